Source: an optimization exercise on an open RTL-to-GDS flow (aim: small area and a short achievable clock period). Production flows keep margins and buffers that such runs may drop. Where RTL was checked, it was by simulation tests only, not by an equivalence proof against the original. The runs stand in the order in which they began. Some may have run side by side, so a run need not build on the results above it, and the first need not be the original design. Not every run is shown, and edits may drop behaviour that the tests do not exercise. The RTL of runs 2, 9 and 17 to 23 was laid out without a check of its function. The clock port is modelled as an ideal driver; clocking choices that lean on that would not hold on a real chip.

==> design/flow/design.v <==
`timescale 1ns / 1ps
module adatreclock(clk, rst, sdi, sample, sample_valid);
	input wire clk;
	input wire rst;
	input wire sdi;
	output wire sample;
	output wire sample_valid;
	reg d1, d2;
	assign sample = d2;
        reg [2:0] sample_timer;
	wire edge_detected;	
        assign edge_detected = (d1 ^ d2);
	assign sample_valid = (sample_timer == 3'b100);	
        always @ (posedge clk) begin
		if (rst) begin
			d1 <= 1'b0;
			d2 <= 1'b0;
			sample_timer <= 3'b0;
		end
		else begin
                d1 <= sdi;
		d2 <= d1;		
		if (edge_detected) begin
			sample_timer <= 3'b0;			
		end
		else begin
			sample_timer <= sample_timer + 3'd1;
		end				
		end
        end		
endmodule
`timescale 1ns / 1ps
module adatreceive(clk8x, rst, sdi, frame_sync, bit_sync,
	ch1, ch2, ch3, ch4,
	ch5, ch6, ch7, ch8);
	input wire clk8x;
	input wire rst;
	input wire sdi;
	output reg frame_sync;
	output wire bit_sync;
	output reg [23:0] ch1;
	output reg [23:0] ch2;
	output reg [23:0] ch3;
	output reg [23:0] ch4;
	output reg [23:0] ch5;
	output reg [23:0] ch6;
	output reg [23:0] ch7;
	output reg [23:0] ch8;
	reg [7:0] bitpos;
	reg [28:0] shiftreg;
	reg prevbit;
	wire [23:0] sample;
	wire [23:0] rsample;
	wire sdi_reclocked;
	wire found_sync_pattern;
	assign sample[23:20] = shiftreg[28:25];
	assign sample[19:16] = shiftreg[23:20];
	assign sample[15:12] = shiftreg[18:15];
	assign sample[11:8]  = shiftreg[13:10];
	assign sample[7:4]   = shiftreg[8:5];
	assign sample[3:0]   = shiftreg[3:0];
	genvar i;
	generate
		for (i = 0; i < 24; i = i + 1) begin
			assign rsample[i] = sample[23-i];
		end
	endgenerate
	adatreclock reclocker(
		.clk(clk8x),
		.rst(rst),
		.sdi(sdi),
		.sample(sdi_reclocked),
		.sample_valid(bit_sync)
	);
	assign found_sync_pattern =
		(shiftreg[28:19] == 10'b0000000000);
	always @ (posedge clk8x) begin
		if (rst) begin
			frame_sync <= 1'b0;
			bitpos <= 8'd0;
			shiftreg <= 29'h1fffffff;
			prevbit <= 1'b0;
			ch1 <= 24'd0;
			ch2 <= 24'd0;
			ch3 <= 24'd0;
			ch4 <= 24'd0;
			ch5 <= 24'd0;
			ch6 <= 24'd0;
			ch7 <= 24'd0;
			ch8 <= 24'd0;
		end
		else begin
		frame_sync <= 0;
		if (bit_sync) begin
			prevbit <= sdi_reclocked;
			shiftreg[28] <= sdi_reclocked ^ prevbit;
			shiftreg[27:0] <= shiftreg[28:1];
			if (found_sync_pattern) begin
				frame_sync <= 1;
				bitpos <= 0;
			end
			else begin
				bitpos <= bitpos + 1;
			end
		end
		case (bitpos)
			8'd34: ch1 <= rsample;
			8'd64: ch2 <= rsample;
			8'd94: ch3 <= rsample;
			8'd124: ch4 <= rsample;
			8'd154: ch5 <= rsample;
			8'd184: ch6 <= rsample;
			8'd214: ch7 <= rsample;
			8'd244: ch8 <= rsample;
		endcase
		end
	end
endmodule
==> design/flow/run.sh <==
#!/bin/bash
# synth_recipe.tcl (not shown) runs the flow's synth.tcl, then flattens the netlist and writes it again
# the make line also repeats each setting of config.mk as NAME=value (left out here)
make -C /OpenROAD-flow-scripts/flow DESIGN_CONFIG=/design/flow/config.mk WORK_HOME=/design/flow/orfs CLKGATE_MAP_FILE= SYNTH_SCRIPT=/design/flow/synth_recipe.tcl finish
==> design/flow/config.mk <==
export PLATFORM = sky130hd
export DESIGN_NAME = adatreceive
export DESIGN_NICKNAME = adatreceive
export VERILOG_FILES = /design/flow/design.v
export SDC_FILE = /design/flow/constraint.sdc
export NUM_CORES = 4
export LEC_CHECK = 0
export CAP_MARGIN = 20
export CORE_MARGIN = 2
export CORE_UTILIZATION = 40
export SLEW_MARGIN = 20
==> design/flow/constraint.sdc <==
create_clock -name core_clock -period 2.7 [get_ports {clk8x}]
set_input_delay 0.5400 -clock core_clock [delete_from_list [all_inputs] [get_ports {clk8x}]]
set_output_delay 0.5400 -clock core_clock [all_outputs]
set_load 0.01 [all_outputs]
==> results.cfg, run 1 <==
[critical_path]
critical_path_required_ns = 2.16
r2r_start = bitpos[0]
critical_path_class = flip-flop to output pin
cp.arrival_ns = 1.86
cp_max_fo = 6
endpoint_kind = output pin
start_kind = flip-flop
crit_start = reclocker.sample_timer[0]

[route]
post_drt_wl_per_cell_um = 20.5
routed.top_layer = met4
dr.pass1.iters = 6
drt.antenna.violating_nets = 0
dr_wl_met2_mm = 14.5
routed-wl-met3_mm = 1.69
drc_errors = 0
via_per_inst = 5.85
m1WireLength_mm = 13.7
wl_mm = 30.7
drtIter0Drc = 999
vias = 8753

[timing]
fin_skew_ns = 0.00996
period_needed_ns = 2.40
setup_viol = 0
period_share_pct = 89.0
slew_viol_final = 0
rsz0062_at_grt = no
hold_violations = 0
holdWs_ns = 0.449
max_freq_mhz = 416
max_slew_margin_pct = 41.8
fin_setup_tns_ns = 0
worst_pin_slew_ns = 0.872

[cts]
post_cts_resized = 0
clk_path_buf_depth = 3
cts_made_buffers = 25
clock-sinks = 236
post_cts_buffers = 0
clk_pin_slew_ns = 0.05
postCtsHoldBufs = 0
h-tree-depth = 1
cts_tree = built
clk_latency_ns = 0.51
cts-root-buf = clkbuf_16

[global_routing]
grt_pass1_vias = 7831
antenna_found_initial = 0
grt_pass1_wl_mm = 46.8
overflow = 0
grt_start_max_net_pins = 83
gr-usage-all-layers_pct = 24.2

[placed_design]
gp_congestion = 0.801
numPortBuffers = 196
post-dp-hpwl_mm = 17.6

[yosys]
synth_seq_cells = 236
muxShareOfSynthArea_pct = 0
yosysUniqueCellTypes = 35
syn_nets = 1098
synth_fa_ha_area_share_pct = 0.680
synth_edf_count = 0
syn_area_um2 = 9210
synth-xor-area-share_pct = 0.476
yosysWarnings = 2
synthSimpleGateAreaFrac_pct = 15.7
syn_inst = 1090
synthArstFlopShare_pct = 0
postSynthAreaPerCell_um2 = 8.45
synth_top_family_by_area = compound AO/OA/AOI/OAI gates
yosysSeqAreaShare_pct = 51.3
synth_compound_area_share_pct = 24.4
synth-main-ff-cell = dfxtp_1

[cells_and_area]
mostFrequentLayoutCell = dfxtp_1
antennaDiodeCount = 0
final_cell_mix = dfxtp_1 (236), a21oi_1 (199), nand3_1 (195), clkdlybuf4s50_1 (195), o21ai_0 (178)
post-route-util_pct = 52.9
area_growth_pct = 30.1
drive_above_1_share_pct = 6.35
fin_nets = 1203

[min_path]
hold_path_class = flip-flop to flip-flop
hold_start = reclocker.sample_timer[0]

[job]
cap_violations = 0

[floorplanning]
rows = 55
die_area_um2 = 24200
io_pins = 197
core_um2 = 22600
fp.dieH_um = 156
initial_core_util_pct = 40.7
fp.dieW_um = 156

[run_status]
status = no timing/DRC/antenna violations
## kinds of logic after synthesis
kind of cell             after synthesis
adder cells (fa/ha/maj)                5
AO/OA/AOI/OAI                        426
buffers and inverters                151
flip-flops                           236
AND/OR/NAND/NOR                      267
XOR/XNOR                               5
## per-stage QoR
step,area [um^2],std cells,setup slack (ns)
6_report,12000,1497,0.297
5_1_grt,12000,1497,0.181
4_1_cts,12000,1497,0.278
3_5_place_dp,11200,1453,0.757
3_3_place_gp,11200,1453,0.764
2_1_floorplan,9210,1090,1.19
## per-layer routing
layer  track usage [%]  up-vias
li1                  -     4106
met1              34.7     4288
met2              38.8      307
met3              3.06       52
met4              6.07        0
met5                 0        -
## cell type report
type / instances / area [um^2]
fill: 2103 / 10700
sequential: 236 / 4720
multi-input combinational: 703 / 3830
timing repair buffer: 222 / 2230
clock buffer: 39 / 778
tap: 285 / 357
inverter: 7 / 26.3
clock inverter: 5 / 25.0
## synthesized netlist by cell type, drive strengths merged, types with 2 or more instances
cell type    n  area, um^2
a211o       29         254
a21oi      199         996
and3        29         181
and4b        2        20.0
and4bb       2        25.0
buf         48         292
clkbuf      96         364
dfxtp      236        4720
ha           5        62.6
inv          7        26.3
nand2        9        33.8
nand3      196         981
nand4b       2        17.5
nand4bb      3        33.8
nor2         7        26.3
nor2b        2        12.5
nor3         2        15.0
nor4         2        12.5
o21ai      195         976
o31ai        2        15.0
or3          4        30.0
or4          2        15.0
xnor2        5        43.8
## critical path, cell delays in order, from the launching register on
cell	delay [ns]
dfxtp_1	0.32
inv_1	0.06
ha_1	0.15
nand2_1	0.06
inv_1	0.18
clkdlybuf4s50_1	0.58
## registers in the layout, indices dropped and copies added (netlist names)
name / flops
bitpos: 8
ch1: 24
ch2: 24
ch3: 24
ch4: 24
ch5: 24
ch6: 24
ch7: 24
ch8: 24
frame_sync: 1
prevbit: 1
reclocker.d1: 1
reclocker.d2: 1
reclocker.sample_timer: 3
shiftreg: 29
## worst paths after layout
| kind | end | slack [ns] | cells past startpoint |
|---|---|---|---|
| hold reg to reg | reclocker.sample_timer[0] | 0.45 | 1 |
| setup / recovery | bit_sync | 0.30 | 5 |
| setup reg to reg | ch5[11] | 0.72 | 6 |
| hold / removal | reclocker.sample_timer[0] | 0.45 | 1 |
Power of run 1 is not shown: the default activity estimate is doubtful for this run.
==> run 2, diff against run 1 <==
==> design/flow/design.v (replaced) <==
`timescale 1ns / 1ps
module adatreclock(clk, rst, sdi, sample, sample_valid);
	input wire clk;
	input wire rst;
	input wire sdi;
	output wire sample;
	output reg sample_valid;
	reg d1, d2;
	reg [2:0] sample_timer;
	wire edge_detected = d1 ^ d2;
	assign sample = d2;
	always @ (posedge clk) begin
		if (rst) begin
			d1 <= 1'b0;
			d2 <= 1'b0;
			sample_timer <= 3'b0;
			sample_valid <= 1'b0;
		end
		else begin
			d1 <= sdi;
			d2 <= d1;
			if (edge_detected)
				sample_timer <= 3'b0;
			else
				sample_timer <= sample_timer + 3'd1;
			sample_valid <= !edge_detected && (sample_timer == 3'd3);
		end
	end
endmodule
`timescale 1ns / 1ps
module adatreceive(clk8x, rst, sdi, frame_sync, bit_sync,
	ch1, ch2, ch3, ch4,
	ch5, ch6, ch7, ch8);
	input wire clk8x;
	input wire rst;
	input wire sdi;
	output reg frame_sync;
	output wire bit_sync;
	output reg [23:0] ch1;
	output reg [23:0] ch2;
	output reg [23:0] ch3;
	output reg [23:0] ch4;
	output reg [23:0] ch5;
	output reg [23:0] ch6;
	output reg [23:0] ch7;
	output reg [23:0] ch8;
	reg [7:0] bitpos;
	reg [28:0] shiftreg;
	reg prevbit;
	wire [23:0] sample;
	wire [23:0] rsample;
	wire [23:0] ldval;
	wire sdi_reclocked;
	wire found_sync_pattern;
	assign sample[23:20] = shiftreg[28:25];
	assign sample[19:16] = shiftreg[23:20];
	assign sample[15:12] = shiftreg[18:15];
	assign sample[11:8]  = shiftreg[13:10];
	assign sample[7:4]   = shiftreg[8:5];
	assign sample[3:0]   = shiftreg[3:0];
	genvar i;
	generate
		for (i = 0; i < 24; i = i + 1) begin
			assign rsample[i] = sample[23-i];
		end
	endgenerate
	assign ldval = rst ? 24'd0 : rsample;
	adatreclock reclocker(
		.clk(clk8x),
		.rst(rst),
		.sdi(sdi),
		.sample(sdi_reclocked),
		.sample_valid(bit_sync)
	);
	assign found_sync_pattern =
		(shiftreg[28:19] == 10'b0000000000);
	wire ld1 = rst | (bitpos == 8'd34);
	wire ld2 = rst | (bitpos == 8'd64);
	wire ld3 = rst | (bitpos == 8'd94);
	wire ld4 = rst | (bitpos == 8'd124);
	wire ld5 = rst | (bitpos == 8'd154);
	wire ld6 = rst | (bitpos == 8'd184);
	wire ld7 = rst | (bitpos == 8'd214);
	wire ld8 = rst | (bitpos == 8'd244);
	always @ (posedge clk8x) begin
		if (ld1) ch1 <= ldval;
		if (ld2) ch2 <= ldval;
		if (ld3) ch3 <= ldval;
		if (ld4) ch4 <= ldval;
		if (ld5) ch5 <= ldval;
		if (ld6) ch6 <= ldval;
		if (ld7) ch7 <= ldval;
		if (ld8) ch8 <= ldval;
	end
	always @ (posedge clk8x) begin
		if (rst) begin
			frame_sync <= 1'b0;
			bitpos <= 8'd0;
			shiftreg <= 29'h1fffffff;
			prevbit <= 1'b0;
		end
		else begin
			frame_sync <= bit_sync & found_sync_pattern;
			if (bit_sync) begin
				prevbit <= sdi_reclocked;
				shiftreg <= {sdi_reclocked ^ prevbit, shiftreg[28:1]};
				if (found_sync_pattern)
					bitpos <= 8'd0;
				else
					bitpos <= bitpos + 8'd1;
			end
		end
	end
endmodule
--- a/design/flow/config.mk
+++ b/design/flow/config.mk
@@ -8,4 +8,5 @@
 export CAP_MARGIN = 20
 export CORE_MARGIN = 2
 export CORE_UTILIZATION = 40
+export SETUP_SLACK_MARGIN = 1.2
 export SLEW_MARGIN = 20
==> results.cfg, run 2 <==
[cts]
clk_path_buf_depth = 3
h-tree-depth = 1
cts-root-buf = clkbuf_16
cts_made_buffers = 23
clk_latency_ns = 0.50
postCtsHoldBufs = 0
clock-sinks = 237
clk_pin_slew_ns = 0.07
cts_tree = built

[critical_path]
slowest_stage = dfxtp_4
crit_chain = buf_12 > nand4b_1 > buf_4 > o21ai_4 > buf_6 > buf_12
crit_top_cell = buf_12
endpoint_kind = flip-flop
critical_path_class = flip-flop to flip-flop
cp_max_fo = 8
cp_num_buf_inv = 4
cp.arrival_ns = 1.88
cp_top_family = buffers and inverters
start_kind = flip-flop
slowest_delay_ns = 0.38
critical_path_required_ns = 2.90

[floorplanning]
core_um2 = 18800
rows = 50
initial_core_util_pct = 41.1
fp.dieW_um = 143
die_area_um2 = 20500
io_pins = 197
fp.dieH_um = 143

[cells_and_area]
largest_reg_flops = 29
antennaDiodeCount = 0
fin_nets = 692
mostFrequentLayoutCell = edfxtp_1
fin_area_um2 = 11100
area_growth_pct = 43.7
largest_register = shiftreg
final_cell_mix = edfxtp_1 (192), buf_2 (189), dfxtp_1 (35)
drive_above_1_share_pct = 48.0

[global_routing]
use_met2_pct = 32.4
overflow = 0
gr-usage-all-layers_pct = 20.0
grt_start_max_net_pins = 40
grt.met3_usage_pct = 3.55
antenna_found_initial = 0
grt_pass1_wl_mm = 30.1
grt_util_met1_pct = 27.9
grt_pass1_vias = 4672
busiest_layer = met2

[placed_design]
gp_congestion = 0.766
post-dp-hpwl_mm = 11.0
numPortBuffers = 196
placed_area_um2 = 10100

[timing]
max_slew_margin_pct = 55.9
rsz0062_at_grt = yes
slew_viol_final = 0
setup_viol = 0
period_share_pct = 62.3
fin_setup_tns_ns = 0
worst_pin_slew_ns = 0.660
period_needed_ns = 1.68
hold_violations = 0
fin_skew_ns = 0.0221
max_freq_mhz = 595

[yosys]
synth_top_area_cell = edfxtp_1
syn_inst = 403
yosysSeqAreaShare_pct = 86.1
netlist.area_leader.share_pct = 74.4
synth_edf_count = 192
postSynthAreaPerCell_um2 = 19.2
syn_nets = 411
synth_common_cells = edfxtp_1 (192), dfxtp_1 (45), nand2_1 (33)
synth_seq_cells = 237
yosysMostFrequentCell = edfxtp_1
yosysWarnings = 2
synth-main-ff-cell = edfxtp_1
synthArstFlopShare_pct = 0
synth.area.top_cells = edfxtp_1 (74%), dfxtp_1 (12%), mux2i_1 (3.9%)
yosysUniqueCellTypes = 29
syn_area_um2 = 7740

[route]
wl_mm = 21.4
drtIter0Drc = 391
dr.pass1.iters = 5
drc_errors = 0
vias = 4714
drt.antenna.violating_nets = 0
via_per_inst = 4.91
post_drt_wl_per_cell_um = 22.3

[run_status]
status = no timing/DRC/antenna violations

[job]
cap_violations = 0

[min_path]
hold_path_class = flip-flop to flip-flop
==> run 2: cell count changes in the layout (fill, tap and decap cells not counted), sizes merged, moves of 9 or more <==
cell and delta:
buf +228, a21oi -196, clkdlybuf4s50 -194, edfxtp +192, dfxtp -191, nand3 -191, o21ai -186, mux2i +30
a211o -29, and3 -27, nand2 +27, nor2b +24, a41o +9
==> run 2: timing repair <==
| action | CTS | global route |
|---|---|---|
| setup buffers | 35 | 17 |
| setup endpoints to repair | 389 | 393 |
| cloned | 14 | 2 |
| pin swaps | 17 | 14 |
| resized for setup | 828 | 21 |
==> run 2: path summary, 6_finish.rpt <==
path	to	slack, ns	cells past startpoint	from
worst max-delay path	ch7[17]	1.02	6	bitpos[7]
worst min register to register	reclocker.sample_timer[0]	0.43	1	reclocker.sample_timer[0]
worst min-delay path	reclocker.sample_timer[0]	0.43	1	reclocker.sample_timer[0]
worst max register to register	ch7[17]	1.02	6	bitpos[7]
==> run 2: layout make-up <==
type | count | area [um^2]
well taps | 260 | 325
fillers | 1439 | 7700
multi-input cells | 158 | 1430
clock buffers | 30 | 643
repair buffers | 258 | 1870
flip-flops and latches | 237 | 6700
clock inverters | 11 | 125
inverters | 6 | 35.0
==> run 2: logic make-up (layout without fill, tap and decap cells) <==
kind of cell | count (synthesis) | after routing | share of synthesized area (%)
muxes | 30 | 30 | 3.88
AOI/OAI and AO/OA | 15 | 23 | 1.28
and+or+nand+nor | 91 | 94 | 6.06
buffers and inverters | 19 | 305 | 1.23
xor gates and xnor gates | 6 | 6 | 0.679
adders and majority gates | 5 | 5 | 0.808
DFF | 237 | 237 | 86.1
==> run 2: layer usage <==
metal  up-vias  share of wire, %
met5         -                 0
met4         0               2.3
met3        31               6.7
met2       195                48
met1      2388                43
li1       2100                 -
==> run 2: stage by stage <==
stage	setup slack, ns	std cells	utilization, %	hold WS [ns]
finish	1.02	960	59.1	0.428
global route	0.994	960	59.1	0.441
CTS	1.05	941	57.8	0.430
detailed placement	0.548	851	53.8	0.421
global placement	0.635	851	53.8	0.406
floorplan	1.08	403	-	0.398
Power of run 2 is not shown: the default activity estimate is doubtful for this run.
==> run 3, diff against run 2 <==
--- a/design/flow/design.v
+++ b/design/flow/design.v
@@ -74,14 +74,24 @@
 	);
 	assign found_sync_pattern =
 		(shiftreg[28:19] == 10'b0000000000);
-	wire ld1 = rst | (bitpos == 8'd34);
-	wire ld2 = rst | (bitpos == 8'd64);
-	wire ld3 = rst | (bitpos == 8'd94);
-	wire ld4 = rst | (bitpos == 8'd124);
-	wire ld5 = rst | (bitpos == 8'd154);
-	wire ld6 = rst | (bitpos == 8'd184);
-	wire ld7 = rst | (bitpos == 8'd214);
-	wire ld8 = rst | (bitpos == 8'd244);
+	reg [7:0] ld_q;
+	wire [7:0] ld_next;
+	assign ld_next[0] = ~found_sync_pattern & (bitpos == 8'd33);
+	assign ld_next[1] = ~found_sync_pattern & (bitpos == 8'd63);
+	assign ld_next[2] = ~found_sync_pattern & (bitpos == 8'd93);
+	assign ld_next[3] = ~found_sync_pattern & (bitpos == 8'd123);
+	assign ld_next[4] = ~found_sync_pattern & (bitpos == 8'd153);
+	assign ld_next[5] = ~found_sync_pattern & (bitpos == 8'd183);
+	assign ld_next[6] = ~found_sync_pattern & (bitpos == 8'd213);
+	assign ld_next[7] = ~found_sync_pattern & (bitpos == 8'd243);
+	wire ld1 = rst | ld_q[0];
+	wire ld2 = rst | ld_q[1];
+	wire ld3 = rst | ld_q[2];
+	wire ld4 = rst | ld_q[3];
+	wire ld5 = rst | ld_q[4];
+	wire ld6 = rst | ld_q[5];
+	wire ld7 = rst | ld_q[6];
+	wire ld8 = rst | ld_q[7];
 	always @ (posedge clk8x) begin
 		if (ld1) ch1 <= ldval;
 		if (ld2) ch2 <= ldval;
@@ -98,11 +108,13 @@
 			bitpos <= 8'd0;
 			shiftreg <= 29'h1fffffff;
 			prevbit <= 1'b0;
+			ld_q <= 8'd0;
 		end
 		else begin
 			frame_sync <= bit_sync & found_sync_pattern;
 			if (bit_sync) begin
 				prevbit <= sdi_reclocked;
+				ld_q <= ld_next;
 				shiftreg <= {sdi_reclocked ^ prevbit, shiftreg[28:1]};
 				if (found_sync_pattern)
 					bitpos <= 8'd0;
==> results.cfg, run 3 <==
[run_status]
status = no timing/DRC/antenna violations

[yosys]
yosysUniqueCellTypes = 35
yosysSeqAreaShare_pct = 84.7
synthArstFlopShare_pct = 0
synth_seq_cells = 245
synth.area.top_cells = edfxtp_1 (72%), dfxtp_1 (13%), mux2i_1 (3.7%)
synth_edf_count = 192
netlist.area_leader.share_pct = 71.6
syn_nets = 430
syn_area_um2 = 8060
synth_top_area_cell = edfxtp_1
syn_inst = 423
postSynthAreaPerCell_um2 = 19.0
synth-main-ff-cell = edfxtp_1
yosysWarnings = 2
yosysMostFrequentCell = edfxtp_1
synth_common_cells = edfxtp_1 (192), dfxtp_1 (53), nand2_1 (32)

[cts]
clock-sinks = 245
clk_latency_ns = 0.50
cts_made_buffers = 24
h-tree-depth = 1
cts_tree = built
clk_pin_slew_ns = 0.06
clk_path_buf_depth = 3
cts-root-buf = clkbuf_16

[timing]
period_needed_ns = 1.61
fin_skew_ns = 0.0126
hold_violations = 0
max_slew_margin_pct = 56.9
period_share_pct = 59.8
rsz0062_at_grt = yes
fin_setup_tns_ns = 0
worst_pin_slew_ns = 0.646
setup_viol = 0
fin_ws_ns = 1.09
max_freq_mhz = 620
slew_viol_final = 0
holdWs_ns = 0.426

[route]
drt.antenna.violating_nets = 0
post_drt_wl_per_cell_um = 19.4
drtIter0Drc = 271
wl_mm = 17.9
drc_errors = 0
via_per_inst = 4.72
vias = 4340
dr.pass1.iters = 4

[floorplanning]
io_pins = 197
fp.dieH_um = 146
die_area_um2 = 21300
rows = 51
fp.dieW_um = 146
core_um2 = 19600
initial_core_util_pct = 41.1

[cells_and_area]
fin_nets = 644
fin_area_um2 = 10200
area_growth_pct = 26.2
nFillCells = 1655
drive_above_1_share_pct = 39.1
final_cell_mix = edfxtp_1 (192), buf_2 (192), dfxtp_1 (49)
antennaDiodeCount = 0
largest_reg_flops = 29
largest_register = shiftreg

[min_path]
min_to = reclocker.sample_timer[0]
hold_depth = 1
hold_start = reclocker.sample_timer[0]
hold_path_class = flip-flop to flip-flop

[critical_path]
start_kind = flip-flop
crit_chain = buf_2
r2r_start = reclocker.sample_valid
cp.arrival_ns = 1.07
cp_max_fo = 1
endpoint_kind = output pin
critical_path_required_ns = 2.16
r2r_cells = 3
r2r_slack_ns = 1.29
critical_path_class = flip-flop to output pin
cp_top_family = flip-flops
slowest_stage = edfxtp_1
slowest_delay_ns = 0.42
r2r-end = bitpos[1]
cp_num_buf_inv = 1

[global_routing]
gr-usage-all-layers_pct = 16.3
grt_start_max_net_pins = 39
grt_pass1_wl_mm = 27.1
antenna_found_initial = 0
overflow = 0
grt_pass1_vias = 4535

[placed_design]
pre_cts_slack_ns = 0.744
numPortBuffers = 196
post-dp-hpwl_mm = 11.4
placed_area_um2 = 10300
gp_congestion = 0.726

[job]
cap_violations = 0
run 3: cell types whose count changed in the layout (fill, tap and decap cells not counted), moves of 9 or more:
cell | before | now
dfxtp_1 | 35 | 49
a41o_4 | 10 | 0
buf_12 | 19 | 0
buf_6 | 13 | 4
buf_4 | 29 | 4
run 3: cells by family (layout without fill, tap and decap cells):
kind of cell,after synthesis,in the layout,synth area share (%)
flops,245,245,84.7
simple gates,103,103,7.33
mux,30,30,3.73
compound gates,19,19,1.96
buf+inv,17,249,1.10
xor+xnor,5,5,0.544
fa+ha+maj,4,4,0.621
run 3: per-layer routing:
metal	up-vias	global-route usage (%)	wire length [um]
li1	2024	-	-
met3	19	3.73	961
met4	0	3.33	200
met1	2167	21.0	7670
met2	130	28.3	9050
met5	-	0	0
run 3: worst max path at each step:
stage	from	end	slack [ns]	depth (start not counted)
6_report	ch2[0]	ch2[0]	1.09	1
5_1_grt	ch2[0]	ch2[0]	1.05	1
4_1_cts	ch2[0]	ch2[0]	1.07	1
3_5_place_dp	rst	ld_q[4]	0.74	3
3_3_place_gp	rst	ld_q[4]	0.79	3
2_1_floorplan	rst	ch1[0]	1.20	3
run 3: cell type report:
cell class                      count  area [um^2]  area share, %
Sequential cell                   245         6830           67.2
Multi-Input combinational cell    161         1170           11.5
Timing Repair Buffer              201         1050           10.3
Clock buffer                       31          648           6.37
Tap cell                          265          332           3.26
Clock inverter                     13          115           1.13
Inverter                            3         15.0          0.148
Timing Repair inverter              1         5.00         0.0492
run 3: per-stage QoR:
stage	std cells	utilization, %
2_1_floorplan	423	-
4_1_cts	917	51.6
3_3_place_gp	872	52.6
3_5_place_dp	872	52.6
5_1_grt	920	51.9
6_report	920	51.9
run 3: what timing repair did:
| item | 4_1_cts | 5_1_grt |
|---|---|---|
| pin swaps | 0 | 1 |
| cloned | 0 | 1 |
| hold buffers | 0 | 0 |
| endpoints found under the setup margin | 209 | 204 |
| setup buffers | 1 | 2 |
| resized for setup | 778 | 9 |
Power of run 3 is not shown: the default activity estimate is doubtful for this run.
==> run 4, diff against run 3 <==
--- a/design/flow/config.mk
+++ b/design/flow/config.mk
@@ -7,6 +7,8 @@
 export LEC_CHECK = 0
 export CAP_MARGIN = 20
 export CORE_MARGIN = 2
-export CORE_UTILIZATION = 40
+export CORE_UTILIZATION = 60
+export CTS_CLUSTER_DIAMETER = 60
+export CTS_CLUSTER_SIZE = 30
 export SETUP_SLACK_MARGIN = 1.2
 export SLEW_MARGIN = 20
==> results.cfg, run 4 <==
[cells_and_area]
post-route-util_pct = 73.5
mostFrequentLayoutCell = buf_2
antennaDiodeCount = 0
nFillCells = 841
fin_area_um2 = 9700
drive_above_1_share_pct = 38.6
area_growth_pct = 20.3
final_cell_mix = buf_2 (194), edfxtp_1 (192), dfxtp_1 (50)
largest_reg_flops = 29
largest_register = shiftreg
fin_nets = 635

[yosys]
yosysWarnings = 2
synth_top_area_cell = edfxtp_1
netlist.area_leader.share_pct = 71.6
syn_inst = 423
synth_edf_count = 192
syn_area_um2 = 8060
yosysUniqueCellTypes = 35
synth.area.top_cells = edfxtp_1 (72%), dfxtp_1 (13%), mux2i_1 (3.7%)
yosysSeqAreaShare_pct = 84.7
postSynthAreaPerCell_um2 = 19.0
syn_nets = 430
synth_seq_cells = 245
synth-main-ff-cell = edfxtp_1
synthArstFlopShare_pct = 0
yosysMostFrequentCell = edfxtp_1
synth_common_cells = edfxtp_1 (192), dfxtp_1 (53), nand2_1 (32)

[cts]
clock-sinks = 245
cts-root-buf = clkbuf_16
clk_pin_slew_ns = 0.10
cts_made_buffers = 13
h-tree-depth = 1
cts_tree = built
clk_latency_ns = 0.49
clk_path_buf_depth = 3

[floorplanning]
fp.dieH_um = 120
die_area_um2 = 14400
core_um2 = 13200
fp.dieW_um = 120
initial_core_util_pct = 61.1
rows = 42
io_pins = 197

[route]
vias = 4303
post_drt_wl_per_cell_um = 19.8
dr.pass1.iters = 5
drtIter0Drc = 342
drc_errors = 0
via_per_inst = 5.31
drt.antenna.violating_nets = 0
wl_mm = 16.1

[critical_path]
cp_top_family = flip-flops
cp_num_buf_inv = 1
crit_chain = buf_2
slowest_delay_ns = 0.42
endpoint_kind = output pin
critical_path_class = flip-flop to output pin
start_kind = flip-flop
cp.arrival_ns = 1.07
slowest_stage = edfxtp_1
critical_path_required_ns = 2.16
cp_max_fo = 1

[global_routing]
grt_pass1_vias = 4145
gr-usage-all-layers_pct = 22.1
antenna_found_initial = 0
overflow = 0
grt_start_max_net_pins = 35
grt_pass1_wl_mm = 24.2

[min_path]
hold_path_class = flip-flop to flip-flop

[timing]
slew_viol_final = 0
period_share_pct = 59.5
max_slew_margin_pct = 58.9
worst_pin_slew_ns = 0.616
period_needed_ns = 1.61
fin_ws_ns = 1.09
setup_viol = 0
fin_setup_tns_ns = 0
fin_skew_ns = 0.0350
max_freq_mhz = 622
rsz0062_at_grt = yes
hold_violations = 0

[placed_design]
pre_cts_slack_ns = 0.732
post-dp-hpwl_mm = 10.0
numPortBuffers = 196
placed_area_um2 = 10200
gp_congestion = 0.790

[run_status]
status = no timing/DRC/antenna violations

[job]
cap_violations = 0
==> run 4: cell counts after synthesis <==
No cell type changed its count.
==> run 4: final timing paths <==
path	from	end	slack, ns	cells past startpoint
worst max-delay path	ch5[15]	ch5[15]	1.09	1
worst min-delay path	reclocker.sample_timer[0]	reclocker.sample_timer[0]	0.43	1
worst max register to register	reclocker.sample_valid	bitpos[7]	1.26	5
worst min register to register	reclocker.sample_timer[0]	reclocker.sample_timer[0]	0.43	1
==> run 4: area by class of cell <==
| cell class | instances | area (um^2) | share of cell area (%) |
|---|---|---|---|
| multi-input cells | 162 | 1170 | 12.1 |
| repair buffers | 203 | 1050 | 10.8 |
| clock inverters | 7 | 76.3 | 0.787 |
| clock buffers | 15 | 333 | 3.43 |
| inverters | 3 | 15.0 | 0.155 |
| flip-flops and latches | 245 | 6830 | 70.5 |
| well taps | 176 | 220 | 2.27 |
==> run 4: routing by layer <==
| layer | vias to the layer above | wire length [um] | global-route usage [%] |
|---|---|---|---|
| met4 | 0 | 223 | 4.63 |
| met2 | 172 | 7920 | 36.8 |
| met1 | 2123 | 6950 | 32.0 |
| met5 | - | 0 | 0 |
| li1 | 1992 | - | - |
| met3 | 16 | 965 | 3.14 |
==> run 4: cells by family after synthesis <==
group	synth area share, %
XOR/XNOR	0.544
AO/OA/AOI/OAI	1.96
multiplexers	3.73
flip-flops	84.7
adder cells (fa/ha/maj)	0.621
buffers and inverters	1.10
AND/OR/NAND/NOR	7.33
==> run 4: worst reg2reg max path, cell delays in order (launching register included) <==
cell and delay (ns):
dfxtp_4 0.37, buf_4 0.12, buf_6 0.13, nand4_1 0.11, or4_4 0.50, a21oi_2 0.13
==> run 4: timing repair <==
action,CTS,global route
hold buffers,0,0
setup endpoints to repair,209,310
gates resized for setup,778,6
setup buffers,2,2
pin swaps,0,2
gates cloned,0,1
==> run 4: per-stage QoR <==
step,hold WS (ns),cells
after floorplan,0.398,423
after global placement,0.407,784
after detailed placement,0.422,784
after CTS,0.438,808
after global routing,0.443,811
final,0.432,811
Power of run 4 is not shown: the default activity estimate is doubtful for this run.
==> run 5, diff against run 4 <==
--- a/design/flow/config.mk
+++ b/design/flow/config.mk
@@ -7,8 +7,9 @@
 export LEC_CHECK = 0
 export CAP_MARGIN = 20
 export CORE_MARGIN = 2
-export CORE_UTILIZATION = 60
-export CTS_CLUSTER_DIAMETER = 60
-export CTS_CLUSTER_SIZE = 30
-export SETUP_SLACK_MARGIN = 1.2
+export CORE_UTILIZATION = 75
+export CTS_CLUSTER_DIAMETER = 150
+export CTS_CLUSTER_SIZE = 40
+export PLACE_DENSITY = 0.8
+export SETUP_SLACK_MARGIN = 1.4
 export SLEW_MARGIN = 20
==> results.cfg, run 5 <==
[run_status]
status = did not finish
lastStage = detailed placement
error_line = Error: detail_place.tcl, 38 bad optional access

[yosys]
synth_common_cells = edfxtp_1 (192), dfxtp_1 (53), nand2_1 (32)
synthArstFlopShare_pct = 0
synth_top_area_cell = edfxtp_1
synth_seq_cells = 245
yosysWarnings = 2
synth_edf_count = 192
syn_inst = 423
yosysUniqueCellTypes = 35
yosysSeqAreaShare_pct = 84.7
syn_area_um2 = 8060
synth.area.top_cells = edfxtp_1 (72%), dfxtp_1 (13%), mux2i_1 (3.7%)
yosysMostFrequentCell = edfxtp_1
netlist.area_leader.share_pct = 71.6
postSynthAreaPerCell_um2 = 19.0
synth-main-ff-cell = edfxtp_1
syn_nets = 430

[floorplanning]
fp.dieH_um = 108
io_pins = 197
fp.dieW_um = 108
rows = 37
initial_core_util_pct = 77.7

[placed_design]
numPortBuffers = 196
gp_congestion = 0.772
## run 5: cell counts after synthesis
Identical to the previous run, type by type.
## run 5: cell families after synthesis
group                    share of synthesized area, %
buffers and inverters                            1.10
AO/OA/AOI/OAI                                    1.96
multiplexers                                     3.73
XOR/XNOR                                        0.544
flip-flops                                       84.7
adder cells (fa/ha/maj)                         0.621
AND/OR/NAND/NOR                                  7.33
## run 5: worst max path at each step
stage | start | endpoint | cells past startpoint
floorplan | rst | ch1[0] | 3
global placement | rst | ld_q[4] | 3
## run 5: stage by stage
step	instance area (um^2)	setup WS [ns]	cells	hold slack, ns
2_1_floorplan	8110	1.28	423	0.398
3_3_place_gp	10100	0.852	743	0.413
==> run 6, diff against run 5 <==
==> design/flow/config.mk (replaced) <==
export PLATFORM = sky130hd
export DESIGN_NAME = adatreceive
export DESIGN_NICKNAME = adatreceive
export VERILOG_FILES = /design/flow/design.v
export SDC_FILE = /design/flow/constraint.sdc
export NUM_CORES = 4
export LEC_CHECK = 0
export CAP_MARGIN = 20
export CORE_MARGIN = 2
export CORE_UTILIZATION = 60
export CTS_CLUSTER_DIAMETER = 60
export CTS_CLUSTER_SIZE = 30
export SETUP_SLACK_MARGIN = 0.9
export SLEW_MARGIN = 20
==> results.cfg, run 6 <==
[critical_path]
start_kind = flip-flop
cp.arrival_ns = 1.20
crit_chain = dlygate4sd2_1
slowest_delay_ns = 0.43
cp_top_family = flip-flops
r2r_start = reclocker.sample_valid
slowest_stage = edfxtp_1
critical_path_class = flip-flop to output pin
critical_path_required_ns = 2.16
crit_start = ch8[22]
endpoint_kind = output pin
cp_max_fo = 1
cp_num_buf_inv = 1

[route]
dr_wl_met2_mm = 7.82
drc_errors = 0
dr.pass1.iters = 5
drtIter0Drc = 295
wl_mm = 16.4
drt.antenna.violating_nets = 0
vias = 4376
via_per_inst = 5.42
m1WireLength_mm = 7.10
routed.top_layer = met4
routed-wl-met3_mm = 1.19
post_drt_wl_per_cell_um = 20.3

[cts]
clk_latency_ns = 0.47
cts_made_buffers = 13
clk_pin_slew_ns = 0.11
clk_path_buf_depth = 3
clock-sinks = 245
post_cts_buffers = 0
cts-root-buf = clkbuf_16
h-tree-depth = 1
cts_tree = built

[cells_and_area]
area_growth_pct = 28.7
regArea_um2 = 6830
largest_register = shiftreg
drive_above_1_share_pct = 6.80
mostFrequentLayoutCell = dlygate4sd2_1
nFillCells = 833
fin_nets = 633
final_cell_mix = dlygate4sd2_1 (194), edfxtp_1 (192), dfxtp_1 (52)
antennaDiodeCount = 0
multi_input_area_um2 = 1140
largest_reg_flops = 29

[yosys]
yosysWarnings = 2
syn_area_um2 = 8060
synthArstFlopShare_pct = 0
yosysSeqAreaShare_pct = 84.7
synth_edf_count = 192
yosysMostFrequentCell = edfxtp_1
synth_common_cells = edfxtp_1 (192), dfxtp_1 (53), nand2_1 (32)
synth.area.top_cells = edfxtp_1 (72%), dfxtp_1 (13%), mux2i_1 (3.7%)
synth_seq_cells = 245
syn_inst = 423
netlist.area_leader.share_pct = 71.6
synth-main-ff-cell = edfxtp_1
yosysUniqueCellTypes = 35
syn_nets = 430
postSynthAreaPerCell_um2 = 19.0
synth_top_area_cell = edfxtp_1

[timing]
setup_viol = 0
period_needed_ns = 1.74
hold_violations = 0
rsz0062_at_grt = no
period_share_pct = 64.6
fin_skew_ns = 0.0301
max_slew_margin_pct = 48.2
worst_pin_slew_ns = 0.776
slew_viol_final = 0
fin_setup_tns_ns = 0
max_freq_mhz = 574

[placed_design]
numPortBuffers = 196
post-dp-hpwl_mm = 10.6
gp_congestion = 0.812

[floorplanning]
io_pins = 197
fp.dieH_um = 120
core_um2 = 13200
initial_core_util_pct = 61.1
fp.dieW_um = 120
rows = 42
die_area_um2 = 14400

[min_path]
hold_path_class = flip-flop to flip-flop
hold_start = reclocker.sample_timer[0]

[global_routing]
grt_pass1_vias = 4373
gr-usage-all-layers_pct = 22.9
grt_start_max_net_pins = 45
overflow = 0
antenna_found_initial = 0
grt_pass1_wl_mm = 24.9

[job]
cap_violations = 0

[run_status]
status = no timing/DRC/antenna violations
run 6: metal layers:
| layer | vias up | track usage, % |
|---|---|---|
| met2 | 211 | 37.5 |
| met1 | 2167 | 33.5 |
| met3 | 24 | 3.42 |
| met4 | 0 | 5.07 |
| met5 | - | 0 |
| li1 | 1974 | - |
run 6: final cells by class:
type / instances / area share [%]
clock buffers: 17 / 3.32
well taps: 176 / 2.12
clock inverters: 4 / 0.615
repair buffers: 202 / 17.0
multi-input cells: 161 / 11.0
inverters: 3 / 0.109
flip-flops and latches: 245 / 65.8
run 6: final timing paths:
kind                                     to  slack, ns  cells after the start
hold reg to reg   reclocker.sample_timer[0]       0.45                      1
setup / recovery                    ch8[22]       0.96                      1
hold / removal    reclocker.sample_timer[0]       0.45                      1
setup reg to reg                  bitpos[7]       1.10                      4
run 6: per-stage QoR:
stage                     area [um^2]  utilization, %  setup slack, ns  hold WS (ns)  std cells
after floorplan                  8060               -             1.01         0.398        423
final                           10400            78.6            0.956         0.448        808
after global placement          10200            77.4            0.690         0.405        787
after detailed placement        10200            77.4            0.651         0.436        787
after global routing            10400            78.6            0.909         0.464        808
after CTS                       10400            78.6            0.909         0.451        808
run 6: logic make-up after synthesis:
logic type | count (synthesis) | synth area share, %
DFF | 245 | 84.7
and+or+nand+nor | 103 | 7.33
muxes | 30 | 3.73
AOI/OAI and AO/OA | 19 | 1.96
buffers and inverters | 17 | 1.10
xor gates and xnor gates | 5 | 0.544
adders and majority gates | 4 | 0.621
run 6: timing repair:
item,4_1_cts,5_1_grt
setup endpoints to repair,194,5
resized for setup,194,1
hold buffers,0,0
Power of run 6 is not shown: the default activity estimate is doubtful for this run.
==> run 7, diff against run 6 <==
==> design/flow/flow/run.sh (new file) <==
#!/bin/bash
# Own layout flow: the standard ORFS layout, with one change to clock tree
# synthesis (cts_hook.tcl): the intermediate levels of TritonCTS's tree are
# removed, so the leaf buffers hang directly on the root buffer's net. The tree
# stays balanced (every register is two buffers from the clock port).
set -euo pipefail
here=$(pwd)
export PRE_CTS_TCL=$here/flow/cts_hook.tcl
export POST_GLOBAL_PLACE_TCL=$here/flow/place_hook.tcl
bash standard.sh > "$here/standard_flow.log" 2>&1
==> design/flow/flow/cts_hook.tcl (new file) <==
# Wrap clock_tree_synthesis: after TritonCTS builds its tree, remove the
# buffers between the root buffer and the leaf (cluster) buffers, and hang
# the leaf buffers directly on the net their removed driver was driven by.
rename clock_tree_synthesis tritoncts_clock_tree_synthesis
proc clock_tree_synthesis { args } {
  tritoncts_clock_tree_synthesis {*}$args
  set block [ord::get_db_block]
  for { set level 1 } { $level < 10 } { incr level } {
    foreach inst [$block getInsts] {
      set name [$inst getName]
      if { ![string match "clkbuf_${level}_*" $name] } { continue }
      set in [[$inst findITerm A] getNet]
      set out [[$inst findITerm X] getNet]
      foreach it [$out getITerms] {
        if { [$it getInst] ne $inst } {
          $it disconnect
          $it connect $in
        }
      }
      odb::dbInst_destroy $inst
      odb::dbNet_destroy $out
      puts "cts_hook: removed $name"
    }
  }
}
==> design/flow/flow/place_hook.tcl (new file) <==
# After global placement: put each output port buffer on the spot of the cell
# that drives it (detailed placement then legalizes it next to that cell), so
# that the buffer, not the register, drives the wire to the port.
set block [ord::get_db_block]
foreach inst [$block getInsts] {
  if { ![string match "output*" [$inst getName]] } { continue }
  set net [[$inst findITerm A] getNet]
  if { $net eq "NULL" } { continue }
  foreach it [$net getITerms] {
    if { [$it isOutputSignal] } {
      set drv [$it getInst]
      set loc [$drv getLocation]
      $inst setLocation [lindex $loc 0] [lindex $loc 1]
      break
    }
  }
}
puts "place_hook: output buffers moved to their drivers"
==> design/flow/standard.sh (new file) <==
#!/bin/bash
# synth_recipe.tcl (not shown) runs the flow's synth.tcl, then flattens the netlist and writes it again
# the make line also repeats each setting of config.mk as NAME=value (left out here)
make -C /OpenROAD-flow-scripts/flow DESIGN_CONFIG=/design/flow/config.mk WORK_HOME=/design/flow/orfs CLKGATE_MAP_FILE= SYNTH_SCRIPT=/design/flow/synth_recipe.tcl "${@:-finish}"
--- a/design/flow/config.mk
+++ b/design/flow/config.mk
@@ -10,5 +10,5 @@
 export CORE_UTILIZATION = 60
 export CTS_CLUSTER_DIAMETER = 60
 export CTS_CLUSTER_SIZE = 30
-export SETUP_SLACK_MARGIN = 0.9
+export SETUP_SLACK_MARGIN = 1.2
 export SLEW_MARGIN = 20
removed: design/flow/run.sh
==> results.cfg, run 7 <==
[yosys]
muxShareOfSynthArea_pct = 3.73
yosysWarnings = 2
syn_area_um2 = 8060
synthSimpleGateAreaFrac_pct = 7.33
synth_common_cells = edfxtp_1 (192), dfxtp_1 (53), nand2_1 (32)
netlist.area_leader.share_pct = 71.6
yosysMostFrequentCell = edfxtp_1
synth.area.top_cells = edfxtp_1 (72%), dfxtp_1 (13%), mux2i_1 (3.7%)
synth-xor-area-share_pct = 0.543
yosysUniqueCellTypes = 35
syn_nets = 430
yosysSeqAreaShare_pct = 84.7
synth_top_family_by_area = simple AND/OR/NAND/NOR gates
synth_top_area_cell = edfxtp_1
synthArstFlopShare_pct = 0
synth_edf_count = 192
synth-main-ff-cell = edfxtp_1
syn_inst = 423
synth_compound_area_share_pct = 1.96
synth_fa_ha_area_share_pct = 0.621
postSynthAreaPerCell_um2 = 19.0
synth_seq_cells = 245

[timing]
setup_viol = 0
worst_pin_slew_ns = 0.628
fin_skew_ns = 0.0148
rsz0062_at_grt = yes
period_share_pct = 58.0
period_needed_ns = 1.57
max_slew_margin_pct = 58.0
fin_setup_tns_ns = 0
max_freq_mhz = 638
slew_viol_final = 0
hold_violations = 0

[critical_path]
critical_path_required_ns = 2.16
cp_top_family = flip-flops
cp_max_fo = 1
r2r-end = ld_q[4]
critical_path_class = flip-flop to output pin
endpoint_kind = output pin
r2r_cells = 3
cp.arrival_ns = 1.03
cp_num_buf_inv = 1
slowest_delay_ns = 0.45
worstSetupPathDepth = 1
crit_chain = buf_6
start_kind = flip-flop
slowest_stage = edfxtp_1
r2r_slack_ns = 1.29
r2r_start = shiftreg[28]

[cts]
cts_made_buffers = 15
clock-sinks = 245
clk_latency_ns = 0.43
clk_pin_slew_ns = 0.08
cts_tree = built

[min_path]
min_to = reclocker.sample_timer[0]
hold_start = reclocker.sample_timer[0]
hold_depth = 1
hold_path_class = flip-flop to flip-flop

[placed_design]
placed_area_um2 = 10200
post-dp-hpwl_mm = 12.4
numPortBuffers = 196

[cells_and_area]
area_growth_pct = 21.8
largest_reg_flops = 29
largest_register = shiftreg
fin_area_um2 = 9810
final_cell_mix = edfxtp_1 (192), buf_2 (176), dfxtp_1 (50)
mostFrequentLayoutCell = edfxtp_1
antennaDiodeCount = 0
drive_above_1_share_pct = 38.7
fin_nets = 635

[floorplanning]
core_um2 = 13200
io_pins = 197
fp.dieW_um = 120
rows = 42
initial_core_util_pct = 61.1
die_area_um2 = 14400
fp.dieH_um = 120

[route]
drt.antenna.violating_nets = 0
drtIter0Drc = 424
post_drt_wl_per_cell_um = 24.3
wl_mm = 19.7
via_per_inst = 5.65
dr.pass1.iters = 5
drc_errors = 0
vias = 4586

[global_routing]
grt_pass1_vias = 4351
overflow = 0
antenna_found_initial = 0
grt_pass1_wl_mm = 28.3
grt_start_max_net_pins = 38
gr-usage-all-layers_pct = 28.1

[run_status]
status = no timing/DRC/antenna violations

[job]
cap_violations = 0
-- run 7: cell type report --
class                   instances  area [um^2]
clock inverters                 8         80.1
repair buffers                200         1130
flip-flops and latches        245         6830
clock buffers                  15          343
well taps                     176          220
multi-input cells             165         1190
fillers                       835         3380
inverters                       3         11.3
-- run 7: how the worst max path moves through the flow --
| stage | from | to |
|---|---|---|
| global route | ch1[7] | ch1[7] |
| detailed placement | rst | ch4[12] |
| global placement | rst | ch2[10] |
| finish | ch1[7] | ch1[7] |
| floorplan | rst | ch1[0] |
| CTS | reclocker.sample_valid | bit_sync |
-- run 7: layer usage --
layer  global-route usage, %  wire, um  vias to the layer above
met5                       0         0                        -
met4                    9.49       317                        0
met3                    9.93      1960                       21
met2                    42.3      9270                      275
met1                    38.8      8180                     2305
li1                        -         -                     1985
-- run 7: cell families after synthesis --
| logic type | count (synthesis) |
|---|---|
| buffers and inverters | 17 |
| AO/OA/AOI/OAI | 19 |
| adder cells (fa/ha/maj) | 4 |
| XOR/XNOR | 5 |
| flip-flops | 245 |
| multiplexers | 30 |
| AND/OR/NAND/NOR | 103 |
-- run 7: stage by stage --
stage	setup WS, ns	cells	utilization, %	hold WS [ns]
3_5_place_dp	0.726	784	77.3	0.429
2_1_floorplan	1.20	423	-	0.398
6_report	1.13	812	74.4	0.441
3_3_place_gp	0.777	784	77.3	0.407
4_1_cts	1.13	812	73.7	0.442
5_1_grt	1.10	812	74.4	0.464
-- run 7: what timing repair did --
item	4_1_cts	5_1_grt
hold buffers	0	0
pin swaps	4	0
cloned	4	0
endpoints found under the setup margin	254	341
gates resized for setup	783	32
buffers inserted	1	0
Power of run 7 is not shown: the default activity estimate is doubtful for this run.
==> run 8, diff against run 7 <==
--- a/design/flow/flow/run.sh
+++ b/design/flow/flow/run.sh
@@ -6,5 +6,4 @@
 set -euo pipefail
 here=$(pwd)
 export PRE_CTS_TCL=$here/flow/cts_hook.tcl
-export POST_GLOBAL_PLACE_TCL=$here/flow/place_hook.tcl
 bash standard.sh > "$here/standard_flow.log" 2>&1
removed: design/flow/flow/place_hook.tcl
==> results.cfg, run 8 <==
[job]
cap_violations = 0

[cells_and_area]
largest_register = shiftreg
nFillCells = 848
largest_reg_flops = 29
final_cell_mix = buf_2 (194), edfxtp_1 (192), dfxtp_1 (49)
antennaDiodeCount = 0
fin_nets = 630
multi_input_area_um2 = 1170
drive_above_1_share_pct = 38.1
mostFrequentLayoutCell = buf_2
area_growth_pct = 19.4
regArea_um2 = 6830

[yosys]
synthArstFlopShare_pct = 0
synth_top_area_cell = edfxtp_1
yosysMostFrequentCell = edfxtp_1
syn_inst = 423
synth_seq_cells = 245
netlist.area_leader.share_pct = 71.6
yosysWarnings = 2
yosysSeqAreaShare_pct = 84.7
synth_common_cells = edfxtp_1 (192), dfxtp_1 (53), nand2_1 (32)
yosysUniqueCellTypes = 35
synth.area.top_cells = edfxtp_1 (72%), dfxtp_1 (13%), mux2i_1 (3.7%)
postSynthAreaPerCell_um2 = 19.0
synth-main-ff-cell = edfxtp_1
syn_area_um2 = 8060
syn_nets = 430
synth_edf_count = 192

[cts]
cts_tree = built
clock-sinks = 245
cts_made_buffers = 13
clk_latency_ns = 0.42
clk_pin_slew_ns = 0.11

[floorplanning]
rows = 42
die_area_um2 = 14400
io_pins = 197
fp.dieW_um = 120
fp.dieH_um = 120
core_um2 = 13200
initial_core_util_pct = 61.1

[critical_path]
cp.arrival_ns = 1.01
slowest_stage = edfxtp_1
slowest_delay_ns = 0.43
cp_num_buf_inv = 1
critical_path_class = flip-flop to output pin
cp_top_family = flip-flops
critical_path_required_ns = 2.16
endpoint_kind = output pin
crit_chain = buf_2
start_kind = flip-flop
cp_max_fo = 1

[route]
drtIter0Drc = 366
drt.antenna.violating_nets = 0
vias = 4331
post_drt_wl_per_cell_um = 19.9
wl_mm = 16.0
dr.pass1.iters = 5
via_per_inst = 5.37
drc_errors = 0

[placed_design]
numPortBuffers = 196
gp_congestion = 0.790
post-dp-hpwl_mm = 10.0

[global_routing]
grt_start_max_net_pins = 35
antenna_found_initial = 0
grt_pass1_wl_mm = 24.3
overflow = 0
grt_pass1_vias = 4117
gr-usage-all-layers_pct = 23.2

[min_path]
hold_path_class = flip-flop to flip-flop

[timing]
setup_viol = 0
holdWs_ns = 0.434
fin_setup_tns_ns = 0
max_freq_mhz = 647
max_slew_margin_pct = 59.4
period_share_pct = 57.3
fin_skew_ns = 0.0150
worst_pin_slew_ns = 0.608
period_needed_ns = 1.55
hold_violations = 0
rsz0062_at_grt = yes
slew_viol_final = 0

[run_status]
status = no timing/DRC/antenna violations
-- run 8: cell type report --
cell class,instances,share of cell area (%)
Timing Repair Buffer,200,10.6
Clock buffer,13,2.94
Tap cell,176,2.29
Sequential cell,245,71.0
Clock inverter,7,0.793
Multi-Input combinational cell,162,12.2
Inverter,3,0.117
-- run 8: routing by layer --
metal / GRT usage, % / share of wire (%) / vias to the layer above
li1: - / - / 1982
met5: 0 / 0 / -
met2: 37.3 / 50 / 183
met3: 6.37 / 6.3 / 16
met4: 5.66 / 1.5 / 0
met1: 32.1 / 43 / 2150
-- run 8: kinds of logic (layout without fill, tap and decap cells) --
| kind of cell | Yosys count | count (layout) | synth area share [%] |
|---|---|---|---|
| AND/OR/NAND/NOR | 103 | 104 | 7.33 |
| adder cells (fa/ha/maj) | 4 | 4 | 0.621 |
| buffers and inverters | 17 | 223 | 1.10 |
| multiplexers | 30 | 30 | 3.73 |
| XOR/XNOR | 5 | 5 | 0.544 |
| flip-flops | 245 | 245 | 84.7 |
| AO/OA/AOI/OAI | 19 | 19 | 1.96 |
-- run 8: per-stage QoR --
step,cells,utilization (%),instance area (um^2),setup WS (ns)
2_1_floorplan,423,-,8080,1.20
3_3_place_gp,784,77.3,10200,0.777
3_5_place_dp,784,77.3,10200,0.732
4_1_cts,806,72.9,9620,1.12
5_1_grt,806,72.9,9620,1.11
6_report,806,72.9,9620,1.15
-- run 8: worst paths after layout --
check             slack (ns)                   endpoint  cells past startpoint                      start
setup / recovery        1.15                    ch5[15]                      1                    ch5[15]
hold / removal          0.43  reclocker.sample_timer[0]                      1  reclocker.sample_timer[0]
setup reg to reg        1.29                    ld_q[4]                      3               shiftreg[28]
hold reg to reg         0.43  reclocker.sample_timer[0]                      1  reclocker.sample_timer[0]
-- run 8: worst register-to-register path, stage by stage (launching register included) --
cell     delay [ns]
dfxtp_1        0.37
nor4_4         0.41
nand3_1        0.25
a41o_1         0.28
-- run 8: timing repair --
item,in CTS,in global routing
gates cloned,1,0
resized for setup,778,6
setup endpoints to repair,232,393
setup buffers,1,0
hold buffers,0,0
pin swaps,1,0
Power of run 8 is not shown: the default activity estimate is doubtful for this run.
==> run 9, diff against run 8 <==
--- a/design/flow/design.v
+++ b/design/flow/design.v
@@ -75,6 +75,7 @@
 	assign found_sync_pattern =
 		(shiftreg[28:19] == 10'b0000000000);
 	reg [7:0] ld_q;
+	reg [7:0] ldn_q;	 
 	wire [7:0] ld_next;
 	assign ld_next[0] = ~found_sync_pattern & (bitpos == 8'd33);
 	assign ld_next[1] = ~found_sync_pattern & (bitpos == 8'd63);
@@ -93,14 +94,14 @@
 	wire ld7 = rst | ld_q[6];
 	wire ld8 = rst | ld_q[7];
 	always @ (posedge clk8x) begin
-		if (ld1) ch1 <= ldval;
-		if (ld2) ch2 <= ldval;
-		if (ld3) ch3 <= ldval;
-		if (ld4) ch4 <= ldval;
-		if (ld5) ch5 <= ldval;
-		if (ld6) ch6 <= ldval;
-		if (ld7) ch7 <= ldval;
-		if (ld8) ch8 <= ldval;
+		ch1 <= ({24{ld1}} & ldval) | ({24{ldn_q[0] & ~rst}} & ch1);
+		ch2 <= ({24{ld2}} & ldval) | ({24{ldn_q[1] & ~rst}} & ch2);
+		ch3 <= ({24{ld3}} & ldval) | ({24{ldn_q[2] & ~rst}} & ch3);
+		ch4 <= ({24{ld4}} & ldval) | ({24{ldn_q[3] & ~rst}} & ch4);
+		ch5 <= ({24{ld5}} & ldval) | ({24{ldn_q[4] & ~rst}} & ch5);
+		ch6 <= ({24{ld6}} & ldval) | ({24{ldn_q[5] & ~rst}} & ch6);
+		ch7 <= ({24{ld7}} & ldval) | ({24{ldn_q[6] & ~rst}} & ch7);
+		ch8 <= ({24{ld8}} & ldval) | ({24{ldn_q[7] & ~rst}} & ch8);
 	end
 	always @ (posedge clk8x) begin
 		if (rst) begin
@@ -109,12 +110,14 @@
 			shiftreg <= 29'h1fffffff;
 			prevbit <= 1'b0;
 			ld_q <= 8'd0;
+			ldn_q <= 8'hff;
 		end
 		else begin
 			frame_sync <= bit_sync & found_sync_pattern;
 			if (bit_sync) begin
 				prevbit <= sdi_reclocked;
 				ld_q <= ld_next;
+				ldn_q <= ~ld_next;
 				shiftreg <= {sdi_reclocked ^ prevbit, shiftreg[28:1]};
 				if (found_sync_pattern)
 					bitpos <= 8'd0;
--- a/design/flow/config.mk
+++ b/design/flow/config.mk
@@ -5,6 +5,7 @@
 export SDC_FILE = /design/flow/constraint.sdc
 export NUM_CORES = 4
 export LEC_CHECK = 0
+export ABC_AREA = 1
 export CAP_MARGIN = 20
 export CORE_MARGIN = 2
 export CORE_UTILIZATION = 60
==> results.cfg, run 9 <==
[floorplanning]
core_um2 = 13900
rows = 43
initial_core_util_pct = 61.5
io_pins = 197
fp.dieW_um = 124
fp.dieH_um = 124
die_area_um2 = 15300

[placed_design]
pre_cts_slack_ns = 0.546
gp_congestion = 0.887
post-dp-hpwl_mm = 16.8
numPortBuffers = 196
placed_area_um2 = 10600

[route]
via_per_inst = 5.92
drc_errors = 0
vias = 8036
drtIter0Drc = 1023
drt.antenna.violating_nets = 0
post_drt_wl_per_cell_um = 19.8
dr.pass1.iters = 5
wl_mm = 26.9

[critical_path]
slowest_delay_ns = 0.39
critical_path_required_ns = 2.16
slowest_stage = dfxtp_2
cp_max_fo = 2
cp_num_buf_inv = 1
crit_chain = buf_6
start_kind = flip-flop
critical_path_class = flip-flop to output pin
cp.arrival_ns = 0.94
cp_top_family = flip-flops
endpoint_kind = output pin

[run_status]
status = no timing/DRC/antenna violations

[timing]
fin_ws_ns = 1.22
period_share_pct = 54.9
hold_violations = 0
fin_setup_tns_ns = 0
setup_viol = 0
slew_viol_final = 0
period_needed_ns = 1.48
fin_skew_ns = 0.0219
worst_pin_slew_ns = 1.00
holdWs_ns = 0.433
max_freq_mhz = 675
max_slew_margin_pct = 33.2
rsz0062_at_grt = yes

[yosys]
synth_common_cells = dfxtp_1 (253), nand3_1 (228), o21ai_0 (181)
syn_inst = 1001
yosysUniqueCellTypes = 21
yosysMostFrequentCell = dfxtp_1
postSynthAreaPerCell_um2 = 8.56
synthArstFlopShare_pct = 0
synth_edf_count = 0
synth_seq_cells = 253
syn_nets = 1008
synth-main-ff-cell = dfxtp_1
netlist.area_leader.share_pct = 59.1
yosysWarnings = 2
synth_top_area_cell = dfxtp_1
yosysSeqAreaShare_pct = 59.1
synth.area.top_cells = dfxtp_1 (59%), nand3_1 (13%), o21ai_0 (11%)
syn_area_um2 = 8570

[cells_and_area]
regArea_um2 = 5260
largest_register = shiftreg
area_growth_pct = 22.4
antennaDiodeCount = 0
largest_reg_flops = 29
mostFrequentLayoutCell = nand3_1
drive_above_1_share_pct = 36.8
fin_nets = 1178
nFillCells = 1092
fin_area_um2 = 10500
multi_input_area_um2 = 3080
final_cell_mix = nand3_1 (228), buf_2 (182), o21ai_0 (178)

[global_routing]
overflow = 0
grt_start_max_net_pins = 55
grt_pass1_wl_mm = 40.4
antenna_found_initial = 0
gr-usage-all-layers_pct = 35.2
grt_pass1_vias = 7201

[cts]
clk_latency_ns = 0.44
clock-sinks = 253
postCtsHoldBufs = 0
clk_pin_slew_ns = 0.10
cts_tree = built
cts_made_buffers = 14

[job]
cap_violations = 0

[min_path]
hold_path_class = flip-flop to flip-flop
## run 9: changes by cell type after synthesis, moves of 26 or more
| cell | change |
|---|---|
| clkbuf_1 | +33 |
| dfxtp_1 | +200 |
| edfxtp_1 | -192 |
| inv_1 | +33 |
| mux2i_1 | -30 |
| nand2_1 | +90 |
| nand3_1 | +225 |
| nor2_1 | +41 |
| nor2b_1 | -26 |
| o21ai_0 | +178 |
## run 9: per-layer routing
layer	vias to the layer above	GRT usage (%)	part of all wire (%)
met5	-	0	0
met4	0	12.4	2.2
met3	46	4.66	7.5
met2	404	57.9	48
met1	3867	47.7	42
li1	3719	-	-
## run 9: kinds of logic after synthesis
kind of cell | count (synthesis) | share of synthesized area, %
DFF | 253 | 59.1
AOI/OAI and AO/OA | 212 | 12.4
adders and majority gates | 4 | 0.584
buffers and inverters | 116 | 5.81
and+or+nand+nor | 412 | 21.7
xor gates and xnor gates | 4 | 0.409
## run 9: per-stage QoR
| stage | util, % | cells |
|---|---|---|
| after detailed placement | 75.9 | 1315 |
| final | 75.3 | 1358 |
| after floorplan | - | 1001 |
| after global routing | 75.3 | 1358 |
| after CTS | 74.7 | 1357 |
| after global placement | 75.9 | 1315 |
## run 9: repair_timing
| action | in CTS | in global routing |
|---|---|---|
| setup endpoints to repair | 381 | 56 |
| hold endpoints to repair | 0 | 0 |
| setup buffers | 20 | 0 |
| pin swaps | 0 | 1 |
| gates cloned | 1 | 1 |
| resized for setup | 932 | 38 |
## run 9: worst paths after layout
path                        startpoint                         to  slack (ns)  depth (start not counted)
max                            ch1[13]                    ch1[13]        1.22                          1
min          reclocker.sample_timer[0]  reclocker.sample_timer[0]        0.43                          1
max reg2reg                    ld_q[2]                     ch3[1]        1.26                          2
min reg2reg  reclocker.sample_timer[0]  reclocker.sample_timer[0]        0.43                          1
## run 9: final cells by class
type | instances | area share (%)
multi-input cells | 633 | 29.3
repair inverters | 1 | 0.0835
inverters | 38 | 1.61
clock inverters | 6 | 0.525
flip-flops and latches | 253 | 50.2
clock buffers | 15 | 3.17
repair buffers | 232 | 13.0
well taps | 180 | 2.15
Power of run 9 is not shown: the default activity estimate is doubtful for this run.
==> run 10, diff against run 9 <==
--- a/design/flow/design.v
+++ b/design/flow/design.v
@@ -75,7 +75,6 @@
 	assign found_sync_pattern =
 		(shiftreg[28:19] == 10'b0000000000);
 	reg [7:0] ld_q;
-	reg [7:0] ldn_q;	 
 	wire [7:0] ld_next;
 	assign ld_next[0] = ~found_sync_pattern & (bitpos == 8'd33);
 	assign ld_next[1] = ~found_sync_pattern & (bitpos == 8'd63);
@@ -94,14 +93,14 @@
 	wire ld7 = rst | ld_q[6];
 	wire ld8 = rst | ld_q[7];
 	always @ (posedge clk8x) begin
-		ch1 <= ({24{ld1}} & ldval) | ({24{ldn_q[0] & ~rst}} & ch1);
-		ch2 <= ({24{ld2}} & ldval) | ({24{ldn_q[1] & ~rst}} & ch2);
-		ch3 <= ({24{ld3}} & ldval) | ({24{ldn_q[2] & ~rst}} & ch3);
-		ch4 <= ({24{ld4}} & ldval) | ({24{ldn_q[3] & ~rst}} & ch4);
-		ch5 <= ({24{ld5}} & ldval) | ({24{ldn_q[4] & ~rst}} & ch5);
-		ch6 <= ({24{ld6}} & ldval) | ({24{ldn_q[5] & ~rst}} & ch6);
-		ch7 <= ({24{ld7}} & ldval) | ({24{ldn_q[6] & ~rst}} & ch7);
-		ch8 <= ({24{ld8}} & ldval) | ({24{ldn_q[7] & ~rst}} & ch8);
+		if (ld1) ch1 <= ldval;
+		if (ld2) ch2 <= ldval;
+		if (ld3) ch3 <= ldval;
+		if (ld4) ch4 <= ldval;
+		if (ld5) ch5 <= ldval;
+		if (ld6) ch6 <= ldval;
+		if (ld7) ch7 <= ldval;
+		if (ld8) ch8 <= ldval;
 	end
 	always @ (posedge clk8x) begin
 		if (rst) begin
@@ -110,14 +109,12 @@
 			shiftreg <= 29'h1fffffff;
 			prevbit <= 1'b0;
 			ld_q <= 8'd0;
-			ldn_q <= 8'hff;
 		end
 		else begin
 			frame_sync <= bit_sync & found_sync_pattern;
 			if (bit_sync) begin
 				prevbit <= sdi_reclocked;
 				ld_q <= ld_next;
-				ldn_q <= ~ld_next;
 				shiftreg <= {sdi_reclocked ^ prevbit, shiftreg[28:1]};
 				if (found_sync_pattern)
 					bitpos <= 8'd0;
--- a/design/flow/flow/run.sh
+++ b/design/flow/flow/run.sh
@@ -3,7 +3,9 @@
 # synthesis (cts_hook.tcl): the intermediate levels of TritonCTS's tree are
 # removed, so the leaf buffers hang directly on the root buffer's net. The tree
 # stays balanced (every register is two buffers from the clock port).
+# Port buffers start as buf_1 (the smallest buffer) instead of clkdlybuf4s50_1.
 set -euo pipefail
 here=$(pwd)
 export PRE_CTS_TCL=$here/flow/cts_hook.tcl
+export BUFFER_PORTS_ARGS="-buffer_cell sky130_fd_sc_hd__buf_1"
 bash standard.sh > "$here/standard_flow.log" 2>&1
--- a/design/flow/config.mk
+++ b/design/flow/config.mk
@@ -5,7 +5,6 @@
 export SDC_FILE = /design/flow/constraint.sdc
 export NUM_CORES = 4
 export LEC_CHECK = 0
-export ABC_AREA = 1
 export CAP_MARGIN = 20
 export CORE_MARGIN = 2
 export CORE_UTILIZATION = 60
==> results.cfg, run 10 <==
[critical_path]
cp_num_buf_inv = 1
endpoint_kind = output pin
r2r_cells = 3
critical_path_required_ns = 2.16
cp_top_family = flip-flops
r2r_start = shiftreg[28]
r2r-end = ld_q[6]
slowest_stage = edfxtp_1
slowest_delay_ns = 0.43
r2r_slack_ns = 1.29
start_kind = flip-flop
cp.arrival_ns = 1.00
cp_max_fo = 1
crit_chain = clkbuf_2
critical_path_class = flip-flop to output pin

[cts]
clk_latency_ns = 0.42
postCtsHoldBufs = 0
cts_tree = built
cts_made_buffers = 14
clk_pin_slew_ns = 0.10
clock-sinks = 245

[route]
drc_errors = 0
post_drt_wl_per_cell_um = 18.8
vias = 4294
wl_mm = 15.2
dr.pass1.iters = 4
drtIter0Drc = 320
drt.antenna.violating_nets = 0
via_per_inst = 5.31

[cells_and_area]
final_cell_mix = edfxtp_1 (192), clkbuf_2 (153), dfxtp_1 (50)
antennaDiodeCount = 0
multi_input_area_um2 = 1190
mostFrequentLayoutCell = edfxtp_1
nFillCells = 898
largest_reg_flops = 29
drive_above_1_share_pct = 33.6
largest_register = shiftreg
regArea_um2 = 6830
area_growth_pct = 20.0
fin_nets = 633

[timing]
hold_violations = 0
setup_viol = 0
max_freq_mhz = 651
rsz0062_at_grt = yes
fin_setup_tns_ns = 0
period_share_pct = 56.9
slew_viol_final = 0
max_slew_margin_pct = 64.2
fin_skew_ns = 0.0129
worst_pin_slew_ns = 0.535
period_needed_ns = 1.54

[global_routing]
grt_start_max_net_pins = 31
overflow = 0
grt_pass1_wl_mm = 22.3
antenna_found_initial = 0
gr-usage-all-layers_pct = 21.4
grt_pass1_vias = 4023

[floorplanning]
io_pins = 197
initial_core_util_pct = 61.1
die_area_um2 = 14400
core_um2 = 13200
fp.dieW_um = 120
fp.dieH_um = 120
rows = 42

[yosys]
syn_area_um2 = 8060
synth_top_area_cell = edfxtp_1
synthArstFlopShare_pct = 0
netlist.area_leader.share_pct = 71.6
synth_common_cells = edfxtp_1 (192), dfxtp_1 (53), nand2_1 (32)
postSynthAreaPerCell_um2 = 19.0
yosysUniqueCellTypes = 35
synth_seq_cells = 245
syn_inst = 423
yosysWarnings = 2
yosysMostFrequentCell = edfxtp_1
synth-main-ff-cell = edfxtp_1
synth_edf_count = 192
synth.area.top_cells = edfxtp_1 (72%), dfxtp_1 (13%), mux2i_1 (3.7%)
syn_nets = 430
yosysSeqAreaShare_pct = 84.7

[min_path]
hold_path_class = input pin to flip-flop
min_to = reclocker.d1
hold_depth = 2
hold_start = sdi

[placed_design]
post-dp-hpwl_mm = 9.32
numPortBuffers = 196
gp_congestion = 0.764

[run_status]
status = no timing/DRC/antenna violations

[job]
cap_violations = 0
==> run 10: changes by cell type after synthesis, sizes merged, moves of 6 or more <==
cell	previous run	this run
a32o	0	6
o21ai	199	3
nand2	130	33
mux2i	0	30
nor2b	0	26
buf	39	8
inv	38	3
or2	0	8
nor2	53	11
clkbuf	39	6
a21oi	11	4
edfxtp	0	192
nand3	228	3
dfxtp	253	53
==> run 10: timing repair <==
action / CTS / global route
pin swaps: 0 / 0
gates resized for setup: 1 / 170
setup buffers: 2 / 0
endpoints found under the setup margin: 87 / 260
==> run 10: worst max-delay path by stage <==
stage | end | cells past startpoint | start | slack (ns)
detailed placement | ch4[13] | 3 | rst | 0.80
global route | ch8[0] | 1 | ch8[0] | 1.13
floorplan | ch1[0] | 3 | rst | 1.20
finish | ch3[7] | 1 | ch3[7] | 1.16
global placement | ch1[6] | 3 | rst | 0.86
CTS | ch8[0] | 1 | ch8[0] | 1.14
==> run 10: per-stage QoR <==
stage          hold WS, ns  worst slack (ns)  util [%]  std cells  cell area (um^2)
6_report             0.354              1.16      73.3        809              9670
5_1_grt              0.347              1.13      73.3        809              9670
4_1_cts              0.336              1.14      71.5        809              9440
3_5_place_dp         0.425             0.796      68.2        786              9000
3_3_place_gp         0.410             0.857      68.2        786              9000
2_1_floorplan        0.398              1.20         -        423              8080
==> run 10: cell families (layout without fill, tap and decap cells) <==
logic type	count (synthesis)	after routing	synth area share (%)
compound gates	19	19	1.96
xor+xnor	5	5	0.544
fa+ha+maj	4	4	0.621
buf+inv	17	227	1.10
flops	245	245	84.7
mux	30	30	3.73
simple gates	103	103	7.33
==> run 10: metal layers <==
metal,track usage (%),routed length [um]
met5,0,0
met3,5.28,762
met1,29.7,6850
met4,6.40,192
met2,34.1,7400
==> run 10: area by class of cell <==
class	instances	share of cell area (%)
sequential	245	70.7
multi-input combinational	161	12.3
timing repair buffer	203	10.2
clock buffer	14	3.40
tap	176	2.28
clock inverter	7	0.958
inverter	3	0.117
Power of run 10 is not shown: the default activity estimate is doubtful for this run.
==> run 11, diff against run 10 <==
--- a/design/flow/flow/run.sh
+++ b/design/flow/flow/run.sh
@@ -4,8 +4,11 @@
 # removed, so the leaf buffers hang directly on the root buffer's net. The tree
 # stays balanced (every register is two buffers from the clock port).
 # Port buffers start as buf_1 (the smallest buffer) instead of clkdlybuf4s50_1.
+# After global placement each output register is moved next to its port
+# buffer (place_hook.tcl).
 set -euo pipefail
 here=$(pwd)
 export PRE_CTS_TCL=$here/flow/cts_hook.tcl
 export BUFFER_PORTS_ARGS="-buffer_cell sky130_fd_sc_hd__buf_1"
+export POST_GLOBAL_PLACE_TCL=$here/flow/place_hook.tcl
 bash standard.sh > "$here/standard_flow.log" 2>&1
==> design/flow/flow/place_hook.tcl (new file) <==
# After global placement: move each register that drives an output port
# buffer onto that buffer's spot (next to the port); detailed placement then
# legalizes both. This keeps the wire from the register to its port buffer
# short.
set block [ord::get_db_block]
set moved 0
foreach inst [$block getInsts] {
  if { ![string match "output*" [$inst getName]] } { continue }
  set net [[$inst findITerm A] getNet]
  if { $net eq "NULL" } { continue }
  foreach it [$net getITerms] {
    if { [$it isOutputSignal] } {
      set drv [$it getInst]
      if { [[$drv getMaster] isSequential] } {
        set loc [$inst getLocation]
        $drv setLocation [lindex $loc 0] [lindex $loc 1]
        incr moved
      }
      break
    }
  }
}
puts "place_hook: moved $moved registers to their output port buffers"
==> results.cfg, run 11 <==
[timing]
rsz0062_at_grt = yes
slew_viol_final = 0
fin_setup_tns_ns = 0
hold_violations = 0
period_needed_ns = 1.55
setup_viol = 0
period_share_pct = 57.4
max_slew_margin_pct = 61.5
fin_skew_ns = 0.0161
holdWs_ns = 0.383
worst_pin_slew_ns = 0.577
max_freq_mhz = 645

[cts]
postCtsHoldBufs = 0
cts_made_buffers = 14
clock-sinks = 245
cts_tree = built
clk_latency_ns = 0.43
clk_pin_slew_ns = 0.10

[min_path]
hold_depth = 2
min_to = reclocker.d1
hold_start = sdi
hold_path_class = input pin to flip-flop

[critical_path]
crit_chain = buf_1
r2r-end = ld_q[4]
r2r_slack_ns = 1.29
cp.arrival_ns = 1.01
critical_path_class = flip-flop to output pin
cp_num_buf_inv = 1
r2r_cells = 4
cp_top_family = flip-flops
endpoint_kind = output pin
start_kind = flip-flop
critical_path_required_ns = 2.16
cp_max_fo = 1
slowest_delay_ns = 0.44
r2r_start = shiftreg[21]
slowest_stage = edfxtp_1

[job]
cap_violations = 0

[yosys]
yosysMostFrequentCell = edfxtp_1
postSynthAreaPerCell_um2 = 19.0
synth_seq_cells = 245
netlist.area_leader.share_pct = 71.6
syn_inst = 423
synth_edf_count = 192
synthArstFlopShare_pct = 0
synth_top_area_cell = edfxtp_1
syn_nets = 430
yosysUniqueCellTypes = 35
yosysWarnings = 2
synth.area.top_cells = edfxtp_1 (72%), dfxtp_1 (13%), mux2i_1 (3.7%)
synth-main-ff-cell = edfxtp_1
synth_common_cells = edfxtp_1 (192), dfxtp_1 (53), nand2_1 (32)
yosysSeqAreaShare_pct = 84.7
syn_area_um2 = 8060

[route]
vias = 4389
drtIter0Drc = 401
wl_mm = 16.0
via_per_inst = 5.41
dr.pass1.iters = 5
drc_errors = 0
drt.antenna.violating_nets = 0
post_drt_wl_per_cell_um = 19.7

[cells_and_area]
multi_input_area_um2 = 1190
final_cell_mix = edfxtp_1 (192), clkbuf_2 (155), dfxtp_1 (50)
fin_area_um2 = 9690
area_growth_pct = 20.2
fin_nets = 634
antennaDiodeCount = 0
fin_cells = 811
largest_register = shiftreg
drive_above_1_share_pct = 34.5
largest_reg_flops = 29
mostFrequentLayoutCell = edfxtp_1
nFillCells = 828
regArea_um2 = 6830

[floorplanning]
rows = 42
initial_core_util_pct = 61.1
core_um2 = 13200
io_pins = 197
fp.dieW_um = 120
die_area_um2 = 14400
fp.dieH_um = 120

[placed_design]
dp_cells = 786
placed_area_um2 = 9000
post-dp-hpwl_mm = 9.82
numPortBuffers = 196

[global_routing]
grt_pass1_vias = 4141
grt_pass1_wl_mm = 23.7
gr-usage-all-layers_pct = 22.7
antenna_found_initial = 0
grt_start_max_net_pins = 32
overflow = 0

[run_status]
status = no timing/DRC/antenna violations
## run 11: worst max-delay path by stage
| stage | startpoint | to | slack [ns] | cells after the start |
|---|---|---|---|---|
| after global placement | rst | ch1[6] | 0.86 | 3 |
| after floorplan | rst | ch1[0] | 1.20 | 3 |
| final | ch7[11] | ch7[11] | 1.15 | 1 |
| after detailed placement | rst | ch1[0] | 0.75 | 3 |
| after global routing | ch7[11] | ch7[11] | 1.09 | 1 |
| after CTS | ch7[11] | ch7[11] | 1.11 | 1 |
## run 11: stage by stage
step	setup slack, ns	utilization (%)
after floorplan	1.20	-
after global placement	0.857	68.2
after detailed placement	0.748	68.2
after CTS	1.11	71.5
after global routing	1.09	73.4
final	1.15	73.4
## run 11: what timing repair did
action / CTS / global route
pin swaps: 0 / 1
endpoints found under the setup margin: 94 / 270
gates resized for setup: 4 / 171
buffers inserted: 0 / 3
## run 11: logic make-up after synthesis
group	count (synthesis)	synth area share [%]
DFF	245	84.7
adders and majority gates	4	0.621
buffers and inverters	17	1.10
muxes	30	3.73
xor gates and xnor gates	5	0.544
and+or+nand+nor	103	7.33
AOI/OAI and AO/OA	19	1.96
## run 11: per-layer routing
| layer | global-route usage [%] | wire length (um) | part of all wire [%] |
|---|---|---|---|
| met1 | 31.7 | 7030 | 44 |
| met2 | 36.3 | 7840 | 49 |
| met3 | 5.51 | 974 | 6.1 |
| met4 | 6.25 | 127 | 0.80 |
| met5 | 0 | 0 | 0 |
## run 11: cell type report
cell class	count	area share (%)
well taps	176	2.27
flip-flops and latches	245	70.5
multi-input cells	161	12.3
clock inverters	8	1.01
clock buffers	14	3.40
inverters	3	0.116
repair buffers	204	10.3
Power of run 11 is not shown: the default activity estimate is doubtful for this run.
==> run 12, diff against run 11 <==
==> design/flow/flow/run.sh (replaced) <==
#!/bin/bash
# Own layout flow: the standard ORFS layout, with one change to clock tree
# synthesis (cts_hook.tcl): the intermediate levels of TritonCTS's tree are
# removed, so the leaf buffers hang directly on the root buffer's net. The tree
# stays balanced (every register is two buffers from the clock port).
# Port buffers start as buf_1 (the smallest buffer) instead of clkdlybuf4s50_1.
set -euo pipefail
here=$(pwd)
export PRE_CTS_TCL=$here/flow/cts_hook.tcl
export BUFFER_PORTS_ARGS="-buffer_cell sky130_fd_sc_hd__buf_1"
bash standard.sh > "$here/standard_flow.log" 2>&1
--- a/design/flow/config.mk
+++ b/design/flow/config.mk
@@ -10,5 +10,5 @@
 export CORE_UTILIZATION = 60
 export CTS_CLUSTER_DIAMETER = 60
 export CTS_CLUSTER_SIZE = 30
-export SETUP_SLACK_MARGIN = 1.2
+export SETUP_SLACK_MARGIN = 1.1
 export SLEW_MARGIN = 20
removed: design/flow/flow/place_hook.tcl
==> results.cfg, run 12 <==
[yosys]
synth-main-ff-cell = edfxtp_1
synth_edf_count = 192
syn_nets = 430
netlist.area_leader.share_pct = 71.6
yosysMostFrequentCell = edfxtp_1
synth_compound_area_share_pct = 1.96
yosysSeqAreaShare_pct = 84.7
synthSimpleGateAreaFrac_pct = 7.33
synth-xor-area-share_pct = 0.543
synth_seq_cells = 245
syn_inst = 423
synth_common_cells = edfxtp_1 (192), dfxtp_1 (53), nand2_1 (32)
muxShareOfSynthArea_pct = 3.73
syn_area_um2 = 8060
synth_top_area_cell = edfxtp_1
synth_top_family_by_area = simple AND/OR/NAND/NOR gates
synth_fa_ha_area_share_pct = 0.621
yosysWarnings = 2
yosysUniqueCellTypes = 35
synthArstFlopShare_pct = 0
synth.area.top_cells = edfxtp_1 (72%), dfxtp_1 (13%), mux2i_1 (3.7%)
postSynthAreaPerCell_um2 = 19.0

[critical_path]
worstSetupPathDepth = 2
cp.arrival_ns = 1.62
endpoint_kind = flip-flop
critical_path_class = input pin to flip-flop
cp_max_fo = 24
crit_chain = clkbuf_2 > or2_2
r2r_cells = 4
cp_num_buf_inv = 1
r2r_slack_ns = 1.27
critical_path_required_ns = 2.75
cp_top_family = simple AND/OR/NAND/NOR gates
slowest_delay_ns = 0.71
start_kind = input pin
slowest_stage = or2_2

[job]
cap_violations = 0

[cells_and_area]
largest_reg_flops = 29
final_cell_mix = buf_1 (195), edfxtp_1 (192), dfxtp_1 (52)
antennaDiodeCount = 0
fin_nets = 631
nFillCells = 906
post-route-util_pct = 71.4
largest_register = shiftreg
area_growth_pct = 16.9
mostFrequentLayoutCell = buf_1
drive_above_1_share_pct = 7.12

[route]
drc_errors = 0
vias = 4295
wl_mm = 15.1
via_per_inst = 5.32
dr.pass1.iters = 5
post_drt_wl_per_cell_um = 18.6
drt.antenna.violating_nets = 0
drtIter0Drc = 363

[placed_design]
gp_congestion = 0.753
numPortBuffers = 196
pre_cts_slack_ns = 0.692
post-dp-hpwl_mm = 9.46

[cts]
postCtsHoldBufs = 0
clk_pin_slew_ns = 0.09
clock-sinks = 245
cts_tree = built
cts_made_buffers = 14
clk_latency_ns = 0.42

[floorplanning]
die_area_um2 = 14400
initial_core_util_pct = 61.1
fp.dieW_um = 120
rows = 42
io_pins = 197
fp.dieH_um = 120
core_um2 = 13200

[global_routing]
antenna_found_initial = 0
grt_start_max_net_pins = 36
grt_pass1_vias = 4020
overflow = 0
grt_pass1_wl_mm = 22.7
gr-usage-all-layers_pct = 21.9

[min_path]
hold_path_class = input pin to flip-flop
hold_depth = 2

[timing]
holdWs_ns = 0.319
period_needed_ns = 1.57
max_freq_mhz = 637
fin_ws_ns = 1.13
slew_viol_final = 0
hold_violations = 0
period_share_pct = 58.1
worst_pin_slew_ns = 0.782
fin_skew_ns = 0.0124
setup_viol = 0
fin_setup_tns_ns = 0
max_slew_margin_pct = 47.9
rsz0062_at_grt = yes

[run_status]
status = no timing/DRC/antenna violations
[run 12: layout make-up]
| type | count | area [um^2] | area share (%) |
|---|---|---|---|
| clock buffers | 14 | 329 | 3.49 |
| clock inverters | 8 | 97.6 | 1.04 |
| inverters | 3 | 11.3 | 0.120 |
| multi-input cells | 161 | 1150 | 12.2 |
| flip-flops and latches | 245 | 6830 | 72.5 |
| well taps | 176 | 220 | 2.34 |
| repair buffers | 201 | 778 | 8.26 |
[run 12: repair_timing]
item	in CTS	in global routing
setup buffers	0	1
endpoints found under the setup margin	8	64
cloned	0	0
resized for setup	2	3
pin swaps	0	0
[run 12: per-layer routing]
layer	GRT usage [%]	vias up	share of wire (%)
li1	-	1970	-
met1	30.8	2138	44
met2	33.3	173	48
met3	6.18	14	6.7
met4	8.24	0	1.5
met5	0	-	0
[run 12: kinds of logic after synthesis]
group | count (synthesis)
AOI/OAI and AO/OA | 19
DFF | 245
and+or+nand+nor | 103
muxes | 30
adders and majority gates | 4
xor gates and xnor gates | 5
buffers and inverters | 17
[run 12: path summary, 6_finish.rpt]
kind                        startpoint                        end
min                                sdi               reclocker.d1
max reg2reg                  bitpos[0]                    ld_q[3]
max                                rst                    ch8[11]
min reg2reg  reclocker.sample_timer[0]  reclocker.sample_timer[0]
[run 12: stage by stage]
| step | cell area (um^2) | instances |
|---|---|---|
| floorplan | 8060 | 423 |
| global placement | 8970 | 785 |
| detailed placement | 8970 | 785 |
| CTS | 9400 | 807 |
| global route | 9420 | 808 |
| finish | 9420 | 808 |
Power of run 12 is not shown: the default activity estimate is doubtful for this run.
==> run 13, diff against run 12 <==
--- a/design/flow/config.mk
+++ b/design/flow/config.mk
@@ -10,5 +10,5 @@
 export CORE_UTILIZATION = 60
 export CTS_CLUSTER_DIAMETER = 60
 export CTS_CLUSTER_SIZE = 30
-export SETUP_SLACK_MARGIN = 1.1
+export SETUP_SLACK_MARGIN = 1.0
 export SLEW_MARGIN = 20
==> results.cfg, run 13 <==
[cells_and_area]
final_cell_mix = buf_1 (195), edfxtp_1 (192), dfxtp_1 (52)
largest_register = shiftreg
largest_reg_flops = 29
nFillCells = 911
antennaDiodeCount = 0
area_growth_pct = 16.6
drive_above_1_share_pct = 6.97
fin_nets = 630
mostFrequentLayoutCell = buf_1
fin_cells = 807

[timing]
fin_skew_ns = 0.0127
hold_violations = 0
slew_viol_final = 0
setup_viol = 0
period_needed_ns = 1.59
max_freq_mhz = 630
fin_setup_tns_ns = 0
max_slew_margin_pct = 44.9
worst_pin_slew_ns = 0.827
period_share_pct = 58.8
fin_ws_ns = 1.11
rsz0062_at_grt = no

[yosys]
synth-main-ff-cell = edfxtp_1
synth_top_area_cell = edfxtp_1
syn_nets = 430
yosysWarnings = 2
synth_edf_count = 192
yosysMostFrequentCell = edfxtp_1
yosysSeqAreaShare_pct = 84.7
synth_fa_ha_area_share_pct = 0.621
synth-xor-area-share_pct = 0.543
synth_compound_area_share_pct = 1.96
netlist.area_leader.share_pct = 71.6
synth.area.top_cells = edfxtp_1 (72%), dfxtp_1 (13%), mux2i_1 (3.7%)
synth_seq_cells = 245
yosysUniqueCellTypes = 35
syn_area_um2 = 8060
synthSimpleGateAreaFrac_pct = 7.33
synth_common_cells = edfxtp_1 (192), dfxtp_1 (53), nand2_1 (32)
postSynthAreaPerCell_um2 = 19.0
synth_top_family_by_area = simple AND/OR/NAND/NOR gates
syn_inst = 423
synthArstFlopShare_pct = 0
muxShareOfSynthArea_pct = 3.73

[route]
vias = 4268
drc_errors = 0
dr_wl_met2_mm = 7.12
wl_mm = 15.1
routed-wl-met3_mm = 1.00
m1WireLength_mm = 6.76
post_drt_wl_per_cell_um = 18.7
routed.top_layer = met4
drtIter0Drc = 293
drt.antenna.violating_nets = 0
dr.pass1.iters = 5
via_per_inst = 5.29

[global_routing]
overflow = 0
grt_pass1_wl_mm = 22.7
gr-usage-all-layers_pct = 21.9
grt_start_max_net_pins = 36
antenna_found_initial = 0
grt_pass1_vias = 4020

[critical_path]
slowest_delay_ns = 0.46
cp_top_family = flip-flops
cp_max_fo = 11
slowest_stage = dfxtp_2
critical_path_class = flip-flop to output pin
cp.arrival_ns = 1.05
critical_path_required_ns = 2.16
cp_num_buf_inv = 1
start_kind = flip-flop
r2r_start = reclocker.sample_valid
r2r-end = bitpos[1]
endpoint_kind = output pin
crit_chain = buf_1
worstSetupPathDepth = 1
r2r_cells = 3
r2r_slack_ns = 1.23

[cts]
clk_latency_ns = 0.42
clock-sinks = 245
clk_pin_slew_ns = 0.09
cts_made_buffers = 14
cts_tree = built

[min_path]
min_to = reclocker.d1
hold_start = sdi
hold_depth = 2
hold_path_class = input pin to flip-flop

[placed_design]
gp_congestion = 0.753
pre_cts_slack_ns = 0.692
post-dp-hpwl_mm = 9.46
dp_cells = 785
numPortBuffers = 196

[floorplanning]
fp.dieW_um = 120
fp.dieH_um = 120
die_area_um2 = 14400
io_pins = 197
rows = 42
initial_core_util_pct = 61.1
core_um2 = 13200

[run_status]
status = no timing/DRC/antenna violations

[job]
cap_violations = 0
-- run 13: cell counts after synthesis --
No cell type changed its count.
-- run 13: stage by stage --
stage	hold WS (ns)	cell area [um^2]	util [%]
after global placement	0.411	8970	68.0
after CTS	0.306	9400	71.2
after detailed placement	0.416	8970	68.0
final	0.320	9400	71.3
after floorplan	0.398	8060	-
after global routing	0.341	9400	71.3
-- run 13: layer usage --
metal  GRT usage (%)  vias up
met1            30.7     2110
met2            33.3      177
met4            8.24        0
li1                -     1968
met5               0        -
met3            6.18       13
-- run 13: what timing repair did --
item,CTS,global route
hold buffers,0,0
buffers inserted,0,0
endpoints found under the setup margin,0,8
gates resized for setup,0,1
-- run 13: kinds of logic (layout without fill, tap and decap cells) --
kind of cell / count (synthesis) / count (layout)
compound gates: 19 / 19
xor+xnor: 5 / 5
fa+ha+maj: 4 / 4
buf+inv: 17 / 225
flops: 245 / 245
mux: 30 / 30
simple gates: 103 / 103
-- run 13: worst max path at each step --
stage	from	end	slack, ns
final	reclocker.sample_valid	bit_sync	1.11
after global routing	reclocker.sample_valid	bit_sync	1.03
after CTS	reclocker.sample_valid	bitpos[1]	1.06
after detailed placement	rst	ch6[7]	0.69
after global placement	rst	ch6[7]	0.72
after floorplan	rst	ch1[0]	1.01
-- run 13: final cells by class --
| cell class | count | area, um^2 | share of cell area [%] |
|---|---|---|---|
| tap | 176 | 220 | 2.34 |
| sequential | 245 | 6830 | 72.6 |
| clock inverter | 8 | 97.6 | 1.04 |
| clock buffer | 14 | 329 | 3.50 |
| multi-input combinational | 161 | 1140 | 12.2 |
| inverter | 3 | 11.3 | 0.120 |
| timing repair buffer | 200 | 771 | 8.20 |
Power of run 13 is not shown: the default activity estimate is doubtful for this run.
==> run 14, diff against run 13 <==
--- a/design/flow/config.mk
+++ b/design/flow/config.mk
@@ -10,5 +10,5 @@
 export CORE_UTILIZATION = 60
 export CTS_CLUSTER_DIAMETER = 60
 export CTS_CLUSTER_SIZE = 30
-export SETUP_SLACK_MARGIN = 1.0
+export SETUP_SLACK_MARGIN = 1.3
 export SLEW_MARGIN = 20
==> results.cfg, run 14 <==
[yosys]
synth_top_area_cell = edfxtp_1
synth.area.top_cells = edfxtp_1 (72%), dfxtp_1 (13%), mux2i_1 (3.7%)
synth-main-ff-cell = edfxtp_1
synth_common_cells = edfxtp_1 (192), dfxtp_1 (53), nand2_1 (32)
yosysUniqueCellTypes = 35
netlist.area_leader.share_pct = 71.6
syn_nets = 430
syn_inst = 423
postSynthAreaPerCell_um2 = 19.0
syn_area_um2 = 8060
yosysMostFrequentCell = edfxtp_1
synthArstFlopShare_pct = 0
yosysWarnings = 2
synth_edf_count = 192
yosysSeqAreaShare_pct = 84.7
synth_seq_cells = 245

[floorplanning]
die_area_um2 = 14400
fp.dieH_um = 120
initial_core_util_pct = 61.1
core_um2 = 13200
fp.dieW_um = 120
rows = 42
io_pins = 197

[cells_and_area]
mostFrequentLayoutCell = edfxtp_1
fin_nets = 639
drive_above_1_share_pct = 34.3
largest_register = shiftreg
nFillCells = 902
regArea_um2 = 6840
antennaDiodeCount = 0
largest_reg_flops = 29
final_cell_mix = edfxtp_1 (192), clkbuf_2 (151), dfxtp_1 (47)
area_growth_pct = 20.4
multi_input_area_um2 = 1230

[global_routing]
antenna_found_initial = 0
grt_pass1_vias = 4003
overflow = 0
grt_pass1_wl_mm = 22.5
grt_start_max_net_pins = 34
gr-usage-all-layers_pct = 21.6

[critical_path]
r2r_cells = 4
r2r_start = reclocker.sample_valid
cp_num_buf_inv = 1
start_kind = flip-flop
slowest_stage = edfxtp_1
critical_path_required_ns = 2.16
cp.arrival_ns = 1.02
slowest_delay_ns = 0.45
crit_start = ch3[0]
critical_path_class = flip-flop to output pin
cp_top_family = flip-flops
r2r_slack_ns = 1.34
cp_max_fo = 1
worstSetupPathDepth = 1
crit_path_end = ch3[0]
endpoint_kind = output pin
r2r-end = bitpos[7]
crit_chain = buf_1

[placed_design]
post-dp-hpwl_mm = 9.37
numPortBuffers = 196
gp_congestion = 0.764

[cts]
clk_pin_slew_ns = 0.10
postCtsHoldBufs = 0
clock-sinks = 245
clk_latency_ns = 0.41
cts_made_buffers = 13
cts_tree = built

[timing]
fin_skew_ns = 0.0140
rsz0062_at_grt = yes
period_share_pct = 57.7
worst_pin_slew_ns = 0.534
setup_viol = 0
fin_setup_tns_ns = 0
max_freq_mhz = 642
slew_viol_final = 0
max_slew_margin_pct = 64.3
hold_violations = 0
period_needed_ns = 1.56

[route]
via_per_inst = 5.28
dr.pass1.iters = 4
post_drt_wl_per_cell_um = 19.0
drt.antenna.violating_nets = 0
wl_mm = 15.5
drc_errors = 0
vias = 4306
drtIter0Drc = 322

[min_path]
hold_path_class = input pin to flip-flop

[job]
cap_violations = 0

[run_status]
status = no timing/DRC/antenna violations
run 14: changes by cell type in the layout (fill, tap and decap cells not counted), sizes merged:
cell	delta
inv	-5
or2	+3
buf	-143
clkinv	+1
clkbuf	+151
clkinvlp	+1
run 14: kinds of logic (layout without fill, tap and decap cells):
| group | count (synthesis) | after routing | share of synthesized area [%] |
|---|---|---|---|
| xor+xnor | 5 | 5 | 0.544 |
| compound gates | 19 | 19 | 1.96 |
| simple gates | 103 | 106 | 7.33 |
| flops | 245 | 245 | 84.7 |
| mux | 30 | 30 | 3.73 |
| fa+ha+maj | 4 | 4 | 0.621 |
| buf+inv | 17 | 230 | 1.10 |
run 14: layout make-up:
type | instances | area share [%]
flip-flops and latches | 245 | 70.5
well taps | 176 | 2.27
inverters | 3 | 0.155
clock inverters | 5 | 0.761
clock buffers | 15 | 3.00
multi-input cells | 164 | 12.6
repair buffers | 207 | 10.7
run 14: metrics by stage:
step	std cells	setup WS (ns)	area (um^2)	utilization, %	hold slack, ns
finish	815	1.14	9700	73.6	0.352
CTS	807	1.12	9400	71.2	0.330
global placement	784	0.724	8980	68.1	0.410
global route	815	1.12	9700	73.6	0.351
floorplan	423	1.28	8100	-	0.398
detailed placement	784	0.690	8980	68.1	0.428
run 14: worst min-delay path by stage:
stage                               from                        end  cells past startpoint
4_1_cts                              sdi               reclocker.d1                      2
5_1_grt                              sdi               reclocker.d1                      2
2_1_floorplan  reclocker.sample_timer[0]  reclocker.sample_timer[0]                      1
3_5_place_dp   reclocker.sample_timer[0]  reclocker.sample_timer[0]                      1
6_report                             sdi               reclocker.d1                      2
3_3_place_gp   reclocker.sample_timer[0]  reclocker.sample_timer[0]                      1
run 14: layer usage:
metal,GRT usage [%],wire (um)
met1,30.5,6670
met2,33.9,7660
met3,5.23,991
met4,6.84,167
met5,0,0
run 14: repair_timing:
item / 4_1_cts / 5_1_grt
setup buffers: 2 / 6
setup endpoints to repair: 525 / 276
gates resized for setup: 10 / 170
cloned: 1 / 2
pin swaps: 2 / 8
Power of run 14 is not shown: the default activity estimate is doubtful for this run.
==> run 15, diff against run 14 <==
--- a/design/flow/design.v
+++ b/design/flow/design.v
@@ -45,7 +45,9 @@
 	output reg [23:0] ch7;
 	output reg [23:0] ch8;
 	reg [7:0] bitpos;
-	reg [28:0] shiftreg;
+	reg [9:0] hist_hi;
+	reg [18:0] hist_lo;
+	wire [28:0] shiftreg = {hist_hi, hist_lo};
 	reg prevbit;
 	wire [23:0] sample;
 	wire [23:0] rsample;
@@ -93,6 +95,10 @@
 	wire ld7 = rst | ld_q[6];
 	wire ld8 = rst | ld_q[7];
 	always @ (posedge clk8x) begin
+		if (bit_sync)
+			hist_lo <= {hist_hi[0], hist_lo[18:1]};
+	end
+	always @ (posedge clk8x) begin
 		if (ld1) ch1 <= ldval;
 		if (ld2) ch2 <= ldval;
 		if (ld3) ch3 <= ldval;
@@ -106,7 +112,7 @@
 		if (rst) begin
 			frame_sync <= 1'b0;
 			bitpos <= 8'd0;
-			shiftreg <= 29'h1fffffff;
+			hist_hi <= 10'h3ff;
 			prevbit <= 1'b0;
 			ld_q <= 8'd0;
 		end
@@ -115,7 +121,7 @@
 			if (bit_sync) begin
 				prevbit <= sdi_reclocked;
 				ld_q <= ld_next;
-				shiftreg <= {sdi_reclocked ^ prevbit, shiftreg[28:1]};
+				hist_hi <= {sdi_reclocked ^ prevbit, hist_hi[9:1]};
 				if (found_sync_pattern)
 					bitpos <= 8'd0;
 				else
--- a/design/flow/config.mk
+++ b/design/flow/config.mk
@@ -10,5 +10,5 @@
 export CORE_UTILIZATION = 60
 export CTS_CLUSTER_DIAMETER = 60
 export CTS_CLUSTER_SIZE = 30
-export SETUP_SLACK_MARGIN = 1.3
+export SETUP_SLACK_MARGIN = 1.2
 export SLEW_MARGIN = 20
==> results.cfg, run 15 <==
[route]
vias = 4078
dr_wl_met2_mm = 8.29
dr.pass1.iters = 4
routed.top_layer = met4
routed-wl-met3_mm = 1.02
drc_errors = 0
drtIter0Drc = 383
m1WireLength_mm = 6.43
via_per_inst = 5.29
post_drt_wl_per_cell_um = 20.7
drt.antenna.violating_nets = 0
wl_mm = 16.0

[floorplanning]
io_pins = 197
rows = 42
initial_core_util_pct = 60.7
die_area_um2 = 14200
fp.dieW_um = 119
fp.dieH_um = 119
core_um2 = 13100

[yosys]
yosysSeqAreaShare_pct = 88.0
synth.area.top_cells = edfxtp_1 (79%), dfxtp_1 (8.5%), nor2b_1 (1.4%)
syn_nets = 391
synth_top_area_cell = edfxtp_1
netlist.area_leader.share_pct = 79.4
synth_seq_cells = 245
syn_area_um2 = 7980
yosysWarnings = 2
yosysUniqueCellTypes = 39
syn_inst = 384
postSynthAreaPerCell_um2 = 20.8
yosysMostFrequentCell = edfxtp_1
synth_common_cells = edfxtp_1 (211), dfxtp_1 (34), nor2b_1 (18)
synth_edf_count = 211
synth-main-ff-cell = edfxtp_1
synthArstFlopShare_pct = 0

[run_status]
status = no timing/DRC/antenna violations

[timing]
period_needed_ns = 1.55
fin_setup_tns_ns = 0
worst_pin_slew_ns = 0.557
max_slew_margin_pct = 62.8
rsz0062_at_grt = yes
slew_viol_final = 0
fin_skew_ns = 0.0139
max_freq_mhz = 647
setup_viol = 0
period_share_pct = 57.2
hold_violations = 0

[cells_and_area]
area_growth_pct = 18.2
final_cell_mix = edfxtp_1 (211), clkbuf_2 (97), buf_1 (94)
fin_nets = 597
nFillCells = 888
drive_above_1_share_pct = 25.4
antennaDiodeCount = 0
mostFrequentLayoutCell = edfxtp_1

[cts]
cts_made_buffers = 13
clk_pin_slew_ns = 0.10
clock-sinks = 245
cts_tree = built
clk_latency_ns = 0.41

[min_path]
hold_path_class = input pin to flip-flop
hold_depth = 2

[critical_path]
worstSetupPathDepth = 1
cp.arrival_ns = 1.01
cp_num_buf_inv = 1
r2r_cells = 4
cp_max_fo = 1
slowest_stage = edfxtp_1
endpoint_kind = output pin
critical_path_class = flip-flop to output pin
crit_chain = buf_1
start_kind = flip-flop
cp_top_family = flip-flops
slowest_delay_ns = 0.45
critical_path_required_ns = 2.16

[global_routing]
antenna_found_initial = 0
grt_start_max_net_pins = 34
grt_pass1_vias = 3864
gr-usage-all-layers_pct = 22.3
grt_pass1_wl_mm = 22.7
overflow = 0

[placed_design]
gp_congestion = 0.738
numPortBuffers = 196
post-dp-hpwl_mm = 9.84

[job]
cap_violations = 0
[run 15: changes by cell type in the layout (fill, tap and decap cells not counted), sizes merged, moves of 4 or more]
cell    before  now
clkbuf     166  109
buf         56  102
mux2i       30   10
dfxtp       53   34
edfxtp     192  211
nand2       33   14
nor2b       26   18
and2b        0    7
inv          5   10
a22o         1    5
nor4         2    6
[run 15: cells by family after synthesis]
kind of cell	synth area share [%]
DFF	88.0
and+or+nand+nor	6.65
AOI/OAI and AO/OA	1.87
buffers and inverters	1.10
muxes	1.25
xor gates and xnor gates	0.549
adders and majority gates	0.627
[run 15: final timing paths]
path              start      endpoint  slack, ns
max              ch5[2]        ch5[2]       1.15
min                 sdi  reclocker.d1       0.33
max reg2reg   bitpos[0]     bitpos[6]       1.33
min reg2reg  hist_lo[4]    hist_lo[3]       0.42
[run 15: per-layer routing]
metal | global-route usage (%) | vias to the layer above
li1 | - | 1870
met2 | 37.4 | 152
met1 | 29.6 | 2038
met5 | 0 | -
met3 | 4.93 | 18
met4 | 7.21 | 0
[run 15: worst register-to-register path: stages (launching register included)]
cell and delay [ns]:
dfxtp_2 0.38, ha_1 0.20, nand4_2 0.20, or3_1 0.41, a21oi_2 0.13
[run 15: layout make-up]
class                           instances  area (um^2)  share of cell area [%]
Timing Repair Buffer                  200          896                    9.50
Multi-Input combinational cell        127          931                    9.87
Inverter                                5         18.8                   0.199
Clock buffer                           11          275                    2.92
Sequential cell                       245         7020                    74.5
Tap cell                              176          220                    2.34
Clock inverter                          7         63.8                   0.677
[run 15: what timing repair did]
action	in CTS	in global routing
cloned	2	1
pin swaps	2	0
buffers inserted	2	0
setup endpoints to repair	114	341
gates resized for setup	6	107
hold buffers	0	0
[run 15: stage by stage]
| step | instances | utilization, % | cell area (um^2) | setup slack (ns) | hold WS (ns) |
|---|---|---|---|---|---|
| after floorplan | 384 | - | 8010 | 1.23 | 0.397 |
| after CTS | 770 | 70.6 | 9280 | 1.15 | 0.326 |
| after detailed placement | 748 | 67.8 | 8900 | 0.726 | 0.405 |
| after global placement | 748 | 67.8 | 8900 | 0.782 | 0.402 |
| final | 771 | 71.8 | 9430 | 1.15 | 0.334 |
| after global routing | 771 | 71.8 | 9430 | 1.14 | 0.351 |
Power of run 15 is not shown: the default activity estimate is doubtful for this run.
==> run 16, diff against run 15 <==
--- a/design/flow/flow/run.sh
+++ b/design/flow/flow/run.sh
@@ -4,8 +4,11 @@
 # removed, so the leaf buffers hang directly on the root buffer's net. The tree
 # stays balanced (every register is two buffers from the clock port).
 # Port buffers start as buf_1 (the smallest buffer) instead of clkdlybuf4s50_1.
+# After global placement each output port buffer is moved next to the
+# register that drives it, as a buf_2 kept at that size (place_hook.tcl).
 set -euo pipefail
 here=$(pwd)
 export PRE_CTS_TCL=$here/flow/cts_hook.tcl
 export BUFFER_PORTS_ARGS="-buffer_cell sky130_fd_sc_hd__buf_1"
+export POST_GLOBAL_PLACE_TCL=$here/flow/place_hook.tcl
 bash standard.sh > "$here/standard_flow.log" 2>&1
==> design/flow/flow/place_hook.tcl (new file) <==
# After global placement: put each output port buffer on the spot of the
# register (or gate) that drives it, so that the register sees only the
# buffer's input and the buffer drives the wire to the port. The buffer is
# made a buf_2 and kept at that size and place by marking it don't-touch
# (detailed placement still legalizes it next to its driver).
set block [ord::get_db_block]
set db [ord::get_db]
set buf2 [$db findMaster sky130_fd_sc_hd__buf_2]
set moved 0
foreach inst [$block getInsts] {
  if { ![string match "output*" [$inst getName]] } { continue }
  set net [[$inst findITerm A] getNet]
  if { $net eq "NULL" } { continue }
  foreach it [$net getITerms] {
    if { [$it isOutputSignal] } {
      set loc [[$it getInst] getLocation]
      $inst swapMaster $buf2
      $inst setLocation [lindex $loc 0] [lindex $loc 1]
      $inst setDoNotTouch 1
      incr moved
      break
    }
  }
}
puts "place_hook: moved $moved output buffers to their drivers"
==> results.cfg, run 16 <==
[cts]
clk_latency_ns = 0.43
cts_made_buffers = 14
clock-sinks = 245
postCtsHoldBufs = 0
clk_pin_slew_ns = 0.10
cts_tree = built

[global_routing]
grt.met3_usage_pct = 7.66
busiest_layer = met2
grt_pass1_vias = 4073
grt_util_met1_pct = 30.2
gr-usage-all-layers_pct = 24.3
overflow = 0
use_met2_pct = 40.3
grt_start_max_net_pins = 33
antenna_found_initial = 0
grt_pass1_wl_mm = 24.9

[critical_path]
endpoint_kind = output pin
r2r_start = bitpos[0]
slowest_stage = edfxtp_1
r2r_slack_ns = 1.33
r2r_cells = 4
cp_num_buf_inv = 1
cp.arrival_ns = 0.98
critical_path_required_ns = 2.16
cp_max_fo = 1
slowest_delay_ns = 0.40
critical_path_class = flip-flop to output pin
start_kind = flip-flop
r2r-end = bitpos[6]
cp_top_family = flip-flops
crit_chain = buf_2

[yosys]
synth_top_family_by_area = simple AND/OR/NAND/NOR gates
synth_fa_ha_area_share_pct = 0.627
yosysMostFrequentCell = edfxtp_1
synthSimpleGateAreaFrac_pct = 6.65
synthArstFlopShare_pct = 0
synth_common_cells = edfxtp_1 (211), dfxtp_1 (34), nor2b_1 (18)
yosysSeqAreaShare_pct = 88.0
synth.area.top_cells = edfxtp_1 (79%), dfxtp_1 (8.5%), nor2b_1 (1.4%)
syn_inst = 384
synth_top_area_cell = edfxtp_1
netlist.area_leader.share_pct = 79.4
postSynthAreaPerCell_um2 = 20.8
syn_area_um2 = 7980
synth_edf_count = 211
yosysUniqueCellTypes = 39
synth_compound_area_share_pct = 1.87
muxShareOfSynthArea_pct = 1.25
synth_seq_cells = 245
yosysWarnings = 2
synth-main-ff-cell = edfxtp_1
synth-xor-area-share_pct = 0.549
syn_nets = 391

[timing]
fin_skew_ns = 0.0149
period_share_pct = 56.2
hold_violations = 0
slew_viol_final = 0
setup_viol = 0
rsz0062_at_grt = yes
max_slew_margin_pct = 64.6
max_freq_mhz = 659
worst_pin_slew_ns = 0.530
period_needed_ns = 1.52
fin_setup_tns_ns = 0

[cells_and_area]
antennaDiodeCount = 0
fin_nets = 598
drive_above_1_share_pct = 41.7
area_growth_pct = 20.9
final_cell_mix = edfxtp_1 (211), buf_2 (194), dfxtp_1 (31)
mostFrequentLayoutCell = edfxtp_1
nFillCells = 820

[min_path]
min_to = reclocker.d1
hold_start = sdi
hold_path_class = input pin to flip-flop
hold_depth = 2

[floorplanning]
fp.dieW_um = 119
fp.dieH_um = 119
io_pins = 197
initial_core_util_pct = 60.7
core_um2 = 13100
rows = 42
die_area_um2 = 14200

[route]
dr.pass1.iters = 6
drt.antenna.violating_nets = 0
drtIter0Drc = 384
vias = 4226
via_per_inst = 5.45
wl_mm = 17.3
drc_errors = 0
post_drt_wl_per_cell_um = 22.3

[run_status]
status = no timing/DRC/antenna violations

[job]
cap_violations = 0

[placed_design]
post-dp-hpwl_mm = 11.0
numPortBuffers = 196
## run 16: cell counts after synthesis
Identical to the previous run, type by type.
## run 16: worst max-delay path by stage
stage | startpoint | endpoint | slack (ns) | cells past startpoint
2_1_floorplan | rst | ch1[0] | 1.23 | 3
3_3_place_gp | rst | ch4[12] | 0.78 | 2
3_5_place_dp | rst | ch4[5] | 0.72 | 3
4_1_cts | ch2[21] | ch2[21] | 1.16 | 1
5_1_grt | ch6[18] | ch6[18] | 1.13 | 1
6_report | ch2[21] | ch2[21] | 1.18 | 1
## run 16: cell families after synthesis
| family | Yosys count |
|---|---|
| compound gates | 19 |
| xor+xnor | 5 |
| fa+ha+maj | 4 |
| buf+inv | 15 |
| flops | 245 |
| mux | 10 |
| simple gates | 86 |
## run 16: what timing repair did
item | 4_1_cts | 5_1_grt
setup buffers | 1 | 0
gates cloned | 1 | 3
endpoints found under the setup margin | 132 | 411
pin swaps | 1 | 3
resized for setup | 3 | 12
## run 16: final cells by class
class | instances | area [um^2] | area share (%)
tap | 176 | 220 | 2.28
multi-input combinational | 128 | 938 | 9.73
inverter | 5 | 18.8 | 0.195
clock inverter | 8 | 96.3 | 0.999
clock buffer | 14 | 339 | 3.51
timing repair buffer | 199 | 1010 | 10.5
sequential | 245 | 7020 | 72.8
## run 16: stage by stage
stage | std cells | utilization, % | hold WS [ns] | setup slack [ns] | cell area, um^2
after global placement | 748 | 67.8 | 0.402 | 0.782 | 8900
final | 775 | 73.4 | 0.313 | 1.18 | 9650
after global routing | 775 | 73.4 | 0.337 | 1.13 | 9650
after detailed placement | 748 | 69.6 | 0.408 | 0.725 | 9150
after floorplan | 384 | - | 0.397 | 1.23 | 8010
after CTS | 772 | 73.1 | 0.298 | 1.16 | 9600
## run 16: per-layer routing
metal  share of wire, %  vias up
li1                   -     1883
met4                2.5        0
met1                 39     2116
met2                 50      198
met3                8.4       29
met5                  0        -
Power of run 16 is not shown: the default activity estimate is doubtful for this run.
==> run 17, diff against run 16 <==
--- a/design/flow/design.v
+++ b/design/flow/design.v
@@ -36,14 +36,14 @@
 	input wire sdi;
 	output reg frame_sync;
 	output wire bit_sync;
-	output reg [23:0] ch1;
-	output reg [23:0] ch2;
-	output reg [23:0] ch3;
-	output reg [23:0] ch4;
-	output reg [23:0] ch5;
-	output reg [23:0] ch6;
-	output reg [23:0] ch7;
-	output reg [23:0] ch8;
+	output wire [23:0] ch1;
+	output wire [23:0] ch2;
+	output wire [23:0] ch3;
+	output wire [23:0] ch4;
+	output wire [23:0] ch5;
+	output wire [23:0] ch6;
+	output wire [23:0] ch7;
+	output wire [23:0] ch8;
 	reg [7:0] bitpos;
 	reg [9:0] hist_hi;
 	reg [18:0] hist_lo;
@@ -86,27 +86,19 @@
 	assign ld_next[5] = ~found_sync_pattern & (bitpos == 8'd183);
 	assign ld_next[6] = ~found_sync_pattern & (bitpos == 8'd213);
 	assign ld_next[7] = ~found_sync_pattern & (bitpos == 8'd243);
-	wire ld1 = rst | ld_q[0];
-	wire ld2 = rst | ld_q[1];
-	wire ld3 = rst | ld_q[2];
-	wire ld4 = rst | ld_q[3];
-	wire ld5 = rst | ld_q[4];
-	wire ld6 = rst | ld_q[5];
-	wire ld7 = rst | ld_q[6];
-	wire ld8 = rst | ld_q[7];
+	wire [7:0] ld = ld_q | {8{rst}};
+	wire [7:0] ldn = ~ld;
+	adatrx_hold #(.W(24)) chreg1 (.clk(clk8x), .ld(ld[0]), .ldn(ldn[0]), .d(ldval), .q(ch1));
+	adatrx_hold #(.W(24)) chreg2 (.clk(clk8x), .ld(ld[1]), .ldn(ldn[1]), .d(ldval), .q(ch2));
+	adatrx_hold #(.W(24)) chreg3 (.clk(clk8x), .ld(ld[2]), .ldn(ldn[2]), .d(ldval), .q(ch3));
+	adatrx_hold #(.W(24)) chreg4 (.clk(clk8x), .ld(ld[3]), .ldn(ldn[3]), .d(ldval), .q(ch4));
+	adatrx_hold #(.W(24)) chreg5 (.clk(clk8x), .ld(ld[4]), .ldn(ldn[4]), .d(ldval), .q(ch5));
+	adatrx_hold #(.W(24)) chreg6 (.clk(clk8x), .ld(ld[5]), .ldn(ldn[5]), .d(ldval), .q(ch6));
+	adatrx_hold #(.W(24)) chreg7 (.clk(clk8x), .ld(ld[6]), .ldn(ldn[6]), .d(ldval), .q(ch7));
+	adatrx_hold #(.W(24)) chreg8 (.clk(clk8x), .ld(ld[7]), .ldn(ldn[7]), .d(ldval), .q(ch8));
 	always @ (posedge clk8x) begin
 		if (bit_sync)
 			hist_lo <= {hist_hi[0], hist_lo[18:1]};
-	end
-	always @ (posedge clk8x) begin
-		if (ld1) ch1 <= ldval;
-		if (ld2) ch2 <= ldval;
-		if (ld3) ch3 <= ldval;
-		if (ld4) ch4 <= ldval;
-		if (ld5) ch5 <= ldval;
-		if (ld6) ch6 <= ldval;
-		if (ld7) ch7 <= ldval;
-		if (ld8) ch8 <= ldval;
 	end
 	always @ (posedge clk8x) begin
 		if (rst) begin
@@ -130,3 +122,12 @@
 		end
 	end
 endmodule
+module adatrx_hold #(parameter W = 24) (clk, ld, ldn, d, q);
+	input wire clk;
+	input wire ld;
+	input wire ldn;
+	input wire [W-1:0] d;
+	output reg [W-1:0] q;
+	always @ (posedge clk)
+		q <= ({W{ld}} & d) | ({W{ldn}} & q);
+endmodule
==> design/flow/flow/run.sh (replaced) <==
#!/bin/bash
# Own layout flow: the standard ORFS layout, with one change to clock tree
# synthesis (cts_hook.tcl): the intermediate levels of TritonCTS's tree are
# removed, so the leaf buffers hang directly on the root buffer's net. The tree
# stays balanced (every register is two buffers from the clock port).
# Port buffers start as buf_1 (the smallest buffer) instead of clkdlybuf4s50_1.
set -euo pipefail
here=$(pwd)
export PRE_CTS_TCL=$here/flow/cts_hook.tcl
export BUFFER_PORTS_ARGS="-buffer_cell sky130_fd_sc_hd__buf_1"
bash standard.sh > "$here/standard_flow.log" 2>&1
--- a/design/flow/config.mk
+++ b/design/flow/config.mk
@@ -12,3 +12,4 @@
 export CTS_CLUSTER_SIZE = 30
 export SETUP_SLACK_MARGIN = 1.2
 export SLEW_MARGIN = 20
+export SYNTH_HIERARCHICAL = 1
removed: design/flow/flow/place_hook.tcl
==> results.cfg, run 17 <==
[run_status]
status = no timing/DRC/antenna violations

[cells_and_area]
nFillCells = 985
area_growth_pct = 19.2
final_cell_mix = a22o_1 (166), dfxtp_1 (142), buf_2 (89)
antennaDiodeCount = 0
regArea_um2 = 5200
fin_nets = 816
mostFrequentLayoutCell = a22o_1
multi_input_area_um2 = 2710
drive_above_1_share_pct = 45.9

[route]
drt.antenna.violating_nets = 0
post_drt_wl_per_cell_um = 22.0
drc_errors = 0
wl_mm = 21.8
dr.pass1.iters = 5
vias = 6054
drtIter0Drc = 552
via_per_inst = 6.10

[yosys]
synth-main-ff-cell = dfxtp_1
yosysMostFrequentCell = dfxtp_1
yosysWarnings = 9
yosysSeqAreaShare_pct = 62.5
syn_inst = 615
syn_area_um2 = 8150
syn_nets = 622
synth_top_area_cell = dfxtp_1
synth_seq_cells = 245
synth_common_cells = dfxtp_1 (226), a22o_1 (166), nor2b_1 (35)
synth_edf_count = 19
postSynthAreaPerCell_um2 = 13.2
synth.area.top_cells = dfxtp_1 (56%), a22o_1 (18%), edfxtp_1 (7.0%)
netlist.area_leader.share_pct = 55.5
yosysUniqueCellTypes = 41
synthArstFlopShare_pct = 0

[min_path]
hold_depth = 2
hold_start = sdi
min_to = reclocker.d1
hold_path_class = input pin to flip-flop

[timing]
period_share_pct = 55.3
worst_pin_slew_ns = 0.939
slew_viol_final = 0
rsz0062_at_grt = no
hold_violations = 0
setup_viol = 0
period_needed_ns = 1.49
max_freq_mhz = 669
fin_setup_tns_ns = 0
max_slew_margin_pct = 37.2
fin_skew_ns = 0.0308

[cts]
cts_made_buffers = 14
clk_pin_slew_ns = 0.10
clock-sinks = 245
postCtsHoldBufs = 0
clk_latency_ns = 0.44
cts_tree = built

[floorplanning]
core_um2 = 13200
fp.dieW_um = 121
fp.dieH_um = 121
die_area_um2 = 14500
io_pins = 197
rows = 42
initial_core_util_pct = 61.5

[critical_path]
endpoint_kind = output pin
r2r_slack_ns = 1.26
slowest_stage = dfxtp_1
start_kind = flip-flop
r2r_start = hist_lo[17]
crit_chain = buf_2
critical_path_class = flip-flop to output pin
cp_num_buf_inv = 1
slowest_delay_ns = 0.38
cp_max_fo = 2
cp.arrival_ns = 0.95
r2r-end = chreg1.q[9]
cp_top_family = flip-flops
critical_path_required_ns = 2.16
r2r_cells = 2

[global_routing]
grt_util_met1_pct = 39.3
busiest_layer = met2
use_met2_pct = 44.6
gr-usage-all-layers_pct = 28.3
antenna_found_initial = 0
grt_pass1_wl_mm = 31.3
grt.met3_usage_pct = 5.09
grt_start_max_net_pins = 33
grt_pass1_vias = 5484
overflow = 0

[placed_design]
numPortBuffers = 196
post-dp-hpwl_mm = 14.0
gp_congestion = 0.827

[job]
cap_violations = 0
## run 17: cell count changes after synthesis, moves of 3 or more
cell      change
a211o_1       +9
nand2_1       -9
inv_1         +8
edfxtp_1    -192
a22o_1      +161
buf_6        +31
nor2b_1      +17
dfxtp_1     +192
nand2b_1      -3
a22o_2       +32
and2b_1       -7
mux2i_1       -9
## run 17: cell families after synthesis
kind of cell             share of synthesized area (%)
flip-flops                                        62.5
AO/OA/AOI/OAI                                     24.0
AND/OR/NAND/NOR                                   6.37
buffers and inverters                             5.76
XOR/XNOR                                         0.538
adder cells (fa/ha/maj)                          0.614
multiplexers                                     0.123
## run 17: modules after synthesis (local to each module, per instance), a selection
module	copies in the design	cells	flops+latches	cell area, um^2
adatreclock	1	16	6	195
adatreceive	1	183	47	2020
## run 17: routing by layer
metal  vias up  part of all wire, %
met4         0                  2.1
met3        32                  6.5
met1      3027                   43
met2       265                   48
li1       2730                    -
met5         -                    0
## run 17: timing repair
action,in CTS,in global routing
pin swaps,3,6
setup endpoints to repair,289,313
gates resized for setup,142,149
setup buffers,5,3
cloned,2,6
## run 17: final cells by class
cell class	count	area share, %
flip-flops and latches	245	53.6
multi-input cells	323	27.9
repair buffers	214	11.4
clock buffers	15	3.75
well taps	176	2.27
clock inverters	7	0.657
inverters	13	0.503
## run 17: worst max path at each step
stage,from,end,slack (ns),cells past startpoint
finish,chreg6.q[3],ch6[3],1.21,1
global route,chreg6.q[16],ch6[16],1.18,1
CTS,rst,chreg4.q[1],1.15,4
detailed placement,rst,chreg4.q[23],0.31,4
global placement,rst,chreg4.q[23],0.32,4
floorplan,rst,chreg1.q[21],1.21,5
## run 17: per-stage QoR
step	hold slack [ns]	cell area, um^2	setup slack [ns]	instances	utilization, %
after global routing	0.347	9710	1.18	993	73.3
final	0.336	9710	1.21	993	73.3
after global placement	0.403	8760	0.322	955	66.1
after floorplan	0.400	8150	1.21	615	-
after CTS	0.317	9440	1.15	984	71.3
after detailed placement	0.407	8760	0.306	955	66.1
Power of run 17 is not shown: the default activity estimate is doubtful for this run.
==> run 18, diff against run 17 <==
--- a/design/flow/flow/run.sh
+++ b/design/flow/flow/run.sh
@@ -4,8 +4,11 @@
 # removed, so the leaf buffers hang directly on the root buffer's net. The tree
 # stays balanced (every register is two buffers from the clock port).
 # Port buffers start as buf_1 (the smallest buffer) instead of clkdlybuf4s50_1.
+# After global placement each output port buffer is moved next to the
+# register that drives it, as a buf_2 kept at that size (place_hook.tcl).
 set -euo pipefail
 here=$(pwd)
 export PRE_CTS_TCL=$here/flow/cts_hook.tcl
 export BUFFER_PORTS_ARGS="-buffer_cell sky130_fd_sc_hd__buf_1"
+export POST_GLOBAL_PLACE_TCL=$here/flow/place_hook.tcl
 bash standard.sh > "$here/standard_flow.log" 2>&1
==> design/flow/flow/place_hook.tcl (new file) <==
# After global placement: put each output port buffer on the spot of the
# register (or gate) that drives it, so that the register sees only the
# buffer's input and the buffer drives the wire to the port. The buffer is
# made a buf_2 and kept at that size and place by marking it don't-touch
# (detailed placement still legalizes it next to its driver).
set block [ord::get_db_block]
set db [ord::get_db]
set buf2 [$db findMaster sky130_fd_sc_hd__buf_2]
set moved 0
foreach inst [$block getInsts] {
  if { ![string match "output*" [$inst getName]] } { continue }
  set net [[$inst findITerm A] getNet]
  if { $net eq "NULL" } { continue }
  foreach it [$net getITerms] {
    if { [$it isOutputSignal] } {
      set loc [[$it getInst] getLocation]
      $inst swapMaster $buf2
      $inst setLocation [lindex $loc 0] [lindex $loc 1]
      $inst setDoNotTouch 1
      incr moved
      break
    }
  }
}
puts "place_hook: moved $moved output buffers to their drivers"
--- a/design/flow/config.mk
+++ b/design/flow/config.mk
@@ -10,6 +10,6 @@
 export CORE_UTILIZATION = 60
 export CTS_CLUSTER_DIAMETER = 60
 export CTS_CLUSTER_SIZE = 30
-export SETUP_SLACK_MARGIN = 1.2
+export SETUP_SLACK_MARGIN = 1.3
 export SLEW_MARGIN = 20
 export SYNTH_HIERARCHICAL = 1
==> results.cfg, run 18 <==
[cells_and_area]
area_growth_pct = 31.1
multi_input_area_um2 = 2750
nFillCells = 842
mostFrequentLayoutCell = buf_2
drive_above_1_share_pct = 67.6
antennaDiodeCount = 0
fin_nets = 913
final_cell_mix = buf_2 (194), dfxtp_2 (193), a22o_1 (166)
regArea_um2 = 5350

[yosys]
synthSimpleGateAreaFrac_pct = 6.37
synthArstFlopShare_pct = 0
postSynthAreaPerCell_um2 = 13.2
yosysUniqueCellTypes = 41
synth_edf_count = 19
syn_inst = 615
synth_top_area_cell = dfxtp_1
syn_area_um2 = 8150
yosysWarnings = 9
yosysMostFrequentCell = dfxtp_1
synth-xor-area-share_pct = 0.538
synth_fa_ha_area_share_pct = 0.614
syn_nets = 622
synth_common_cells = dfxtp_1 (226), a22o_1 (166), nor2b_1 (35)
muxShareOfSynthArea_pct = 0.123
synth-main-ff-cell = dfxtp_1
synth_seq_cells = 245
synth_compound_area_share_pct = 24.0
netlist.area_leader.share_pct = 55.5
synth_top_family_by_area = compound AO/OA/AOI/OAI gates
yosysSeqAreaShare_pct = 62.5
synth.area.top_cells = dfxtp_1 (56%), a22o_1 (18%), edfxtp_1 (7.0%)

[critical_path]
cp_max_fo = 2
critical_path_required_ns = 2.16
cp_top_family = flip-flops
cp.arrival_ns = 0.93
worstSetupPathDepth = 1
endpoint_kind = output pin
slowest_stage = dfxtp_2
cp_num_buf_inv = 1
crit_chain = buf_2
start_kind = flip-flop
r2r_cells = 3
slowest_delay_ns = 0.36
critical_path_class = flip-flop to output pin

[route]
dr.pass1.iters = 5
drt.antenna.violating_nets = 0
drtIter0Drc = 648
wl_mm = 24.0
post_drt_wl_per_cell_um = 22.0
via_per_inst = 6.03
vias = 6575
drc_errors = 0

[cts]
clock-sinks = 245
cts_tree = built
clk_latency_ns = 0.43
clk_pin_slew_ns = 0.09
postCtsHoldBufs = 0
cts_made_buffers = 15

[timing]
fin_skew_ns = 0.0180
fin_setup_tns_ns = 0
max_freq_mhz = 680
worst_pin_slew_ns = 0.797
period_needed_ns = 1.47
max_slew_margin_pct = 46.8
rsz0062_at_grt = yes
period_share_pct = 54.5
slew_viol_final = 0
setup_viol = 0
hold_violations = 0

[floorplanning]
fp.dieH_um = 121
io_pins = 197
initial_core_util_pct = 61.5
fp.dieW_um = 121
die_area_um2 = 14500
rows = 42
core_um2 = 13200

[global_routing]
grt_start_max_net_pins = 32
overflow = 0
grt_pass1_wl_mm = 36.4
antenna_found_initial = 0
grt_pass1_vias = 6273
gr-usage-all-layers_pct = 32.8

[placed_design]
numPortBuffers = 196
post-dp-hpwl_mm = 14.6

[min_path]
hold_depth = 2
hold_path_class = input pin to flip-flop

[job]
cap_violations = 0

[run_status]
status = no timing/DRC/antenna violations
## run 18: what timing repair did
item | 4_1_cts | 5_1_grt
gates resized for setup | 225 | 21
setup buffers | 85 | 25
hold endpoints to repair | 0 | 0
setup endpoints to repair | 397 | 356
gates cloned | 5 | 0
pin swaps | 6 | 4
## run 18: kinds of logic (layout without fill, tap and decap cells)
kind of cell / after synthesis / in the layout
AO/OA/AOI/OAI: 222 / 222
XOR/XNOR: 5 / 5
adder cells (fa/ha/maj): 4 / 4
buffers and inverters: 55 / 349
flip-flops: 245 / 245
multiplexers: 1 / 1
AND/OR/NAND/NOR: 83 / 88
## run 18: final timing paths
path	startpoint	to	slack, ns
setup reg to reg	hist_hi[6]	ld_q[7]	1.31
setup / recovery	chreg4.q[5]	ch4[5]	1.23
hold reg to reg	hist_lo[14]	hist_lo[13]	0.43
hold / removal	sdi	reclocker.d1	0.32
## run 18: per-stage QoR
| step | utilization [%] | hold WS [ns] | area [um^2] | setup slack, ns | std cells |
|---|---|---|---|---|---|
| after floorplan | - | 0.400 | 8160 | 1.24 | 615 |
| after global placement | 66.1 | 0.407 | 8750 | 0.533 | 952 |
| after detailed placement | 67.9 | 0.409 | 8990 | 0.486 | 952 |
| after CTS | 78.7 | 0.307 | 10400 | 1.21 | 1065 |
| after global routing | 80.7 | 0.322 | 10700 | 1.20 | 1090 |
| final | 80.7 | 0.318 | 10700 | 1.23 | 1090 |
## run 18: Yosys stat by module, one instance, submodules excluded, a selection
| module | cells | copies in the design |
|---|---|---|
| adatreceive | 183 | 1 |
| adatreclock | 16 | 1 |
## run 18: final cells by class
class	count	share of cell area, %
sequential	245	50.1
multi-input combinational	320	25.7
timing repair buffer	313	17.5
clock buffer	15	3.30
tap	176	2.06
clock inverter	8	0.691
inverter	13	0.644
## run 18: routing by layer
metal  share of wire, %  up-vias  routed length (um)  global-route usage [%]
met4                2.7        0                 641                    12.1
met3                8.8       44                2120                    8.49
met1                 40     3234                9580                    43.2
met2                 49      383               11600                    52.4
met5                  0        -                   0                       0
li1                   -     2914                   -                       -
Power of run 18 is not shown: the default activity estimate is doubtful for this run.
==> run 19, diff against run 18 <==
--- a/design/flow/config.mk
+++ b/design/flow/config.mk
@@ -10,6 +10,6 @@
 export CORE_UTILIZATION = 60
 export CTS_CLUSTER_DIAMETER = 60
 export CTS_CLUSTER_SIZE = 30
-export SETUP_SLACK_MARGIN = 1.3
+export SETUP_SLACK_MARGIN = 1.2
 export SLEW_MARGIN = 20
 export SYNTH_HIERARCHICAL = 1
==> results.cfg, run 19 <==
[global_routing]
gr-usage-all-layers_pct = 29.2
overflow = 0
grt_start_max_net_pins = 32
antenna_found_initial = 0
grt_pass1_wl_mm = 32.3
grt_pass1_vias = 5450

[critical_path]
r2r-end = bitpos[6]
r2r_start = bitpos[0]
slowest_delay_ns = 0.36
crit_start = chreg1.q[12]
crit_chain = buf_2
slowest_stage = dfxtp_1
critical_path_required_ns = 2.16
worstSetupPathDepth = 1
crit_path_end = ch1[12]
endpoint_kind = output pin
cp_top_family = flip-flops
critical_path_class = flip-flop to output pin
r2r_slack_ns = 1.25
start_kind = flip-flop
cp_num_buf_inv = 1
cp_max_fo = 2
r2r_cells = 4
cp.arrival_ns = 0.95

[cells_and_area]
fin_nets = 812
antennaDiodeCount = 0
area_growth_pct = 18.6
fin_cells = 989
drive_above_1_share_pct = 44.2
final_cell_mix = buf_2 (194), dfxtp_1 (176), a22o_1 (166)
mostFrequentLayoutCell = buf_2

[min_path]
hold_path_class = input pin to flip-flop

[yosys]
synth_common_cells = dfxtp_1 (226), a22o_1 (166), nor2b_1 (35)
netlist.area_leader.share_pct = 55.5
yosysSeqAreaShare_pct = 62.5
synthArstFlopShare_pct = 0
yosysUniqueCellTypes = 41
syn_nets = 622
synth.area.top_cells = dfxtp_1 (56%), a22o_1 (18%), edfxtp_1 (7.0%)
syn_area_um2 = 8150
synth_seq_cells = 245
synth_top_area_cell = dfxtp_1
yosysWarnings = 9
synth-main-ff-cell = dfxtp_1
postSynthAreaPerCell_um2 = 13.2
synth_edf_count = 19
yosysMostFrequentCell = dfxtp_1
syn_inst = 615

[cts]
clk_pin_slew_ns = 0.11
cts_made_buffers = 14
clk_latency_ns = 0.44
cts_tree = built
clock-sinks = 245
postCtsHoldBufs = 0

[timing]
max_slew_margin_pct = 37.5
max_freq_mhz = 672
setup_viol = 0
period_needed_ns = 1.49
hold_violations = 0
fin_setup_tns_ns = 0
holdWs_ns = 0.321
slew_viol_final = 0
rsz0062_at_grt = yes
fin_skew_ns = 0.0233
worst_pin_slew_ns = 0.936
period_share_pct = 55.1

[job]
cap_violations = 0

[route]
drt.antenna.violating_nets = 0
dr.pass1.iters = 5
via_per_inst = 6.07
drc_errors = 0
vias = 6000
drtIter0Drc = 492
wl_mm = 22.5
post_drt_wl_per_cell_um = 22.7

[placed_design]
post-dp-hpwl_mm = 14.7
dp_cells = 955
numPortBuffers = 196

[floorplanning]
core_um2 = 13200
fp.dieW_um = 121
io_pins = 197
fp.dieH_um = 121
initial_core_util_pct = 61.5
die_area_um2 = 14500
rows = 42

[run_status]
status = no timing/DRC/antenna violations
## run 19: cell counts after synthesis
No cell type changed its count.
## run 19: cell type report
| class | count | area [um^2] |
|---|---|---|
| clock buffers | 13 | 325 |
| clock inverters | 9 | 108 |
| fillers | 1003 | 3580 |
| inverters | 13 | 48.8 |
| multi-input cells | 323 | 2710 |
| flip-flops and latches | 245 | 5160 |
| well taps | 176 | 220 |
| repair buffers | 210 | 1090 |
## run 19: what timing repair did
action                                  4_1_cts  5_1_grt
setup buffers                                 1        3
endpoints found under the setup margin      204      241
resized for setup                            31       51
cloned                                        1        7
pin swaps                                     2        8
## run 19: kinds of logic (layout without fill, tap and decap cells)
kind of cell / after synthesis / count (layout) / share of synthesized area [%]
AO/OA/AOI/OAI: 222 / 222 / 24.0
flip-flops: 245 / 245 / 62.5
multiplexers: 1 / 1 / 0.123
XOR/XNOR: 5 / 5 / 0.538
adder cells (fa/ha/maj): 4 / 4 / 0.614
buffers and inverters: 55 / 245 / 5.76
AND/OR/NAND/NOR: 83 / 91 / 6.37
## run 19: worst min-delay path by stage
stage | from | to | cells after the start
3_5_place_dp | hist_lo[9] | hist_lo[8] | 0
4_1_cts | sdi | reclocker.d1 | 2
5_1_grt | sdi | reclocker.d1 | 2
2_1_floorplan | hist_lo[14] | hist_lo[13] | 0
3_3_place_gp | hist_lo[4] | hist_lo[3] | 0
6_report | sdi | reclocker.d1 | 2
## run 19: Yosys stat by module (local to each module, per instance), a selection
module / copies in the design / flip-flops and latches / area, um^2 / cells
adatreceive: 1 / 47 / 2020 / 183
adatreclock: 1 / 6 / 195 / 16
## run 19: per-layer routing
metal | vias to the layer above | track usage [%] | part of all wire (%)
met5 | - | 0 | 0
li1 | 2708 | - | -
met1 | 2982 | 40.1 | 42
met3 | 43 | 7.69 | 7.3
met4 | 0 | 10.6 | 2.9
met2 | 267 | 44.8 | 47
## run 19: metrics by stage
step / area [um^2] / setup slack (ns) / util, %
after floorplan: 8150 / 1.21 / -
after global placement: 8760 / 0.322 / 66.1
after detailed placement: 9000 / 0.303 / 68.0
after CTS: 9520 / 1.17 / 71.9
after global routing: 9660 / 1.18 / 73.0
final: 9660 / 1.21 / 73.0
Power of run 19 is not shown: the default activity estimate is doubtful for this run.
==> run 20, diff against run 19 <==
==> design/flow/design.v (replaced) <==
`timescale 1ns / 1ps
module adatreclock(clk, rst, sdi, sample, sample_valid);
	input wire clk;
	input wire rst;
	input wire sdi;
	output wire sample;
	output reg sample_valid;
	reg d1, d2;
	reg [2:0] sample_timer;
	wire edge_detected = d1 ^ d2;
	assign sample = d2;
	always @ (posedge clk) begin
		if (rst) begin
			d1 <= 1'b0;
			d2 <= 1'b0;
			sample_timer <= 3'b0;
			sample_valid <= 1'b0;
		end
		else begin
			d1 <= sdi;
			d2 <= d1;
			if (edge_detected)
				sample_timer <= 3'b0;
			else
				sample_timer <= sample_timer + 3'd1;
			sample_valid <= !edge_detected && (sample_timer == 3'd3);
		end
	end
endmodule
`timescale 1ns / 1ps
module adatreceive(clk8x, rst, sdi, frame_sync, bit_sync,
	ch1, ch2, ch3, ch4,
	ch5, ch6, ch7, ch8);
	input wire clk8x;
	input wire rst;
	input wire sdi;
	output reg frame_sync;
	output wire bit_sync;
	output wire [23:0] ch1;
	output wire [23:0] ch2;
	output wire [23:0] ch3;
	output wire [23:0] ch4;
	output wire [23:0] ch5;
	output wire [23:0] ch6;
	output wire [23:0] ch7;
	output wire [23:0] ch8;
	reg [7:0] bitpos;
	reg prevbit;
	wire sdi_reclocked;
	adatreclock reclocker(
		.clk(clk8x),
		.rst(rst),
		.sdi(sdi),
		.sample(sdi_reclocked),
		.sample_valid(bit_sync)
	);
	wire [9:0] hist_hi;
	wire [18:0] hist_lo;
	wire [28:0] shiftreg = {hist_hi, hist_lo};
	wire bit_sync_n = ~bit_sync;
	adatrx_hold_set #(.W(10)) hist_hi_reg (.clk(clk8x), .set(rst),
		.ld(bit_sync), .ldn(bit_sync_n),
		.d({sdi_reclocked ^ prevbit, hist_hi[9:1]}), .q(hist_hi));
	adatrx_hold #(.W(19)) hist_lo_reg (.clk(clk8x),
		.ld(bit_sync), .ldn(bit_sync_n),
		.d({hist_hi[0], hist_lo[18:1]}), .q(hist_lo));
	wire [23:0] sample = {shiftreg[28:25], shiftreg[23:20], shiftreg[18:15],
		shiftreg[13:10], shiftreg[8:5], shiftreg[3:0]};
	wire [23:0] rsample;
	genvar i;
	generate
		for (i = 0; i < 24; i = i + 1) begin : rev
			assign rsample[i] = sample[23-i];
		end
	endgenerate
	wire found_sync_pattern = (shiftreg[28:19] == 10'b0000000000);
	reg [7:0] ld_q;
	wire [7:0] ld_next;
	assign ld_next[0] = ~found_sync_pattern & (bitpos == 8'd33);
	assign ld_next[1] = ~found_sync_pattern & (bitpos == 8'd63);
	assign ld_next[2] = ~found_sync_pattern & (bitpos == 8'd93);
	assign ld_next[3] = ~found_sync_pattern & (bitpos == 8'd123);
	assign ld_next[4] = ~found_sync_pattern & (bitpos == 8'd153);
	assign ld_next[5] = ~found_sync_pattern & (bitpos == 8'd183);
	assign ld_next[6] = ~found_sync_pattern & (bitpos == 8'd213);
	assign ld_next[7] = ~found_sync_pattern & (bitpos == 8'd243);
	wire [7:0] ld = ld_q & ~{8{rst}};
	wire [7:0] ldn = ~ld_q & ~{8{rst}};
	adatrx_hold #(.W(24)) chreg1 (.clk(clk8x), .ld(ld[0]), .ldn(ldn[0]), .d(rsample), .q(ch1));
	adatrx_hold #(.W(24)) chreg2 (.clk(clk8x), .ld(ld[1]), .ldn(ldn[1]), .d(rsample), .q(ch2));
	adatrx_hold #(.W(24)) chreg3 (.clk(clk8x), .ld(ld[2]), .ldn(ldn[2]), .d(rsample), .q(ch3));
	adatrx_hold #(.W(24)) chreg4 (.clk(clk8x), .ld(ld[3]), .ldn(ldn[3]), .d(rsample), .q(ch4));
	adatrx_hold #(.W(24)) chreg5 (.clk(clk8x), .ld(ld[4]), .ldn(ldn[4]), .d(rsample), .q(ch5));
	adatrx_hold #(.W(24)) chreg6 (.clk(clk8x), .ld(ld[5]), .ldn(ldn[5]), .d(rsample), .q(ch6));
	adatrx_hold #(.W(24)) chreg7 (.clk(clk8x), .ld(ld[6]), .ldn(ldn[6]), .d(rsample), .q(ch7));
	adatrx_hold #(.W(24)) chreg8 (.clk(clk8x), .ld(ld[7]), .ldn(ldn[7]), .d(rsample), .q(ch8));
	always @ (posedge clk8x) begin
		if (rst) begin
			frame_sync <= 1'b0;
			bitpos <= 8'd0;
			prevbit <= 1'b0;
			ld_q <= 8'd0;
		end
		else begin
			frame_sync <= bit_sync & found_sync_pattern;
			if (bit_sync) begin
				prevbit <= sdi_reclocked;
				ld_q <= ld_next;
				if (found_sync_pattern)
					bitpos <= 8'd0;
				else
					bitpos <= bitpos + 8'd1;
			end
		end
	end
endmodule
module adatrx_hold #(parameter W = 24) (clk, ld, ldn, d, q);
	input wire clk;
	input wire ld;
	input wire ldn;
	input wire [W-1:0] d;
	output reg [W-1:0] q;
	always @ (posedge clk)
		q <= ({W{ld}} & d) | ({W{ldn}} & q);
endmodule
module adatrx_hold_set #(parameter W = 10) (clk, set, ld, ldn, d, q);
	input wire clk;
	input wire set;
	input wire ld;
	input wire ldn;
	input wire [W-1:0] d;
	output reg [W-1:0] q;
	always @ (posedge clk)
		q <= {W{set}} | ({W{ld}} & d) | ({W{ldn}} & q);
endmodule
--- a/design/flow/config.mk
+++ b/design/flow/config.mk
@@ -10,6 +10,6 @@
 export CORE_UTILIZATION = 60
 export CTS_CLUSTER_DIAMETER = 60
 export CTS_CLUSTER_SIZE = 30
-export SETUP_SLACK_MARGIN = 1.2
+export SETUP_SLACK_MARGIN = 1.1
 export SLEW_MARGIN = 20
 export SYNTH_HIERARCHICAL = 1
==> results.cfg, run 20 <==
[yosys]
yosysMostFrequentCell = dfxtp_1
yosysSeqAreaShare_pct = 61.3
synth_common_cells = dfxtp_1 (245), a22o_1 (183), buf_6 (39)
syn_area_um2 = 8000
synth_seq_cells = 245
syn_inst = 603
yosysWarnings = 11
synthArstFlopShare_pct = 0
synth_top_area_cell = dfxtp_1
synth.area.top_cells = dfxtp_1 (61%), a22o_1 (20%), buf_6 (5.5%)
postSynthAreaPerCell_um2 = 13.3
syn_nets = 610
yosysUniqueCellTypes = 38
synth-main-ff-cell = dfxtp_1
synth_edf_count = 0
netlist.area_leader.share_pct = 61.3

[route]
drt.antenna.violating_nets = 0
via_per_inst = 6.22
dr.pass1.iters = 6
vias = 6030
post_drt_wl_per_cell_um = 22.4
drc_errors = 0
wl_mm = 21.7
drtIter0Drc = 556

[timing]
period_share_pct = 56.8
fin_skew_ns = 0.0208
worst_pin_slew_ns = 0.944
max_slew_margin_pct = 37.0
period_needed_ns = 1.53
rsz0062_at_grt = yes
fin_setup_tns_ns = 0
max_freq_mhz = 652
setup_viol = 0
hold_violations = 0
slew_viol_final = 0

[cells_and_area]
nFillCells = 986
final_cell_mix = dfxtp_1 (242), buf_2 (194), a22o_1 (183)
fin_nets = 793
post-route-util_pct = 71.5
mostFrequentLayoutCell = dfxtp_1
drive_above_1_share_pct = 37.0
antennaDiodeCount = 0
area_growth_pct = 17.5

[run_status]
status = no timing/DRC/antenna violations

[cts]
clock-sinks = 245
cts_made_buffers = 15
clk_pin_slew_ns = 0.10
clk_latency_ns = 0.43
cts_tree = built

[critical_path]
crit_start = hist_hi_reg.q[7]
critical_path_required_ns = 3.01
cp_max_fo = 11
cp.arrival_ns = 1.84
start_kind = flip-flop
endpoint_kind = flip-flop
critical_path_class = flip-flop to flip-flop
r2r_start = hist_hi_reg.q[7]

[floorplanning]
io_pins = 197
fp.dieH_um = 119
fp.dieW_um = 119
rows = 42
die_area_um2 = 14300
core_um2 = 13100
initial_core_util_pct = 60.9

[global_routing]
grt_start_max_net_pins = 31
overflow = 0
grt_pass1_vias = 5690
gr-usage-all-layers_pct = 30.2
grt_pass1_wl_mm = 33.1
antenna_found_initial = 0

[min_path]
hold_path_class = input pin to flip-flop
hold_start = sdi

[job]
cap_violations = 0

[placed_design]
post-dp-hpwl_mm = 14.5
numPortBuffers = 196
[run 20: repair_timing]
action | in CTS | in global routing
endpoints found under the setup margin | 136 | 84
buffers inserted | 0 | 3
pin swaps | 0 | 0
hold buffers | 0 | 0
resized for setup | 3 | 9
[run 20: worst paths after layout]
check | slack, ns | to | depth (start not counted)
setup / recovery | 1.17 | ld_q[7] | 3
hold / removal | 0.31 | reclocker.d1 | 2
setup reg to reg | 1.17 | ld_q[7] | 3
hold reg to reg | 0.43 | reclocker.sample_timer[0] | 1
[run 20: area by class of cell]
class	instances	area (um^2)	share of cell area [%]
Clock inverter	10	136	1.45
Sequential cell	245	4910	52.3
Inverter	3	11.3	0.120
Tap cell	176	220	2.34
Clock buffer	13	325	3.46
Multi-Input combinational cell	309	2670	28.4
Timing Repair Buffer	214	1120	12.0
[run 20: through the flow]
stage	setup WS [ns]	std cells	cell area (um^2)	hold slack, ns
final	1.17	970	9400	0.310
after detailed placement	0.529	943	8850	0.424
after global routing	1.04	970	9400	0.320
after global placement	0.586	943	8600	0.416
after floorplan	1.19	603	8000	0.405
after CTS	0.974	966	9320	0.300
[run 20: critical path, stage by stage, from the launching register on]
cell     delay [ns]
dfxtp_1        0.52
nor4_4         0.34
nand3_2        0.25
a32o_1         0.31
[run 20: kinds of logic (layout without fill, tap and decap cells)]
group                      Yosys count  after routing  synth area share (%)
AOI/OAI and AO/OA                  239            239                  26.6
xor gates and xnor gates             5              5                 0.548
muxes                                1              1                 0.125
buffers and inverters               49            240                  6.32
DFF                                245            245                  61.3
adders and majority gates            4              4                 0.626
and+or+nand+nor                     60             60                  4.43
[run 20: Yosys stat by module, one instance, submodules excluded, excerpt]
module / cells / times used / flip-flops and latches / cell area (um^2)
adatreceive: 106 / 1 / 18 / 951
adatreclock: 16 / 1 / 6 / 195
[run 20: routing by layer]
metal | global-route usage (%) | wire, um
met5 | 0 | 0
met4 | 12.9 | 712
met3 | 6.99 | 1450
met2 | 48.6 | 10300
met1 | 39.3 | 9230
Power of run 20 is not shown: the default activity estimate is doubtful for this run.
==> run 21, diff against run 20 <==
--- a/design/flow/config.mk
+++ b/design/flow/config.mk
@@ -10,6 +10,6 @@
 export CORE_UTILIZATION = 60
 export CTS_CLUSTER_DIAMETER = 60
 export CTS_CLUSTER_SIZE = 30
-export SETUP_SLACK_MARGIN = 1.1
+export SETUP_SLACK_MARGIN = 1.2
 export SLEW_MARGIN = 20
 export SYNTH_HIERARCHICAL = 1
==> results.cfg, run 21 <==
[run_status]
status = no timing/DRC/antenna violations

[cells_and_area]
drive_above_1_share_pct = 42.3
nFillCells = 979
fin_nets = 791
mostFrequentLayoutCell = dfxtp_1
final_cell_mix = dfxtp_1 (202), buf_2 (194), a22o_1 (183)
antennaDiodeCount = 0
fin_area_um2 = 9460
area_growth_pct = 18.3

[placed_design]
numPortBuffers = 196
post-dp-hpwl_mm = 14.5
placed_area_um2 = 8850
pre_cts_slack_ns = 0.529

[cts]
cts_tree = built
clock-sinks = 245
clk_pin_slew_ns = 0.10
clk_latency_ns = 0.44
postCtsHoldBufs = 0
cts_made_buffers = 15

[global_routing]
antenna_found_initial = 0
grt_pass1_wl_mm = 33.2
grt_pass1_vias = 5682
overflow = 0
grt_start_max_net_pins = 31
gr-usage-all-layers_pct = 30.3

[timing]
max_freq_mhz = 629
fin_setup_tns_ns = 0
fin_ws_ns = 1.11
fin_skew_ns = 0.0263
max_slew_margin_pct = 36.7
period_share_pct = 58.9
slew_viol_final = 0
worst_pin_slew_ns = 0.949
setup_viol = 0
holdWs_ns = 0.309
period_needed_ns = 1.59
hold_violations = 0
rsz0062_at_grt = yes

[critical_path]
endpoint_kind = output pin
cp_top_family = flip-flops
critical_path_class = flip-flop to output pin
cp.arrival_ns = 1.05
crit_chain = buf_2
slowest_stage = dfxtp_4
slowest_delay_ns = 0.45
critical_path_required_ns = 2.16
cp_num_buf_inv = 1
cp_max_fo = 13
start_kind = flip-flop

[floorplanning]
fp.dieH_um = 119
die_area_um2 = 14300
rows = 42
initial_core_util_pct = 60.9
core_um2 = 13100
fp.dieW_um = 119
io_pins = 197

[yosys]
syn_area_um2 = 8000
yosysWarnings = 11
synth_top_area_cell = dfxtp_1
netlist.area_leader.share_pct = 61.3
yosysUniqueCellTypes = 38
synth.area.top_cells = dfxtp_1 (61%), a22o_1 (20%), buf_6 (5.5%)
synth_seq_cells = 245
postSynthAreaPerCell_um2 = 13.3
synth-main-ff-cell = dfxtp_1
yosysSeqAreaShare_pct = 61.3
yosysMostFrequentCell = dfxtp_1
synth_edf_count = 0
synth_common_cells = dfxtp_1 (245), a22o_1 (183), buf_6 (39)
synthArstFlopShare_pct = 0
syn_nets = 610
syn_inst = 603

[min_path]
hold_path_class = input pin to flip-flop

[job]
cap_violations = 0

[route]
drtIter0Drc = 663
dr.pass1.iters = 5
drc_errors = 0
post_drt_wl_per_cell_um = 22.7
vias = 6044
via_per_inst = 6.24
drt.antenna.violating_nets = 0
wl_mm = 22.0
==> run 21: cell counts after synthesis <==
Identical to the previous run, type by type.
==> run 21: logic make-up after synthesis <==
logic type | synth area share, %
flip-flops | 61.3
AND/OR/NAND/NOR | 4.43
multiplexers | 0.125
buffers and inverters | 6.32
AO/OA/AOI/OAI | 26.6
adder cells (fa/ha/maj) | 0.626
XOR/XNOR | 0.548
==> run 21: routing by layer <==
layer / wire (um) / global-route usage [%] / share of wire [%]
met5: 0 / 0 / 0
met4: 789 / 12.7 / 3.6
met3: 1420 / 6.90 / 6.5
met2: 10500 / 48.8 / 48
met1: 9270 / 39.4 / 42
==> run 21: per-module statistics from Yosys (local to each module, per instance), a selection <==
| module | cell area (um^2) | cells inside | copies in the design | flip-flops and latches |
|---|---|---|---|---|
| adatreceive | 951 | 106 | 1 | 18 |
| adatreclock | 195 | 16 | 1 | 6 |
==> run 21: layout make-up <==
| cell class | count | area, um^2 | share of cell area (%) |
|---|---|---|---|
| clock buffers | 13 | 325 | 3.44 |
| flip-flops and latches | 245 | 4960 | 52.4 |
| repair buffers | 212 | 1110 | 11.8 |
| multi-input cells | 309 | 2690 | 28.5 |
| clock inverters | 10 | 136 | 1.44 |
| well taps | 176 | 220 | 2.33 |
| inverters | 3 | 11.3 | 0.119 |
==> run 21: worst paths after layout <==
kind                                   from                        end  slack, ns  depth (start not counted)
setup / recovery     reclocker.sample_valid                   bit_sync       1.11                          1
hold / removal                          sdi               reclocker.d1       0.31                          2
setup reg to reg     reclocker.sample_valid           hist_hi_reg.q[8]       1.20                          2
hold reg to reg   reclocker.sample_timer[0]  reclocker.sample_timer[0]       0.43                          1
==> run 21: stage by stage <==
stage | utilization, % | cells
2_1_floorplan | - | 603
3_3_place_gp | 65.5 | 943
3_5_place_dp | 67.3 | 943
4_1_cts | 71.1 | 966
5_1_grt | 72.0 | 968
6_report | 72.0 | 968
==> run 21: timing repair <==
item,in CTS,in global routing
buffers inserted,0,1
endpoints found under the setup margin,157,124
resized for setup,8,49
pin swaps,0,1
hold endpoints to repair,0,0
Power of run 21 is not shown: the default activity estimate is doubtful for this run.
==> run 22, diff against run 21 <==
--- a/design/flow/design.v
+++ b/design/flow/design.v
@@ -1,13 +1,15 @@
 `timescale 1ns / 1ps
-module adatreclock(clk, rst, sdi, sample, sample_valid);
+module adatreclock(clk, rst, sdi, sample, sample_valid, sample_valid_n);
 	input wire clk;
 	input wire rst;
 	input wire sdi;
 	output wire sample;
 	output reg sample_valid;
+	output reg sample_valid_n;
 	reg d1, d2;
 	reg [2:0] sample_timer;
 	wire edge_detected = d1 ^ d2;
+	wire next_valid = !edge_detected && (sample_timer == 3'd3);
 	assign sample = d2;
 	always @ (posedge clk) begin
 		if (rst) begin
@@ -15,6 +17,7 @@
 			d2 <= 1'b0;
 			sample_timer <= 3'b0;
 			sample_valid <= 1'b0;
+			sample_valid_n <= 1'b1;
 		end
 		else begin
 			d1 <= sdi;
@@ -23,7 +26,8 @@
 				sample_timer <= 3'b0;
 			else
 				sample_timer <= sample_timer + 3'd1;
-			sample_valid <= !edge_detected && (sample_timer == 3'd3);
+			sample_valid <= next_valid;
+			sample_valid_n <= !next_valid;
 		end
 	end
 endmodule
@@ -47,22 +51,24 @@
 	reg [7:0] bitpos;
 	reg prevbit;
 	wire sdi_reclocked;
+	wire bit_sync_n;	 
+	wire bs = ~bit_sync_n;	 
 	adatreclock reclocker(
 		.clk(clk8x),
 		.rst(rst),
 		.sdi(sdi),
 		.sample(sdi_reclocked),
-		.sample_valid(bit_sync)
+		.sample_valid(bit_sync),
+		.sample_valid_n(bit_sync_n)
 	);
 	wire [9:0] hist_hi;
 	wire [18:0] hist_lo;
 	wire [28:0] shiftreg = {hist_hi, hist_lo};
-	wire bit_sync_n = ~bit_sync;
 	adatrx_hold_set #(.W(10)) hist_hi_reg (.clk(clk8x), .set(rst),
-		.ld(bit_sync), .ldn(bit_sync_n),
+		.ld(bs), .ldn(bit_sync_n),
 		.d({sdi_reclocked ^ prevbit, hist_hi[9:1]}), .q(hist_hi));
 	adatrx_hold #(.W(19)) hist_lo_reg (.clk(clk8x),
-		.ld(bit_sync), .ldn(bit_sync_n),
+		.ld(bs), .ldn(bit_sync_n),
 		.d({hist_hi[0], hist_lo[18:1]}), .q(hist_lo));
 	wire [23:0] sample = {shiftreg[28:25], shiftreg[23:20], shiftreg[18:15],
 		shiftreg[13:10], shiftreg[8:5], shiftreg[3:0]};
@@ -102,8 +108,8 @@
 			ld_q <= 8'd0;
 		end
 		else begin
-			frame_sync <= bit_sync & found_sync_pattern;
-			if (bit_sync) begin
+			frame_sync <= bs & found_sync_pattern;
+			if (bs) begin
 				prevbit <= sdi_reclocked;
 				ld_q <= ld_next;
 				if (found_sync_pattern)
==> design/flow/flow/run.sh (replaced) <==
#!/bin/bash
set -euo pipefail
here=$(pwd)
export PRE_CTS_TCL=$here/flow/cts_hook.tcl
export BUFFER_PORTS_ARGS="-buffer_cell sky130_fd_sc_hd__buf_1"
export POST_GLOBAL_PLACE_TCL=$here/flow/place_hook.tcl
bash standard.sh > "$here/standard_flow.log" 2>&1
--- a/design/flow/flow/cts_hook.tcl
+++ b/design/flow/flow/cts_hook.tcl
@@ -1,6 +1,6 @@
-# Wrap clock_tree_synthesis: after TritonCTS builds its tree, remove the
-# buffers between the root buffer and the leaf (cluster) buffers, and hang
-# the leaf buffers directly on the net their removed driver was driven by.
+# Wrap clock_tree_synthesis: after TritonCTS builds its tree,
+# (1) remove the buffers between the root buffer and the leaf (cluster)
+#     buffers, and
 rename clock_tree_synthesis tritoncts_clock_tree_synthesis
 proc clock_tree_synthesis { args } {
   tritoncts_clock_tree_synthesis {*}$args
@@ -22,4 +22,49 @@
       puts "cts_hook: removed $name"
     }
   }
+  foreach inst [$block getInsts] {
+    if { [string match "clkbuf_0_*" [$inst getName]] } { split_root $block $inst }
+  }
 }
+
+proc split_root { block root } {
+  set in [[$root findITerm A] getNet]
+  set out [[$root findITerm X] getNet]
+  set master [$root getMaster]
+  set core [$block getCoreArea]
+  set cx [expr { ([$core xMin] + [$core xMax]) / 2 }]
+  set cy [expr { ([$core yMin] + [$core yMax]) / 2 }]
+  # group the loads by quadrant around the core's centre
+  array set group {}
+  foreach it [$out getITerms] {
+    if { [$it getInst] eq $root } { continue }
+    set box [[$it getInst] getBBox]
+    set x [expr { ([$box xMin] + [$box xMax]) / 2 }]
+    set y [expr { ([$box yMin] + [$box yMax]) / 2 }]
+    set q [expr { ($x >= $cx ? 1 : 0) + ($y >= $cy ? 2 : 0) }]
+    lappend group($q) [list $it $x $y]
+  }
+  set k 0
+  foreach q [lsort [array names group]] {
+    set sx 0; set sy 0; set n 0
+    foreach e $group($q) { incr sx [lindex $e 1]; incr sy [lindex $e 2]; incr n }
+    set name "clkbuf_root_${k}_[$in getName]"
+    set buf [odb::dbInst_create $block $master $name]
+    set net [odb::dbNet_create $block "clknet_root_${k}_[$in getName]"]
+    $net setSigType CLOCK
+    [$buf findITerm A] connect $in
+    [$buf findITerm X] connect $net
+    foreach e $group($q) {
+      set it [lindex $e 0]
+      $it disconnect
+      $it connect $net
+    }
+    $buf setLocation [expr { $sx / $n }] [expr { $sy / $n }]
+    $buf setPlacementStatus PLACED
+    $buf setSourceType TIMING
+    puts "cts_hook: $name drives $n loads"
+    incr k
+  }
+  odb::dbInst_destroy $root
+  odb::dbNet_destroy $out
+}
--- a/design/flow/config.mk
+++ b/design/flow/config.mk
@@ -10,6 +10,6 @@
 export CORE_UTILIZATION = 60
 export CTS_CLUSTER_DIAMETER = 60
 export CTS_CLUSTER_SIZE = 30
-export SETUP_SLACK_MARGIN = 1.2
+export SETUP_SLACK_MARGIN = 1.1
 export SLEW_MARGIN = 20
 export SYNTH_HIERARCHICAL = 1
==> results.cfg, run 22 <==
[cells_and_area]
mostFrequentLayoutCell = dfxtp_1
drive_above_1_share_pct = 39.1
area_growth_pct = 20.0
final_cell_mix = dfxtp_1 (237), buf_2 (194), a22o_1 (180)
fin_nets = 811
antennaDiodeCount = 0
nFillCells = 934
fin_cells = 987

[job]
cap_violations = 0

[critical_path]
slowest_delay_ns = 0.58
r2r_slack_ns = 1.00
cp_num_buf_inv = 0
endpoint_kind = flip-flop
r2r_start = hist_hi_reg.q[3]
cp_top_family = simple AND/OR/NAND/NOR gates
crit_chain = or4_4 > or3_4 > a32o_1
cp_max_fo = 4
r2r_cells = 3
critical_path_class = flip-flop to flip-flop
cp.arrival_ns = 1.88
slowest_stage = or4_4
r2r-end = ld_q[7]
critical_path_required_ns = 2.89
start_kind = flip-flop

[route]
dr.pass1.iters = 5
drc_errors = 0
via_per_inst = 6.04
post_drt_wl_per_cell_um = 21.7
drtIter0Drc = 454
drt.antenna.violating_nets = 0
wl_mm = 21.5
vias = 5963

[timing]
holdWs_ns = 0.429
setup_viol = 0
fin_skew_ns = 0.0392
period_needed_ns = 1.70
max_slew_margin_pct = 57.0
fin_setup_tns_ns = 0
slew_viol_final = 0
rsz0062_at_grt = yes
worst_pin_slew_ns = 0.643
max_freq_mhz = 590
period_share_pct = 62.8
hold_violations = 0

[yosys]
synth_common_cells = dfxtp_1 (246), a22o_1 (180), buf_6 (37)
synth_edf_count = 0
syn_inst = 612
postSynthAreaPerCell_um2 = 13.1
yosysUniqueCellTypes = 40
syn_nets = 619
synth_top_area_cell = dfxtp_1
netlist.area_leader.share_pct = 61.2
synth.area.top_cells = dfxtp_1 (61%), a22o_1 (20%), buf_6 (5.2%)
synthArstFlopShare_pct = 0
syn_area_um2 = 8040
yosysSeqAreaShare_pct = 61.2
yosysMostFrequentCell = dfxtp_1
synth-main-ff-cell = dfxtp_1
synth_seq_cells = 246
yosysWarnings = 11

[floorplanning]
die_area_um2 = 14300
rows = 42
io_pins = 197
core_um2 = 13200
fp.dieH_um = 120
initial_core_util_pct = 61.0
fp.dieW_um = 120

[cts]
cts_made_buffers = 14
clock-sinks = 246
postCtsHoldBufs = 0
cts_tree = built
clk_pin_slew_ns = 0.11
clk_latency_ns = 0.32

[min_path]
hold_depth = 1
hold_start = reclocker.sample_timer[0]
hold_path_class = flip-flop to flip-flop
min_to = reclocker.sample_timer[0]

[placed_design]
numPortBuffers = 196
post-dp-hpwl_mm = 13.9
dp_cells = 951

[global_routing]
gr-usage-all-layers_pct = 29.5
grt_pass1_vias = 5713
grt_start_max_net_pins = 31
antenna_found_initial = 0
grt_pass1_wl_mm = 33.2
overflow = 0

[run_status]
status = no timing/DRC/antenna violations
==> run 22: cell types whose count changed in the layout (fill, tap and decap cells not counted), moves of 3 or more <==
cell and delta:
dfxtp_4 +4, a22o_1 -3, a21oi_1 -3, dfxtp_2 -38, inv_6 -3, a21oi_2 +3
nor4_2 -3, nand4b_1 +4, nand2_1 +4, nor3_1 -3, buf_4 +7, clkbuf_16 +3
dfxtp_1 +35
==> run 22: area by class of cell, without the clock buffers <==
cell class	count	area (um^2)	area share [%]
Sequential cell	246	4950	51.3
Multi-Input combinational cell	316	2740	28.4
Timing Repair Buffer	220	1180	12.3
Tap cell	176	220	2.28
Clock inverter	8	129	1.34
Inverter	4	18.8	0.195
Timing Repair inverter	1	7.51	0.0778
==> run 22: per-module statistics from Yosys, one instance, submodules excluded, a selection <==
| module | times used | cells | cell area, um^2 | flops+latches |
|---|---|---|---|---|
| adatreceive | 1 | 111 | 955 | 18 |
| adatreclock | 1 | 20 | 238 | 7 |
==> run 22: cells by family after synthesis <==
logic type / after synthesis / synth area share, %
mux: 1 / 0.124
flops: 246 / 61.2
simple gates: 66 / 4.89
compound gates: 238 / 26.4
xor+xnor: 7 / 0.762
buf+inv: 50 / 5.94
fa+ha+maj: 4 / 0.622
==> run 22: worst register-to-register path, cell delays in order (launching register included) <==
cell and delay [ns]:
dfxtp_4 0.36, or4_4 0.58, or3_4 0.38, a32o_1 0.25
==> run 22: through the flow <==
step | setup slack (ns) | utilization, % | instance area (um^2)
6_report | 1.00 | 73.2 | 9650
5_1_grt | 0.966 | 73.2 | 9650
4_1_cts | 1.00 | 72.9 | 9610
3_5_place_dp | 0.445 | 67.7 | 8930
3_3_place_gp | 0.503 | 65.9 | 8690
2_1_floorplan | 1.06 | - | 8050
==> run 22: timing repair <==
item                                    in CTS  in global routing
pin swaps                                   10                  1
cloned                                       1                  0
buffers inserted                             7                  4
endpoints found under the hold margin        0                  0
gates resized for setup                     27                  6
endpoints found under the setup margin     148                 57
==> run 22: worst max-delay path by stage <==
stage | start | endpoint | cells after the start
2_1_floorplan | hist_hi_reg.q[1] | ld_q[3] | 3
3_3_place_gp | rst | chreg1.q[23] | 3
3_5_place_dp | rst | chreg1.q[14] | 3
4_1_cts | hist_hi_reg.q[3] | ld_q[7] | 3
5_1_grt | hist_hi_reg.q[3] | ld_q[7] | 3
6_report | hist_hi_reg.q[3] | ld_q[7] | 3
==> run 22: per-layer routing <==
layer | share of wire [%] | wire length, um | vias to the layer above | track usage, %
li1 | - | - | 2735 | -
met1 | 42 | 9050 | 2922 | 40.3
met2 | 48 | 10300 | 272 | 47.9
met3 | 7.5 | 1610 | 34 | 5.85
met4 | 2.2 | 465 | 0 | 8.68
met5 | 0 | 0 | - | 0
Power of run 22 is not shown: the default activity estimate is doubtful for this run.
==> run 23, diff against run 22 <==
--- a/design/flow/config.mk
+++ b/design/flow/config.mk
@@ -10,6 +10,6 @@
 export CORE_UTILIZATION = 60
 export CTS_CLUSTER_DIAMETER = 60
 export CTS_CLUSTER_SIZE = 30
-export SETUP_SLACK_MARGIN = 1.1
+export SETUP_SLACK_MARGIN = 1.2
 export SLEW_MARGIN = 20
 export SYNTH_HIERARCHICAL = 1
==> results.cfg, run 23 <==
[global_routing]
grt_pass1_wl_mm = 32.5
gr-usage-all-layers_pct = 28.6
overflow = 0
grt_util_met1_pct = 38.0
grt_pass1_vias = 5682
busiest_layer = met2
use_met2_pct = 46.6
grt.met3_usage_pct = 6.13
grt_start_max_net_pins = 31
antenna_found_initial = 0

[min_path]
hold_path_class = flip-flop to flip-flop
min_to = reclocker.sample_timer[0]
hold_start = reclocker.sample_timer[0]
hold_depth = 1

[cells_and_area]
mostFrequentLayoutCell = dfxtp_1
final_cell_mix = dfxtp_1 (236), buf_2 (194), a22o_1 (180)
antennaDiodeCount = 0
drive_above_1_share_pct = 39.1
fin_nets = 808
nFillCells = 919
area_growth_pct = 20.4
post-route-util_pct = 73.4

[yosys]
synth.area.top_cells = dfxtp_1 (61%), a22o_1 (20%), buf_6 (5.2%)
yosysWarnings = 11
synth_seq_cells = 246
yosysUniqueCellTypes = 40
synthArstFlopShare_pct = 0
synth_common_cells = dfxtp_1 (246), a22o_1 (180), buf_6 (37)
synth-main-ff-cell = dfxtp_1
syn_area_um2 = 8040
syn_nets = 619
netlist.area_leader.share_pct = 61.2
postSynthAreaPerCell_um2 = 13.1
synth_top_area_cell = dfxtp_1
syn_inst = 612
synth_edf_count = 0
yosysSeqAreaShare_pct = 61.2
yosysMostFrequentCell = dfxtp_1

[floorplanning]
fp.dieH_um = 120
rows = 42
initial_core_util_pct = 61.0
die_area_um2 = 14300
fp.dieW_um = 120
core_um2 = 13200
io_pins = 197

[route]
dr.pass1.iters = 5
vias = 6037
wl_mm = 21.3
drt.antenna.violating_nets = 0
drtIter0Drc = 562
drc_errors = 0
post_drt_wl_per_cell_um = 21.6
via_per_inst = 6.14

[critical_path]
cp.arrival_ns = 1.87
critical_path_class = flip-flop to flip-flop
start_kind = flip-flop
endpoint_kind = flip-flop
r2r_start = hist_hi_reg.q[4]
critical_path_required_ns = 2.91
cp_max_fo = 4
r2r-end = ld_q[7]
r2r_slack_ns = 1.03
r2r_cells = 3

[timing]
fin_skew_ns = 0.0484
period_needed_ns = 1.67
setup_viol = 0
slew_viol_final = 0
worst_pin_slew_ns = 0.646
max_slew_margin_pct = 56.8
hold_violations = 0
period_share_pct = 61.7
fin_setup_tns_ns = 0
rsz0062_at_grt = yes
max_freq_mhz = 600

[cts]
cts_tree = built
clk_latency_ns = 0.32
postCtsHoldBufs = 0
clock-sinks = 246
clk_pin_slew_ns = 0.10
cts_made_buffers = 15

[placed_design]
post-dp-hpwl_mm = 13.7
numPortBuffers = 196

[job]
cap_violations = 0

[run_status]
status = no timing/DRC/antenna violations
-- run 23: how the worst max path moves through the flow --
stage	startpoint	to	slack [ns]	depth (start not counted)
after floorplan	hist_hi_reg.q[1]	ld_q[3]	1.06	3
after detailed placement	rst	chreg7.q[0]	0.39	3
after global placement	rst	chreg7.q[1]	0.48	3
after global routing	hist_hi_reg.q[3]	ld_q[7]	1.02	3
after CTS	hist_hi_reg.q[3]	ld_q[7]	1.02	3
final	hist_hi_reg.q[4]	ld_q[7]	1.03	3
-- run 23: modules after synthesis (local to each module, per instance), a selection --
module       flops+latches  copies in the design  cells  area, um^2
adatreclock              7                     1     20         238
adatreceive             18                     1    111         955
-- run 23: stage by stage --
| step | worst slack, ns | hold slack, ns | instance area, um^2 | std cells |
|---|---|---|---|---|
| detailed placement | 0.393 | 0.424 | 8880 | 946 |
| global placement | 0.483 | 0.417 | 8640 | 946 |
| CTS | 1.02 | 0.437 | 9610 | 980 |
| floorplan | 1.06 | 0.405 | 8070 | 612 |
| finish | 1.03 | 0.432 | 9680 | 984 |
| global route | 1.02 | 0.471 | 9680 | 984 |
-- run 23: layer usage --
metal / vias to the layer above / routed length (um)
met5: - / 0
met4: 0 / 603
met3: 48 / 1560
met2: 268 / 9750
met1: 2999 / 9390
li1: 2722 / -
-- run 23: layout make-up, without the clock buffers --
class / count / area, um^2 / area share (%)
sequential: 246 / 4950 / 51.1
tap: 176 / 220 / 2.28
timing repair inverter: 1 / 7.51 / 0.0776
timing repair buffer: 216 / 1150 / 11.8
inverter: 4 / 18.8 / 0.194
clock inverter: 9 / 143 / 1.47
multi-input combinational: 316 / 2800 / 28.9
-- run 23: kinds of logic (layout without fill, tap and decap cells) --
| kind of cell | count (synthesis) | after routing | share of synthesized area (%) |
|---|---|---|---|
| xor+xnor | 7 | 7 | 0.762 |
| fa+ha+maj | 4 | 4 | 0.622 |
| compound gates | 238 | 238 | 26.4 |
| mux | 1 | 1 | 0.124 |
| simple gates | 66 | 66 | 4.89 |
| buf+inv | 50 | 246 | 5.94 |
| flops | 246 | 246 | 61.2 |
-- run 23: critical path: stages, from the launching register on --
cell and delay, ns:
dfxtp_4 0.36, or4_4 0.58, or3_4 0.37, a32o_1 0.26
-- run 23: timing repair --
item                                    4_1_cts  5_1_grt
gates resized for setup                      33        9
cloned                                        1        0
pin swaps                                     5        4
endpoints found under the setup margin      214       57
buffers inserted                              8        4
Power of run 23 is not shown: the default activity estimate is doubtful for this run.
==> run 24, diff against run 23 <==
--- a/design/flow/design.v
+++ b/design/flow/design.v
@@ -79,17 +79,12 @@
 			assign rsample[i] = sample[23-i];
 		end
 	endgenerate
-	wire found_sync_pattern = (shiftreg[28:19] == 10'b0000000000);
+	reg found_q;		 
+	reg [7:0] pre_q;	 
+	wire found_sync_pattern = found_q;
 	reg [7:0] ld_q;
-	wire [7:0] ld_next;
-	assign ld_next[0] = ~found_sync_pattern & (bitpos == 8'd33);
-	assign ld_next[1] = ~found_sync_pattern & (bitpos == 8'd63);
-	assign ld_next[2] = ~found_sync_pattern & (bitpos == 8'd93);
-	assign ld_next[3] = ~found_sync_pattern & (bitpos == 8'd123);
-	assign ld_next[4] = ~found_sync_pattern & (bitpos == 8'd153);
-	assign ld_next[5] = ~found_sync_pattern & (bitpos == 8'd183);
-	assign ld_next[6] = ~found_sync_pattern & (bitpos == 8'd213);
-	assign ld_next[7] = ~found_sync_pattern & (bitpos == 8'd243);
+	reg bs_d;
+	wire [7:0] ld_next = pre_q & ~{8{found_q}};
 	wire [7:0] ld = ld_q & ~{8{rst}};
 	wire [7:0] ldn = ~ld_q & ~{8{rst}};
 	adatrx_hold #(.W(24)) chreg1 (.clk(clk8x), .ld(ld[0]), .ldn(ldn[0]), .d(rsample), .q(ch1));
@@ -106,12 +101,22 @@
 			bitpos <= 8'd0;
 			prevbit <= 1'b0;
 			ld_q <= 8'd0;
+			found_q <= 1'b0;
+			pre_q <= 8'd0;
+			bs_d <= 1'b0;
 		end
 		else begin
+			found_q <= (hist_hi == 10'b0000000000);
+			pre_q <= {bitpos == 8'd243, bitpos == 8'd213, bitpos == 8'd183,
+				bitpos == 8'd153, bitpos == 8'd123, bitpos == 8'd93,
+				bitpos == 8'd63, bitpos == 8'd33};
 			frame_sync <= bs & found_sync_pattern;
+			bs_d <= bs;
 			if (bs) begin
 				prevbit <= sdi_reclocked;
 				ld_q <= ld_next;
+			end
+			if (bs_d) begin
 				if (found_sync_pattern)
 					bitpos <= 8'd0;
 				else
--- a/design/flow/config.mk
+++ b/design/flow/config.mk
@@ -10,6 +10,6 @@
 export CORE_UTILIZATION = 60
 export CTS_CLUSTER_DIAMETER = 60
 export CTS_CLUSTER_SIZE = 30
-export SETUP_SLACK_MARGIN = 1.2
+export SETUP_SLACK_MARGIN = 1.3
 export SLEW_MARGIN = 20
 export SYNTH_HIERARCHICAL = 1
==> results.cfg, run 24 <==
[run_status]
status = no timing/DRC/antenna violations

[route]
via_per_inst = 6.08
drt.antenna.violating_nets = 0
drtIter0Drc = 485
drc_errors = 0
vias = 6007
post_drt_wl_per_cell_um = 22.0
wl_mm = 21.7
dr.pass1.iters = 5

[floorplanning]
rows = 42
io_pins = 197
initial_core_util_pct = 61.7
fp.dieH_um = 121
fp.dieW_um = 121
core_um2 = 13300
die_area_um2 = 14700

[placed_design]
placed_area_um2 = 9030
post-dp-hpwl_mm = 14.2
numPortBuffers = 196

[yosys]
synth_top_area_cell = dfxtp_1
synth_seq_cells = 256
synth.area.top_cells = dfxtp_1 (62%), a22o_1 (19%), buf_6 (5.1%)
synth-main-ff-cell = dfxtp_1
synthArstFlopShare_pct = 0
yosysWarnings = 11
syn_inst = 629
yosysMostFrequentCell = dfxtp_1
syn_area_um2 = 8230
synth_common_cells = dfxtp_1 (256), a22o_1 (179), buf_6 (37)
syn_nets = 636
postSynthAreaPerCell_um2 = 13.1
synth_edf_count = 0
yosysUniqueCellTypes = 35
netlist.area_leader.share_pct = 62.2
yosysSeqAreaShare_pct = 62.2

[cells_and_area]
antennaDiodeCount = 0
area_growth_pct = 17.9
post-route-util_pct = 72.7
drive_above_1_share_pct = 35.1
fin_nets = 811
final_cell_mix = dfxtp_1 (253), buf_2 (194), a22o_1 (179)
mostFrequentLayoutCell = dfxtp_1
fin_area_um2 = 9710

[timing]
fin_skew_ns = 0.0271
max_slew_margin_pct = 40.6
hold_violations = 0
max_freq_mhz = 728
rsz0062_at_grt = yes
period_share_pct = 50.9
period_needed_ns = 1.37
slew_viol_final = 0
setup_viol = 0
worst_pin_slew_ns = 0.889
fin_setup_tns_ns = 0

[critical_path]
worstSetupPathDepth = 1
start_kind = flip-flop
slowest_stage = dfxtp_1
cp_top_family = flip-flops
cp_num_buf_inv = 1
critical_path_required_ns = 2.16
crit_chain = buf_2
slowest_delay_ns = 0.37
critical_path_class = flip-flop to output pin
cp.arrival_ns = 0.83
endpoint_kind = output pin
cp_max_fo = 2
r2r_cells = 2

[global_routing]
grt_pass1_wl_mm = 33.2
antenna_found_initial = 0
grt_pass1_vias = 5748
overflow = 0
grt_start_max_net_pins = 41
gr-usage-all-layers_pct = 28.7

[min_path]
hold_path_class = input pin to flip-flop
hold_depth = 2

[cts]
postCtsHoldBufs = 0
clk_latency_ns = 0.31
cts_tree = built
clock-sinks = 256
cts_made_buffers = 15
clk_pin_slew_ns = 0.11

[job]
cap_violations = 0
==> run 24: area by class of cell, without the clock buffers <==
type,count,area [um^2]
clock inverters,9,123
multi-input cells,327,2790
flip-flops and latches,256,5130
well taps,176,220
inverters,3,11.3
repair buffers,200,1030
fillers,960,3640
==> run 24: kinds of logic after synthesis <==
family | synth area share, %
and+or+nand+nor | 4.91
xor gates and xnor gates | 0.638
buffers and inverters | 5.90
muxes | 0.365
AOI/OAI and AO/OA | 25.3
adders and majority gates | 0.608
DFF | 62.2
==> run 24: path summary, 6_finish.rpt <==
kind | from | to | slack, ns
worst max-delay path | chreg1.q[17] | ch1[17] | 1.33
worst min-delay path | sdi | reclocker.d1 | 0.43
worst max register to register | ld_q[5] | chreg6.q[23] | 1.38
worst min register to register | reclocker.sample_timer[0] | reclocker.sample_timer[0] | 0.45
==> run 24: modules after synthesis, one instance, submodules excluded, a selection <==
module	copies in the design	flip-flops and latches	area (um^2)	cells
adatreceive	1	28	1150	128
adatreclock	1	7	238	20
==> run 24: layer usage <==
metal	share of wire, %	vias up	GRT usage [%]
met5	0	-	0
met4	2.5	0	10.1
met3	5.9	32	4.84
met2	48	226	47.3
met1	43	3002	38.5
li1	-	2747	-
==> run 24: per-stage QoR <==
| step | hold slack (ns) | worst slack, ns | instances |
|---|---|---|---|
| 3_5_place_dp | 0.427 | 0.460 | 958 |
| 4_1_cts | 0.433 | 1.30 | 986 |
| 5_1_grt | 0.449 | 1.28 | 988 |
| 6_report | 0.434 | 1.33 | 988 |
| 3_3_place_gp | 0.417 | 0.572 | 958 |
| 2_1_floorplan | 0.405 | 1.30 | 629 |
==> run 24: what timing repair did <==
action	in CTS	in global routing
endpoints found under the setup margin	200	62
gates resized for setup	20	8
buffers inserted	0	0
pin swaps	1	1
gates cloned	2	2
Power of run 24 is not shown: the default activity estimate is doubtful for this run.
==> run 25, diff against run 24 <==
--- a/design/flow/flow/cts_hook.tcl
+++ b/design/flow/flow/cts_hook.tcl
@@ -25,6 +25,8 @@
   foreach inst [$block getInsts] {
     if { [string match "clkbuf_0_*" [$inst getName]] } { split_root $block $inst }
   }
+  # connect the new root buffers' power and ground pins
+  global_connect
 }
 
 proc split_root { block root } {
--- a/design/flow/flow/place_hook.tcl
+++ b/design/flow/flow/place_hook.tcl
@@ -22,4 +22,6 @@
     }
   }
 }
+# re-apply the power and ground connections to the swapped cells
+global_connect
 puts "place_hook: moved $moved output buffers to their drivers"
==> results.cfg, run 25 <==
[critical_path]
cp_top_family = flip-flops
r2r_start = ld_q[4]
critical_path_class = flip-flop to output pin
start_kind = flip-flop
crit_chain = buf_2
r2r-end = chreg5.q[23]
r2r_slack_ns = 1.38
crit_start = chreg1.q[17]
cp_max_fo = 2
slowest_stage = dfxtp_1
endpoint_kind = output pin
cp.arrival_ns = 0.83
slowest_delay_ns = 0.37
critical_path_required_ns = 2.16
worstSetupPathDepth = 1
cp_num_buf_inv = 1
r2r_cells = 2
crit_path_end = ch1[17]

[global_routing]
gr-usage-all-layers_pct = 28.7
overflow = 0
grt_start_max_net_pins = 41
antenna_found_initial = 0
grt_pass1_vias = 5748
grt_pass1_wl_mm = 33.2

[floorplanning]
rows = 42
die_area_um2 = 14700
fp.dieH_um = 121
io_pins = 197
initial_core_util_pct = 61.7
core_um2 = 13300
fp.dieW_um = 121

[yosys]
synth_common_cells = dfxtp_1 (256), a22o_1 (179), buf_6 (37)
synthSimpleGateAreaFrac_pct = 4.91
syn_nets = 636
synth-main-ff-cell = dfxtp_1
netlist.area_leader.share_pct = 62.2
yosysSeqAreaShare_pct = 62.2
synth_compound_area_share_pct = 25.3
synth_top_family_by_area = compound AO/OA/AOI/OAI gates
synthArstFlopShare_pct = 0
synth.area.top_cells = dfxtp_1 (62%), a22o_1 (19%), buf_6 (5.1%)
syn_area_um2 = 8230
synth_top_area_cell = dfxtp_1
yosysMostFrequentCell = dfxtp_1
synth_seq_cells = 256
yosysWarnings = 11
muxShareOfSynthArea_pct = 0.365
postSynthAreaPerCell_um2 = 13.1
synth_edf_count = 0
syn_inst = 629
synth_fa_ha_area_share_pct = 0.608
yosysUniqueCellTypes = 35
synth-xor-area-share_pct = 0.638

[cells_and_area]
mostFrequentLayoutCell = dfxtp_1
antennaDiodeCount = 0
drive_above_1_share_pct = 35.1
fin_nets = 811
area_growth_pct = 17.9
final_cell_mix = dfxtp_1 (253), buf_2 (194), a22o_1 (179)

[cts]
clock-sinks = 256
clk_latency_ns = 0.31
cts_tree = built
cts_made_buffers = 15
post_cts_buffers = 0
clk_pin_slew_ns = 0.11

[timing]
hold_violations = 0
setup_viol = 0
period_needed_ns = 1.37
slew_viol_final = 0
period_share_pct = 50.8
max_freq_mhz = 729
max_slew_margin_pct = 40.5
worst_pin_slew_ns = 0.891
fin_setup_tns_ns = 0
rsz0062_at_grt = yes
fin_skew_ns = 0.0271

[placed_design]
numPortBuffers = 196
post-dp-hpwl_mm = 14.2

[route]
drtIter0Drc = 485
via_per_inst = 6.08
wl_mm = 21.7
vias = 6005
post_drt_wl_per_cell_um = 22.0
dr.pass1.iters = 5
drt.antenna.violating_nets = 0
drc_errors = 0

[min_path]
hold_path_class = input pin to flip-flop

[run_status]
status = no timing/DRC/antenna violations

[job]
cap_violations = 0
[run 25: cell counts after synthesis]
No cell type changed its count.
[run 25: repair_timing]
item / in CTS / in global routing
setup endpoints to repair: 200 / 62
hold buffers: 0 / 0
gates resized for setup: 20 / 8
cloned: 2 / 2
pin swaps: 1 / 1
[run 25: modules after synthesis, one instance, submodules excluded, excerpt]
module       copies in the design  flip-flops and latches  cells
adatreceive                     1                      28    128
adatreclock                     1                       7     20
[run 25: metrics by stage]
step	setup slack, ns	util, %	cells	hold WS (ns)	area, um^2
after global routing	1.28	72.7	988	0.449	9710
after floorplan	1.30	-	629	0.405	8270
after global placement	0.572	65.8	958	0.417	8780
final	1.33	72.7	988	0.434	9710
after CTS	1.30	72.5	986	0.433	9680
after detailed placement	0.460	67.6	958	0.427	9030
[run 25: final cells by class, without the clock buffers]
type | instances | area [um^2]
Tap cell | 176 | 220
Inverter | 3 | 11.3
Clock inverter | 9 | 123
Multi-Input combinational cell | 327 | 2790
Timing Repair Buffer | 200 | 1030
Fill cell | 960 | 3640
Sequential cell | 256 | 5130
[run 25: metal layers]
metal / vias up / track usage [%] / wire (um) / share of wire (%)
li1: 2747 / - / - / -
met1: 3001 / 38.5 / 9330 / 43
met2: 225 / 47.3 / 10500 / 49
met3: 32 / 4.84 / 1310 / 6.0
met4: 0 / 10.1 / 540 / 2.5
met5: - / 0 / 0 / 0
[run 25: worst min path at each step]
stage                              start                         to  slack (ns)  cells after the start
2_1_floorplan  reclocker.sample_timer[0]  reclocker.sample_timer[0]        0.40                      1
3_3_place_gp   reclocker.sample_timer[0]  reclocker.sample_timer[0]        0.42                      1
3_5_place_dp   reclocker.sample_timer[0]  reclocker.sample_timer[0]        0.43                      1
4_1_cts                              sdi               reclocker.d1        0.43                      2
5_1_grt                              sdi               reclocker.d1        0.45                      2
6_report                             sdi               reclocker.d1        0.43                      2
[run 25: logic make-up (layout without fill, tap and decap cells)]
logic type	after synthesis	after routing
AO/OA/AOI/OAI	236	236
multiplexers	3	3
buffers and inverters	50	229
flip-flops	256	256
XOR/XNOR	6	6
AND/OR/NAND/NOR	74	78
adder cells (fa/ha/maj)	4	4
Power of run 25 is not shown: the default activity estimate is doubtful for this run.
==> run 26, diff against run 25 <==
--- a/design/flow/flow/place_hook.tcl
+++ b/design/flow/flow/place_hook.tcl
@@ -6,7 +6,7 @@
 set block [ord::get_db_block]
 set db [ord::get_db]
 set buf2 [$db findMaster sky130_fd_sc_hd__buf_2]
-set moved 0
+set moved {}
 foreach inst [$block getInsts] {
   if { ![string match "output*" [$inst getName]] } { continue }
   set net [[$inst findITerm A] getNet]
@@ -16,12 +16,13 @@
       set loc [[$it getInst] getLocation]
       $inst swapMaster $buf2
       $inst setLocation [lindex $loc 0] [lindex $loc 1]
-      $inst setDoNotTouch 1
-      incr moved
+      lappend moved $inst
       break
     }
   }
 }
-# re-apply the power and ground connections to the swapped cells
+# re-apply the power and ground connections to the swapped cells, then
+# mark them don't-touch
 global_connect
-puts "place_hook: moved $moved output buffers to their drivers"
+foreach inst $moved { $inst setDoNotTouch 1 }
+puts "place_hook: moved [llength $moved] output buffers to their drivers"
==> results.cfg, run 26 <==
[route]
via_per_inst = 6.08
drc_errors = 0
post_drt_wl_per_cell_um = 22.0
vias = 6004
drt.antenna.violating_nets = 0
drtIter0Drc = 481
wl_mm = 21.7
dr.pass1.iters = 5

[cts]
clk_pin_slew_ns = 0.11
cts_made_buffers = 15
clk_latency_ns = 0.31
clock-sinks = 256
postCtsHoldBufs = 0
post_cts_buffers = 0
cts_tree = built

[global_routing]
grt.met3_usage_pct = 4.84
antenna_found_initial = 0
grt_util_met1_pct = 38.5
grt_start_max_net_pins = 41
use_met2_pct = 47.3
grt_pass1_wl_mm = 33.2
overflow = 0
grt_pass1_vias = 5748
busiest_layer = met2
gr-usage-all-layers_pct = 28.7

[yosys]
synth-main-ff-cell = dfxtp_1
synth.area.top_cells = dfxtp_1 (62%), a22o_1 (19%), buf_6 (5.1%)
yosysSeqAreaShare_pct = 62.2
synth_edf_count = 0
syn_nets = 636
synth_top_area_cell = dfxtp_1
yosysUniqueCellTypes = 35
syn_area_um2 = 8230
synthArstFlopShare_pct = 0
synth_common_cells = dfxtp_1 (256), a22o_1 (179), buf_6 (37)
yosysMostFrequentCell = dfxtp_1
postSynthAreaPerCell_um2 = 13.1
synth_seq_cells = 256
netlist.area_leader.share_pct = 62.2
yosysWarnings = 11
syn_inst = 629

[critical_path]
slowest_delay_ns = 0.37
critical_path_class = flip-flop to output pin
crit_chain = buf_2
start_kind = flip-flop
cp.arrival_ns = 0.83
critical_path_required_ns = 2.16
cp_max_fo = 2
endpoint_kind = output pin
cp_top_family = flip-flops
cp_num_buf_inv = 1
slowest_stage = dfxtp_1

[placed_design]
numPortBuffers = 196
post-dp-hpwl_mm = 14.2

[cells_and_area]
drive_above_1_share_pct = 35.1
fin_nets = 811
multi_input_area_um2 = 2790
area_growth_pct = 17.9
regArea_um2 = 5130
nFillCells = 960
final_cell_mix = dfxtp_1 (253), buf_2 (194), a22o_1 (179)
mostFrequentLayoutCell = dfxtp_1
antennaDiodeCount = 0

[floorplanning]
fp.dieW_um = 121
initial_core_util_pct = 61.7
io_pins = 197
die_area_um2 = 14700
rows = 42
fp.dieH_um = 121
core_um2 = 13300

[timing]
setup_viol = 0
rsz0062_at_grt = yes
period_share_pct = 50.9
hold_violations = 0
fin_skew_ns = 0.0271
max_freq_mhz = 728
period_needed_ns = 1.37
slew_viol_final = 0
worst_pin_slew_ns = 0.889
max_slew_margin_pct = 40.6
fin_setup_tns_ns = 0

[min_path]
hold_path_class = input pin to flip-flop

[job]
cap_violations = 0

[run_status]
status = no timing/DRC/antenna violations
## run 26: cell counts after synthesis
No cell type changed its count.
## run 26: timing repair
item / in CTS / in global routing
resized for setup: 20 / 8
gates cloned: 2 / 2
setup endpoints to repair: 200 / 62
pin swaps: 1 / 1
## run 26: stage by stage
| step | hold WS [ns] | area [um^2] | setup slack, ns | cells | util (%) |
|---|---|---|---|---|---|
| 5_1_grt | 0.449 | 9710 | 1.28 | 988 | 72.7 |
| 3_3_place_gp | 0.417 | 8780 | 0.572 | 958 | 65.8 |
| 3_5_place_dp | 0.427 | 9030 | 0.460 | 958 | 67.6 |
| 4_1_cts | 0.433 | 9680 | 1.30 | 986 | 72.5 |
| 6_report | 0.434 | 9710 | 1.33 | 988 | 72.7 |
| 2_1_floorplan | 0.405 | 8270 | 1.30 | 629 | - |
## run 26: worst paths after layout
check | startpoint | endpoint | slack (ns) | depth (start not counted)
worst max register to register | ld_q[5] | chreg6.q[23] | 1.38 | 2
worst min-delay path | sdi | reclocker.d1 | 0.43 | 2
worst max-delay path | chreg1.q[17] | ch1[17] | 1.33 | 1
worst min register to register | reclocker.sample_timer[0] | reclocker.sample_timer[0] | 0.45 | 1
## run 26: per-module statistics from Yosys, one instance, submodules excluded, excerpt
module | cells inside | times used | cell area [um^2]
adatreceive | 128 | 1 | 1150
adatreclock | 20 | 1 | 238
## run 26: layout make-up, without the clock buffers
| class | count | area share [%] |
|---|---|---|
| Timing Repair Buffer | 200 | 10.6 |
| Multi-Input combinational cell | 327 | 28.7 |
| Clock inverter | 9 | 1.26 |
| Tap cell | 176 | 2.27 |
| Sequential cell | 256 | 52.8 |
| Inverter | 3 | 0.116 |
## run 26: layer usage
layer | share of wire [%] | wire length (um) | vias to the layer above
met1 | 43 | 9390 | 2999
met5 | 0 | 0 | -
met4 | 2.5 | 540 | 0
met3 | 5.9 | 1270 | 32
li1 | - | - | 2747
met2 | 48 | 10500 | 226
## run 26: cell families after synthesis
logic type	share of synthesized area (%)
simple gates	4.91
mux	0.365
buf+inv	5.90
flops	62.2
xor+xnor	0.638
compound gates	25.3
fa+ha+maj	0.608
Power of run 26 is not shown: the default activity estimate is doubtful for this run.
==> run 27, diff against run 26 <==
--- a/design/flow/config.mk
+++ b/design/flow/config.mk
@@ -7,7 +7,7 @@
 export LEC_CHECK = 0
 export CAP_MARGIN = 20
 export CORE_MARGIN = 2
-export CORE_UTILIZATION = 60
+export CORE_UTILIZATION = 66
 export CTS_CLUSTER_DIAMETER = 60
 export CTS_CLUSTER_SIZE = 30
 export SETUP_SLACK_MARGIN = 1.3
==> results.cfg, run 27 <==
[critical_path]
cp_num_buf_inv = 1
r2r_start = ld_q[5]
slowest_stage = dfxtp_1
cp_max_fo = 2
endpoint_kind = output pin
r2r_slack_ns = 1.36
crit_start = chreg2.q[12]
slowest_delay_ns = 0.36
worstSetupPathDepth = 1
start_kind = flip-flop
cp_top_family = flip-flops
cp.arrival_ns = 0.84
crit_path_end = ch2[12]
critical_path_class = flip-flop to output pin
critical_path_required_ns = 2.16
r2r-end = chreg6.q[1]
r2r_cells = 2
crit_chain = buf_2

[timing]
period_share_pct = 51.0
rsz0062_at_grt = yes
worst_pin_slew_ns = 0.637
fin_setup_tns_ns = 0
setup_viol = 0
max_freq_mhz = 726
max_slew_margin_pct = 57.4
fin_skew_ns = 0.0311
period_needed_ns = 1.38
hold_violations = 0
slew_viol_final = 0

[cts]
clock-sinks = 256
clk_latency_ns = 0.32
postCtsHoldBufs = 0
cts_made_buffers = 13
clk_pin_slew_ns = 0.10
cts_tree = built

[yosys]
yosysSeqAreaShare_pct = 62.2
syn_area_um2 = 8230
yosysUniqueCellTypes = 35
yosysWarnings = 11
syn_inst = 629
synth_common_cells = dfxtp_1 (256), a22o_1 (179), buf_6 (37)
postSynthAreaPerCell_um2 = 13.1
synth.area.top_cells = dfxtp_1 (62%), a22o_1 (19%), buf_6 (5.1%)
synth-main-ff-cell = dfxtp_1
synth_edf_count = 0
syn_nets = 636
yosysMostFrequentCell = dfxtp_1
synth_seq_cells = 256
synth_top_area_cell = dfxtp_1
synthArstFlopShare_pct = 0
netlist.area_leader.share_pct = 62.2

[cells_and_area]
mostFrequentLayoutCell = dfxtp_1
fin_nets = 816
fin_cells = 982
post-route-util_pct = 79.8
area_growth_pct = 17.4
fin_area_um2 = 9660
drive_above_1_share_pct = 35.4
final_cell_mix = dfxtp_1 (250), buf_2 (194), a22o_1 (179)
nFillCells = 790
antennaDiodeCount = 0

[floorplanning]
rows = 40
fp.dieW_um = 116
io_pins = 197
core_um2 = 12100
fp.dieH_um = 116
die_area_um2 = 13400
initial_core_util_pct = 68.0

[global_routing]
overflow = 0
grt_pass1_wl_mm = 32.3
antenna_found_initial = 0
gr-usage-all-layers_pct = 30.7
grt_start_max_net_pins = 31
grt_pass1_vias = 5763

[route]
drtIter0Drc = 619
vias = 6115
dr.pass1.iters = 5
wl_mm = 21.5
via_per_inst = 6.23
drc_errors = 0
post_drt_wl_per_cell_um = 21.9
drt.antenna.violating_nets = 0

[min_path]
hold_path_class = flip-flop to flip-flop

[placed_design]
placed_area_um2 = 9040
dp_cells = 953
numPortBuffers = 196
post-dp-hpwl_mm = 13.9

[run_status]
status = no timing/DRC/antenna violations

[job]
cap_violations = 0
[run 27: how the worst min path moves through the flow]
stage,start,endpoint,slack [ns],depth (start not counted)
CTS,reclocker.sample_timer[0],reclocker.sample_timer[0],0.45,1
global placement,reclocker.sample_timer[0],reclocker.sample_timer[0],0.42,1
global route,reclocker.sample_timer[0],reclocker.sample_timer[0],0.47,1
detailed placement,reclocker.sample_timer[0],reclocker.sample_timer[0],0.44,1
floorplan,reclocker.sample_timer[0],reclocker.sample_timer[0],0.40,1
finish,reclocker.sample_timer[0],reclocker.sample_timer[0],0.44,1
[run 27: metal layers]
layer	global-route usage (%)	share of wire (%)	routed length, um
met5	0	0	0
met4	11.4	3.1	656
met3	4.50	6.8	1460
met2	50.1	48	10300
met1	42.1	42	9030
[run 27: cell families after synthesis]
group | Yosys count | share of synthesized area, %
muxes | 3 | 0.365
xor gates and xnor gates | 6 | 0.638
and+or+nand+nor | 74 | 4.91
adders and majority gates | 4 | 0.608
buffers and inverters | 50 | 5.90
DFF | 256 | 62.2
AOI/OAI and AO/OA | 236 | 25.3
[run 27: Yosys stat by module (local to each module, per instance), excerpt]
module / flip-flops and latches / cells inside / copies in the design
adatreclock: 7 / 20 / 1
adatreceive: 28 / 128 / 1
[run 27: cell type report, without the clock buffers]
class	instances	area, um^2	share of cell area [%]
Multi-Input combinational cell	327	2780	28.7
Timing Repair inverter	1	7.51	0.0777
Timing Repair Buffer	206	1080	11.2
Tap cell	168	210	2.18
Inverter	3	15.0	0.155
Clock inverter	6	80.1	0.829
Sequential cell	256	5130	53.1
[run 27: repair_timing]
| action | 4_1_cts | 5_1_grt |
|---|---|---|
| gates cloned | 1 | 4 |
| endpoints found under the setup margin | 235 | 74 |
| resized for setup | 22 | 11 |
| setup buffers | 2 | 1 |
| pin swaps | 0 | 1 |
[run 27: metrics by stage]
step / hold WS (ns) / setup WS, ns
after detailed placement: 0.439 / 0.373
after CTS: 0.453 / 1.30
after floorplan: 0.405 / 1.30
after global placement: 0.418 / 0.490
final: 0.444 / 1.32
after global routing: 0.471 / 1.29
Power of run 27 is not shown: the default activity estimate is doubtful for this run.
==> run 28, diff against run 27 <==
--- a/design/flow/config.mk
+++ b/design/flow/config.mk
@@ -7,9 +7,9 @@
 export LEC_CHECK = 0
 export CAP_MARGIN = 20
 export CORE_MARGIN = 2
-export CORE_UTILIZATION = 66
+export CORE_UTILIZATION = 60
 export CTS_CLUSTER_DIAMETER = 60
 export CTS_CLUSTER_SIZE = 30
-export SETUP_SLACK_MARGIN = 1.3
+export SETUP_SLACK_MARGIN = 1.35
 export SLEW_MARGIN = 20
 export SYNTH_HIERARCHICAL = 1
==> results.cfg, run 28 <==
[yosys]
muxShareOfSynthArea_pct = 0.365
syn_nets = 636
yosysWarnings = 11
synth_common_cells = dfxtp_1 (256), a22o_1 (179), buf_6 (37)
syn_inst = 629
synthSimpleGateAreaFrac_pct = 4.91
synth.area.top_cells = dfxtp_1 (62%), a22o_1 (19%), buf_6 (5.1%)
syn_area_um2 = 8230
synth_top_family_by_area = compound AO/OA/AOI/OAI gates
synth-main-ff-cell = dfxtp_1
synth-xor-area-share_pct = 0.638
synth_fa_ha_area_share_pct = 0.608
synth_top_area_cell = dfxtp_1
yosysSeqAreaShare_pct = 62.2
synthArstFlopShare_pct = 0
postSynthAreaPerCell_um2 = 13.1
netlist.area_leader.share_pct = 62.2
synth_edf_count = 0
synth_seq_cells = 256
yosysMostFrequentCell = dfxtp_1
synth_compound_area_share_pct = 25.3
yosysUniqueCellTypes = 35

[critical_path]
cp_max_fo = 5
endpoint_kind = flip-flop
critical_path_required_ns = 2.93
critical_path_class = flip-flop to flip-flop
r2r_slack_ns = 1.34
start_kind = flip-flop
cp.arrival_ns = 1.59
r2r_cells = 4

[cells_and_area]
fin_nets = 826
final_cell_mix = buf_2 (194), a22o_1 (179), dfxtp_1 (140)
area_growth_pct = 21.8
mostFrequentLayoutCell = buf_2
regArea_um2 = 5280
multi_input_area_um2 = 2840
antennaDiodeCount = 0
nFillCells = 913
drive_above_1_share_pct = 50.3
fin_area_um2 = 10000

[min_path]
hold_path_class = input pin to flip-flop
hold_depth = 2

[route]
drtIter0Drc = 561
drt.antenna.violating_nets = 0
post_drt_wl_per_cell_um = 22.9
dr.pass1.iters = 5
via_per_inst = 6.15
wl_mm = 23.0
drc_errors = 0
vias = 6168

[global_routing]
antenna_found_initial = 0
grt_pass1_wl_mm = 34.0
gr-usage-all-layers_pct = 29.8
grt_start_max_net_pins = 28
overflow = 0
grt_pass1_vias = 5839

[timing]
fin_ws_ns = 1.34
hold_violations = 0
fin_setup_tns_ns = 0
fin_skew_ns = 0.0105
max_freq_mhz = 736
setup_viol = 0
period_share_pct = 50.3
rsz0062_at_grt = yes
max_slew_margin_pct = 55.3
slew_viol_final = 0
worst_pin_slew_ns = 0.670
period_needed_ns = 1.36

[floorplanning]
fp.dieW_um = 121
die_area_um2 = 14700
rows = 42
initial_core_util_pct = 61.7
io_pins = 197
core_um2 = 13300
fp.dieH_um = 121

[cts]
clock-sinks = 256
cts_tree = built
cts_made_buffers = 15
clk_latency_ns = 0.30
clk_pin_slew_ns = 0.09

[placed_design]
post-dp-hpwl_mm = 14.2
pre_cts_slack_ns = 0.483
placed_area_um2 = 9090
numPortBuffers = 196

[job]
cap_violations = 0

[run_status]
status = no timing/DRC/antenna violations
==> run 28: cell counts after synthesis <==
Identical to the previous run, type by type.
==> run 28: what timing repair did <==
| action | 4_1_cts | 5_1_grt |
|---|---|---|
| setup buffers | 2 | 4 |
| gates cloned | 7 | 3 |
| pin swaps | 4 | 2 |
| endpoints found under the setup margin | 245 | 224 |
| hold buffers | 0 | 0 |
| resized for setup | 23 | 123 |
==> run 28: per-layer routing <==
layer	share of wire [%]	routed length, um	GRT usage, %	up-vias
met1	42	9560	39.5	3090
met3	6.2	1440	5.03	41
met4	2.4	543	7.90	0
li1	-	-	-	2778
met5	0	0	0	-
met2	50	11400	50.6	259
==> run 28: modules after synthesis, one instance, submodules excluded, excerpt <==
| module | times used | cells | flip-flops and latches |
|---|---|---|---|
| adatreceive | 1 | 128 | 28 |
| adatreclock | 1 | 20 | 7 |
==> run 28: cells by family (layout without fill, tap and decap cells) <==
group	after synthesis	count (layout)
xor gates and xnor gates	6	6
DFF	256	256
buffers and inverters	50	241
muxes	3	3
and+or+nand+nor	74	81
AOI/OAI and AO/OA	236	236
adders and majority gates	4	4
==> run 28: area by class of cell, without the clock buffers <==
| class | instances | share of cell area, % |
|---|---|---|
| repair inverters | 1 | 0.0749 |
| inverters | 3 | 0.150 |
| flip-flops and latches | 256 | 52.6 |
| repair buffers | 211 | 11.7 |
| clock inverters | 10 | 0.986 |
| multi-input cells | 330 | 28.3 |
| well taps | 176 | 2.20 |
==> run 28: final timing paths <==
check,to,from
max,bitpos[6],bitpos[0]
min reg2reg,reclocker.sample_timer[0],reclocker.sample_timer[0]
max reg2reg,bitpos[6],bitpos[0]
min,reclocker.d1,sdi
==> run 28: metrics by stage <==
stage               hold slack (ns)  std cells  util [%]
floorplan                     0.405        629         -
global placement              0.417        961      66.3
detailed placement            0.447        961      68.1
CTS                           0.453        996      73.2
global route                  0.468       1003      75.1
finish                        0.440       1003      75.1
==> run 28: worst max-delay path, stage by stage (launching register included) <==
cell and delay [ns]:
dfxtp_4 0.38, ha_2 0.19, nand4_1 0.16, or3_1 0.42, a21oi_2 0.14
Power of run 28 is not shown: the default activity estimate is doubtful for this run.

[what the ideal ports hide]
No port has a modelled driver above. Below, the same layouts with a new extraction and two added sets of constraints. Step 1 sets driving cells, clkbuf_16 on the clock port and buf_2 on the other inputs (assumed; they add their load-dependent delay and slew). Step 2 times the ports against the registers' clock, not the clock port: input delays grow and output delays shrink by t, the midpoint of the rising clock arrivals with the driver on. Slacks: ideal / step 1 / step 2; pairs: ideal / step 1.
run | t, ns | setup WS [ns] | worst setup path at the end | worst slew at a driven data input, ns | pins driven straight from the clock port
run 1 | 0.555 | 0.297 / 0.249 / 0.718 | register to register | 0.04 | 1
run 2 | 0.538 | 1.019 / 1.015 / 0.772 | input to register | 0.03 | 1
run 3 | 0.534 | 1.086 / 1.042 / 0.754 | input to register | 0.03 | 1
run 4 | 0.510 | 1.093 / 1.053 / 0.878 | input to register | 0.04 | 1
run 6 | 0.495 | 0.956 / 0.917 / 0.650 | input to register | 0.03 | 1
run 7 | 0.461 | 1.133 / 1.089 / 0.862 | input to register | 0.03 | 1
run 8 | 0.455 | 1.154 / 1.114 / 0.893 | input to register | 0.04 | 1
run 9 | 0.471 | 1.218 / 1.175 / 0.779 | input to register | 0.03 | 1
run 10 | 0.456 | 1.165 / 1.125 / 0.824 | input to register | 0.03 | 1
run 11 | 0.456 | 1.151 / 1.111 / 0.866 | input to register | 0.03 | 1
run 12 | 0.453 | 1.131 / 1.140 / 0.697 | input to register | 0.03 | 1
run 13 | 0.453 | 1.113 / 1.073 / 0.683 | input to register | 0.03 | 1
run 14 | 0.451 | 1.143 / 1.101 / 0.877 | input to register | 0.03 | 1
run 15 | 0.442 | 1.154 / 1.115 / 0.921 | input to register | 0.03 | 1
run 16 | 0.458 | 1.183 / 1.144 / 0.922 | input to register | 0.03 | 1
run 17 | 0.462 | 1.206 / 1.166 / 0.848 | input to register | 0.04 | 1
run 18 | 0.462 | 1.229 / 1.189 / 0.958 | input to register | 0.04 | 1
run 19 | 0.467 | 1.213 / 1.169 / 0.839 | input to register | 0.04 | 1
run 20 | 0.462 | 1.165 / 1.142 / 0.782 | input to register | 0.04 | 1
run 21 | 0.468 | 1.109 / 1.066 / 0.861 | input to register | 0.04 | 1
run 22 | 0.395 | 1.004 / 1.004 / 0.866 | input to register | 0.04 | 4
run 23 | 0.390 | 1.034 / 1.034 / 0.882 | input to register | 0.03 | 4
run 24 | 0.391 | 1.327 / 1.236 / 0.964 | input to register | 0.07 | 4
run 25 | 0.391 | 1.327 / 1.237 / 0.964 | input to register | 0.07 | 4
run 26 | 0.391 | 1.327 / 1.236 / 0.965 | input to register | 0.07 | 4
run 27 | 0.390 | 1.323 / 1.234 / 1.008 | input to register | 0.06 | 4
run 28 | 0.389 | 1.341 / 1.263 / 1.000 | input to register | 0.07 | 4
After both steps every run listed still meets setup and hold. For run 9, which loses most, drivers alone change the setup slack by -0.043 ns; drivers and shift together by -0.439 ns.
